From an optimization exercise on the open Yosys and OpenROAD flow, aimed at small area; shortcuts taken in it are not production practice.
RTL that was checked went through simulation tests only; none was proved equivalent to the original.
Runs are listed by start time; runs that overlapped did not see each other's results, and the first one shown may already differ from the original design.
The series may have gaps, and a smaller design here may also do less where the tests do not look.
For run 3, only the layout was checked, not whether the RTL still works.
In runs 7 to 9 and 11 to 18 the design's own scripts or RTL, not TritonCTS, make the clock network.
The clock input has no modelled driver; a real chip could not lean on it and would need a root buffer or a full tree.

## flow/config.mk

```make
export PLATFORM = sky130hd
export DESIGN_NAME = VM
export DESIGN_NICKNAME = VM
export VERILOG_FILES = /design/flow/design.v
export SDC_FILE = /design/flow/constraint.sdc
export NUM_CORES = 4
export LEC_CHECK = 0
export CAP_MARGIN = 20
export CORE_MARGIN = 2
export CORE_UTILIZATION = 40
export SLEW_MARGIN = 20
```

## flow/run.sh

```bash
#!/bin/bash
# synth_recipe.tcl (not shown) runs the flow's synth.tcl, then flattens the netlist and writes it again
# the make line also repeats each setting of config.mk as NAME=value (left out here)
make -C /OpenROAD-flow-scripts/flow DESIGN_CONFIG=/design/flow/config.mk WORK_HOME=/design/flow/orfs CLKGATE_MAP_FILE= SYNTH_SCRIPT=/design/flow/synth_recipe.tcl finish
```

## flow/constraint.sdc

```tcl
create_clock -name core_clock -period 10.0 [get_ports {clk}]
set_input_delay 2.0000 -clock core_clock [delete_from_list [all_inputs] [get_ports {clk}]]
set_output_delay 2.0000 -clock core_clock [all_outputs]
set_load 0.01 [all_outputs]
```

## flow/design.v

```verilog
`timescale 1ns / 1ps
module divider #(
parameter N = 50000000,
	      WIDTH = 32
)
(
    input clk,
    input rst,
    output reg clk_out,
    output rise
);
reg [WIDTH-1:0]counter;
assign rise = (counter == N-1) && !clk_out;
always @(posedge clk) begin
	if (rst) begin
		counter <= 0;
	end
	else if (counter == N-1) begin
		counter <= 0;
	end
	else begin
		counter <= counter + 1;
	end
end
always @(posedge clk) begin
	if (rst) begin
		clk_out <= 0;
	end
	else if (counter == N-1) begin
		clk_out <= !clk_out;
	end
end
endmodule
`timescale 1ns / 1ps
module coin_collector(one_yuan, ten_yuan, op_start, amount_value, clk, status, counter, g1_bought, g2_bought,
cancel, rst, reset);
input one_yuan;
input ten_yuan;
input clk;
input [3:0] status;
input g1_bought;
input g2_bought;
input cancel;
input rst;
input reset;
output reg [7:0] amount_value;
output reg op_start;
output reg counter;
reg bought_lock;
always @(posedge clk) begin
if (reset) begin
    amount_value<=0;
    op_start<=0;
    counter<=0;
    bought_lock<=0;
end
else begin
if(one_yuan==1) begin
    if(counter==0) begin
    amount_value<=(amount_value+2)>30?amount_value:amount_value+2;
    counter<=1;
    end
end
else if(ten_yuan==1) begin
        if(counter==0) begin
        amount_value<=(amount_value+20)>30?amount_value:amount_value+20;
        counter<=1;
        end
        end
else begin
    counter<=0;
end
if(g1_bought==1) begin
if(bought_lock==0) begin
amount_value<=amount_value-5;
bought_lock<=1;
end
end
else if(g2_bought==1) begin
if(bought_lock==0) begin
amount_value<=amount_value-10;
bought_lock<=1;
end
end
else begin
bought_lock<=0;
end
if(amount_value!=0 && status==1) begin
  op_start<=1;
end
if(status!=1) begin
  op_start<=0;
end
if(cancel==1||rst==0) begin
amount_value<=0;
end
end
end
endmodule  
`timescale 1ns / 1ps
module VMControl(
reset, rst, clk, op_start, coin_value, cancel, buy_g1, buy_g2, on, occupy, get_good, ret_coin, ret_value, good1, good2, status, display_mode,
g1_bought, g2_bought
);
input reset;
input rst;
input clk;
input op_start;
input [7:0] coin_value;
input cancel;
input buy_g1;
input buy_g2;
output reg on;
output reg occupy;
output reg get_good;
output reg ret_coin;
output reg [7:0] ret_value;
output reg good1;
output reg good2;
output reg g1_bought;
output reg g2_bought;
output reg [3:0] status;
output reg [3:0] display_mode;
reg [7:0] amount_twopfive;
reg [7:0] amount_five;
reg buy_lock, cancel_lock, wait_type;
wire clk_n;
reg [31:0] counter;
parameter S_off=0, S0=1, S1=2, S2=3, S3=4, S4=5, S5=6, S6=7, S_wait=8;
parameter WAIT_CYCLES = 500;
always @(posedge clk) begin
if (reset) begin
  amount_twopfive<=5;
  amount_five<=5;
  status<=S_off;
  on<=0;
  occupy<=0;
  get_good<=0;
  ret_coin<=0;
  ret_value<=0;
  good1<=0;
  good2<=0;
  g1_bought<=0;
  g2_bought<=0;
  display_mode<=0;
  buy_lock<=0;
  cancel_lock<=0;
  wait_type<=0;
  counter<=0;
end
else
case (status)
  S_off : begin
    on<=0;
    occupy<=0;
    get_good<=0;
    ret_coin<=0;
    ret_value<=0;
    good1<=0;
    good2<=0;
    ret_value<=coin_value;
	if(rst==1) begin
	status<=S0;
	end
  end
  S0 : begin
    on<=1;
    occupy<=0;
    get_good<=0;
    ret_coin<=0;
    ret_value<=coin_value;
    good1<=0;
    good2<=0;
    display_mode<=0;
    if(op_start==1) begin
      status<=S1;
    end
	else if(rst==0) begin
	status<=S_off;
	end
  end
  S1: begin
    on<=1;
    occupy<=1;
    get_good<=0;
    ret_coin<=0;
    ret_value<=coin_value;
    good1<=0;
    good2<=0;
    if(coin_value<5) begin
      status<=S1;
    end
    else if(coin_value<10) begin
      if(amount_twopfive==0) begin
        status<=S1;
      end
      else begin
        status<=S2;
      end
    end
    else begin
      if(amount_twopfive==0&&amount_five==0) begin
        status<=S1;
      end
      else if(amount_twopfive!=0 && amount_five==0) begin
        status<=S2;
      end
      else if(amount_twopfive==0 && amount_five!=0) begin
        status<=S3;
      end
      else begin
        status<=S4;
      end
    end
	if(rst==0) begin
	status<=S6;
	end
	else if(cancel==1) begin
	cancel_lock<=1;
	status<=S6;
	end
  end
  S2: begin
    on<=1;
    occupy<=1;
    get_good<=0;
    ret_coin<=0;
    ret_value<=coin_value;
    good1<=1;
    good2<=0;
    if(coin_value<10) begin
      status<=S2;
    end
    else if(amount_five==0) begin
      status<=S2;
    end
    else begin
      status<=S4;
    end
	if(rst==0) begin
	status<=S6;
	end
	if(buy_g1==1 && buy_lock==0) begin
	amount_twopfive<=amount_twopfive-1;
	buy_lock<=1;
	g1_bought<=1;
	status<=S5;
	end
	if(cancel==1) begin
	cancel_lock<=1;
	status<=S6;
	end
  end
  S3: begin
    on<=1;
    occupy<=1;
    get_good<=0;
    ret_coin<=0;
    ret_value<=coin_value;
    good1<=0;
    good2<=1;
	if(rst==0) begin
	status<=S6;
	end
	if(buy_g2==1 && buy_lock==0) begin
	amount_five<=amount_five-1;
	buy_lock<=1;
	g2_bought<=1;
	status<=S5;
	end
	if(cancel==1) begin
	cancel_lock<=1;
	status<=S6;
	end
  end
  S4: begin
    on<=1;
    occupy<=1;
    get_good<=0;
    ret_coin<=0;
    ret_value<=coin_value;
    good1<=1;
    good2<=1;
	if(rst==0) begin
	status<=S6;
	end
	if(buy_g1==1 && buy_lock==0) begin
	amount_twopfive<=amount_twopfive-1;
	buy_lock<=1;
	g1_bought<=1;
	status<=S5;
	end
	if(buy_g2==1 && buy_lock==0) begin
	amount_five<=amount_five-1;
	buy_lock<=1;
	g2_bought<=1;
	status<=S5;
	end
	if(cancel==1) begin
	cancel_lock<=1;
	status<=S6;
	end
  end
  S5: begin
  on<=1;
  occupy<=1;
  ret_coin<=0;
  ret_value<=coin_value;
  get_good<=1;
  if(buy_g1==0||buy_g2==0) begin
  buy_lock<=0;
  status<=S_wait;
  wait_type<=0;
  end
  end
  S6: begin
  on<=1;
  occupy<=1;
  get_good<=0;
  ret_coin<=1;
  ret_value<=coin_value;
  good1<=0;
  good2<=0;
  cancel_lock<=0;
  status<=S_wait;
  wait_type<=1;
  end
  S_wait: begin
  if(!wait_type) begin
  if(counter!=WAIT_CYCLES) begin
    on<=1;
    occupy<=1;
    ret_coin<=0;
    ret_value<=coin_value;
      if(coin_value<5) begin
          good1<=0; good2<=0;
        end
        else if(coin_value<10) begin
          if(amount_twopfive==0) begin
            good1<=0; good2<=0;
          end
          else begin
            good1<=1; good2<=0;
          end
        end
        else begin
          if(amount_twopfive==0&&amount_five==0) begin
            good1<=0; good2<=0;
          end
          else if(amount_twopfive!=0 && amount_five==0) begin
            good1<=1; good2<=0;
          end
          else if(amount_twopfive==0 && amount_five!=0) begin
            good1<=0; good2<=1;
          end
          else begin
            good1<=1; good2<=1;
          end
        end
    get_good<=1;
    g1_bought<=0;
      g2_bought<=0;
    counter<=counter+1;
    end
  else if(counter==WAIT_CYCLES) begin
    on<=1;
    occupy<=1;
    ret_coin<=0;
    ret_value<=coin_value;
    get_good<=0;
    g1_bought<=0;
      g2_bought<=0;
    counter<=0;
    status<=S1;
    end
    end
  else begin
  if(counter!=WAIT_CYCLES) begin
      on<=1;
      occupy<=1;
      get_good<=0;
      ret_coin<=1;
      ret_value<=coin_value;
      good1<=0;
      good2<=0;
      counter<=counter+1;
      end
  else if(counter==WAIT_CYCLES) begin
      on<=1;
      occupy<=0;
      get_good<=0;
      ret_coin<=0;
      ret_value<=0;
      good1<=0;
      good2<=0;
      counter<=0;
      status<=S0;
      end
  end
  end
  default: begin
  end
endcase
end
endmodule  
`timescale 1ns / 1ps
module display(
clk,
reset,
rst,
occupy,
coin_value,
AN,
seg_out
    );
input reset;
input rst;
input clk;
input occupy;
input [7:0] coin_value;
output reg [7:0] AN;
output reg [7:0] seg_out;
reg [2:0] scan;
reg [4:0] data;
reg [7:0] temp;
parameter DIV_N = 50;
reg [4:0] data_q;
reg [7:0] seg_q;
wire clk_n;
wire scan_step;
divider #(DIV_N, 32) div(clk,reset,clk_n,scan_step);
always @(posedge clk) begin
	if(reset) begin
		scan<=0;
	end
	else if(scan_step) begin
		scan<=scan+1;
	end
end
always @(posedge clk) begin
	if(reset) begin
		data_q<=5'b11111;
		seg_q<=8'b11111111;
	end
	else begin
		data_q<=data;
		seg_q<=seg_out;
	end
end
always @* begin
if(rst==0) begin
	AN=8'b00000000;
end
else begin
if(occupy==1) begin
	case(scan)
	3'b001: AN=8'b11111110;
	3'b010: AN=8'b11111101;
	3'b011: AN=8'b11111011;
	default: AN=8'b11111111;
	endcase
end
else begin
case(scan)
	3'b001: AN=8'b11110111;
	3'b010: AN=8'b11101111;
	3'b011: AN=8'b11011111;
	3'b100: AN=8'b10111111;
	3'b101: AN=8'b01111111;
	default: AN=8'b11111111;
	endcase
	end
end
end
always @* begin
temp=coin_value>>1;
data=data_q;
if(rst==0) begin
	data=31;
end
else begin
	if(occupy==0) begin
		case(AN)
		8'b11110111: data=0;
		8'b11101111: data=1;
		8'b11011111: data=2;
		8'b10111111: data=3;
		8'b01111111: data=4;
		endcase
	end
	else begin
	if(coin_value<20) begin
				if((coin_value-(temp<<1))==1) begin
		case(AN)
		8'b11111110: data=5'b10101;
		8'b11111101: data=temp[4:0];
		8'b11111011: data=5'b11111;
		endcase
		end
		else begin
		case(AN)
		8'b11111110: data=5'b10000;
		8'b11111101: data=temp[4:0];
		8'b11111011: data=5'b11111;
		endcase
		end
	end
	else begin
				if((coin_value-(temp<<1))==1) begin
		case(AN)
		8'b11111110: data=5'b10101;
		8'b11111101: data=temp[4:0]-10;
		8'b11111011: data=5'b10001;
		endcase
		end
		else begin
		case(AN)
		8'b11111110: data=5'b10000;
		8'b11111101: data=temp[4:0]-10;
		8'b11111011: data=5'b10001;
		endcase
		end
	end
	end
end
end
always @* begin
seg_out=seg_q;
if(occupy==1) begin
	case(data) 
	5'b00000: seg_out=8'b01000000;   
	5'b00001: seg_out=8'b01111001;   
	5'b00010: seg_out=8'b00100100;   
	5'b00011: seg_out=8'b00110000;   
	5'b00100: seg_out=8'b00011001;   
	5'b00101: seg_out=8'b00010010;   
	5'b00110: seg_out=8'b00000010;   
	5'b00111: seg_out=8'b01111000;   
	5'b01000: seg_out=8'b00000000;   
	5'b01001: seg_out=8'b00010000;   
	5'b10000: seg_out=8'b11000000;   
	5'b10001: seg_out=8'b11111001;   
	5'b10010: seg_out=8'b10100100;   
	5'b10011: seg_out=8'b10110000;   
	5'b10100: seg_out=8'b10011001;   
	5'b10101: seg_out=8'b10010010;   
	5'b10110: seg_out=8'b10000010;   
	5'b10111: seg_out=8'b11111000;   
	5'b11000: seg_out=8'b10000000;   
	5'b11001: seg_out=8'b10010000;   
	5'b11111: seg_out=8'b11111111;
	endcase
	end
	else begin
	case(data) 
	5'b00000: seg_out=8'b11000000;   
	5'b00001: seg_out=8'b11000111;   
	5'b00010: seg_out=8'b11000111;   
	5'b00011: seg_out=8'b10000110;   
	5'b00100: seg_out=8'b10001001;   
	default:  seg_out=8'b11111111;
	endcase
	end
end
endmodule
`timescale 1ns / 1ps
module VM(one_yuan, ten_yuan, clk, rst, cancel, buy_g1, buy_g2, on , occupy, get_good, ret_coin, good1, good2, AN, seg_out,status, reset);
input one_yuan;
input ten_yuan;
input clk;
input rst;
input cancel;
input buy_g1;
input buy_g2;
input reset;
output on;
output occupy;
output get_good;
output ret_coin;
output good1;
output good2;
output [7:0] AN;
output [7:0] seg_out;
output wire [3:0] status;
wire op_start;
wire [7:0] amount_value;
wire [7:0] ret_value;
wire [3:0] display_mode;
wire g1_bought, g2_bought;
wire counter;
coin_collector cc(one_yuan, ten_yuan, op_start, amount_value, clk, status, counter, g1_bought, g2_bought, cancel, rst, reset);
VMControl control(reset, rst, clk, op_start, amount_value, cancel, buy_g1, buy_g2, on, occupy, get_good, ret_coin, ret_value, good1, good2, status, display_mode, g1_bought, g2_bought);
display dis(clk, reset, rst, occupy, amount_value, AN, seg_out);
endmodule
```

==> impl_metrics.yaml, run 1 <==
placed_design:
  postPlaceCellArea_um2: 7615
  io_buffers: 33
  hpwl_mm: 11.63
  gpl.final_weighted_congestion: 0.8144
timing:
  final-hold-violation-count: 0
  finalCritPeriodShare: 0.7895
  tightest_slew_ps: 994.7
  max_slew_margin: 0.3329
  fin_skew_ps: 10.33
  setup_violations: 0
  maxClockFrequency_mhz: 126.7
  setup_repair_after_global_routing_missed_its_margin: "false"
  timing_max_transition_violations_final: 0
  minimum_period_implied_by_the_final_worst_setup_slack_ps: 7895
  fin_tns_setup_ps: 0
synth:
  postSynthRegisterBits: 122
  syn_avg_cell_area_um2: 7.876
  synth-edff-count: 0
  dominant_synthesized_flop_cell: "sky130_fd_sc_hd__dfxtp_1"
  yosys_warnings: 4
  synth.net_count: 939
  netlist_instances: 907
  synth_async_sr_flop_share: 0
  synthesized_cell_area_um2: 7143
  ys_seq_area_frac: 0.3419
  ys_types: 79
routing:
  route.detailed.wl_per_inst_um: 14.67
  drt_pre_antenna_iters: 7
  initialDrtViolationCount: 561
  ant_nets: 0
  route.vias.total: 6349
  routed_wl_mm: 17.01
  drc: 0
  vias_per_cell: 5.478
final_layout:
  multiInputGateArea_um2: 4414
  fin_area_um2: 8224
  layout.area.seq_um2: 2442
  nFillCells: 1687
  drive_above_1_share: 0.05675
  antenna_cells: 0
  syn_to_final_growth_pct: 15.13
  design.final.nets: 953
clock_network:
  clock_pin_slew_on_the_worst_setup_and_hold_paths_ps: 50
  htree_levels: 4
  clkLatencyLatePin_ps: 420
  clock_buffers_created_by_tritoncts: 17
  cts-root-buf: "sky130_fd_sc_hd__clkbuf_16"
  tritoncts: "built"
  postCtsResizedCells: 0
  postCtsHoldBufs: 0
  clock_path_buffers: 2
  numClockSinks: 122
  post-cts-setup-buffer-count: 0
global_route:
  gr-usage-all-layers: 0.1892
  number_of_global_route_vias_before_repair: 5720
  grt_start_max_net_pins: 36
  antenna_found_initial: 0
  wire_length_of_the_first_global_routing_pass_mm: 28.61
  gr-total-overflow: 0
worst_hold_path:
  worstHoldPathType: "reg -> reg"
die:
  floorplan.die.width_um: 137.6
  row_count: 48
  die-height_um: 137.6
  fp.coreArea_um2: 17360
  floorplan.initialDensity: 0.4115
  die_area_um2: 18940
  io_pins: 34
critical_path:
  timing.critical_path.mode_cell: "sky130_fd_sc_hd__clkdlybuf4s50_1"
  critPathRequiredTime_ps: 8000
  worstPathCellList: "clkdlybuf4s50_1 > buf_4 > nor2b_1 > o211ai_1 > nor3_2 > a211oi_1 > o31ai_2 > o21ai_1 > a211o_1 > a31o_1 > clkdlybuf4s50_1"
  critical-path-max-stage-delay_ps: 810
  startpoint_to_endpoint_class_of_the_critical_path: "in -> out"
  worst_endpoint_data_arrival_time_ps: 5900
  worstSetupEndpointType: "primary output"
  worst_setup_path_start_kind: "input pin"
  cp_max_fo: 22
  cpMaxStageDelayCell: "sky130_fd_sc_hd__o31ai_2"
status:
  outcome: "complete, no violations"
flow_run:
  cap_violations: 0
[final timing paths]
| kind | from | end | slack, ps | cells after the start |
|---|---|---|---|---|
| setup / recovery | rst | seg_out[1] | 2100 | 11 |
| hold / removal | dis.div.counter[0] | dis.div.counter[0] | 460 | 1 |
| setup reg to reg | dis.scan[2] | dis.seg_q[1] | 5480 | 10 |
| hold reg to reg | dis.div.counter[0] | dis.div.counter[0] | 460 | 1 |
[final cells by class]
cell class	instances	share of cell area
clock buffers	20	0.05431
clock inverters	12	0.01978
inverters	29	0.01324
multi-input cells	713	0.5367
flip-flops and latches	122	0.2970
well taps	225	0.03423
repair buffers	38	0.04473
[synth_stat cells, types with 6 or more instances]
cell type	number	area [um^2]
sky130_fd_sc_hd__buf_2	7	35.03
sky130_fd_sc_hd__a31oi_1	12	75.07
sky130_fd_sc_hd__ha_1	24	300.3
sky130_fd_sc_hd__a211oi_1	17	127.6
sky130_fd_sc_hd__nor4b_1	7	61.31
sky130_fd_sc_hd__nand2b_1	10	62.56
sky130_fd_sc_hd__and4_1	6	52.55
sky130_fd_sc_hd__xor2_1	46	402.9
sky130_fd_sc_hd__and3_1	19	118.9
sky130_fd_sc_hd__a21oi_1	51	255.2
sky130_fd_sc_hd__dfxtp_1	122	2442
sky130_fd_sc_hd__clkbuf_1	32	120.1
sky130_fd_sc_hd__nor2b_1	9	56.30
sky130_fd_sc_hd__nand2_1	80	300.3
sky130_fd_sc_hd__o2111ai_1	6	52.55
sky130_fd_sc_hd__nand4_1	11	68.82
sky130_fd_sc_hd__o211ai_1	8	60.06
sky130_fd_sc_hd__nor3_1	28	140.1
sky130_fd_sc_hd__nand3_1	39	195.2
sky130_fd_sc_hd__nor4_1	14	87.58
sky130_fd_sc_hd__inv_1	27	101.4
sky130_fd_sc_hd__nor2_1	147	551.8
sky130_fd_sc_hd__and2_1	9	56.30
sky130_fd_sc_hd__xnor2_1	35	306.5
sky130_fd_sc_hd__or3_1	6	37.54
sky130_fd_sc_hd__o21ai_0	36	180.2
sky130_fd_sc_hd__a211o_1	6	52.55
[layer usage]
| layer | wire, um | vias up | track usage |
|---|---|---|---|
| met4 | 241 | 0 | 0.06586 |
| met3 | 746 | 22 | 0.04010 |
| met5 | 0 | - | 0 |
| met1 | 8448 | 2931 | 0.2623 |
| met2 | 7570 | 128 | 0.2902 |
| li1 | - | 3268 | - |
[flip-flops by register name, indices dropped and copies added (netlist names), 3 cells and up]
name	count
control.status	4
cc.amount_value	8
dis.scan	3
dis.data_q	5
control.amount_twopfive	8
dis.div.counter	32
dis.seg_q	8
control.counter	32
control.amount_five	8
[layout by cell type (no fill, tap or decap), drive strengths merged, types with 6 or more instances in the layout]
cell type      count
a211oi            18
clkbuf            20
o211ai             8
xnor2             35
nand3             39
xor2              46
o21ai             39
nor4              14
and4               6
and2              11
or3                6
a31oi             12
nor2             147
ha                24
nand2b            10
and3              19
a211o              6
dfxtp            122
o2111ai            6
nand2             80
nor4b             10
inv               31
nor3              29
a21oi             52
nor2b              9
clkdlybuf4s50     33
nand4             11
[logic make-up (layout without fill, tap and decap cells)]
| family | count (synthesis) | in the layout | synth area share |
|---|---|---|---|
| and+or+nand+nor | 405 | 405 | 0.2789 |
| AOI/OAI and AO/OA | 198 | 198 | 0.1897 |
| DFF | 122 | 122 | 0.3419 |
| xor gates and xnor gates | 81 | 81 | 0.09932 |
| buffers and inverters | 72 | 99 | 0.04116 |
| adders and majority gates | 24 | 24 | 0.04204 |
| muxes | 5 | 5 | 0.007007 |
[stage by stage]
stage	hold slack, ps	instances	worst slack, ps	utilization
floorplan	429.2	907	3987	-
finish	463.8	1159	2105	0.4738
global placement	448.6	1127	2260	0.4387
CTS	470.4	1159	2138	0.4738
detailed placement	457.4	1127	2135	0.4387
global route	491.8	1159	1748	0.4738
[critical path: cells and delay by family]
kind	cells	cell delay (ps)
AO/OA/AOI/OAI	6	2110
AND/OR/NAND/NOR	2	600
buffers and inverters	3	1180
Power of run 1 is not shown: the default activity estimate is doubtful for this run.
==> inputs of run 2 (changes only) <==
==> flow/design.v (replaced) <==
module VM(one_yuan, ten_yuan, clk, rst, cancel, buy_g1, buy_g2, on, occupy, get_good, ret_coin, good1, good2, AN, seg_out, status, reset);
input one_yuan;
input ten_yuan;
input clk;
input rst;
input cancel;
input buy_g1;
input buy_g2;
input reset;
output on;
output occupy;
output get_good;
output ret_coin;
output reg good1;
output reg good2;
output reg [7:0] AN;
output reg [7:0] seg_out;
output [3:0] status;
localparam S_off=4'd0, S0=4'd1, S1=4'd2, S2=4'd3, S3=4'd4, S4=4'd5, S5=4'd6, S6=4'd7, S_wait=4'd8;
reg [3:0] st;
reg v;
reg [2:0] s1, s2;         
reg jam;                  
reg pend, ptype;          
reg op_start;
reg [8:0] cnt;            
reg [7:0] amt;            
reg ce;                   
assign status = st;
wire in_off = (st == S_off);
wire in_s0 = (st == S0);
wire in_s1 = (st == S1);
wire in_s2 = (st == S2);
wire in_s3 = (st == S3);
wire in_s4 = (st == S4);
wire in_s5 = (st == S5);
wire in_s6 = (st == S6);
wire in_w = (st == S_wait);
assign on = ~(in_off | in_s0) | v;
assign occupy = ~(in_off | in_s0 | in_s1) | (in_s1 & v);
assign get_good = (in_s5 & v) | (in_w & ~v);
assign ret_coin = in_w & v;
wire s1z = (s1 == 0);
wire s2z = (s2 == 0);
wire ok1 = (amt >= 5) & ~s1z;
wire ok2 = (amt >= 10) & ~s2z;
wire done = (cnt == 9'd500);
wire buy1 = ~jam & buy_g1 & (in_s2 | in_s4);
wire buy2 = ~jam & buy_g2 & (in_s3 | in_s4);
reg [3:0] nst;
reg nv;
always @* begin
  nst = st;
  nv = 1'b1;
  case (st)
    S_off: begin nst = rst ? S0 : S_off; nv = 1'b0; end
    S0: begin
      if (op_start) begin nst = S1; nv = 1'b0; end
      else if (!rst) nst = S_off;
    end
    S1: begin
      if (!rst || cancel) nst = S6;
      else if (ok1 && ok2) nst = S4;
      else if (ok1) nst = S2;
      else if (ok2) nst = S3;
    end
    S2: begin
      if (cancel) nst = S6;
      else if (buy1) begin nst = S5; nv = 1'b0; end
      else if (!rst) nst = S6;
      else if (ok2) nst = S4;
    end
    S3: begin
      if (cancel) nst = S6;
      else if (buy2) begin nst = S5; nv = 1'b0; end
      else if (!rst) nst = S6;
    end
    S4: begin
      if (cancel) nst = S6;
      else if (buy1 || buy2) begin nst = S5; nv = 1'b0; end
      else if (!rst) nst = S6;
    end
    S5: if (!buy_g1 || !buy_g2) begin nst = S_wait; nv = 1'b0; end
    S6: nst = S_wait;
    S_wait: if (done) nst = v ? S0 : S1;
             else nv = v;
    default: ;
  endcase
end
always @(posedge clk) begin
  if (reset) begin
    st <= S_off;
    v <= 1'b0;
    s1 <= 3'd5;
    s2 <= 3'd5;
    jam <= 1'b0;
    pend <= 1'b0;
    ptype <= 1'b0;
    op_start <= 1'b0;
    cnt <= 9'd0;
    good1 <= 1'b0;
    good2 <= 1'b0;
  end else begin
    st <= nst;
    v <= nv;
    s1 <= s1 - buy1;
    s2 <= s2 - buy2;
    if ((buy1 || buy2) && cancel) jam <= 1'b1;
    pend <= buy1 | buy2;
    ptype <= buy1;
    op_start <= in_s0 & (op_start | (amt != 0));
    cnt <= (in_w && !done) ? cnt + 9'd1 : 9'd0;
    if (in_s2 || in_s4) good1 <= 1'b1;
    else if (in_w && !v && !done) good1 <= ok1;
    else if (!in_s5 && !in_w) good1 <= 1'b0;
    else if (in_w && v) good1 <= 1'b0;
    if (in_s3 || in_s4) good2 <= 1'b1;
    else if (in_w && !v && !done) good2 <= ok2;
    else if (!in_s5 && !in_w) good2 <= 1'b0;
    else if (in_w && v) good2 <= 1'b0;
  end
end
always @(posedge clk) begin
  if (reset) begin
    amt <= 8'd0;
    ce <= 1'b0;
  end else begin
    ce <= one_yuan | ten_yuan;
    if (!rst || cancel) amt <= 8'd0;
    else if (pend) amt <= amt - (ptype ? 8'd5 : 8'd10);
    else if (!ce && one_yuan) begin if (amt <= 8'd28) amt <= amt + 8'd2; end
    else if (!ce && ten_yuan) begin if (amt <= 8'd10) amt <= amt + 8'd20; end
  end
end
reg [6:0] div;            
reg [2:0] scan;
reg [4:0] data_q;
reg [7:0] seg_q;
reg [4:0] data;
always @(posedge clk) begin
  if (reset) begin
    div <= 7'd0;
    scan <= 3'd0;
    data_q <= 5'b11111;
    seg_q <= 8'hff;
  end else begin
    div <= (div == 7'd99) ? 7'd0 : div + 7'd1;
    if (div == 7'd49) scan <= scan + 3'd1;
    data_q <= data;
    seg_q <= seg_out;
  end
end
wire hi = (amt >= 8'd20);
always @* begin
  if (!rst) AN = 8'h00;
  else if (occupy)
    case (scan)
      3'd1: AN = 8'b11111110;
      3'd2: AN = 8'b11111101;
      3'd3: AN = 8'b11111011;
      default: AN = 8'hff;
    endcase
  else
    case (scan)
      3'd1: AN = 8'b11110111;
      3'd2: AN = 8'b11101111;
      3'd3: AN = 8'b11011111;
      3'd4: AN = 8'b10111111;
      3'd5: AN = 8'b01111111;
      default: AN = 8'hff;
    endcase
end
always @* begin
  data = data_q;
  if (!rst) data = 5'd31;
  else if (!occupy) begin
    if (scan >= 3'd1 && scan <= 3'd5) data = {2'b00, scan - 3'd1};
  end else
    case (scan)
      3'd1: data = amt[0] ? 5'b10101 : 5'b10000;
      3'd2: data = hi ? amt[5:1] - 5'd10 : amt[5:1];
      3'd3: data = hi ? 5'b10001 : 5'b11111;
      default: ;
    endcase
end
always @* begin
  seg_out = seg_q;
  if (occupy)
    case (data)
      5'b00000: seg_out = 8'b01000000;
      5'b00001: seg_out = 8'b01111001;
      5'b00010: seg_out = 8'b00100100;
      5'b00011: seg_out = 8'b00110000;
      5'b00100: seg_out = 8'b00011001;
      5'b00101: seg_out = 8'b00010010;
      5'b00110: seg_out = 8'b00000010;
      5'b00111: seg_out = 8'b01111000;
      5'b01000: seg_out = 8'b00000000;
      5'b01001: seg_out = 8'b00010000;
      5'b10000: seg_out = 8'b11000000;
      5'b10001: seg_out = 8'b11111001;
      5'b10010: seg_out = 8'b10100100;
      5'b10011: seg_out = 8'b10110000;
      5'b10100: seg_out = 8'b10011001;
      5'b10101: seg_out = 8'b10010010;
      5'b10110: seg_out = 8'b10000010;
      5'b10111: seg_out = 8'b11111000;
      5'b11000: seg_out = 8'b10000000;
      5'b11001: seg_out = 8'b10010000;
      5'b11111: seg_out = 8'b11111111;
      default: ;
    endcase
  else
    case (data)
      5'b00000: seg_out = 8'b11000000;
      5'b00001: seg_out = 8'b11000111;
      5'b00010: seg_out = 8'b11000111;
      5'b00011: seg_out = 8'b10000110;
      5'b00100: seg_out = 8'b10001001;
      default: seg_out = 8'b11111111;
    endcase
end
endmodule
--- a/flow/config.mk
+++ b/flow/config.mk
@@ -6,6 +6,7 @@
 export NUM_CORES = 4
 export LEC_CHECK = 0
+export ABC_AREA = 1
 export CAP_MARGIN = 20
 export CORE_MARGIN = 2
-export CORE_UTILIZATION = 40
+export CORE_UTILIZATION = 60
 export SLEW_MARGIN = 20
==> run 2 against run 1 <==
  * Sequential cell count decreased by 64
  * Global-route usage up 8.3 points
  * Via count is 37% lower
  * Worst hold slack worse by 3.6 ps
  * Setup slack improved by 710 ps
  * Register-to-register slack improved by 1300 ps
  * Core utilization increased by 25 points
  * Die area decreased by 62%
==> impl_metrics.yaml, run 2 <==
status:
  outcome: "complete, no violations"
synth:
  synthesized_cell_area_um2: 3895
  synth.largest_area_cell: "sky130_fd_sc_hd__dfxtp_1"
  yosys_warnings: 1
  synth.net_count: 622
  synth_compound_gate_area_share: 0.1703
  ys_top_cells_by_count: "sky130_fd_sc_hd__nand2_1, sky130_fd_sc_hd__inv_1, sky130_fd_sc_hd__nor2_1"
  synth_most_common_cell: "sky130_fd_sc_hd__nand2_1"
  yosys.area.top_type_share: 0.2981
  synth_async_sr_flop_share: 0
  combinational_family_with_the_most_area_after_synthesis: "simple AND/OR/NAND/NOR gates"
  synth-simple-area-share: 0.3209
  ys_types: 49
  xor_xnor_portion_of_the_synthesized_cell_area: 0.01574
  yosys.area_share.adder: 0.08545
  post_synth_main_area_contributors: "sky130_fd_sc_hd__dfxtp_1, sky130_fd_sc_hd__nand2_1, sky130_fd_sc_hd__inv_1"
  netlist_instances: 588
  postSynthRegisterBits: 58
  post_synth_mux_area_share: 0
  syn_avg_cell_area_um2: 6.624
  dominant_synthesized_flop_cell: "sky130_fd_sc_hd__dfxtp_1"
  synth-edff-count: 0
  ys_seq_area_frac: 0.2981
global_route:
  number_of_global_route_vias_before_repair: 3655
  grt_start_max_net_pins: 27
  wire_length_of_the_first_global_routing_pass_mm: 16.12
  gr-usage-all-layers: 0.2717
  gr-total-overflow: 0
  antenna_found_initial: 0
timing:
  maxClockFrequency_mhz: 139.1
  fin_tns_setup_ps: 0
  fin_skew_ps: 12.49
  timing_max_transition_violations_final: 0
  tightest_slew_ps: 821.2
  finalCritPeriodShare: 0.7189
  final-hold-violation-count: 0
  setup_repair_after_global_routing_missed_its_margin: "false"
  max_slew_margin: 0.4519
  minimum_period_implied_by_the_final_worst_setup_slack_ps: 7189
  setup_violations: 0
critical_path:
  startpoint_to_endpoint_class_of_the_critical_path: "in -> out"
  cp_max_fo: 13
  worstSetupEndpointType: "primary output"
  worst_endpoint_data_arrival_time_ps: 5190
  timing.critical_path.mode_cell: "sky130_fd_sc_hd__nand2_1"
  worst_setup_path_start_kind: "input pin"
  critical-path-max-stage-delay_ps: 590
  cpMaxStageDelayCell: "sky130_fd_sc_hd__clkdlybuf4s50_1"
  worstPathCellList: "clkdlybuf4s50_1 > inv_1 > a21oi_1 > nand2_1 > nand2_1 > inv_1 > nand3_1 > nand2_1 > nor2_1 > nand3_2 > nand2_1 > nand3_1 > nand2_1 > clkdlybuf4s50_1"
  critPathRequiredTime_ps: 8000
routing:
  drt_pre_antenna_iters: 5
  route.vias.total: 4022
  route.detailed.wl_per_inst_um: 13.33
  vias_per_cell: 5.721
  routed_wl_mm: 9.368
  initialDrtViolationCount: 262
  ant_nets: 0
  drc: 0
die:
  die-height_um: 84.57
  die_area_um2: 7152
  io_pins: 34
  floorplan.die.width_um: 84.57
  fp.coreArea_um2: 6314
  floorplan.initialDensity: 0.6169
  row_count: 29
clock_network:
  clkLatencyLatePin_ps: 350
  htree_levels: 3
  post-cts-setup-buffer-count: 0
  tritoncts: "built"
  numClockSinks: 58
  clock_pin_slew_on_the_worst_setup_and_hold_paths_ps: 70
  postCtsHoldBufs: 0
  clock_buffers_created_by_tritoncts: 9
  cts-root-buf: "sky130_fd_sc_hd__clkbuf_8"
  postCtsResizedCells: 0
  clock_path_buffers: 2
final_layout:
  largest_register_ff_count: 9
  layout.cells.most_common: "sky130_fd_sc_hd__nand2_1"
  largest-register: "cnt"
  design.final.nets: 655
  antenna_cells: 0
  largest_registers: "cnt: 9 flops, amt: 8 flops, seg_q: 8 flops"
  final_cell_mix: "sky130_fd_sc_hd__nand2_1, sky130_fd_sc_hd__inv_1, sky130_fd_sc_hd__nor2_1"
  syn_to_final_growth_pct: 16.77
  drive_above_1_share: 0.06709
flow_run:
  cap_violations: 0
placed_design:
  hpwl_mm: 6.841
  gpl.final_weighted_congestion: 0.9269
  io_buffers: 33
worst_hold_path:
  worstHoldPathType: "reg -> reg"
[run 2: metrics by stage]
| step | utilization | hold WS [ps] | area, um^2 | std cells | worst slack, ps |
|---|---|---|---|---|---|
| finish | 0.7204 | 460.2 | 4548 | 703 | 2811 |
| CTS | 0.7204 | 473.1 | 4548 | 703 | 2860 |
| floorplan | - | 417.3 | 3895 | 588 | 4853 |
| global route | 0.7204 | 489.7 | 4548 | 703 | 2436 |
| detailed placement | 0.6752 | 457.4 | 4263 | 687 | 2873 |
| global placement | 0.6752 | 432.5 | 4263 | 687 | 2966 |
[run 2: layer usage]
metal | global-route usage | part of all wire | vias up
met3 | 0.05998 | 0.066 | 25
li1 | - | - | 2002
met4 | 0.1010 | 0.019 | 0
met5 | 0 | 0 | -
met2 | 0.4488 | 0.46 | 152
met1 | 0.3482 | 0.45 | 1843
[run 2: kinds of logic (layout without fill, tap and decap cells)]
kind of cell             Yosys count  in the layout
adder cells (fa/ha/maj)           26             26
buffers and inverters            109            147
AND/OR/NAND/NOR                  282            282
flip-flops                        58             58
AO/OA/AOI/OAI                    106            106
XOR/XNOR                           7              7
[run 2: worst max-delay path, delay by kind of cell]
kind | cells | cell delay, ps
buffers and inverters | 4 | 1410
and+or+nand+nor | 9 | 1590
AOI/OAI and AO/OA | 1 | 180
[run 2: cell type report]
type	instances	area [um^2]
multi-input combinational	421	2307
fill	546	1765
sequential	58	1161
inverter	98	367.9
timing repair buffer	33	330.3
clock buffer	12	165.2
clock inverter	4	120.1
tap	77	96.34
[run 2: final timing paths]
| path | startpoint | endpoint | slack, ps | cells past startpoint |
|---|---|---|---|---|
| hold reg to reg | cnt[0] | cnt[0] | 460 | 1 |
| hold / removal | cnt[0] | cnt[0] | 460 | 1 |
| setup / recovery | rst | seg_out[4] | 2810 | 14 |
| setup reg to reg | scan[1] | seg_q[4] | 6740 | 18 |
Power of run 2 is not shown: the default activity estimate is doubtful for this run.
==> inputs of run 3 (changes only) <==
--- a/flow/design.v
+++ b/flow/design.v
@@ -45,5 +45,6 @@
 wire ok1 = (amt >= 5) & ~s1z;
 wire ok2 = (amt >= 10) & ~s2z;
-wire done = (cnt == 9'd500);
+wire done = cnt[8] & cnt[7] & cnt[5] & cnt[4] & cnt[3] & cnt[1] & cnt[0];
+wire [8:0] cnt_step = {cnt[7:0], ~(cnt[8] ^ cnt[3])};
 wire buy1 = ~jam & buy_g1 & (in_s2 | in_s4);
 wire buy2 = ~jam & buy_g2 & (in_s3 | in_s4);
@@ -98,5 +99,5 @@
     ptype <= 1'b0;
     op_start <= 1'b0;
-    cnt <= 9'd0;
+    cnt <= 9'd238;
     good1 <= 1'b0;
     good2 <= 1'b0;
@@ -110,5 +111,5 @@
     ptype <= buy1;
     op_start <= in_s0 & (op_start | (amt != 0));
-    cnt <= (in_w && !done) ? cnt + 9'd1 : 9'd0;
+    cnt <= (in_w && !done) ? cnt_step : 9'd238;
     if (in_s2 || in_s4) good1 <= 1'b1;
     else if (in_w && !v && !done) good1 <= ok1;
@@ -121,4 +122,6 @@
   end
 end
+wire add_en = pend | (!ce && one_yuan && amt <= 8'd28) | (!ce && !one_yuan && ten_yuan && amt <= 8'd10);
+wire [7:0] add_k = pend ? (ptype ? 8'd251 : 8'd246) : (one_yuan ? 8'd2 : 8'd20);
 always @(posedge clk) begin
   if (reset) begin
@@ -128,10 +131,9 @@
     ce <= one_yuan | ten_yuan;
     if (!rst || cancel) amt <= 8'd0;
-    else if (pend) amt <= amt - (ptype ? 8'd5 : 8'd10);
-    else if (!ce && one_yuan) begin if (amt <= 8'd28) amt <= amt + 8'd2; end
-    else if (!ce && ten_yuan) begin if (amt <= 8'd10) amt <= amt + 8'd20; end
+    else if (add_en) amt <= amt + add_k;
   end
 end
 reg [6:0] div;            
+wire div_jump = (div[5:0] == 6'b011100);
 reg [2:0] scan;
 reg [4:0] data_q;
@@ -140,11 +142,11 @@
 always @(posedge clk) begin
   if (reset) begin
-    div <= 7'd0;
+    div <= 7'd115;
     scan <= 3'd0;
     data_q <= 5'b11111;
     seg_q <= 8'hff;
   end else begin
-    div <= (div == 7'd99) ? 7'd0 : div + 7'd1;
-    if (div == 7'd49) scan <= scan + 3'd1;
+    div <= {div[5:0], ~(div[6] ^ div[0]) ^ div_jump};
+    if (div_jump) scan <= scan + 3'd1;
     data_q <= data;
     seg_q <= seg_out;
==> flow/flow/run.sh (new file) <==
#!/bin/bash
# Standard ORFS layout (standard.sh, synthesis unchanged) with two changes:
# the port buffers use the smallest buffer, and the clock tree is built from
# one cluster without dummy loads.
set -euo pipefail
bash standard.sh \
  "BUFFER_PORTS_ARGS=-buffer_cell sky130_fd_sc_hd__buf_1" \
  "CTS_ARGS=-sink_clustering_enable -repair_clock_nets -sink_clustering_size 100 -sink_clustering_max_diameter 500 -buf_list {sky130_fd_sc_hd__clkbuf_4 sky130_fd_sc_hd__clkbuf_8 sky130_fd_sc_hd__clkbuf_16} -dont_use_dummy_load" \
  finish > flow_make.log 2>&1
==> flow/standard.sh (new file) <==
#!/bin/bash
# synth_recipe.tcl (not shown) runs the flow's synth.tcl, then flattens the netlist and writes it again
# the make line also repeats each setting of config.mk as NAME=value (left out here)
make -C /OpenROAD-flow-scripts/flow DESIGN_CONFIG=/design/flow/config.mk WORK_HOME=/design/flow/orfs CLKGATE_MAP_FILE= SYNTH_SCRIPT=/design/flow/synth_recipe.tcl "${@:-finish}"
removed: flow/run.sh
==> run 3 against run 2 <==
  * Design area is 7.8% lower
  * Fmax is 26% higher
  * Die area is 0.49% higher
  * Clock skew is 7.4 ps higher
  * Highest routed layer unchanged
  * Synthesized cell count decreased by 7.5%
  * Register-to-register slack better by 440 ps
  * Clock-buffer cell count is 3 lower
==> impl_metrics.yaml, run 3 <==
worst_hold_path:
  worstHoldPathType: "reg -> reg"
  min_from: "cnt[6]"
final_layout:
  final_cell_mix: "sky130_fd_sc_hd__nand2_1, sky130_fd_sc_hd__inv_1, sky130_fd_sc_hd__dfxtp_1"
  drive_above_1_share: 0.1603
  instances_no_fill: 651
  antenna_cells: 0
  layout.cells.most_common: "sky130_fd_sc_hd__nand2_1"
  largest-register: "cnt"
  syn_to_final_growth_pct: 7.095
  design.final.nets: 607
  largest_registers: "cnt: 9 flops, amt: 8 flops, seg_q: 8 flops"
  largest_register_ff_count: 9
critical_path:
  cpMaxStageDelayCell: "sky130_fd_sc_hd__inv_1"
  timing.critical_path.from: "rst"
  cp_max_fo: 13
  cp-endpoint: "seg_out[5]"
  worstSetupEndpointType: "primary output"
  critPathRequiredTime_ps: 8000
  worst_setup_path_start_kind: "input pin"
  worst_endpoint_data_arrival_time_ps: 3710
  worst-r2r-setup-slack_ps: 7180
  critical-path-max-stage-delay_ps: 250
  crit_buf_inv: 4
  timing.rr.start: "scan[1]"
  timing.critical_path.depth: 14
  worst_r2r_endpoint: "seg_q[2]"
  worstPathCellList: "buf_1 > inv_1 > nor2_1 > nand2_2 > nand2_1 > inv_2 > nand3_4 > nand2_4 > nor2_8 > nand2_8 > nand2_2 > nand3_2 > nand2_1 > buf_1"
  reg2reg_depth: 20
  startpoint_to_endpoint_class_of_the_critical_path: "in -> out"
  critical_path.top_delay_family: "simple AND/OR/NAND/NOR gates"
clock_network:
  numClockSinks: 58
  htree_levels: 3
  clock_path_buffers: 2
  postCtsResizedCells: 0
  clock_buffers_created_by_tritoncts: 9
  clock_pin_slew_on_the_worst_setup_and_hold_paths_ps: 50
  clkLatencyLatePin_ps: 340
  post-cts-setup-buffer-count: 0
  postCtsHoldBufs: 0
  cts-root-buf: "sky130_fd_sc_hd__clkbuf_8"
  tritoncts: "built"
timing:
  fin_skew_ps: 19.86
  tightest_slew_ps: 898.3
  maxClockFrequency_mhz: 175.0
  final-hold-violation-count: 0
  fin_tns_setup_ps: 0
  finalCritPeriodShare: 0.5715
  timing_max_transition_violations_final: 0
  max_slew_margin: 0.4011
  setup_violations: 0
  setup_repair_after_global_routing_missed_its_margin: "false"
  minimum_period_implied_by_the_final_worst_setup_slack_ps: 5715
placed_design:
  dp.cells: 642
  gpl.final_weighted_congestion: 0.9137
  io_buffers: 33
  hpwl_mm: 6.746
die:
  floorplan.initialDensity: 0.6201
  floorplan.die.width_um: 84.78
  fp.coreArea_um2: 6314
  io_pins: 34
  die_area_um2: 7187
  row_count: 29
  die-height_um: 84.78
synth:
  synth-edff-count: 0
  ys_types: 47
  syn_avg_cell_area_um2: 7.197
  post_synth_main_area_contributors: "sky130_fd_sc_hd__dfxtp_1, sky130_fd_sc_hd__nand2_1, sky130_fd_sc_hd__ha_1"
  postSynthRegisterBits: 58
  synth_most_common_cell: "sky130_fd_sc_hd__nand2_1"
  synth.largest_area_cell: "sky130_fd_sc_hd__dfxtp_1"
  yosys.area.top_type_share: 0.2966
  yosys_warnings: 1
  netlist_instances: 544
  synthesized_cell_area_um2: 3915
  synth.net_count: 575
  synth_async_sr_flop_share: 0
  ys_top_cells_by_count: "sky130_fd_sc_hd__nand2_1, sky130_fd_sc_hd__inv_1, sky130_fd_sc_hd__dfxtp_1"
  ys_seq_area_frac: 0.2966
  dominant_synthesized_flop_cell: "sky130_fd_sc_hd__dfxtp_1"
routing:
  ant_nets: 0
  drc: 0
  initialDrtViolationCount: 178
  vias_per_cell: 5.452
  route.vias.total: 3549
  route.detailed.wl_per_inst_um: 13.83
  drt_pre_antenna_iters: 4
  routed_wl_mm: 9.004
global_route:
  wire_length_of_the_first_global_routing_pass_mm: 15.19
  gr-total-overflow: 0
  number_of_global_route_vias_before_repair: 3356
  grt_start_max_net_pins: 26
  gr-usage-all-layers: 0.2604
  antenna_found_initial: 0
status:
  outcome: "complete, no violations"
flow_run:
  cap_violations: 0
[run 3: metal layers]
layer / track usage / up-vias / share of wire / routed length (um)
met1: 0.3376 / 1620 / 0.46 / 4155
met3: 0.07178 / 10 / 0.043 / 390
met5: 0 / - / 0 / 0
met4: 0.07071 / 0 / 0.012 / 105
li1: - / 1842 / - / -
met2: 0.4273 / 77 / 0.48 / 4353
[run 3: worst min path at each step]
stage | to | cells past startpoint
after global placement | cnt[3] | 1
final | cnt[7] | 1
after global routing | cnt[7] | 1
after CTS | cnt[7] | 1
after detailed placement | cnt[7] | 1
after floorplan | div[5] | 2
[run 3: per-stage QoR]
stage | cell area, um^2 | worst slack, ps | hold slack, ps | util
detailed placement | 4069 | 4293 | 407.0 | 0.6445
finish | 4193 | 4285 | 413.3 | 0.6641
global placement | 4069 | 4350 | 392.8 | 0.6445
CTS | 4193 | 4287 | 415.7 | 0.6641
global route | 4193 | 4071 | 422.1 | 0.6641
floorplan | 3915 | 4958 | 391.6 | -
[run 3: layout make-up]
cell class	count	area (um^2)
clock buffers	9	123.9
fillers	599	2121
inverters	80	304.0
multi-input cells	394	2384
flip-flops and latches	58	1161
well taps	77	96.34
repair buffers	33	123.9
[run 3: kinds of logic (layout without fill, tap and decap cells)]
| group | after synthesis | count (layout) | synth area share |
|---|---|---|---|
| and+or+nand+nor | 272 | 272 | 0.3710 |
| buffers and inverters | 92 | 122 | 0.09460 |
| AOI/OAI and AO/OA | 89 | 89 | 0.1400 |
| DFF | 58 | 58 | 0.2966 |
| adders and majority gates | 23 | 23 | 0.07542 |
| xor gates and xnor gates | 10 | 10 | 0.02237 |
Power of run 3 is not shown: the default activity estimate is doubtful for this run.
==> inputs of run 4 (changes only) <==
--- a/flow/design.v
+++ b/flow/design.v
@@ -43,6 +43,8 @@
 wire s1z = (s1 == 0);
 wire s2z = (s2 == 0);
-wire ok1 = (amt >= 5) & ~s1z;
-wire ok2 = (amt >= 10) & ~s2z;
+wire ge5 = (|amt[7:3]) | (amt[2] & (amt[1] | amt[0]));
+wire ge10 = (|amt[7:4]) | (amt[3] & (amt[2] | amt[1]));
+wire ok1 = ge5 & ~s1z;
+wire ok2 = ge10 & ~s2z;
 wire done = cnt[8] & cnt[7] & cnt[5] & cnt[4] & cnt[3] & cnt[1] & cnt[0];
 wire [8:0] cnt_step = {cnt[7:0], ~(cnt[8] ^ cnt[3])};
@@ -122,5 +124,7 @@
   end
 end
-wire add_en = pend | (!ce && one_yuan && amt <= 8'd28) | (!ce && !one_yuan && ten_yuan && amt <= 8'd10);
+wire le28 = ~(|amt[7:5]) & ~(amt[4] & amt[3] & amt[2] & (amt[1] | amt[0]));
+wire le10 = ~(|amt[7:4]) & ~(amt[3] & (amt[2] | (amt[1] & amt[0])));
+wire add_en = pend | (!ce && one_yuan && le28) | (!ce && !one_yuan && ten_yuan && le10);
 wire [7:0] add_k = pend ? (ptype ? 8'd251 : 8'd246) : (one_yuan ? 8'd2 : 8'd20);
 always @(posedge clk) begin
@@ -136,90 +140,87 @@
 reg [6:0] div;            
 wire div_jump = (div[5:0] == 6'b011100);
-reg [2:0] scan;
+reg [2:0] sp;
 reg [4:0] data_q;
-reg [7:0] seg_q;
-reg [4:0] data;
+reg [4:0] cq;
+reg [4:0] d;
+reg [4:0] code;
 always @(posedge clk) begin
   if (reset) begin
     div <= 7'd115;
-    scan <= 3'd0;
+    sp <= 3'd7;
     data_q <= 5'b11111;
-    seg_q <= 8'hff;
+    cq <= 5'b11111;
   end else begin
     div <= {div[5:0], ~(div[6] ^ div[0]) ^ div_jump};
-    if (div_jump) scan <= scan + 3'd1;
-    data_q <= data;
-    seg_q <= seg_out;
+    if (div_jump) sp <= sp + 3'd1;
+    data_q <= d;
+    cq <= code;
   end
 end
-wire hi = (amt >= 8'd20);
+wire hi = (|amt[7:5]) | (amt[4] & (amt[3] | amt[2]));
+wire [4:0] dig = hi ? amt[5:1] - 5'd10 : amt[5:1];
 always @* begin
   if (!rst) AN = 8'h00;
   else if (occupy)
-    case (scan)
-      3'd1: AN = 8'b11111110;
-      3'd2: AN = 8'b11111101;
-      3'd3: AN = 8'b11111011;
+    case (sp)
+      3'd0: AN = 8'b11111110;
+      3'd1: AN = 8'b11111101;
+      3'd2: AN = 8'b11111011;
       default: AN = 8'hff;
     endcase
   else
-    case (scan)
-      3'd1: AN = 8'b11110111;
-      3'd2: AN = 8'b11101111;
-      3'd3: AN = 8'b11011111;
-      3'd4: AN = 8'b10111111;
-      3'd5: AN = 8'b01111111;
+    case (sp)
+      3'd0: AN = 8'b11110111;
+      3'd1: AN = 8'b11101111;
+      3'd2: AN = 8'b11011111;
+      3'd3: AN = 8'b10111111;
+      3'd4: AN = 8'b01111111;
       default: AN = 8'hff;
     endcase
 end
 always @* begin
-  data = data_q;
-  if (!rst) data = 5'd31;
+  d = data_q;
+  if (!rst) d = 5'd31;
   else if (!occupy) begin
-    if (scan >= 3'd1 && scan <= 3'd5) data = {2'b00, scan - 3'd1};
+    if (sp <= 3'd4) d = {2'b00, sp};
   end else
-    case (scan)
-      3'd1: data = amt[0] ? 5'b10101 : 5'b10000;
-      3'd2: data = hi ? amt[5:1] - 5'd10 : amt[5:1];
-      3'd3: data = hi ? 5'b10001 : 5'b11111;
+    case (sp)
+      3'd0: d = {2'b10, amt[0], 1'b0, amt[0]};
+      3'd1: d = dig;
+      3'd2: d = {hi ? 4'b1000 : 4'b1111, 1'b1};
       default: ;
     endcase
 end
-always @* begin
-  seg_out = seg_q;
-  if (occupy)
-    case (data)
-      5'b00000: seg_out = 8'b01000000;
-      5'b00001: seg_out = 8'b01111001;
-      5'b00010: seg_out = 8'b00100100;
-      5'b00011: seg_out = 8'b00110000;
-      5'b00100: seg_out = 8'b00011001;
-      5'b00101: seg_out = 8'b00010010;
-      5'b00110: seg_out = 8'b00000010;
-      5'b00111: seg_out = 8'b01111000;
-      5'b01000: seg_out = 8'b00000000;
-      5'b01001: seg_out = 8'b00010000;
-      5'b10000: seg_out = 8'b11000000;
-      5'b10001: seg_out = 8'b11111001;
-      5'b10010: seg_out = 8'b10100100;
-      5'b10011: seg_out = 8'b10110000;
-      5'b10100: seg_out = 8'b10011001;
-      5'b10101: seg_out = 8'b10010010;
-      5'b10110: seg_out = 8'b10000010;
-      5'b10111: seg_out = 8'b11111000;
-      5'b11000: seg_out = 8'b10000000;
-      5'b11001: seg_out = 8'b10010000;
-      5'b11111: seg_out = 8'b11111111;
-      default: ;
-    endcase
-  else
-    case (data)
-      5'b00000: seg_out = 8'b11000000;
-      5'b00001: seg_out = 8'b11000111;
-      5'b00010: seg_out = 8'b11000111;
-      5'b00011: seg_out = 8'b10000110;
-      5'b00100: seg_out = 8'b10001001;
-      default: seg_out = 8'b11111111;
-    endcase
+wire valid = ~d[3] | ~(d[2] | d[1]) | (&d);
+always @* begin
+  if (occupy) code = valid ? d : cq;
+  else if (d[4:3] != 2'b00) code = 5'b11111;
+  else case (d[2:0])
+    3'd0: code = 5'b10000;
+    3'd1: code = 5'b11010;
+    3'd2: code = 5'b11010;
+    3'd3: code = 5'b11011;
+    3'd4: code = 5'b11100;
+    default: code = 5'b11111;
+  endcase
+end
+always @* begin
+  seg_out[7] = code[4];
+  case (code[3:0])
+    4'd0: seg_out[6:0] = 7'b1000000;
+    4'd1: seg_out[6:0] = 7'b1111001;
+    4'd2: seg_out[6:0] = 7'b0100100;
+    4'd3: seg_out[6:0] = 7'b0110000;
+    4'd4: seg_out[6:0] = 7'b0011001;
+    4'd5: seg_out[6:0] = 7'b0010010;
+    4'd6: seg_out[6:0] = 7'b0000010;
+    4'd7: seg_out[6:0] = 7'b1111000;
+    4'd8: seg_out[6:0] = 7'b0000000;
+    4'd9: seg_out[6:0] = 7'b0010000;
+    4'd10: seg_out[6:0] = 7'b1000111;
+    4'd11: seg_out[6:0] = 7'b0000110;
+    4'd12: seg_out[6:0] = 7'b0001001;
+    default: seg_out[6:0] = 7'b1111111;
+  endcase
 end
 endmodule
==> flow/flow/run.sh (replaced) <==
#!/bin/bash
# Layout flow: the standard synthesis, then the combinational logic between
# the registers is mapped again by ABC for area (registers, their names and cell
# types are untouched), then the standard ORFS layout with the smallest port
# buffers and a clock tree built without dummy loads.
set -euo pipefail
W=$(pwd)
R=$W/orfs/results/$FLOW_PLATFORM/VM/base
L=$W/orfs/logs/$FLOW_PLATFORM/VM/base
LIB=$FLOW_HOME/platforms/sky130hd/lib/sky130_fd_sc_hd__tt_025C_1v80.lib

# 1. standard synthesis
bash standard.sh synth > $W/log_1_synth.log 2>&1

# 2. remap the combinational logic
cp $R/1_2_yosys.v $W/std_synth.v
python3 $W/flow/mkcells.py $LIB $W/std_synth.v $W/cells.v
DONTUSE=$(grep -o -- '-dont_use [A-Za-z0-9_]*' $L/1_2_yosys.log | sort -u | tr '\n' ' ')
cat > $W/resynth.ys <<EOT
read_verilog $W/cells.v
read_verilog $W/std_synth.v
hierarchy -top $FLOW_TOP
flatten
hierarchy -top $FLOW_TOP
rename -hide w:*.*
techmap
opt -fast
opt_clean -purge
stat -liberty $LIB
abc -liberty $LIB $DONTUSE -script $W/flow/abc.script
splitnets
opt_clean -purge
hilomap -singleton -hicell sky130_fd_sc_hd__conb_1 HI -locell sky130_fd_sc_hd__conb_1 LO
insbuf -buf sky130_fd_sc_hd__buf_4 A X
stat -liberty $LIB
check
write_verilog -noattr -noexpr -nohex -nodec $W/resynth.v
EOT
yosys -l $W/log_2_resynth.log $W/resynth.ys > /dev/null 2>&1
cp $W/resynth.v $R/1_2_yosys.v
rm -f $R/1_synth.odb $R/1_synth.sdc
touch $R/1_2_yosys.v

# 3. layout
bash standard.sh \
  "BUFFER_PORTS_ARGS=-buffer_cell sky130_fd_sc_hd__buf_1" \
  "CTS_ARGS=-sink_clustering_enable -repair_clock_nets -sink_clustering_size 100 -sink_clustering_max_diameter 500 -buf_list {sky130_fd_sc_hd__clkbuf_4 sky130_fd_sc_hd__clkbuf_8 sky130_fd_sc_hd__clkbuf_16} -dont_use_dummy_load" \
  finish > $W/log_3_layout.log 2>&1
==> flow/flow/abc.script (new file) <==
&get -n
&deepsyn -T 120
&put
dch -f
amap
==> flow/flow/mkcells.py (new file) <==
# Emit Verilog models of the sky130hd combinational cells used in a netlist,
# and blackbox stubs for its flip-flops, from the Liberty file.
import re, sys
lib = open(sys.argv[1]).read()
net = open(sys.argv[2]).read()
used = sorted(set(re.findall(r'\b(sky130_fd_sc_hd__\w+)\s+\S+\s*\(', net)))
def cellblock(name):
    i = lib.index('cell ("%s")' % name) if ('cell ("%s")' % name) in lib else lib.index('cell (%s)' % name)
    depth = 0; j = lib.index('{', i)
    k = j
    while True:
        if lib[k] == '{': depth += 1
        elif lib[k] == '}':
            depth -= 1
            if depth == 0: break
        k += 1
    return lib[j:k]
def conv(f):
    f = f.replace('!', '~').replace('+', '|').replace('*', '&')
    # implicit AND by space between operands
    f = re.sub(r'(?<=[\w)])\s+(?=[\w(~])', ' & ', f.strip())
    return f
out = []
for c in used:
    b = cellblock(c)
    pins = re.findall(r'pin\s*\(\s*"?(\w+)"?\s*\)\s*\{(.*?)\n\s{8}\}', b, re.S)
    if 'ff (' in b or 'ff(' in b or 'latch' in b:
        ins = []; outs = []
        for p, body in re.findall(r'pin\s*\(\s*"?(\w+)"?\s*\)\s*\{(.*?)direction\s*:\s*"?(\w+)', b, re.S) and [] or []:
            pass
        dirs = re.findall(r'pin\s*\(\s*"?(\w+)"?\s*\)\s*\{[^{}]*?direction\s*:\s*"?(\w+)"?', b, re.S)
        ports = [p for p, d in dirs]
        decl = ''.join(f"  {'input' if d=='input' else 'output'} {p};\n" for p, d in dirs)
        out.append(f"(* blackbox *)\nmodule {c}({', '.join(ports)});\n{decl}endmodule\n")
        continue
    dirs = re.findall(r'pin\s*\(\s*"?(\w+)"?\s*\)\s*\{[^{}]*?direction\s*:\s*"?(\w+)"?', b, re.S)
    funcs = dict(re.findall(r'pin\s*\(\s*"?(\w+)"?\s*\)\s*\{[^{}]*?function\s*:\s*"([^"]*)"', b, re.S))
    ports = [p for p, d in dirs]
    body = ''
    for p, d in dirs:
        body += f"  {'input' if d=='input' else 'output'} {p};\n"
    for p, d in dirs:
        if d == 'output':
            body += f"  assign {p} = {conv(funcs[p])};\n"
    out.append(f"module {c}({', '.join(ports)});\n{body}endmodule\n")
open(sys.argv[3], 'w').write('\n'.join(out))
==> run 4 against run 3 <==
  * Still clean
  * Non-clock buffer count grew 1
  * Synthesized cell count down 36%
  * Fmax shrank 23%
  * Sequential cell count is 3 lower
  * Worst hold slack improved by 13 ps
  * Critical endpoint is now seg_out[0]
  * Largest cell class unchanged
  * Highest routed layer unchanged
==> impl_metrics.yaml, run 4 <==
status:
  outcome: "complete, no violations"
die:
  fp.coreArea_um2: 4058
  floorplan.die.width_um: 69.45
  floorplan.initialDensity: 0.6334
  die-height_um: 69.45
  row_count: 23
  io_pins: 34
  die_area_um2: 4823
global_route:
  number_of_global_route_vias_before_repair: 2273
  gr-usage-all-layers: 0.2590
  antenna_found_initial: 0
  wire_length_of_the_first_global_routing_pass_mm: 10.21
  grt_start_max_net_pins: 30
  gr-total-overflow: 0
clock_network:
  clock_path_buffers: 2
  postCtsResizedCells: 0
  clkLatencyLatePin_ps: 310
  cts-root-buf: "sky130_fd_sc_hd__clkbuf_8"
  clock_pin_slew_on_the_worst_setup_and_hold_paths_ps: 90
  numClockSinks: 55
  post-cts-setup-buffer-count: 0
  htree_levels: 2
  clock_buffers_created_by_tritoncts: 5
  tritoncts: "built"
  postCtsHoldBufs: 0
worst_hold_path:
  min_from: "cnt[6]"
  worstHoldPathType: "reg -> reg"
timing:
  setup_repair_after_global_routing_missed_its_margin: "false"
  maxClockFrequency_mhz: 134.7
  minimum_period_implied_by_the_final_worst_setup_slack_ps: 7426
  timing_max_transition_violations_final: 0
  fin_skew_ps: 8.476
  tightest_slew_ps: 678.6
  setup_violations: 0
  finalCritPeriodShare: 0.7426
  final-hold-violation-count: 0
  max_slew_margin: 0.5428
  fin_tns_setup_ps: 0
routing:
  vias_per_cell: 5.787
  route.detailed.wl_per_inst_um: 13.77
  route.vias.total: 2529
  initialDrtViolationCount: 162
  drt_pre_antenna_iters: 4
  drc: 0
  routed_wl_mm: 6.016
  ant_nets: 0
synth:
  netlist_instances: 348
  syn_avg_cell_area_um2: 7.385
  synthesized_cell_area_um2: 2570
  yosys_warnings: 1
  synth.net_count: 356
final_layout:
  layout.cells.most_common: "sky130_fd_sc_hd__nor2_1"
  syn_to_final_growth_pct: 10.22
  nFillCells: 358
  largest_registers: "cnt: 9 flops, amt: 8 flops, div: 7 flops"
  antenna_cells: 0
  largest_register_ff_count: 9
  final_cell_mix: "sky130_fd_sc_hd__nor2_1, sky130_fd_sc_hd__dfxtp_1, sky130_fd_sc_hd__clkinv_1"
  layout.area.seq_um2: 1101
  design.final.nets: 397
  largest-register: "cnt"
  multiInputGateArea_um2: 1270
  drive_above_1_share: 0.01550
critical_path:
  critPathRequiredTime_ps: 8000
  timing.critical_path.from: "rst"
  cpMaxStageDelayCell: "sky130_fd_sc_hd__nor2_1"
  critical-path-max-stage-delay_ps: 340
  startpoint_to_endpoint_class_of_the_critical_path: "in -> out"
  crit_buf_inv: 7
  worstPathCellList: "buf_1 > clkinv_1 > a21oi_1 > o41ai_1 > nand2_1 > o32ai_1 > nor2_1 > clkinv_1 > o22ai_1 > clkinv_1 > nor2_1 > clkinv_1 > nor2_1 > clkinv_1 > o31ai_1 > o32a_1 > buf_1"
  worst_setup_path_start_kind: "input pin"
  worst_endpoint_data_arrival_time_ps: 5430
  critical_path.top_delay_family: "compound AO/OA/AOI/OAI gates"
  cp_max_fo: 11
  timing.critical_path.mode_cell: "sky130_fd_sc_hd__clkinv_1"
  timing.rr.start: "v"
  worst-r2r-setup-slack_ps: 5130
  worstSetupEndpointType: "primary output"
placed_design:
  gpl.final_weighted_congestion: 0.8870
  hpwl_mm: 4.579
  io_buffers: 33
flow_run:
  cap_violations: 0
-- run 4: cell type report --
class                      instances  share of cell area
multi-input combinational        240              0.4483
sequential                        55              0.3887
inverter                          53             0.07023
timing repair buffer              34             0.04638
clock buffer                       5             0.02429
tap                               50             0.02208
-- run 4: worst reg2reg max path, stage by stage (launching register included) --
cell and delay [ps]:
sky130_fd_sc_hd__dfxtp_1 380, sky130_fd_sc_hd__clkinv_1 150, sky130_fd_sc_hd__nand2_1 100, sky130_fd_sc_hd__o21ai_0 170, sky130_fd_sc_hd__o31ai_1 570, sky130_fd_sc_hd__clkinv_1 470, sky130_fd_sc_hd__nor2_1 320, sky130_fd_sc_hd__nor2_1 110
sky130_fd_sc_hd__a31oi_1 320, sky130_fd_sc_hd__o32ai_1 190, sky130_fd_sc_hd__nor2_1 340, sky130_fd_sc_hd__clkinv_1 180, sky130_fd_sc_hd__o22ai_1 400, sky130_fd_sc_hd__clkinv_1 210, sky130_fd_sc_hd__a41oi_1 330, sky130_fd_sc_hd__clkinv_1 150
sky130_fd_sc_hd__or3_1 350
-- run 4: path summary, 6_finish.rpt --
path,cells after the start,to
max,17,seg_out[0]
min,1,cnt[7]
max reg2reg,16,cq[0]
min reg2reg,1,cnt[7]
-- run 4: per-layer routing --
| layer | vias up | part of all wire | GRT usage | routed length [um] |
|---|---|---|---|---|
| met1 | 1133 | 0.47 | 0.3517 | 2849 |
| met2 | 86 | 0.45 | 0.4113 | 2700 |
| met5 | - | 0 | 0 | 0 |
| met4 | 0 | 0.017 | 0.09586 | 102 |
| met3 | 13 | 0.060 | 0.04797 | 363 |
| li1 | 1297 | - | - | - |
-- run 4: metrics by stage --
step           hold slack (ps)  area, um^2  worst slack (ps)  std cells  utilization
2_1_floorplan            394.0        2570              3186        348            -
3_3_place_gp             400.5        2764              2899        432       0.6812
3_5_place_dp             408.5        2764              2655        432       0.6812
4_1_cts                  429.6        2833              2631        437       0.6981
5_1_grt                  457.9        2833              1948        437       0.6981
6_report                 426.4        2833              2574        437       0.6981
Power of run 4 is not shown: the default activity estimate is doubtful for this run.
==> inputs of run 5 (changes only) <==
--- a/flow/design.v
+++ b/flow/design.v
@@ -22,7 +22,7 @@
 reg [2:0] s1, s2;         
 reg jam;                  
-reg pend, ptype;          
-reg op_start;
-reg [8:0] cnt;            
+reg [8:0] cnt;
+wire op_start = cnt[0];
+wire ptype = cnt[4];
 reg [7:0] amt;            
 reg ce;                   
@@ -51,4 +51,5 @@
 wire buy1 = ~jam & buy_g1 & (in_s2 | in_s4);
 wire buy2 = ~jam & buy_g2 & (in_s3 | in_s4);
+wire pend = (in_s5 & ~v) | (in_s6 & v);
 reg [3:0] nst;
 reg nv;
@@ -63,5 +64,5 @@
     end
     S1: begin
-      if (!rst || cancel) nst = S6;
+      if (!rst || cancel) begin nst = S6; nv = 1'b0; end
       else if (ok1 && ok2) nst = S4;
       else if (ok1) nst = S2;
@@ -69,18 +70,18 @@
     end
     S2: begin
-      if (cancel) nst = S6;
+      if (cancel) begin nst = S6; nv = buy1; end
       else if (buy1) begin nst = S5; nv = 1'b0; end
-      else if (!rst) nst = S6;
+      else if (!rst) begin nst = S6; nv = 1'b0; end
       else if (ok2) nst = S4;
     end
     S3: begin
-      if (cancel) nst = S6;
+      if (cancel) begin nst = S6; nv = buy2; end
       else if (buy2) begin nst = S5; nv = 1'b0; end
-      else if (!rst) nst = S6;
+      else if (!rst) begin nst = S6; nv = 1'b0; end
     end
     S4: begin
-      if (cancel) nst = S6;
+      if (cancel) begin nst = S6; nv = buy1 | buy2; end
       else if (buy1 || buy2) begin nst = S5; nv = 1'b0; end
-      else if (!rst) nst = S6;
+      else if (!rst) begin nst = S6; nv = 1'b0; end
     end
     S5: if (!buy_g1 || !buy_g2) begin nst = S_wait; nv = 1'b0; end
@@ -98,7 +99,4 @@
     s2 <= 3'd5;
     jam <= 1'b0;
-    pend <= 1'b0;
-    ptype <= 1'b0;
-    op_start <= 1'b0;
     cnt <= 9'd238;
     good1 <= 1'b0;
@@ -110,8 +108,5 @@
     s2 <= s2 - buy2;
     if ((buy1 || buy2) && cancel) jam <= 1'b1;
-    pend <= buy1 | buy2;
-    ptype <= buy1;
-    op_start <= in_s0 & (op_start | (amt != 0));
-    cnt <= (in_w && !done) ? cnt_step : 9'd238;
+    cnt <= (in_w && !done) ? cnt_step : {4'b0111, buy1, 3'b111, in_s0 & (op_start | (amt != 0))};
     if (in_s2 || in_s4) good1 <= 1'b1;
     else if (in_w && !v && !done) good1 <= ok1;
==> run 5 against run 4 <==
  * Design area is 0.53% lower
  * Clock-buffer cell count stayed put
  * Die area stayed put
  * Global-route usage is 0.43 points higher
  * First-iteration DRC count is 48% higher
  * Sequential cell count is 3 lower
  * Fmax is 4.8% lower
  * Critical path depth stayed put
  * Non-clock buffer count stayed put
  * Critical endpoint is now seg_out[1]
  * Highest routed layer unchanged
==> impl_metrics.yaml, run 5 <==
timing:
  timing_max_transition_violations_final: 0
  hold-worst-slack_ps: 429.9
  fin_skew_ps: 21.83
  finalCritPeriodShare: 0.7801
  max_slew_margin: 0.5633
  fin_tns_setup_ps: 0
  tightest_slew_ps: 655.0
  final-hold-violation-count: 0
  maxClockFrequency_mhz: 128.2
  setup_violations: 0
  minimum_period_implied_by_the_final_worst_setup_slack_ps: 7801
  setup_repair_after_global_routing_missed_its_margin: "false"
die:
  die-height_um: 69.45
  io_pins: 34
  fp.coreArea_um2: 4058
  row_count: 23
  floorplan.die.width_um: 69.45
  floorplan.initialDensity: 0.6334
  die_area_um2: 4823
final_layout:
  fin_area_um2: 2818
  instances_no_fill: 444
  nFillCells: 367
  layout.area.seq_um2: 1041
  layout.cells.most_common: "sky130_fd_sc_hd__nor2_1"
  largest_registers: "cnt: 9 flops, amt: 8 flops, div: 7 flops"
  drive_above_1_share: 0.01523
  largest-register: "cnt"
  multiInputGateArea_um2: 1334
  syn_to_final_growth_pct: 9.640
  design.final.nets: 404
  antenna_cells: 0
  final_cell_mix: "sky130_fd_sc_hd__nor2_1, sky130_fd_sc_hd__dfxtp_1, sky130_fd_sc_hd__clkinv_1"
  largest_register_ff_count: 9
placed_design:
  dp.cells: 439
  hpwl_mm: 4.778
  postPlaceCellArea_um2: 2749
  gpl.final_weighted_congestion: 0.8977
  io_buffers: 33
clock_network:
  htree_levels: 2
  post-cts-setup-buffer-count: 0
  clock_path_buffers: 2
  clock_buffers_created_by_tritoncts: 5
  postCtsHoldBufs: 0
  clock_pin_slew_on_the_worst_setup_and_hold_paths_ps: 90
  numClockSinks: 52
  clkLatencyLatePin_ps: 310
  tritoncts: "built"
  postCtsResizedCells: 0
  cts-root-buf: "sky130_fd_sc_hd__clkbuf_8"
critical_path:
  critical-path-max-stage-delay_ps: 610
  startpoint_to_endpoint_class_of_the_critical_path: "in -> out"
  worst_endpoint_data_arrival_time_ps: 5800
  cpMaxStageDelayCell: "sky130_fd_sc_hd__a221oi_1"
  worstSetupEndpointType: "primary output"
  cp_max_fo: 15
  worst_setup_path_start_kind: "input pin"
  worstPathCellList: "buf_1 > clkinv_1 > a31oi_1 > o21ai_0 > a21oi_1 > o21ai_0 > nand2_1 > o32ai_1 > nor2_1 > clkinv_1 > a221oi_1 > clkinv_1 > o21ai_0 > o31ai_1 > nand2b_1 > o22ai_1 > buf_1"
  critPathRequiredTime_ps: 8000
routing:
  vias_per_cell: 5.860
  route.vias.total: 2602
  drt_pre_antenna_iters: 6
  ant_nets: 0
  routed_wl_mm: 6.203
  initialDrtViolationCount: 239
  route.detailed.wl_per_inst_um: 13.97
  drc: 0
worst_hold_path:
  worstHoldPathType: "reg -> reg"
global_route:
  gr-usage-all-layers: 0.2633
  antenna_found_initial: 0
  wire_length_of_the_first_global_routing_pass_mm: 10.41
  number_of_global_route_vias_before_repair: 2269
  gr-total-overflow: 0
  grt_start_max_net_pins: 25
synth:
  netlist_instances: 357
  syn_avg_cell_area_um2: 7.199
  yosys_warnings: 1
  synthesized_cell_area_um2: 2570
  synth.net_count: 365
status:
  outcome: "complete, no violations"
flow_run:
  cap_violations: 0
run 5: critical path: cells and delay by family:
kind / cells / cell delay [ps]
buf+inv: 5 / 1130
compound gates: 9 / 2090
simple gates: 3 / 570
run 5: metal layers:
layer	vias up	part of all wire	track usage
met4	0	0.017	0.08497
met2	104	0.46	0.4252
met5	-	0	0
met3	15	0.064	0.03779
met1	1168	0.46	0.3632
li1	1315	-	-
run 5: final timing paths:
path         slack (ps)  startpoint  cells past startpoint    endpoint
min                 430      cnt[2]                      1      cnt[3]
max reg2reg        6280       st[2]                     14       cq[0]
min reg2reg         430      cnt[2]                      1      cnt[3]
max                2200         rst                     17  seg_out[1]
run 5: through the flow:
step / setup WS, ps / util
4_1_cts: 2269 / 0.6944
2_1_floorplan: 3041 / -
6_report: 2199 / 0.6944
3_3_place_gp: 2614 / 0.6775
3_5_place_dp: 2310 / 0.6775
5_1_grt: 1771 / 0.6944
run 5: cell type report:
cell class	count	area share
multi-input combinational	255	0.4734
sequential	52	0.3695
timing repair buffer	34	0.04663
tap	50	0.02220
clock buffer	5	0.02442
inverter	48	0.06394
Power of run 5 is not shown: the default activity estimate is doubtful for this run.
==> inputs of run 6 (changes only) <==
--- a/flow/design.v
+++ b/flow/design.v
@@ -136,5 +136,6 @@
 wire div_jump = (div[5:0] == 6'b011100);
 reg [2:0] sp;
-reg [4:0] data_q;
+reg [2:0] dq;
+wire [4:0] data_q = {dq[2], dq[2] & dq[1], dq[1], ~(dq[2] ^ dq[1]), dq[0]};
 reg [4:0] cq;
 reg [4:0] d;
@@ -144,10 +145,10 @@
     div <= 7'd115;
     sp <= 3'd7;
-    data_q <= 5'b11111;
+    dq <= 3'b111;
     cq <= 5'b11111;
   end else begin
     div <= {div[5:0], ~(div[6] ^ div[0]) ^ div_jump};
     if (div_jump) sp <= sp + 3'd1;
-    data_q <= d;
+    dq <= {d[4], d[2], d[0]};
     cq <= code;
   end
--- a/flow/flow/run.sh
+++ b/flow/flow/run.sh
@@ -3,5 +3,5 @@
 # the registers is mapped again by ABC for area (registers, their names and cell
 # types are untouched), then the standard ORFS layout with the smallest port
-# buffers and a clock tree built without dummy loads.
+# buffers and a clock tree of one buffer (flow/cts_pre.tcl).
 set -euo pipefail
 W=$(pwd)
@@ -43,6 +43,7 @@
 
 # 3. layout
+export FLOW_CLOCK_BUFFER=sky130_fd_sc_hd__clkbuf_16
 bash standard.sh \
   "BUFFER_PORTS_ARGS=-buffer_cell sky130_fd_sc_hd__buf_1" \
-  "CTS_ARGS=-sink_clustering_enable -repair_clock_nets -sink_clustering_size 100 -sink_clustering_max_diameter 500 -buf_list {sky130_fd_sc_hd__clkbuf_4 sky130_fd_sc_hd__clkbuf_8 sky130_fd_sc_hd__clkbuf_16} -dont_use_dummy_load" \
+  "PRE_CTS_TCL=$W/flow/cts_pre.tcl" \
   finish > $W/log_3_layout.log 2>&1
==> flow/flow/cts_pre.tcl (new file) <==
# Clock tree: the clock port drives a single clock buffer, placed at the centre
# of the registers, which drives every register clock pin. This replaces
# clock_tree_synthesis for this small design (about 50 registers).
proc clock_tree_synthesis { args } {
  set block [ord::get_db_block]
  set sx 0
  set sy 0
  set n 0
  foreach iterm [[$block findNet clk] getITerms] {
    set inst [$iterm getInst]
    set box [$inst getBBox]
    set sx [expr { $sx + ([$box xMin] + [$box xMax]) / 2 }]
    set sy [expr { $sy + ([$box yMin] + [$box yMax]) / 2 }]
    incr n
  }
  set dbu [$block getDbUnitsPerMicron]
  set x [expr { double($sx) / $n / $dbu }]
  set y [expr { double($sy) / $n / $dbu }]
  puts "clock buffer for $n clock pins at ($x, $y)"
  insert_buffer -buffer_cell $::env(FLOW_CLOCK_BUFFER) -net clk \
    -location [list $x $y] -buffer_name clkbuf_root -net_name clknet_root
  [$block findNet clknet_root] setSigType CLOCK
  [$block findNet clk] setSigType CLOCK
  set_propagated_clock [all_clocks]
}
==> run 6 against run 5 <==
  * Synthesized area down 3.3%
  * The flow now stops in clock tree synthesis (4_1_cts)
  * Synthesized cell count down 3.9%
==> impl_metrics.yaml, run 6 <==
synth:
  synthesized_cell_area_um2: 2485
  synth.net_count: 351
  syn_avg_cell_area_um2: 7.245
  netlist_instances: 343
  yosys_warnings: 1
status:
  outcome: "aborted with a tool error"
  haltStage: "clock tree synthesis (4_1_cts)"
  error_message: "Error: cts.tcl, 36 invalid command name \"NULL\""
placed_design:
  hpwl_mm: 4.618
  dp.cells: 426
  gpl.final_weighted_congestion: 0.9340
  io_buffers: 33
  placement.setup.worst_slack_ps: 3019
die:
  floorplan.initialDensity: 0.6212
  io_pins: 34
  floorplan.die.width_um: 68.36
  row_count: 23
  die-height_um: 68.36
## run 6: how the worst max path moves through the flow
stage,from,slack (ps),cells past startpoint,end
detailed placement,rst,3020,16,seg_out[0]
floorplan,rst,3820,12,seg_out[2]
global placement,rst,3200,15,seg_out[6]
## run 6: through the flow
step / instance area (um^2) / hold slack, ps / utilization
after detailed placement: 2671 / 413.0 / 0.6678
after global placement: 2671 / 399.5 / 0.6678
after floorplan: 2485 / 394.0 / -
==> inputs of run 7 (changes only) <==
--- a/flow/flow/run.sh
+++ b/flow/flow/run.sh
@@ -3,5 +3,5 @@
 # the registers is mapped again by ABC for area (registers, their names and cell
 # types are untouched), then the standard ORFS layout with the smallest port
-# buffers and a clock tree of one buffer (flow/cts_pre.tcl).
+# buffers and a clock tree of one level of buffers (flow/cts_pre.tcl).
 set -euo pipefail
 W=$(pwd)
@@ -43,5 +43,6 @@
 
 # 3. layout
-export FLOW_CLOCK_BUFFER=sky130_fd_sc_hd__clkbuf_16
+export FLOW_CLOCK_BUFFER=sky130_fd_sc_hd__clkbuf_8
+export FLOW_CLOCK_GROUPS=3
 bash standard.sh \
   "BUFFER_PORTS_ARGS=-buffer_cell sky130_fd_sc_hd__buf_1" \
==> flow/flow/cts_pre.tcl (replaced) <==
# Clock tree for this small design: the registers are split by position into
# FLOW_CLOCK_GROUPS groups (k-means on their locations) and the clock port
# drives one clock buffer per group, placed at the group's centre, which drives
# that group's register clock pins. This replaces clock_tree_synthesis.
proc clock_tree_synthesis { args } {
  set block [ord::get_db_block]
  set dbu [$block getDbUnitsPerMicron]
  set k $::env(FLOW_CLOCK_GROUPS)
  set pins {}
  foreach iterm [[$block findNet clk] getITerms] {
    set box [[$iterm getInst] getBBox]
    lappend pins [list $iterm [expr { ([$box xMin] + [$box xMax]) / 2.0 / $dbu }] \
      [expr { ([$box yMin] + [$box yMax]) / 2.0 / $dbu }]]
  }
  set pins [lsort -real -index 1 $pins]
  set n [llength $pins]
  # start from k slices along x, then refine with k-means
  set cent {}
  for { set g 0 } { $g < $k } { incr g } {
    set p [lindex $pins [expr { int(($g + 0.5) * $n / $k) }]]
    lappend cent [list [lindex $p 1] [lindex $p 2]]
  }
  for { set it 0 } { $it < 20 } { incr it } {
    set assign {}
    foreach p $pins {
      set best 0
      set bd 1e30
      for { set g 0 } { $g < $k } { incr g } {
        set c [lindex $cent $g]
        set d [expr { abs([lindex $p 1] - [lindex $c 0]) + abs([lindex $p 2] - [lindex $c 1]) }]
        if { $d < $bd } { set bd $d; set best $g }
      }
      lappend assign $best
    }
    set newc {}
    for { set g 0 } { $g < $k } { incr g } {
      set sx 0; set sy 0; set m 0
      foreach p $pins a $assign {
        if { $a == $g } { set sx [expr { $sx + [lindex $p 1] }]; set sy [expr { $sy + [lindex $p 2] }]; incr m }
      }
      if { $m > 0 } { lappend newc [list [expr { $sx / $m }] [expr { $sy / $m }]] } else { lappend newc [lindex $cent $g] }
    }
    set cent $newc
  }
  for { set g 0 } { $g < $k } { incr g } {
    set loads {}
    foreach p $pins a $assign {
      if { $a == $g } {
        set iterm [lindex $p 0]
        lappend loads [get_pins "[[$iterm getInst] getName]/[[$iterm getMTerm] getName]"]
      }
    }
    if { [llength $loads] == 0 } { continue }
    set c [lindex $cent $g]
    puts "clock buffer $g: [llength $loads] clock pins at ($c)"
    insert_buffer -buffer_cell $::env(FLOW_CLOCK_BUFFER) -net clk -load_pins $loads \
      -location $c -buffer_name clkbuf_$g -net_name clknet_$g
  }
  set clk_net [$block findNet clk]
  $clk_net setSigType CLOCK
  foreach iterm [$clk_net getITerms] {
    foreach o [[$iterm getInst] getITerms] {
      if { [$o isOutputSignal] } { [$o getNet] setSigType CLOCK }
    }
  }
  set_propagated_clock [all_clocks]
}
==> run 7 against run 6 <==
  * Synthesized area is the same
  * Now clean on timing, DRC and antenna
  * Synthesized cell count unchanged
==> impl_metrics.yaml, run 7 <==
clock_network:
  postCtsHoldBufs: 0
  clkLatencyLatePin_ps: 170
  post-cts-setup-buffer-count: 0
  postCtsResizedCells: 0
  clock_pin_slew_on_the_worst_setup_and_hold_paths_ps: 120
timing:
  max_slew_margin: 0.4973
  timing_max_transition_violations_final: 0
  fin_skew_ps: 24.34
  minimum_period_implied_by_the_final_worst_setup_slack_ps: 7131
  tightest_slew_ps: 750.6
  setup_repair_after_global_routing_missed_its_margin: "false"
  maxClockFrequency_mhz: 140.2
  final-hold-violation-count: 0
  finalCritPeriodShare: 0.7131
  fin_tns_setup_ps: 0
  setup_violations: 0
worst_hold_path:
  worstHoldPathType: "reg -> reg"
  min_path_cells: 1
final_layout:
  layout.cells.most_common: "sky130_fd_sc_hd__nor2_1"
  layout.area.seq_um2: 1001
  design.final.nets: 389
  drive_above_1_share: 0.01055
  largest-register: "cnt"
  nFillCells: 368
  multiInputGateArea_um2: 1296
  syn_to_final_growth_pct: 9.164
  antenna_cells: 0
  largest_register_ff_count: 9
  final_cell_mix: "sky130_fd_sc_hd__nor2_1, sky130_fd_sc_hd__dfxtp_1, sky130_fd_sc_hd__clkinv_1"
  largest_registers: "cnt: 9 flops, amt: 8 flops, div: 7 flops"
routing:
  routed_wl_mm: 5.927
  initialDrtViolationCount: 167
  drc: 0
  vias_per_cell: 5.774
  route.vias.total: 2477
  drt_pre_antenna_iters: 4
  route.detailed.wl_per_inst_um: 13.82
  ant_nets: 0
global_route:
  grt_start_max_net_pins: 21
  wire_length_of_the_first_global_routing_pass_mm: 9.839
  gr-usage-all-layers: 0.2663
  antenna_found_initial: 0
  gr-total-overflow: 0
  number_of_global_route_vias_before_repair: 2250
critical_path:
  worst-r2r-setup-slack_ps: 6170
  critical_path.top_delay_family: "compound AO/OA/AOI/OAI gates"
  cp_max_fo: 12
  critical-path-max-stage-delay_ps: 380
  worstPathCellList: "buf_1 > clkinv_1 > a31oi_1 > a21oi_1 > nand3_1 > nand2_1 > nor2_1 > nand2_1 > o21ai_0 > clkinv_1 > o21ai_0 > nor2_1 > o31ai_1 > nand2_1 > nand2_1 > buf_1"
  worstSetupEndpointType: "primary output"
  startpoint_to_endpoint_class_of_the_critical_path: "in -> out"
  worst_endpoint_data_arrival_time_ps: 5130
  critPathRequiredTime_ps: 8000
  reg2reg_depth: 11
  timing.critical_path.depth: 16
  cpMaxStageDelayCell: "sky130_fd_sc_hd__a31oi_1"
  worst_setup_path_start_kind: "input pin"
  crit_buf_inv: 4
  timing.critical_path.mode_cell: "sky130_fd_sc_hd__nand2_1"
synth:
  synthesized_cell_area_um2: 2485
  synth.net_count: 351
  netlist_instances: 343
  yosys_warnings: 1
  syn_avg_cell_area_um2: 7.245
die:
  io_pins: 34
  floorplan.die.width_um: 68.36
  floorplan.initialDensity: 0.6212
  fp.coreArea_um2: 4000
  die-height_um: 68.36
  die_area_um2: 4672
  row_count: 23
flow_run:
  cap_violations: 0
placed_design:
  io_buffers: 33
  hpwl_mm: 4.618
  gpl.final_weighted_congestion: 0.9340
status:
  outcome: "complete, no violations"
## run 7: final timing paths
check	startpoint	endpoint
worst max register to register	st[3]	cq[1]
worst min-delay path	cnt[2]	cnt[3]
worst max-delay path	rst	seg_out[0]
worst min register to register	cnt[2]	cnt[3]
## run 7: worst reg2reg max path: stages (launching register included)
cell                       delay [ps]
sky130_fd_sc_hd__dfxtp_1          510
sky130_fd_sc_hd__nor2_1           160
sky130_fd_sc_hd__a31oi_1          650
sky130_fd_sc_hd__clkinv_1         370
sky130_fd_sc_hd__nand2_1          170
sky130_fd_sc_hd__clkinv_1         100
sky130_fd_sc_hd__o41ai_1          680
sky130_fd_sc_hd__nand3_1          140
sky130_fd_sc_hd__nand2_1          120
sky130_fd_sc_hd__nor2_1            90
sky130_fd_sc_hd__o32ai_1          600
sky130_fd_sc_hd__nand2_1          120
## run 7: area by class of cell, clock buffers not listed
class	instances	share of cell area
multi-input cells	244	0.4779
well taps	50	0.02306
flip-flops and latches	50	0.3690
repair buffers	34	0.04843
inverters	48	0.06642
## run 7: stage by stage
stage / cells / utilization / hold slack, ps / setup slack [ps] / area (um^2)
6_report: 429 / 0.6781 / 434.2 / 2869 / 2713
5_1_grt: 429 / 0.6781 / 468.4 / 2545 / 2713
4_1_cts: 429 / 0.6781 / 436.6 / 3005 / 2713
3_5_place_dp: 426 / 0.6678 / 413.0 / 3019 / 2671
3_3_place_gp: 426 / 0.6678 / 399.5 / 3201 / 2671
2_1_floorplan: 343 / - / 394.0 / 3821 / 2485
## run 7: per-layer routing
layer,track usage,vias to the layer above,wire [um]
met1,0.3607,1105,2783
met3,0.03618,14,365
li1,-,1280,-
met5,0,-,0
met2,0.4466,78,2662
met4,0.06500,0,116
Power of run 7 is not shown: the default activity estimate is doubtful for this run.
==> inputs of run 8 (changes only) <==
--- a/flow/flow/run.sh
+++ b/flow/flow/run.sh
@@ -43,6 +43,6 @@
 
 # 3. layout
-export FLOW_CLOCK_BUFFER=sky130_fd_sc_hd__clkbuf_8
-export FLOW_CLOCK_GROUPS=3
+export FLOW_CLOCK_BUFFER=sky130_fd_sc_hd__clkbuf_16
+export FLOW_CLOCK_GROUPS=2
 bash standard.sh \
   "BUFFER_PORTS_ARGS=-buffer_cell sky130_fd_sc_hd__buf_1" \
==> flow/flow/abc.script (replaced) <==
&get -n
&deepsyn -T 60
&put
dch -f
amap
&get -n
&deepsyn -T 60
&put
dch -f
amap
&get -n
&deepsyn -T 60
&put
dch -f
amap
==> run 8 against run 7 <==
  * Synthesized cell count decreased by 0.58%
  * Core utilization rose by 0.14 points
  * Worst hold slack got worse by 2.2 ps
  * Design area down 0.51%
  * Largest cell class unchanged
  * Wire length decreased by 0.22%
  * Critical path depth shrank 1
  * Synthesized area shrank 0.91%
  * Sequential share of layout area rose by 0.19 points
  * Setup slack improved by 190 ps
  * First-iteration DRC count shrank 3.6%
  * Still clean on timing, DRC and antenna
  * Critical endpoint unchanged
  * Sequential cell count unchanged
  * Fmax is 2.7% higher
==> impl_metrics.yaml, run 8 <==
die:
  die-height_um: 68.06
  row_count: 23
  floorplan.die.width_um: 68.06
  die_area_um2: 4632
  io_pins: 34
  floorplan.initialDensity: 0.6200
  fp.coreArea_um2: 3971
critical_path:
  reg2reg_depth: 15
  worst_setup_path_start_kind: "input pin"
  critPathRequiredTime_ps: 8000
  startpoint_to_endpoint_class_of_the_critical_path: "in -> out"
  worstSetupEndpointType: "primary output"
  cp_max_fo: 13
  worst_endpoint_data_arrival_time_ps: 4940
timing:
  setup_violations: 0
  minimum_period_implied_by_the_final_worst_setup_slack_ps: 6943
  setup_repair_after_global_routing_missed_its_margin: "false"
  final-hold-violation-count: 0
  timing_max_transition_violations_final: 0
  fin_tns_setup_ps: 0
  tightest_slew_ps: 694.9
  maxClockFrequency_mhz: 144.0
  finalCritPeriodShare: 0.6943
  fin_skew_ps: 14.75
  max_slew_margin: 0.5367
synth:
  syn_avg_cell_area_um2: 7.221
  synth.net_count: 349
  yosys_warnings: 1
  netlist_instances: 341
  synthesized_cell_area_um2: 2462
clock_network:
  postCtsResizedCells: 0
  clkLatencyLatePin_ps: 160
  postCtsHoldBufs: 0
  post-cts-setup-buffer-count: 0
  clock_pin_slew_on_the_worst_setup_and_hold_paths_ps: 80
final_layout:
  final_cell_mix: "sky130_fd_sc_hd__nor2_1, sky130_fd_sc_hd__dfxtp_1, sky130_fd_sc_hd__clkinv_1"
  nFillCells: 376
  drive_above_1_share: 0.007979
  design.final.nets: 386
  multiInputGateArea_um2: 1270
  largest_registers: "cnt: 9 flops, amt: 8 flops, div: 7 flops"
  syn_to_final_growth_pct: 9.604
  layout.cells.most_common: "sky130_fd_sc_hd__nor2_1"
  largest_register_ff_count: 9
  layout.area.seq_um2: 1001
  largest-register: "cnt"
  antenna_cells: 0
routing:
  ant_nets: 0
  vias_per_cell: 5.765
  route.vias.total: 2456
  drt_pre_antenna_iters: 4
  routed_wl_mm: 5.914
  initialDrtViolationCount: 161
  route.detailed.wl_per_inst_um: 13.88
  drc: 0
worst_hold_path:
  min_path_cells: 2
  worstHoldPathType: "reg -> reg"
global_route:
  antenna_found_initial: 0
  gr-usage-all-layers: 0.2566
  wire_length_of_the_first_global_routing_pass_mm: 9.397
  number_of_global_route_vias_before_repair: 2046
  gr-total-overflow: 0
  grt_start_max_net_pins: 33
flow_run:
  cap_violations: 0
placed_design:
  hpwl_mm: 4.573
  io_buffers: 33
  gpl.final_weighted_congestion: 0.9273
status:
  outcome: "complete, no violations"
run 8: layer usage:
metal | wire, um | global-route usage | share of wire | vias up
li1 | - | - | - | 1268
met1 | 2902 | 0.3730 | 0.49 | 1122
met2 | 2711 | 0.4320 | 0.46 | 60
met3 | 229 | 0.01151 | 0.039 | 6
met4 | 70 | 0.03250 | 0.012 | 0
met5 | 0 | 0 | 0 | -
run 8: area by class of cell, clock buffers not listed:
cell class / instances / share of cell area
multi-input combinational: 241 / 0.4706
inverter: 49 / 0.06815
timing repair buffer: 34 / 0.04868
tap: 50 / 0.02318
sequential: 50 / 0.3709
run 8: per-stage QoR:
| stage | area (um^2) | worst slack, ps | hold WS [ps] | utilization | instances |
|---|---|---|---|---|---|
| final | 2699 | 3057 | 432.1 | 0.6796 | 426 |
| after global routing | 2699 | 2645 | 453.4 | 0.6796 | 426 |
| after CTS | 2699 | 3095 | 437.5 | 0.6796 | 426 |
| after detailed placement | 2649 | 3120 | 409.9 | 0.6670 | 424 |
| after global placement | 2649 | 3255 | 404.6 | 0.6670 | 424 |
| after floorplan | 2462 | 3529 | 394.0 | - | 341 |
run 8: final timing paths:
path                                    to  slack (ps)   start
worst max-delay path            seg_out[0]        3060     rst
worst min-delay path                div[3]         430  div[2]
worst max register to register       cq[3]        6080   st[3]
worst min register to register      div[3]         430  div[2]
run 8: worst max-delay path: stages:
cell                       delay, ps
sky130_fd_sc_hd__buf_1           130
sky130_fd_sc_hd__clkinv_1        310
sky130_fd_sc_hd__a31oi_1         370
sky130_fd_sc_hd__o31ai_1         190
sky130_fd_sc_hd__nand3_1         100
sky130_fd_sc_hd__nand2_1          70
sky130_fd_sc_hd__nor2_1          240
sky130_fd_sc_hd__clkinv_1        170
sky130_fd_sc_hd__o32ai_1         320
sky130_fd_sc_hd__clkinv_1        220
sky130_fd_sc_hd__o22ai_1         240
sky130_fd_sc_hd__o21ai_0         130
sky130_fd_sc_hd__o21ai_0         150
sky130_fd_sc_hd__o22a_1          150
sky130_fd_sc_hd__buf_1           140
Power of run 8 is not shown: the default activity estimate is doubtful for this run.
==> inputs of run 9 (changes only) <==
--- a/flow/design.v
+++ b/flow/design.v
@@ -92,4 +92,6 @@
   endcase
 end
+always @(posedge clk)
+  cnt <= (in_w && !done) ? cnt_step : {4'b0111, buy1, 3'b111, in_s0 & (op_start | (amt != 0))};
 always @(posedge clk) begin
   if (reset) begin
@@ -99,5 +101,4 @@
     s2 <= 3'd5;
     jam <= 1'b0;
-    cnt <= 9'd238;
     good1 <= 1'b0;
     good2 <= 1'b0;
@@ -108,5 +109,4 @@
     s2 <= s2 - buy2;
     if ((buy1 || buy2) && cancel) jam <= 1'b1;
-    cnt <= (in_w && !done) ? cnt_step : {4'b0111, buy1, 3'b111, in_s0 & (op_start | (amt != 0))};
     if (in_s2 || in_s4) good1 <= 1'b1;
     else if (in_w && !v && !done) good1 <= ok1;
@@ -141,4 +141,6 @@
 reg [4:0] d;
 reg [4:0] code;
+always @(posedge clk)
+  cq <= code;
 always @(posedge clk) begin
   if (reset) begin
@@ -146,10 +148,8 @@
     sp <= 3'd7;
     dq <= 3'b111;
-    cq <= 5'b11111;
   end else begin
     div <= {div[5:0], ~(div[6] ^ div[0]) ^ div_jump};
     if (div_jump) sp <= sp + 3'd1;
     dq <= {d[4], d[2], d[0]};
-    cq <= code;
   end
 end
==> run 9 against run 8 <==
  * Still clean
  * Cell count shrank 1.2%
  * Fmax fell by 3.4%
  * Sequential cell count did not move
  * Critical path type unchanged
==> impl_metrics.yaml, run 9 <==
status:
  outcome: "complete, no violations"
timing:
  finalCritPeriodShare: 0.7185
  setup_violations: 0
  timing_max_transition_violations_final: 0
  tightest_slew_ps: 926.8
  final-hold-violation-count: 0
  fin_skew_ps: 10.55
  max_slew_margin: 0.3821
  minimum_period_implied_by_the_final_worst_setup_slack_ps: 7185
  maxClockFrequency_mhz: 139.2
  fin_tns_setup_ps: 0
  setup_repair_after_global_routing_missed_its_margin: "false"
critical_path:
  worst_endpoint_data_arrival_time_ps: 5190
  cp_max_fo: 11
  worstPathCellList: "buf_1 > clkinv_1 > a31oi_1 > o31a_1 > o41ai_1 > nor2_1 > clkinv_1 > a221oi_1 > nor3_1 > a211oi_1 > nor2_1 > o21a_1 > or2_0 > buf_1"
  critical-path-max-stage-delay_ps: 550
  worstSetupEndpointType: "primary output"
  cpMaxStageDelayCell: "sky130_fd_sc_hd__a221oi_1"
  reg2reg_depth: 12
  timing.rr.start: "v"
  worst-r2r-setup-slack_ps: 6550
  critPathRequiredTime_ps: 8000
  worst_setup_path_start_kind: "input pin"
  worst_r2r_endpoint: "cq[2]"
  startpoint_to_endpoint_class_of_the_critical_path: "in -> out"
final_layout:
  drive_above_1_share: 0.008086
  nFillCells: 373
  layout.cells.most_common: "sky130_fd_sc_hd__nor2_1"
  final_cell_mix: "sky130_fd_sc_hd__nor2_1, sky130_fd_sc_hd__clkinv_1, sky130_fd_sc_hd__dfxtp_1"
  largest_registers: "cnt: 9 flops, amt: 8 flops, div: 7 flops"
  largest-register: "cnt"
  syn_to_final_growth_pct: 9.747
  layout.area.seq_um2: 1001
  design.final.nets: 381
  largest_register_ff_count: 9
  antenna_cells: 0
  multiInputGateArea_um2: 1222
routing:
  route.detailed.wl_per_inst_um: 12.93
  drt_pre_antenna_iters: 4
  route.vias.total: 2374
  initialDrtViolationCount: 178
  ant_nets: 0
  vias_per_cell: 5.639
  routed_wl_mm: 5.445
  drc: 0
global_route:
  grt_start_max_net_pins: 27
  gr-total-overflow: 0
  number_of_global_route_vias_before_repair: 1921
  gr-usage-all-layers: 0.2360
  wire_length_of_the_first_global_routing_pass_mm: 8.687
  antenna_found_initial: 0
clock_network:
  clkLatencyLatePin_ps: 160
  postCtsResizedCells: 0
  post-cts-setup-buffer-count: 0
  clock_pin_slew_on_the_worst_setup_and_hold_paths_ps: 90
  postCtsHoldBufs: 0
synth:
  syn_avg_cell_area_um2: 7.220
  synth.net_count: 344
  synthesized_cell_area_um2: 2426
  netlist_instances: 336
  yosys_warnings: 1
die:
  die_area_um2: 4568
  floorplan.die.width_um: 67.59
  fp.coreArea_um2: 3943
  row_count: 23
  io_pins: 34
  floorplan.initialDensity: 0.6154
  die-height_um: 67.59
placed_design:
  hpwl_mm: 4.192
  io_buffers: 33
  gpl.final_weighted_congestion: 0.8821
worst_hold_path:
  min_from: "div[2]"
  min_path_cells: 2
  worstHoldPathType: "reg -> reg"
  worst_hold_path.endpoint: "div[3]"
flow_run:
  cap_violations: 0
run 9: worst max-delay path, delay by kind of cell:
| kind | cells | cell delay [ps] |
|---|---|---|
| AO/OA/AOI/OAI | 6 | 1760 |
| buffers and inverters | 4 | 820 |
| AND/OR/NAND/NOR | 4 | 610 |
run 9: final cells by class, clock buffers not listed:
type,count,share of cell area
Sequential cell,50,0.3759
Inverter,52,0.07331
Timing Repair Buffer,34,0.04934
Multi-Input combinational cell,233,0.4591
Tap cell,50,0.02350
run 9: worst max-delay path by stage:
stage               start    endpoint  slack, ps  cells after the start
CTS                   rst  seg_out[3]       2800                     14
detailed placement    rst  seg_out[0]       2810                     14
finish                rst  seg_out[3]       2810                     14
floorplan             rst  seg_out[0]       3520                     13
global route          rst  seg_out[0]       2340                     14
global placement      rst  seg_out[3]       2940                     14
run 9: stage by stage:
stage	instance area, um^2	worst slack (ps)	util	cells	hold WS [ps]
after CTS	2663	2797	0.6753	421	424.6
final	2663	2815	0.6753	421	419.9
after global routing	2663	2340	0.6753	421	454.5
after global placement	2613	2938	0.6626	419	396.9
after floorplan	2426	3517	-	336	394.0
after detailed placement	2613	2814	0.6626	419	409.4
run 9: metal layers:
layer | global-route usage | vias to the layer above | wire [um]
met5 | 0 | - | 0
met4 | 0.007653 | 0 | 12
met3 | 0.01167 | 2 | 246
met2 | 0.3836 | 70 | 2508
met1 | 0.3613 | 1066 | 2677
li1 | - | 1236 | -
Power of run 9 is not shown: the default activity estimate is doubtful for this run.
==> inputs of run 10 (changes only) <==
--- a/flow/flow/run.sh
+++ b/flow/flow/run.sh
@@ -43,6 +43,6 @@
 
 # 3. layout
-export FLOW_CLOCK_BUFFER=sky130_fd_sc_hd__clkbuf_16
-export FLOW_CLOCK_GROUPS=2
+export FLOW_CLOCK_BUFFER=sky130_fd_sc_hd__clkbuf_4
+export FLOW_CLOCK_GROUPS=4
 bash standard.sh \
   "BUFFER_PORTS_ARGS=-buffer_cell sky130_fd_sc_hd__buf_1" \
--- a/flow/config.mk
+++ b/flow/config.mk
@@ -9,4 +9,4 @@
 export CAP_MARGIN = 20
 export CORE_MARGIN = 2
-export CORE_UTILIZATION = 60
+export CORE_UTILIZATION = 80
 export SLEW_MARGIN = 20
==> run 10 against run 9 <==
  * The run now fails in global placement (3_3_place_gp)
  * Synthesized area stayed put
  * Synthesized cell count unchanged
==> impl_metrics.yaml, run 10 <==
synth:
  synth.net_count: 344
  yosys_warnings: 1
  netlist_instances: 336
  synthesized_cell_area_um2: 2426
  syn_avg_cell_area_um2: 7.220
die:
  io_pins: 34
  floorplan.die.width_um: 59.07
  row_count: 19
  floorplan.initialDensity: 0.8576
  die-height_um: 59.07
placed_design:
  io_buffers: 33
status:
  outcome: "aborted with a tool error"
  error_message: "[ERROR GPL-0301] Utilization 103.816 % exceeds 100%."
  haltStage: "global placement (3_3_place_gp)"
==> inputs of run 11 (changes only) <==
--- a/flow/design.v
+++ b/flow/design.v
@@ -136,20 +136,18 @@
 wire div_jump = (div[5:0] == 6'b011100);
 reg [2:0] sp;
-reg [2:0] dq;
-wire [4:0] data_q = {dq[2], dq[2] & dq[1], dq[1], ~(dq[2] ^ dq[1]), dq[0]};
-reg [4:0] cq;
+reg [3:0] r;
+wire [4:0] data_q = {r[0] & ~(r[1] ^ r[2]), r[2] & r[1], r[2:0]};
+wire [4:0] cq = {r[3], r[2] & r[1], r[2:0]};
 reg [4:0] d;
 reg [4:0] code;
-always @(posedge clk)
-  cq <= code;
 always @(posedge clk) begin
   if (reset) begin
     div <= 7'd115;
     sp <= 3'd7;
-    dq <= 3'b111;
+    r <= 4'b1111;
   end else begin
     div <= {div[5:0], ~(div[6] ^ div[0]) ^ div_jump};
     if (div_jump) sp <= sp + 3'd1;
-    dq <= {d[4], d[2], d[0]};
+    r <= {code[4], (sp <= 3'd1) ? code[2:0] : d[2:0]};
   end
 end
@@ -194,6 +192,6 @@
   else case (d[2:0])
     3'd0: code = 5'b10000;
-    3'd1: code = 5'b11010;
-    3'd2: code = 5'b11010;
+    3'd1: code = 5'b11110;
+    3'd2: code = 5'b11110;
     3'd3: code = 5'b11011;
     3'd4: code = 5'b11100;
@@ -214,7 +212,9 @@
     4'd8: seg_out[6:0] = 7'b0000000;
     4'd9: seg_out[6:0] = 7'b0010000;
-    4'd10: seg_out[6:0] = 7'b1000111;
+    4'd10: seg_out[6:0] = 7'b0000110;    
     4'd11: seg_out[6:0] = 7'b0000110;
     4'd12: seg_out[6:0] = 7'b0001001;
+    4'd13: seg_out[6:0] = 7'b0010011;
+    4'd14: seg_out[6:0] = 7'b1000111;
     default: seg_out[6:0] = 7'b1111111;
   endcase
--- a/flow/flow/run.sh
+++ b/flow/flow/run.sh
@@ -43,6 +43,6 @@
 
 # 3. layout
-export FLOW_CLOCK_BUFFER=sky130_fd_sc_hd__clkbuf_4
-export FLOW_CLOCK_GROUPS=4
+export FLOW_CLOCK_BUFFER=sky130_fd_sc_hd__clkbuf_16
+export FLOW_CLOCK_GROUPS=2
 bash standard.sh \
   "BUFFER_PORTS_ARGS=-buffer_cell sky130_fd_sc_hd__buf_1" \
--- a/flow/config.mk
+++ b/flow/config.mk
@@ -9,4 +9,4 @@
 export CAP_MARGIN = 20
 export CORE_MARGIN = 2
-export CORE_UTILIZATION = 80
+export CORE_UTILIZATION = 60
 export SLEW_MARGIN = 20
==> run 11 against run 10 <==
  * The run now finishes clean
  * Synthesized cell count down 3.0%
  * Synthesized area down 2.8%
==> impl_metrics.yaml, run 11 <==
final_layout:
  final_cell_mix: "sky130_fd_sc_hd__nor2_1, sky130_fd_sc_hd__clkinv_1, sky130_fd_sc_hd__dfxtp_1"
  nFillCells: 334
  multiInputGateArea_um2: 1224
  drive_above_1_share: 0.01108
  instances_no_fill: 409
  layout.cells.most_common: "sky130_fd_sc_hd__nor2_1"
  layout.area.seq_um2: 920.9
  largest_registers: "cnt: 9 flops, amt: 8 flops, div: 7 flops"
  largest-register: "cnt"
  design.final.nets: 371
  syn_to_final_growth_pct: 9.921
  fin_area_um2: 2592
  antenna_cells: 0
  largest_register_ff_count: 9
routing:
  vias_per_cell: 5.949
  initialDrtViolationCount: 208
  drt_pre_antenna_iters: 4
  ant_nets: 0
  route.vias.total: 2433
  route.detailed.wl_per_inst_um: 14.21
  routed_wl_mm: 5.812
  drc: 0
global_route:
  gr-usage-all-layers: 0.2686
  wire_length_of_the_first_global_routing_pass_mm: 9.577
  gr-total-overflow: 0
  antenna_found_initial: 0
  number_of_global_route_vias_before_repair: 2177
  grt_start_max_net_pins: 25
die:
  die-height_um: 66.70
  fp.coreArea_um2: 3716
  row_count: 22
  die_area_um2: 4448
  floorplan.initialDensity: 0.6347
  io_pins: 34
  floorplan.die.width_um: 66.70
clock_network:
  clock_pin_slew_on_the_worst_setup_and_hold_paths_ps: 80
  postCtsResizedCells: 0
  postCtsHoldBufs: 0
  clkLatencyLatePin_ps: 150
  post-cts-setup-buffer-count: 0
timing:
  max_slew_margin: 0.5178
  fin_skew_ps: 7.033
  setup_repair_after_global_routing_missed_its_margin: "false"
  tightest_slew_ps: 714.0
  maxClockFrequency_mhz: 137.5
  timing_max_transition_violations_final: 0
  fin_tns_setup_ps: 0
  finalCritPeriodShare: 0.7273
  minimum_period_implied_by_the_final_worst_setup_slack_ps: 7273
  final-hold-violation-count: 0
  setup_violations: 0
flow_run:
  cap_violations: 0
critical_path:
  worst_endpoint_data_arrival_time_ps: 5270
  critPathRequiredTime_ps: 8000
  worst_setup_path_start_kind: "input pin"
  startpoint_to_endpoint_class_of_the_critical_path: "in -> out"
  worstSetupEndpointType: "primary output"
  timing.rr.start: "st[1]"
  timing.critical_path.from: "rst"
  cp_max_fo: 6
synth:
  syn_avg_cell_area_um2: 7.235
  netlist_instances: 326
  synthesized_cell_area_um2: 2359
  yosys_warnings: 1
  synth.net_count: 334
placed_design:
  postPlaceCellArea_um2: 2542
  gpl.final_weighted_congestion: 0.9803
  io_buffers: 33
  hpwl_mm: 4.487
  dp.cells: 407
worst_hold_path:
  min_from: "cnt[6]"
  worstHoldPathType: "reg -> reg"
status:
  outcome: "complete, no violations"
## run 11: area by class of cell, clock buffers not listed
type	instances	share of cell area
Inverter	53	0.07674
Sequential cell	46	0.3552
Timing Repair Buffer	35	0.05357
Multi-Input combinational cell	225	0.4720
Tap cell	48	0.02317
## run 11: per-stage QoR
stage               hold slack (ps)  worst slack, ps    util
global placement              394.2             3031  0.6842
detailed placement            416.4             2888  0.6842
floorplan                     394.0             3307       -
finish                        428.9             2727  0.6976
CTS                           438.0             2841  0.6976
global route                  463.4             2261  0.6976
## run 11: critical path, stage by stage
cell and delay, ps:
sky130_fd_sc_hd__buf_1 240, sky130_fd_sc_hd__o41ai_1 210, sky130_fd_sc_hd__a31oi_1 350, sky130_fd_sc_hd__clkinv_1 170, sky130_fd_sc_hd__o21ai_0 180, sky130_fd_sc_hd__nor2_1 90
sky130_fd_sc_hd__nor2_1 110, sky130_fd_sc_hd__nor2_1 70, sky130_fd_sc_hd__nor2_1 190, sky130_fd_sc_hd__clkinv_1 170, sky130_fd_sc_hd__o22ai_1 250, sky130_fd_sc_hd__clkinv_1 170
sky130_fd_sc_hd__nor2_1 160, sky130_fd_sc_hd__o21ai_0 130, sky130_fd_sc_hd__o31a_1 160, sky130_fd_sc_hd__o21ai_0 120, sky130_fd_sc_hd__clkinv_1 90, sky130_fd_sc_hd__o21ai_0 190
sky130_fd_sc_hd__o21ai_0 100, sky130_fd_sc_hd__buf_1 130
## run 11: path summary, 6_finish.rpt
kind	to	slack [ps]	depth (start not counted)
setup / recovery	seg_out[1]	2730	20
hold / removal	cnt[7]	430	1
setup reg to reg	r[0]	6110	16
hold reg to reg	cnt[7]	430	1
## run 11: layer usage
layer	wire length (um)	GRT usage	up-vias
met2	2690	0.4750	92
met4	108	0.05612	0
li1	-	-	1221
met1	2688	0.3569	1107
met3	324	0.02196	13
met5	0	0	-
Power of run 11 is not shown: the default activity estimate is doubtful for this run.
==> inputs of run 12 (changes only) <==
--- a/flow/design.v
+++ b/flow/design.v
@@ -121,6 +121,9 @@
 wire le28 = ~(|amt[7:5]) & ~(amt[4] & amt[3] & amt[2] & (amt[1] | amt[0]));
 wire le10 = ~(|amt[7:4]) & ~(amt[3] & (amt[2] | (amt[1] & amt[0])));
-wire add_en = pend | (!ce && one_yuan && le28) | (!ce && !one_yuan && ten_yuan && le10);
-wire [7:0] add_k = pend ? (ptype ? 8'd251 : 8'd246) : (one_yuan ? 8'd2 : 8'd20);
+wire add2 = !ce && one_yuan && le28;
+wire add20 = !ce && !one_yuan && ten_yuan && le10;
+wire [7:0] amt_p2 = {3'b000, amt[4:1] + 4'd1, amt[0]};
+wire [7:0] amt_p20 = {4'b0001, amt[3:2] + 2'd1, amt[1:0]};
+wire [7:0] amt_sub = amt - (ptype ? 8'd5 : 8'd10);
 always @(posedge clk) begin
   if (reset) begin
@@ -130,5 +133,7 @@
     ce <= one_yuan | ten_yuan;
     if (!rst || cancel) amt <= 8'd0;
-    else if (add_en) amt <= amt + add_k;
+    else if (pend) amt <= amt_sub;
+    else if (add2) amt <= amt_p2;
+    else if (add20) amt <= amt_p20;
   end
 end
@@ -139,5 +144,4 @@
 wire [4:0] data_q = {r[0] & ~(r[1] ^ r[2]), r[2] & r[1], r[2:0]};
 wire [4:0] cq = {r[3], r[2] & r[1], r[2:0]};
-reg [4:0] d;
 reg [4:0] code;
 always @(posedge clk) begin
@@ -149,5 +153,5 @@
     div <= {div[5:0], ~(div[6] ^ div[0]) ^ div_jump};
     if (div_jump) sp <= sp + 3'd1;
-    r <= {code[4], (sp <= 3'd1) ? code[2:0] : d[2:0]};
+    r <= {code[4], (sp <= 3'd1) ? code[2:0] : dl};
   end
 end
@@ -173,29 +177,35 @@
     endcase
 end
-always @* begin
-  d = data_q;
-  if (!rst) d = 5'd31;
-  else if (!occupy) begin
-    if (sp <= 3'd4) d = {2'b00, sp};
-  end else
-    case (sp)
-      3'd0: d = {2'b10, amt[0], 1'b0, amt[0]};
-      3'd1: d = dig;
-      3'd2: d = {hi ? 4'b1000 : 4'b1111, 1'b1};
-      default: ;
-    endcase
-end
-wire valid = ~d[3] | ~(d[2] | d[1]) | (&d);
-always @* begin
-  if (occupy) code = valid ? d : cq;
-  else if (d[4:3] != 2'b00) code = 5'b11111;
-  else case (d[2:0])
-    3'd0: code = 5'b10000;
-    3'd1: code = 5'b11110;
-    3'd2: code = 5'b11110;
-    3'd3: code = 5'b11011;
-    3'd4: code = 5'b11100;
-    default: code = 5'b11111;
-  endcase
+wire dig_ok = ~dig[3] | ~(dig[2] | dig[1]) | (&dig);
+reg [2:0] dl;
+always @* begin
+  code = 5'b11111;
+  dl = 3'b111;
+  if (rst) begin
+    if (!occupy) begin
+      case (sp)
+        3'd0: code = 5'b10000;                  
+        3'd1, 3'd2: code = 5'b11110;            
+        3'd3: code = 5'b11011;                  
+        3'd4: code = 5'b11100;                  
+        default:
+          case (r[2:0])
+            3'b010: code = 5'b11110;
+            3'b011: code = 5'b11011;
+            3'b100: code = 5'b11100;
+            default: code = 5'b11111;
+          endcase
+      endcase
+      dl = (sp <= 3'd4) ? sp : r[2:0];
+    end else begin
+      case (sp)
+        3'd0: code = {2'b10, amt[0], 1'b0, amt[0]};
+        3'd1: code = dig_ok ? dig : cq;
+        3'd2: code = hi ? 5'b10001 : 5'b11111;
+        default: code = data_q;
+      endcase
+      dl = (sp == 3'd2) ? code[2:0] : r[2:0];
+    end
+  end
 end
 always @* begin
==> run 12 against run 11 <==
  * Still clean
  * Clock skew up 17 ps
  * Core utilization down 0.27 points
  * Sequential share of layout area up 0.14 points
  * Synthesized cell count up 1.5%
  * Design area down 0.39%
  * Critical path depth down 8
  * Register-to-register slack better by 630 ps
  * Die area down 0.69%
  * Sequential cell count unchanged
  * Critical path type unchanged
==> impl_metrics.yaml, run 12 <==
status:
  outcome: "complete, no violations"
worst_hold_path:
  min_from: "cnt[2]"
  min_path_cells: 1
  worstHoldPathType: "reg -> reg"
timing:
  setup_repair_after_global_routing_missed_its_margin: "false"
  fin_skew_ps: 24.49
  postLayoutSetupSlackWorst_ps: 3732
  timing_max_transition_violations_final: 0
  setup_violations: 0
  finalCritPeriodShare: 0.6268
  maxClockFrequency_mhz: 159.5
  final-hold-violation-count: 0
  max_slew_margin: 0.5169
  fin_tns_setup_ps: 0
  minimum_period_implied_by_the_final_worst_setup_slack_ps: 6268
  tightest_slew_ps: 706.4
critical_path:
  crit_buf_inv: 3
  cp_max_fo: 8
  critical_path.top_delay_family: "simple AND/OR/NAND/NOR gates"
  cp-endpoint: "seg_out[4]"
  worstSetupEndpointType: "primary output"
  worst_setup_path_start_kind: "input pin"
  timing.critical_path.depth: 12
  worst_endpoint_data_arrival_time_ps: 4270
  timing.critical_path.from: "rst"
  cpMaxStageDelayCell: "sky130_fd_sc_hd__nor3_1"
  startpoint_to_endpoint_class_of_the_critical_path: "in -> out"
  critical-path-max-stage-delay_ps: 560
  worst-r2r-setup-slack_ps: 6740
  critPathRequiredTime_ps: 8000
  reg2reg_depth: 13
  timing.rr.start: "amt[5]"
  worstPathCellList: "buf_1 > nand2_1 > nor2_1 > a31oi_1 > nor3_1 > clkinv_1 > o21ai_0 > nand2_1 > nor2_1 > o21ai_0 > o21ai_0 > buf_1"
  worst_r2r_endpoint: "amt[4]"
  timing.critical_path.mode_cell: "sky130_fd_sc_hd__o21ai_0"
global_route:
  globalRouteMet2Util: 0.4763
  grt_start_max_net_pins: 27
  grt_use_met3: 0.01182
  gr-total-overflow: 0
  antenna_found_initial: 0
  gr-usage-all-layers: 0.2617
  number_of_global_route_vias_before_repair: 2176
  use_met1: 0.3439
  grt_most_used_layer: "met2"
  wire_length_of_the_first_global_routing_pass_mm: 9.384
synth:
  syn_avg_cell_area_um2: 7.072
  yosys_warnings: 1
  synthesized_cell_area_um2: 2341
  synth.net_count: 339
  netlist_instances: 331
final_layout:
  largest_register_ff_count: 9
  drive_above_1_share: 0.01090
  largest-register: "cnt"
  antenna_cells: 0
  syn_to_final_growth_pct: 10.32
  largest_registers: "cnt: 9 flops, amt: 8 flops, div: 7 flops"
  final_cell_mix: "sky130_fd_sc_hd__nor2_1, sky130_fd_sc_hd__clkinv_1, sky130_fd_sc_hd__dfxtp_1"
  design.final.nets: 377
  layout.cells.most_common: "sky130_fd_sc_hd__nor2_1"
routing:
  vias_per_cell: 5.839
  route.detailed.wl_per_inst_um: 13.24
  ant_nets: 0
  drc: 0
  initialDrtViolationCount: 303
  drt_pre_antenna_iters: 5
  routed_wl_mm: 5.494
  route.vias.total: 2423
clock_network:
  postCtsResizedCells: 0
  clock_pin_slew_on_the_worst_setup_and_hold_paths_ps: 100
  postCtsHoldBufs: 0
  post-cts-setup-buffer-count: 0
  clkLatencyLatePin_ps: 160
die:
  die-height_um: 66.47
  fp.coreArea_um2: 3716
  io_pins: 34
  floorplan.initialDensity: 0.6300
  die_area_um2: 4418
  row_count: 22
  floorplan.die.width_um: 66.47
placed_design:
  placement.setup.worst_slack_ps: 3782
  gpl.final_weighted_congestion: 0.9321
  hpwl_mm: 4.299
  io_buffers: 33
flow_run:
  cap_violations: 0
## run 12: how the worst min path moves through the flow
stage | end | slack (ps)
3_5_place_dp | cnt[3] | 410
2_1_floorplan | cnt[3] | 390
5_1_grt | cnt[3] | 460
6_report | cnt[3] | 430
4_1_cts | cnt[3] | 430
3_3_place_gp | cnt[3] | 400
## run 12: cell type report, clock buffers not listed
| type | count | area [um^2] |
|---|---|---|
| fill | 329 | 1134 |
| inverter | 47 | 176.4 |
| sequential | 46 | 920.9 |
| multi-input combinational | 237 | 1236 |
| tap | 48 | 60.06 |
| timing repair buffer | 35 | 138.9 |
## run 12: metal layers
metal	wire, um	share of wire
met2	2579	0.47
met5	0	0
met3	361	0.066
met1	2481	0.45
met4	71	0.013
## run 12: metrics by stage
stage | utilization | cell area [um^2] | hold slack (ps) | instances
3_3_place_gp | 0.6815 | 2532 | 395.6 | 413
2_1_floorplan | - | 2341 | 394.0 | 331
4_1_cts | 0.6949 | 2582 | 433.6 | 415
6_report | 0.6949 | 2582 | 429.5 | 415
5_1_grt | 0.6949 | 2582 | 457.7 | 415
3_5_place_dp | 0.6815 | 2532 | 409.3 | 413
## run 12: worst register-to-register path: stages, from the launching register on
cell and delay [ps]:
sky130_fd_sc_hd__dfxtp_1 370, sky130_fd_sc_hd__nor3_1 340, sky130_fd_sc_hd__clkinv_1 220, sky130_fd_sc_hd__nor2_1 280, sky130_fd_sc_hd__clkinv_1 190, sky130_fd_sc_hd__nor2_1 230, sky130_fd_sc_hd__a31oi_1 80, sky130_fd_sc_hd__nor4b_1 500
sky130_fd_sc_hd__o22ai_1 170, sky130_fd_sc_hd__a21oi_1 270, sky130_fd_sc_hd__nor2_1 110, sky130_fd_sc_hd__a21oi_1 160, sky130_fd_sc_hd__o221a_1 180, sky130_fd_sc_hd__nor2_1 50
Power of run 12 is not shown: the default activity estimate is doubtful for this run.
==> inputs of run 13 (changes only) <==
--- a/flow/design.v
+++ b/flow/design.v
@@ -25,16 +25,17 @@
 wire op_start = cnt[0];
 wire ptype = cnt[4];
-reg [7:0] amt;            
+reg [6:0] amt_q;
+wire [7:0] amt = {amt_q[6] | amt_q[5], amt_q};
 reg ce;                   
 assign status = st;
-wire in_off = (st == S_off);
-wire in_s0 = (st == S0);
-wire in_s1 = (st == S1);
-wire in_s2 = (st == S2);
-wire in_s3 = (st == S3);
-wire in_s4 = (st == S4);
-wire in_s5 = (st == S5);
-wire in_s6 = (st == S6);
-wire in_w = (st == S_wait);
+wire in_w = st[3];
+wire in_off = ~st[3] & (st[2:0] == 3'd0);
+wire in_s0 = (st[2:0] == 3'd1);
+wire in_s1 = (st[2:0] == 3'd2);
+wire in_s2 = (st[2:0] == 3'd3);
+wire in_s3 = (st[2:0] == 3'd4);
+wire in_s4 = (st[2:0] == 3'd5);
+wire in_s5 = (st[2:0] == 3'd6);
+wire in_s6 = (st[2:0] == 3'd7);
 assign on = ~(in_off | in_s0) | v;
 assign occupy = ~(in_off | in_s0 | in_s1) | (in_s1 & v);
@@ -51,43 +52,55 @@
 wire buy1 = ~jam & buy_g1 & (in_s2 | in_s4);
 wire buy2 = ~jam & buy_g2 & (in_s3 | in_s4);
+wire buy = buy1 | buy2;
 wire pend = (in_s5 & ~v) | (in_s6 & v);
+wire buy_cancel = buy & cancel;
 reg [3:0] nst;
 reg nv;
 always @* begin
-  nst = st;
-  nv = 1'b1;
-  case (st)
-    S_off: begin nst = rst ? S0 : S_off; nv = 1'b0; end
-    S0: begin
-      if (op_start) begin nst = S1; nv = 1'b0; end
-      else if (!rst) nst = S_off;
-    end
-    S1: begin
-      if (!rst || cancel) begin nst = S6; nv = 1'b0; end
+  if (in_w) begin
+    nst = done ? (v ? S0 : S1) : S_wait;
+    nv = v | done;
+  end else
+  case (st[2:0])
+    3'd0: begin nst = rst ? S0 : S_off; nv = 1'b0; end
+    3'd1: begin
+      nst = op_start ? S1 : (rst ? S0 : S_off);
+      nv = ~op_start;
+    end
+    3'd2: begin
+      if (!rst || cancel) nst = S6;
       else if (ok1 && ok2) nst = S4;
       else if (ok1) nst = S2;
       else if (ok2) nst = S3;
-    end
-    S2: begin
-      if (cancel) begin nst = S6; nv = buy1; end
-      else if (buy1) begin nst = S5; nv = 1'b0; end
-      else if (!rst) begin nst = S6; nv = 1'b0; end
+      else nst = S1;
+      nv = rst & ~cancel;
+    end
+    3'd3: begin
+      if (cancel) nst = S6;
+      else if (buy1) nst = S5;
+      else if (!rst) nst = S6;
       else if (ok2) nst = S4;
-    end
-    S3: begin
-      if (cancel) begin nst = S6; nv = buy2; end
-      else if (buy2) begin nst = S5; nv = 1'b0; end
-      else if (!rst) begin nst = S6; nv = 1'b0; end
-    end
-    S4: begin
-      if (cancel) begin nst = S6; nv = buy1 | buy2; end
-      else if (buy1 || buy2) begin nst = S5; nv = 1'b0; end
-      else if (!rst) begin nst = S6; nv = 1'b0; end
-    end
-    S5: if (!buy_g1 || !buy_g2) begin nst = S_wait; nv = 1'b0; end
-    S6: nst = S_wait;
-    S_wait: if (done) nst = v ? S0 : S1;
-             else nv = v;
-    default: ;
+      else nst = S2;
+      nv = buy_cancel;
+    end
+    3'd4: begin
+      if (cancel) nst = S6;
+      else if (buy2) nst = S5;
+      else if (!rst) nst = S6;
+      else nst = S3;
+      nv = buy_cancel;
+    end
+    3'd5: begin
+      if (cancel) nst = S6;
+      else if (buy) nst = S5;
+      else if (!rst) nst = S6;
+      else nst = S4;
+      nv = buy_cancel;
+    end
+    3'd6: begin
+      nst = (buy_g1 && buy_g2) ? S5 : S_wait;
+      nv = buy_g1 & buy_g2;
+    end
+    default: begin nst = S_wait; nv = 1'b1; end
   endcase
 end
@@ -108,13 +121,7 @@
     s1 <= s1 - buy1;
     s2 <= s2 - buy2;
-    if ((buy1 || buy2) && cancel) jam <= 1'b1;
-    if (in_s2 || in_s4) good1 <= 1'b1;
-    else if (in_w && !v && !done) good1 <= ok1;
-    else if (!in_s5 && !in_w) good1 <= 1'b0;
-    else if (in_w && v) good1 <= 1'b0;
-    if (in_s3 || in_s4) good2 <= 1'b1;
-    else if (in_w && !v && !done) good2 <= ok2;
-    else if (!in_s5 && !in_w) good2 <= 1'b0;
-    else if (in_w && v) good2 <= 1'b0;
+    if (buy_cancel) jam <= 1'b1;
+    good1 <= in_s2 | in_s4 | (in_s5 & good1) | (in_w & ~v & (done ? good1 : ok1));
+    good2 <= in_s3 | in_s4 | (in_s5 & good2) | (in_w & ~v & (done ? good2 : ok2));
   end
 end
@@ -128,12 +135,12 @@
 always @(posedge clk) begin
   if (reset) begin
-    amt <= 8'd0;
+    amt_q <= 7'd0;
     ce <= 1'b0;
   end else begin
     ce <= one_yuan | ten_yuan;
-    if (!rst || cancel) amt <= 8'd0;
-    else if (pend) amt <= amt_sub;
-    else if (add2) amt <= amt_p2;
-    else if (add20) amt <= amt_p20;
+    if (!rst || cancel) amt_q <= 7'd0;
+    else if (pend) amt_q <= amt_sub[6:0];
+    else if (add2) amt_q <= amt_p2[6:0];
+    else if (add20) amt_q <= amt_p20[6:0];
   end
 end
==> run 13 against run 12 <==
  * Still clean
  * Fmax rose by 1.3%
  * Die area fell by 4.4%
  * Design area fell by 4.5%
  * Clock skew fell by 19 ps
  * Via count fell by 4.2%
  * First-iteration DRC count fell by 35%
  * Worst hold slack got worse by 1.3 ps
  * Core utilization fell by 1.1 points
  * Sequential cell count fell by 1
  * Critical path depth rose by 4
  * Critical path type is now reg -> out
  * Highest routed layer unchanged
==> impl_metrics.yaml, run 13 <==
status:
  outcome: "complete, no violations"
die:
  die_area_um2: 4224
  io_pins: 34
  die-height_um: 65.00
  fp.coreArea_um2: 3606
  floorplan.initialDensity: 0.6190
  floorplan.die.width_um: 65.00
  row_count: 22
global_route:
  antenna_found_initial: 0
  gr-total-overflow: 0
  grt_start_max_net_pins: 24
  number_of_global_route_vias_before_repair: 2173
  gr-usage-all-layers: 0.2695
  wire_length_of_the_first_global_routing_pass_mm: 9.384
clock_network:
  postCtsHoldBufs: 0
  post-cts-setup-buffer-count: 0
  clock_pin_slew_on_the_worst_setup_and_hold_paths_ps: 90
  clkLatencyLatePin_ps: 150
  postCtsResizedCells: 0
synth:
  synth.net_count: 320
  synthesized_cell_area_um2: 2232
  yosys_warnings: 1
  netlist_instances: 312
  syn_avg_cell_area_um2: 7.154
timing:
  final-hold-violation-count: 0
  setup_violations: 0
  max_slew_margin: 0.4120
  fin_skew_ps: 5.242
  hold-worst-slack_ps: 428.2
  finalCritPeriodShare: 0.6186
  fin_tns_setup_ps: 0
  setup_repair_after_global_routing_missed_its_margin: "false"
  timing_max_transition_violations_final: 0
  tightest_slew_ps: 874.5
  maxClockFrequency_mhz: 161.6
  minimum_period_implied_by_the_final_worst_setup_slack_ps: 6186
routing:
  drt_pre_antenna_iters: 5
  dr.max_layer_used: "met4"
  routed_wl_mm: 5.568
  ant_nets: 0
  initialDrtViolationCount: 198
  met3_wirelength_um: 357
  route.detailed.wl_per_inst_um: 14.10
  drc: 0
  route.vias.total: 2321
  drt-met1-wl_mm: 2.416
  met2RoutedLength_mm: 2.721
  vias_per_cell: 5.876
final_layout:
  largest_registers: "cnt: 9 flops, amt_q: 7 flops, div: 7 flops"
  syn_to_final_growth_pct: 10.48
  antenna_cells: 0
  design.final.nets: 357
  largest-register: "cnt"
  drive_above_1_share: 0.008646
  layout.cells.most_common: "sky130_fd_sc_hd__nor2_1"
  largest_register_ff_count: 9
  final_cell_mix: "sky130_fd_sc_hd__nor2_1, sky130_fd_sc_hd__dfxtp_1, sky130_fd_sc_hd__clkinv_1"
placed_design:
  hpwl_mm: 4.324
  io_buffers: 33
  gpl.final_weighted_congestion: 0.9540
critical_path:
  worst-r2r-setup-slack_ps: 7110
  cp_max_fo: 7
  crit_buf_inv: 4
  timing.critical_path.mode_cell: "sky130_fd_sc_hd__a21oi_1"
  startpoint_to_endpoint_class_of_the_critical_path: "reg -> out"
  worstPathCellList: "nand2_1 > o31ai_1 > clkinv_1 > o22ai_1 > or2_0 > a21oi_1 > o311ai_0 > clkinv_1 > nor2_1 > nor2_1 > a21oi_1 > clkinv_1 > a21oi_1 > nor2_1 > a21oi_1 > buf_1"
  timing.critical_path.depth: 16
  worst_setup_path_start_kind: "flip-flop"
  critical_path.top_delay_family: "compound AO/OA/AOI/OAI gates"
  cpMaxStageDelayCell: "sky130_fd_sc_hd__o31ai_1"
  critical-path-max-stage-delay_ps: 730
  reg2reg_depth: 9
  worstSetupEndpointType: "primary output"
  worst_endpoint_data_arrival_time_ps: 4190
  critPathRequiredTime_ps: 8000
flow_run:
  cap_violations: 0
worst_hold_path:
  worstHoldPathType: "reg -> reg"
  min_path_cells: 1
-- run 13: final cells by class, clock buffers not listed --
| cell class | count | area (um^2) |
|---|---|---|
| tap | 48 | 60.06 |
| timing repair buffer | 34 | 131.4 |
| multi-input combinational | 224 | 1166 |
| inverter | 42 | 157.7 |
| sequential | 45 | 900.9 |
| fill | 335 | 1140 |
-- run 13: metal layers --
metal  track usage  vias up
li1              -     1164
met1        0.3570     1057
met2        0.4832       93
met3       0.01736        7
met4       0.05319        0
met5             0        -
-- run 13: worst reg2reg max path: cells and delay by family (launching register included) --
| kind | cells | cell delay, ps |
|---|---|---|
| AOI/OAI and AO/OA | 5 | 1320 |
| and+or+nand+nor | 2 | 410 |
| DFF | 1 | 470 |
| buffers and inverters | 2 | 620 |
-- run 13: worst paths after layout --
kind,end,startpoint
setup / recovery,seg_out[5],st[1]
setup reg to reg,r[0],st[1]
hold reg to reg,cnt[7],cnt[6]
hold / removal,cnt[7],cnt[6]
-- run 13: per-stage QoR --
step                      std cells  setup WS (ps)  cell area [um^2]  utilization
after floorplan                 312           4375              2232            -
after global placement          393           4075              2416       0.6700
after detailed placement        393           3978              2416       0.6700
after CTS                       395           3936              2466       0.6839
after global routing            395           3311              2466       0.6839
final                           395           3814              2466       0.6839
Power of run 13 is not shown: the default activity estimate is doubtful for this run.
==> inputs of run 14 (changes only) <==
--- a/flow/design.v
+++ b/flow/design.v
@@ -18,6 +18,7 @@
 output [3:0] status;
 localparam S_off=4'd0, S0=4'd1, S1=4'd2, S2=4'd3, S3=4'd4, S4=4'd5, S5=4'd6, S6=4'd7, S_wait=4'd8;
-reg [3:0] st;
-reg v;
+reg [3:0] q;
+wire [3:0] st = {q[3] & ~q[1] & ~q[0], q[2] & (~q[3] | q[1]), q[1], q[0] & ~(q[3] & q[2] & ~q[1])};
+wire v = q[3] & (q[2:0] != 3'b000);
 reg [2:0] s1, s2;         
 reg jam;                  
@@ -109,6 +110,5 @@
 always @(posedge clk) begin
   if (reset) begin
-    st <= S_off;
-    v <= 1'b0;
+    q <= 4'b0000;
     s1 <= 3'd5;
     s2 <= 3'd5;
@@ -117,6 +117,8 @@
     good2 <= 1'b0;
   end else begin
-    st <= nst;
-    v <= nv;
+    if (nst == S_wait) q <= {1'b1, nv, 2'b00};
+    else if (nst == S_off) q <= {nv, nv, 1'b0, nv};
+    else if (nst == S2 || nst == S3 || nst == S4) q <= nst;
+    else q <= {nv, nst[2:0]};
     s1 <= s1 - buy1;
     s2 <= s2 - buy2;
==> run 14 against run 13 <==
  * Die area up 0.46%
  * Wire length about the same
  * Clock skew up 3.6 ps
  * Synthesized area rose by 0.50%
  * Setup slack worse by 420 ps
==> impl_metrics.yaml, run 14 <==
synth:
  synthesized_cell_area_um2: 2243
  yosys_warnings: 1
  syn_avg_cell_area_um2: 6.967
  synth.net_count: 330
  netlist_instances: 322
timing:
  hold-worst-slack_ps: 442.7
  final-hold-violation-count: 0
  fin_tns_setup_ps: 0
  tightest_slew_ps: 637.4
  max_slew_margin: 0.5641
  setup_repair_after_global_routing_missed_its_margin: "false"
  timing_max_transition_violations_final: 0
  maxClockFrequency_mhz: 151.3
  setup_violations: 0
  finalCritPeriodShare: 0.6609
  minimum_period_implied_by_the_final_worst_setup_slack_ps: 6609
  fin_skew_ps: 8.808
final_layout:
  largest_registers: "cnt: 9 flops, amt_q: 7 flops, div: 7 flops"
  largest-register: "cnt"
  layout.cells.most_common: "sky130_fd_sc_hd__nor2_1"
  fin_area_um2: 2477
  largest_register_ff_count: 9
  drive_above_1_share: 0.008403
  final_cell_mix: "sky130_fd_sc_hd__nor2_1, sky130_fd_sc_hd__dfxtp_1, sky130_fd_sc_hd__clkinv_1"
  design.final.nets: 367
  antenna_cells: 0
  syn_to_final_growth_pct: 10.43
critical_path:
  startpoint_to_endpoint_class_of_the_critical_path: "reg -> out"
  worst_endpoint_data_arrival_time_ps: 4610
  worst_r2r_endpoint: "r[2]"
  critPathRequiredTime_ps: 8000
  cp_max_fo: 10
  reg2reg_depth: 15
  worst_setup_path_start_kind: "flip-flop"
  timing.rr.start: "q[1]"
  worstSetupEndpointType: "primary output"
  worst-r2r-setup-slack_ps: 6300
worst_hold_path:
  min_from: "div[5]"
  min_path_cells: 1
  worst_hold_path.endpoint: "div[6]"
  worstHoldPathType: "reg -> reg"
placed_design:
  gpl.final_weighted_congestion: 0.9730
  io_buffers: 33
  postPlaceCellArea_um2: 2427
  hpwl_mm: 4.284
routing:
  route.detailed.wl_per_inst_um: 13.75
  vias_per_cell: 5.723
  initialDrtViolationCount: 284
  drt_pre_antenna_iters: 5
  routed_wl_mm: 5.569
  route.vias.total: 2318
  drc: 0
  ant_nets: 0
clock_network:
  postCtsHoldBufs: 0
  clock_pin_slew_on_the_worst_setup_and_hold_paths_ps: 90
  postCtsResizedCells: 0
  clkLatencyLatePin_ps: 150
  post-cts-setup-buffer-count: 0
die:
  fp.coreArea_um2: 3633
  die-height_um: 65.15
  row_count: 22
  floorplan.die.width_um: 65.15
  die_area_um2: 4244
  floorplan.initialDensity: 0.6174
  io_pins: 34
global_route:
  grt_start_max_net_pins: 26
  gr-total-overflow: 0
  gr-usage-all-layers: 0.2695
  number_of_global_route_vias_before_repair: 2096
  antenna_found_initial: 0
  wire_length_of_the_first_global_routing_pass_mm: 9.363
flow_run:
  cap_violations: 0
status:
  outcome: "complete, no violations"
run 14: stage by stage:
| stage | utilization | instances | worst slack, ps |
|---|---|---|---|
| 3_5_place_dp | 0.6680 | 403 | 3717 |
| 2_1_floorplan | - | 322 | 4243 |
| 4_1_cts | 0.6818 | 405 | 3486 |
| 6_report | 0.6818 | 405 | 3391 |
| 5_1_grt | 0.6818 | 405 | 2731 |
| 3_3_place_gp | 0.6680 | 403 | 3996 |
run 14: layout make-up, clock buffers not listed:
class | instances | area, um^2
multi-input combinational | 235 | 1197
fill | 348 | 1156
sequential | 44 | 880.8
inverter | 42 | 157.7
timing repair buffer | 34 | 131.4
tap | 48 | 60.06
run 14: how the worst max path moves through the flow:
stage	start	end	cells after the start
6_report	q[1]	seg_out[1]	21
5_1_grt	q[1]	seg_out[1]	21
4_1_cts	q[1]	seg_out[1]	21
3_5_place_dp	q[1]	seg_out[1]	21
3_3_place_gp	q[1]	seg_out[1]	21
2_1_floorplan	q[1]	seg_out[1]	20
run 14: routing by layer:
layer,GRT usage,wire length [um],vias up,part of all wire
met5,0,0,-,0
met2,0.4820,2652,100,0.48
met3,0.01370,343,12,0.062
met1,0.3732,2513,1020,0.45
met4,0.03125,59,0,0.011
li1,-,-,1186,-
run 14: critical path, cell delays in order, from the launching register on:
cell and delay [ps]:
sky130_fd_sc_hd__dfxtp_1 480, sky130_fd_sc_hd__nor2_1 140, sky130_fd_sc_hd__clkinv_1 100, sky130_fd_sc_hd__nor2_1 50, sky130_fd_sc_hd__nor2_1 260, sky130_fd_sc_hd__nor2_1 110, sky130_fd_sc_hd__nor3_1 480, sky130_fd_sc_hd__clkinv_1 320
sky130_fd_sc_hd__nor2_1 250, sky130_fd_sc_hd__clkinv_1 130, sky130_fd_sc_hd__nor3_1 240, sky130_fd_sc_hd__a21oi_1 80, sky130_fd_sc_hd__o21ai_0 550, sky130_fd_sc_hd__clkinv_1 190, sky130_fd_sc_hd__o21ai_0 100, sky130_fd_sc_hd__o21ai_0 80
sky130_fd_sc_hd__a21oi_1 210, sky130_fd_sc_hd__clkinv_1 110, sky130_fd_sc_hd__nand2_1 90, sky130_fd_sc_hd__o31ai_1 100, sky130_fd_sc_hd__o21ai_0 190, sky130_fd_sc_hd__buf_1 170
Power of run 14 is not shown: the default activity estimate is doubtful for this run.
==> inputs of run 15 (changes only) <==
--- a/flow/flow/run.sh
+++ b/flow/flow/run.sh
@@ -17,5 +17,10 @@
 python3 $W/flow/mkcells.py $LIB $W/std_synth.v $W/cells.v
 DONTUSE=$(grep -o -- '-dont_use [A-Za-z0-9_]*' $L/1_2_yosys.log | sort -u | tr '\n' ' ')
-cat > $W/resynth.ys <<EOT
+# ABC is run from NUM_CORES different random seeds in parallel; the netlist
+# with the smallest cell area is kept.
+NRUN=${NUM_CORES:-4}
+for k in $(seq 1 $NRUN); do
+  sed -e "s/@S1@/$k/" -e "s/@S2@/$((k + 10))/" -e "s/@S3@/$((k + 20))/" $W/flow/abc.script.in > $W/abc_$k.script
+  cat > $W/resynth_$k.ys <<EOT
 read_verilog $W/cells.v
 read_verilog $W/std_synth.v
@@ -28,14 +33,30 @@
 opt_clean -purge
 stat -liberty $LIB
-abc -liberty $LIB $DONTUSE -script $W/flow/abc.script
+abc -liberty $LIB $DONTUSE -script $W/abc_$k.script
 splitnets
 opt_clean -purge
 hilomap -singleton -hicell sky130_fd_sc_hd__conb_1 HI -locell sky130_fd_sc_hd__conb_1 LO
 insbuf -buf sky130_fd_sc_hd__buf_4 A X
-stat -liberty $LIB
+tee -o $W/resynth_$k.stat stat -liberty $LIB
 check
-write_verilog -noattr -noexpr -nohex -nodec $W/resynth.v
+write_verilog -noattr -noexpr -nohex -nodec $W/resynth_$k.v
 EOT
-yosys -l $W/log_2_resynth.log $W/resynth.ys > /dev/null 2>&1
+  yosys -l $W/log_2_resynth_$k.log $W/resynth_$k.ys > /dev/null 2>&1 &
+done
+wait
+BEST=""
+BESTA=""
+for k in $(seq 1 $NRUN); do
+  A=$(grep 'Chip area' $W/resynth_$k.stat | awk '{print $NF}' || true)
+  echo "resynth $k: area $A" >> $W/log_2_resynth_pick.log
+  if [[ -n "$A" && -s $W/resynth_$k.v ]]; then
+    if [[ -z "$BESTA" ]] || awk -v a="$A" -v b="$BESTA" 'BEGIN { exit !(a < b) }'; then
+      BEST=$k
+      BESTA=$A
+    fi
+  fi
+done
+echo "picked $BEST ($BESTA)" >> $W/log_2_resynth_pick.log
+cp $W/resynth_$BEST.v $W/resynth.v
 cp $W/resynth.v $R/1_2_yosys.v
 rm -f $R/1_synth.odb $R/1_synth.sdc
==> flow/flow/abc.script.in (new file) <==
&get -n
&deepsyn -T 60 -S @S1@
&put
dch -f
amap
&get -n
&deepsyn -T 60 -S @S2@
&put
dch -f
amap
&get -n
&deepsyn -T 60 -S @S3@
&put
dch -f
amap
removed: flow/flow/abc.script
==> run 15 against run 14 <==
  * Still clean on timing, DRC and antenna
  * Core utilization grew 0.21 points
  * Via count rose by 1.9%
  * Worst hold slack got worse by 17 ps
  * Register-to-register slack better by 610 ps
  * Highest routed layer unchanged
==> impl_metrics.yaml, run 15 <==
timing:
  setup_violations: 0
  fin_tns_setup_ps: 0
  maxClockFrequency_mhz: 152.6
  minimum_period_implied_by_the_final_worst_setup_slack_ps: 6554
  timing_max_transition_violations_final: 0
  tightest_slew_ps: 883.3
  finalCritPeriodShare: 0.6554
  final-hold-violation-count: 0
  fin_skew_ps: 16.86
  max_slew_margin: 0.3959
  setup_repair_after_global_routing_missed_its_margin: "false"
synth:
  synthesized_cell_area_um2: 2225
  synth.net_count: 321
  syn_avg_cell_area_um2: 7.107
  yosys_warnings: 1
  netlist_instances: 313
routing:
  route.vias.total: 2361
  drc: 0
  initialDrtViolationCount: 228
  route.detailed.wl_per_inst_um: 13.67
  ant_nets: 0
  vias_per_cell: 5.947
  drt_pre_antenna_iters: 5
  routed_wl_mm: 5.428
global_route:
  wire_length_of_the_first_global_routing_pass_mm: 9.170
  use_met1: 0.3717
  number_of_global_route_vias_before_repair: 2049
  grt_use_met3: 0.01736
  gr-total-overflow: 0
  antenna_found_initial: 0
  grt_most_used_layer: "met2"
  grt_start_max_net_pins: 27
  globalRouteMet2Util: 0.4536
  gr-usage-all-layers: 0.2666
critical_path:
  worst_endpoint_data_arrival_time_ps: 4550
  worst_setup_path_start_kind: "input pin"
  reg2reg_depth: 13
  timing.critical_path.mode_cell: "sky130_fd_sc_hd__clkinv_1"
  critical_path.top_delay_family: "buffers and inverters"
  timing.rr.start: "q[3]"
  worstSetupEndpointType: "primary output"
  worst-r2r-setup-slack_ps: 6910
  crit_buf_inv: 5
  cp_max_fo: 13
  critical-path-max-stage-delay_ps: 620
  critPathRequiredTime_ps: 8000
  worstPathCellList: "buf_1 > clkinv_1 > nor3_1 > clkinv_1 > o32ai_1 > o21ai_0 > o21ai_0 > clkinv_1 > a22oi_1 > buf_1"
  worst_r2r_endpoint: "r[1]"
  startpoint_to_endpoint_class_of_the_critical_path: "in -> out"
  cpMaxStageDelayCell: "sky130_fd_sc_hd__nor3_1"
final_layout:
  fin_area_um2: 2466
  antenna_cells: 0
  largest_registers: "cnt: 9 flops, amt_q: 7 flops, div: 7 flops"
  syn_to_final_growth_pct: 10.86
  drive_above_1_share: 0.01146
  final_cell_mix: "sky130_fd_sc_hd__nor2_1, sky130_fd_sc_hd__clkinv_1, sky130_fd_sc_hd__dfxtp_1"
  largest_register_ff_count: 9
  layout.cells.most_common: "sky130_fd_sc_hd__nor2_1"
  largest-register: "cnt"
  design.final.nets: 359
die:
  floorplan.initialDensity: 0.6169
  io_pins: 34
  die_area_um2: 4211
  row_count: 22
  fp.coreArea_um2: 3606
  floorplan.die.width_um: 64.89
  die-height_um: 64.89
status:
  outcome: "complete, no violations"
worst_hold_path:
  min_path_cells: 1
  worst_hold_path.endpoint: "cnt[3]"
  min_from: "cnt[2]"
  worstHoldPathType: "reg -> reg"
clock_network:
  postCtsHoldBufs: 0
  postCtsResizedCells: 0
  clock_pin_slew_on_the_worst_setup_and_hold_paths_ps: 80
  clkLatencyLatePin_ps: 160
  post-cts-setup-buffer-count: 0
placed_design:
  postPlaceCellArea_um2: 2416
  io_buffers: 33
  gpl.final_weighted_congestion: 0.9786
  hpwl_mm: 4.122
flow_run:
  cap_violations: 0
## run 15: worst max path at each step
stage	from	to	slack, ps	cells after the start
after floorplan	rst	seg_out[4]	3920	8
after global placement	rst	seg_out[0]	3710	10
after detailed placement	rst	seg_out[4]	3540	10
after CTS	rst	seg_out[4]	3540	10
after global routing	rst	seg_out[4]	3150	10
final	rst	seg_out[4]	3450	10
## run 15: final cells by class, clock buffers not listed
class	count	area, um^2
fill	324	1140
inverter	48	180.2
multi-input combinational	220	1156
sequential	44	880.8
tap	48	60.06
timing repair buffer	35	138.9
## run 15: layer usage
metal  part of all wire  vias up
li1                   -     1175
met1               0.45     1055
met2               0.46      115
met3              0.071       16
met4              0.020        0
met5                  0        -
## run 15: stage by stage
step                        util  hold slack [ps]  std cells  setup WS [ps]
after floorplan                -            394.0        313           3919
after global placement    0.6700            399.4        395           3709
after detailed placement  0.6700            402.5        395           3542
after CTS                 0.6839            431.1        397           3541
after global routing      0.6839            437.5        397           3152
final                     0.6839            426.1        397           3446
## run 15: worst reg2reg max path, stage by stage, from the launching register on
cell	delay [ps]
sky130_fd_sc_hd__dfxtp_1	400
sky130_fd_sc_hd__clkinv_1	120
sky130_fd_sc_hd__nor2_1	190
sky130_fd_sc_hd__clkinv_1	210
sky130_fd_sc_hd__nor2_1	170
sky130_fd_sc_hd__nor2_1	80
sky130_fd_sc_hd__nand2_1	110
sky130_fd_sc_hd__o211ai_1	250
sky130_fd_sc_hd__nor2_1	230
sky130_fd_sc_hd__clkinv_1	100
sky130_fd_sc_hd__o21ai_0	240
sky130_fd_sc_hd__o32ai_1	140
sky130_fd_sc_hd__nor3_1	490
sky130_fd_sc_hd__o21ai_0	200
Power of run 15 is not shown: the default activity estimate is doubtful for this run.
==> inputs of run 16 (changes only) <==
--- a/flow/flow/run.sh
+++ b/flow/flow/run.sh
@@ -17,7 +17,8 @@
 python3 $W/flow/mkcells.py $LIB $W/std_synth.v $W/cells.v
 DONTUSE=$(grep -o -- '-dont_use [A-Za-z0-9_]*' $L/1_2_yosys.log | sort -u | tr '\n' ' ')
-# ABC is run from NUM_CORES different random seeds in parallel; the netlist
-# with the smallest cell area is kept.
-NRUN=${NUM_CORES:-4}
+# ABC is run from 2 * NUM_CORES different random seeds, NUM_CORES at a time;
+# the netlist with the smallest cell area is kept.
+NPAR=${NUM_CORES:-4}
+NRUN=$((2 * NPAR))
 for k in $(seq 1 $NRUN); do
   sed -e "s/@S1@/$k/" -e "s/@S2@/$((k + 10))/" -e "s/@S3@/$((k + 20))/" $W/flow/abc.script.in > $W/abc_$k.script
@@ -43,4 +44,5 @@
 EOT
   yosys -l $W/log_2_resynth_$k.log $W/resynth_$k.ys > /dev/null 2>&1 &
+  if (( k % NPAR == 0 )); then wait; fi
 done
 wait
@@ -64,6 +66,6 @@
 
 # 3. layout
-export FLOW_CLOCK_BUFFER=sky130_fd_sc_hd__clkbuf_16
-export FLOW_CLOCK_GROUPS=2
+export FLOW_CLOCK_BUFFER=sky130_fd_sc_hd__clkbuf_8
+export FLOW_CLOCK_GROUPS=3
 bash standard.sh \
   "BUFFER_PORTS_ARGS=-buffer_cell sky130_fd_sc_hd__buf_1" \
==> run 16 against run 15 <==
  * Cell count decreased by 0.50%
  * Clock skew grew 7.2 ps
  * Synthesized area down 0.62%
  * Critical path type is now reg -> out
  * Critical endpoint is now seg_out[0]
  * Highest routed layer unchanged
==> impl_metrics.yaml, run 16 <==
status:
  outcome: "complete, no violations"
timing:
  finalCritPeriodShare: 0.5618
  final-hold-violation-count: 0
  max_slew_margin: 0.4638
  fin_skew_ps: 24.06
  setup_violations: 0
  fin_tns_setup_ps: 0
  minimum_period_implied_by_the_final_worst_setup_slack_ps: 5618
  timing_max_transition_violations_final: 0
  maxClockFrequency_mhz: 178.0
  tightest_slew_ps: 793.9
  setup_repair_after_global_routing_missed_its_margin: "false"
global_route:
  globalRouteMet2Util: 0.4549
  gr-total-overflow: 0
  wire_length_of_the_first_global_routing_pass_mm: 9.204
  number_of_global_route_vias_before_repair: 2126
  antenna_found_initial: 0
  grt_start_max_net_pins: 23
  grt_use_met3: 0.02257
  use_met1: 0.3621
  gr-usage-all-layers: 0.2634
  grt_most_used_layer: "met2"
final_layout:
  drive_above_1_share: 0.01441
  largest-register: "cnt"
  antenna_cells: 0
  final_cell_mix: "sky130_fd_sc_hd__nor2_1, sky130_fd_sc_hd__dfxtp_1, sky130_fd_sc_hd__clkinv_1"
  postLayoutCoreUtil: 0.6777
  largest_registers: "cnt: 9 flops, amt_q: 7 flops, div: 7 flops"
  largest_register_ff_count: 9
  syn_to_final_growth_pct: 10.53
  design.final.nets: 357
  layout.cells.most_common: "sky130_fd_sc_hd__nor2_1"
clock_network:
  postCtsResizedCells: 0
  postCtsHoldBufs: 0
  clock_pin_slew_on_the_worst_setup_and_hold_paths_ps: 110
  post-cts-setup-buffer-count: 0
  clkLatencyLatePin_ps: 160
synth:
  netlist_instances: 310
  syn_avg_cell_area_um2: 7.132
  yosys_warnings: 1
  synth.net_count: 318
  synthesized_cell_area_um2: 2211
critical_path:
  startpoint_to_endpoint_class_of_the_critical_path: "reg -> out"
  critical_path.top_delay_family: "compound AO/OA/AOI/OAI gates"
  timing.critical_path.depth: 15
  worstSetupEndpointType: "primary output"
  critical-path-max-stage-delay_ps: 440
  reg2reg_depth: 10
  cp_max_fo: 12
  worst_endpoint_data_arrival_time_ps: 3620
  crit_buf_inv: 6
  worst_setup_path_start_kind: "flip-flop"
  cpMaxStageDelayCell: "sky130_fd_sc_hd__dfxtp_1"
  critPathRequiredTime_ps: 8000
  worstPathCellList: "clkinv_1 > nand2_1 > clkinv_1 > nor2_1 > o21ai_0 > buf_4 > o32ai_1 > clkinv_1 > o21ai_0 > clkinv_1 > o21ai_0 > o21bai_1 > o21ai_0 > a22o_1 > buf_1"
flow_run:
  cap_violations: 0
placed_design:
  hpwl_mm: 4.054
  io_buffers: 33
  gpl.final_weighted_congestion: 0.9211
routing:
  route.vias.total: 2338
  drc: 0
  ant_nets: 0
  drt_pre_antenna_iters: 5
  initialDrtViolationCount: 228
  vias_per_cell: 5.919
  routed_wl_mm: 5.266
  route.detailed.wl_per_inst_um: 13.33
die:
  die-height_um: 64.70
  floorplan.die.width_um: 64.70
  floorplan.initialDensity: 0.6131
  row_count: 22
  fp.coreArea_um2: 3606
  die_area_um2: 4186
  io_pins: 34
worst_hold_path:
  min_path_cells: 1
  worstHoldPathType: "reg -> reg"
==> run 16: final timing paths <==
path / startpoint / slack [ps] / to
worst max-delay path: q[0] / 4380 / seg_out[0]
worst min-delay path: cnt[6] / 410 / cnt[7]
worst max register to register: q[2] / 7180 / q[2]
worst min register to register: cnt[6] / 410 / cnt[7]
==> run 16: per-layer routing <==
layer | part of all wire | up-vias
met5 | 0 | -
met2 | 0.45 | 81
met4 | 0.0099 | 0
met1 | 0.48 | 1078
met3 | 0.055 | 7
li1 | - | 1172
==> run 16: layout make-up, clock buffers not listed <==
| cell class | count | area, um^2 |
|---|---|---|
| timing repair buffer | 35 | 138.9 |
| multi-input combinational | 226 | 1176 |
| tap | 48 | 60.06 |
| inverter | 39 | 146.4 |
| sequential | 44 | 880.8 |
| fill | 353 | 1162 |
==> run 16: per-stage QoR <==
step	hold slack [ps]	cells	worst slack, ps	instance area (um^2)
finish	405.4	395	4382	2444
CTS	412.4	395	4439	2444
detailed placement	405.1	392	4541	2402
floorplan	394.0	310	4575	2211
global placement	395.7	392	4636	2402
global route	446.8	395	3943	2444
Power of run 16 is not shown: the default activity estimate is doubtful for this run.
==> inputs of run 17 (changes only) <==
--- a/flow/design.v
+++ b/flow/design.v
@@ -150,5 +150,7 @@
 wire div_jump = (div[5:0] == 6'b011100);
 reg [2:0] sp;
-reg [3:0] r;
+reg [2:0] rl;
+reg rh;
+wire [3:0] r = {rh, rl};
 wire [4:0] data_q = {r[0] & ~(r[1] ^ r[2]), r[2] & r[1], r[2:0]};
 wire [4:0] cq = {r[3], r[2] & r[1], r[2:0]};
@@ -158,11 +160,13 @@
     div <= 7'd115;
     sp <= 3'd7;
-    r <= 4'b1111;
+    rl <= 3'b111;
   end else begin
     div <= {div[5:0], ~(div[6] ^ div[0]) ^ div_jump};
     if (div_jump) sp <= sp + 3'd1;
-    r <= {code[4], (sp <= 3'd1) ? code[2:0] : dl};
-  end
-end
+    rl <= (sp <= 3'd1) ? code[2:0] : dl;
+  end
+end
+always @(posedge clk)
+  rh <= code[4];
 wire hi = (|amt[7:5]) | (amt[4] & (amt[3] | amt[2]));
 wire [4:0] dig = hi ? amt[5:1] - 5'd10 : amt[5:1];
--- a/flow/flow/run.sh
+++ b/flow/flow/run.sh
@@ -1,7 +1,11 @@
 #!/bin/bash
-# Layout flow: the standard synthesis, then the combinational logic between
-# the registers is mapped again by ABC for area (registers, their names and cell
-# types are untouched), then the standard ORFS layout with the smallest port
-# buffers and a clock tree of one level of buffers (flow/cts_pre.tcl).
+# Layout flow: the standard synthesis (standard.sh synth, unchanged), then
+# the combinational logic between the registers is mapped again by ABC for
+# area, from several random seeds, keeping the smallest netlist (registers,
+# their names and cell types are untouched), then the standard ORFS layout
+# (standard.sh) with the smallest port buffers and a clock tree of one level of
+# clock buffers driven by the clock port (flow/cts_pre.tcl).
+# Logs: log_1_synth.log, log_2_resynth_*.log, log_2_resynth_pick.log,
+# log_3_layout.log here, and ORFS's own logs under orfs/logs.
 set -euo pipefail
 W=$(pwd)
@@ -17,10 +21,10 @@
 python3 $W/flow/mkcells.py $LIB $W/std_synth.v $W/cells.v
 DONTUSE=$(grep -o -- '-dont_use [A-Za-z0-9_]*' $L/1_2_yosys.log | sort -u | tr '\n' ' ')
-# ABC is run from 2 * NUM_CORES different random seeds, NUM_CORES at a time;
+# ABC is run from 3 * NUM_CORES different random seeds, NUM_CORES at a time;
 # the netlist with the smallest cell area is kept.
 NPAR=${NUM_CORES:-4}
-NRUN=$((2 * NPAR))
+NRUN=$((3 * NPAR))
 for k in $(seq 1 $NRUN); do
-  sed -e "s/@S1@/$k/" -e "s/@S2@/$((k + 10))/" -e "s/@S3@/$((k + 20))/" $W/flow/abc.script.in > $W/abc_$k.script
+  sed -e "s/@S1@/$k/" -e "s/@S2@/$((k + 20))/" -e "s/@S3@/$((k + 40))/" -e "s/@S4@/$((k + 60))/" $W/flow/abc.script.in > $W/abc_$k.script
   cat > $W/resynth_$k.ys <<EOT
 read_verilog $W/cells.v
@@ -38,5 +42,5 @@
 opt_clean -purge
 hilomap -singleton -hicell sky130_fd_sc_hd__conb_1 HI -locell sky130_fd_sc_hd__conb_1 LO
-insbuf -buf sky130_fd_sc_hd__buf_4 A X
+insbuf -buf sky130_fd_sc_hd__buf_1 A X
 tee -o $W/resynth_$k.stat stat -liberty $LIB
 check
@@ -66,6 +70,6 @@
 
 # 3. layout
-export FLOW_CLOCK_BUFFER=sky130_fd_sc_hd__clkbuf_8
-export FLOW_CLOCK_GROUPS=3
+export FLOW_CLOCK_BUFFER=sky130_fd_sc_hd__clkbuf_16
+export FLOW_CLOCK_GROUPS=2
 bash standard.sh \
   "BUFFER_PORTS_ARGS=-buffer_cell sky130_fd_sc_hd__buf_1" \
--- a/flow/flow/abc.script.in
+++ b/flow/flow/abc.script.in
@@ -14,2 +14,7 @@
 dch -f
 amap
+&get -n
+&deepsyn -T 60 -S @S4@
+&put
+dch -f
+amap
==> run 17 against run 16 <==
  * Still clean on timing, DRC and antenna
  * Design area up 0.36%
  * Core utilization up 0.24 points
  * Sequential share of layout area down 0.13 points
  * Setup slack worse by 410 ps
  * Critical path type unchanged
  * Largest cell class unchanged
==> impl_metrics.yaml, run 17 <==
status:
  outcome: "complete, no violations"
global_route:
  grt_start_max_net_pins: 26
  wire_length_of_the_first_global_routing_pass_mm: 8.825
  gr-total-overflow: 0
  antenna_found_initial: 0
  number_of_global_route_vias_before_repair: 2024
  gr-usage-all-layers: 0.2543
clock_network:
  clkLatencyLatePin_ps: 160
  post-cts-setup-buffer-count: 0
  clock_pin_slew_on_the_worst_setup_and_hold_paths_ps: 90
  postCtsHoldBufs: 0
  postCtsResizedCells: 0
timing:
  setup_violations: 0
  tightest_slew_ps: 903.8
  max_slew_margin: 0.3960
  minimum_period_implied_by_the_final_worst_setup_slack_ps: 6031
  maxClockFrequency_mhz: 165.8
  timing_max_transition_violations_final: 0
  finalCritPeriodShare: 0.6031
  fin_tns_setup_ps: 0
  setup_repair_after_global_routing_missed_its_margin: "false"
  final-hold-violation-count: 0
  fin_skew_ps: 16.79
critical_path:
  worstPathCellList: "nor2_1 > clkinv_1 > nor2_1 > o21ai_0 > nand4_1 > nor3_1 > nor3_1 > o32ai_1 > o21ai_0 > nor2_1 > o21ai_0 > o21ai_0 > clkinv_1 > o22a_1 > buf_1"
  worstSetupEndpointType: "primary output"
  cp_max_fo: 13
  cp-endpoint: "seg_out[0]"
  crit_buf_inv: 3
  worst_endpoint_data_arrival_time_ps: 4030
  worst_setup_path_start_kind: "flip-flop"
  reg2reg_depth: 10
  timing.critical_path.mode_cell: "sky130_fd_sc_hd__o21ai_0"
  critPathRequiredTime_ps: 8000
  timing.critical_path.from: "q[1]"
  timing.rr.start: "q[2]"
  critical_path.top_delay_family: "compound AO/OA/AOI/OAI gates"
  worst_r2r_endpoint: "rl[0]"
  worst-r2r-setup-slack_ps: 6560
  critical-path-max-stage-delay_ps: 520
  cpMaxStageDelayCell: "sky130_fd_sc_hd__nand4_1"
  startpoint_to_endpoint_class_of_the_critical_path: "reg -> out"
  timing.critical_path.depth: 15
synth:
  yosys_warnings: 1
  syn_avg_cell_area_um2: 7.027
  synthesized_cell_area_um2: 2213
  synth.net_count: 323
  netlist_instances: 315
routing:
  route.vias.total: 2332
  drc: 0
  route.detailed.wl_per_inst_um: 13.48
  vias_per_cell: 5.859
  initialDrtViolationCount: 245
  ant_nets: 0
  routed_wl_mm: 5.367
  drt_pre_antenna_iters: 5
placed_design:
  io_buffers: 33
  gpl.final_weighted_congestion: 0.9714
  postPlaceCellArea_um2: 2401
  hpwl_mm: 4.126
flow_run:
  cap_violations: 0
final_layout:
  largest_register_ff_count: 9
  design.final.nets: 360
  drive_above_1_share: 0.008571
  largest-register: "cnt"
  fin_area_um2: 2452
  multiInputGateArea_um2: 1176
  final_cell_mix: "sky130_fd_sc_hd__nor2_1, sky130_fd_sc_hd__dfxtp_1, sky130_fd_sc_hd__clkinv_1"
  layout.area.seq_um2: 880.8
  nFillCells: 315
  layout.cells.most_common: "sky130_fd_sc_hd__nor2_1"
  antenna_cells: 0
  largest_registers: "cnt: 9 flops, amt_q: 7 flops, div: 7 flops"
  syn_to_final_growth_pct: 10.80
worst_hold_path:
  worstHoldPathType: "reg -> reg"
  min_path_cells: 1
die:
  row_count: 22
  die_area_um2: 4191
  floorplan.initialDensity: 0.6138
  fp.coreArea_um2: 3606
  die-height_um: 64.74
  floorplan.die.width_um: 64.74
  io_pins: 34
## run 17: stage by stage
stage	worst slack, ps	utilization	cells	hold slack [ps]
after CTS	3844	0.6797	398	425.8
after floorplan	4717	-	315	394.0
after detailed placement	4017	0.6659	396	403.4
final	3969	0.6801	398	428.9
after global routing	3478	0.6801	398	453.6
after global placement	4269	0.6659	396	398.5
## run 17: cell type report, clock buffers not listed
class                   count  share of cell area
inverters                  41             0.06276
multi-input cells         229              0.4796
flip-flops and latches     44              0.3592
well taps                  48             0.02449
repair buffers             34             0.05357
## run 17: how the worst min path moves through the flow
stage / startpoint / end / slack (ps)
floorplan: cnt[2] / cnt[3] / 390
CTS: cnt[2] / cnt[3] / 430
detailed placement: cnt[2] / cnt[3] / 400
finish: cnt[2] / cnt[3] / 430
global route: div[2] / div[3] / 450
global placement: cnt[2] / cnt[3] / 400
## run 17: per-layer routing
metal,share of wire,GRT usage
met5,0,0
met4,0.016,0.06117
met3,0.057,0.01042
met2,0.47,0.4330
met1,0.46,0.3564
Power of run 17 is not shown: the default activity estimate is doubtful for this run.
==> inputs of run 18 (changes only) <==
--- a/flow/flow/run.sh
+++ b/flow/flow/run.sh
@@ -21,8 +21,8 @@
 python3 $W/flow/mkcells.py $LIB $W/std_synth.v $W/cells.v
 DONTUSE=$(grep -o -- '-dont_use [A-Za-z0-9_]*' $L/1_2_yosys.log | sort -u | tr '\n' ' ')
-# ABC is run from 3 * NUM_CORES different random seeds, NUM_CORES at a time;
+# ABC is run from 2 * NUM_CORES different random seeds, NUM_CORES at a time;
 # the netlist with the smallest cell area is kept.
 NPAR=${NUM_CORES:-4}
-NRUN=$((3 * NPAR))
+NRUN=$((2 * NPAR))
 for k in $(seq 1 $NRUN); do
   sed -e "s/@S1@/$k/" -e "s/@S2@/$((k + 20))/" -e "s/@S3@/$((k + 40))/" -e "s/@S4@/$((k + 60))/" $W/flow/abc.script.in > $W/abc_$k.script
@@ -70,6 +70,6 @@
 
 # 3. layout
-export FLOW_CLOCK_BUFFER=sky130_fd_sc_hd__clkbuf_16
-export FLOW_CLOCK_GROUPS=2
+export FLOW_CLOCK_CHOICES='{sky130_fd_sc_hd__clkbuf_8 3} {sky130_fd_sc_hd__clkbuf_16 2}'
+export FLOW_CLOCK_MAX_SLEW=0.110
 bash standard.sh \
   "BUFFER_PORTS_ARGS=-buffer_cell sky130_fd_sc_hd__buf_1" \
--- a/flow/flow/cts_pre.tcl
+++ b/flow/flow/cts_pre.tcl
@@ -1,10 +1,54 @@
 # Clock tree for this small design: the registers are split by position into
-# FLOW_CLOCK_GROUPS groups (k-means on their locations) and the clock port
-# drives one clock buffer per group, placed at the group's centre, which drives
-# that group's register clock pins. This replaces clock_tree_synthesis.
+# k groups (k-means on their locations) and the clock port drives one clock
+# buffer per group, placed at the group's centre, which drives that group's
+# register clock pins. This replaces clock_tree_synthesis.
+# The smallest choice in FLOW_CLOCK_CHOICES ("buffer groups" pairs) whose
+# largest clock-pin slew, estimated from placement in a trial run of its own,
+# is at most FLOW_CLOCK_MAX_SLEW (ns) is used; else the last choice.
+set ::my_cts_script [file normalize [info script]]
+
+proc my_clock_trial { buf k } {
+  set t $::env(RESULTS_DIR)/cts_trial_${k}_$buf.tcl
+  set f [open $t w]
+  foreach lib $::env(LIB_FILES) { puts $f "read_liberty $lib" }
+  puts $f "read_db $::env(RESULTS_DIR)/3_place.odb"
+  puts $f "read_sdc $::env(RESULTS_DIR)/3_place.sdc"
+  puts $f "source $::env(PLATFORM_DIR)/setRC.tcl"
+  puts $f "source $::my_cts_script"
+  puts $f "my_clock_tree $buf $k"
+  puts $f "detailed_placement"
+  puts $f "estimate_parasitics -placement"
+  puts $f {set sl 0}
+  puts $f {foreach p [get_pins -hierarchical */CLK] { set x [get_property $p slew_max]; if { $x > $sl } { set sl $x } }}
+  puts $f {puts "FLOW_MAXSLEW $sl"}
+  close $f
+  set exe openroad
+  if { [info exists ::env(OPENROAD_EXE)] } { set exe $::env(OPENROAD_EXE) }
+  set out [exec $exe -no_init -exit $t 2>@1]
+  set fl [open $::env(RESULTS_DIR)/cts_trial_${k}_$buf.log w]
+  puts $fl $out
+  close $fl
+  if { [regexp {FLOW_MAXSLEW ([0-9.eE+-]+)} $out -> sl] } { return $sl }
+  return 1e9
+}
+
 proc clock_tree_synthesis { args } {
+  set choices $::env(FLOW_CLOCK_CHOICES)
+  set pick [lindex $choices end]
+  foreach c [lrange $choices 0 end-1] {
+    set sl [my_clock_trial [lindex $c 0] [lindex $c 1]]
+    puts "clock tree trial $c: largest clock-pin slew $sl ns"
+    if { $sl <= $::env(FLOW_CLOCK_MAX_SLEW) } {
+      set pick $c
+      break
+    }
+  }
+  puts "clock tree: $pick"
+  my_clock_tree [lindex $pick 0] [lindex $pick 1]
+}
+
+proc my_clock_tree { buffer k } {
   set block [ord::get_db_block]
   set dbu [$block getDbUnitsPerMicron]
-  set k $::env(FLOW_CLOCK_GROUPS)
   set pins {}
   foreach iterm [[$block findNet clk] getITerms] {
@@ -54,5 +98,5 @@
     set c [lindex $cent $g]
     puts "clock buffer $g: [llength $loads] clock pins at ($c)"
-    insert_buffer -buffer_cell $::env(FLOW_CLOCK_BUFFER) -net clk -load_pins $loads \
+    insert_buffer -buffer_cell $buffer -net clk -load_pins $loads \
       -location $c -buffer_name clkbuf_$g -net_name clknet_$g
   }
==> run 18 against run 17 <==
  * Still clean on timing, DRC and antenna
  * Fmax down 0.31%
  * Design area down 0.36%
  * Critical path depth unchanged
  * Synthesized cell count stayed put
  * Cell count up 0.25%
  * Sequential cell count is the same
  * Global-route usage about the same
  * Largest cell class unchanged
  * Highest routed layer unchanged
==> impl_metrics.yaml, run 18 <==
status:
  outcome: "complete, no violations"
worst_hold_path:
  worst_hold_path.endpoint: "cnt[3]"
  min_from: "cnt[2]"
  min_path_cells: 1
  worstHoldPathType: "reg -> reg"
clock_network:
  postCtsHoldBufs: 0
  clock_pin_slew_on_the_worst_setup_and_hold_paths_ps: 100
  postCtsResizedCells: 0
  clkLatencyLatePin_ps: 150
  post-cts-setup-buffer-count: 0
final_layout:
  antenna_cells: 0
  drive_above_1_share: 0.01140
  largest_registers: "cnt: 9 flops, amt_q: 7 flops, div: 7 flops"
  design.final.nets: 361
  syn_to_final_growth_pct: 10.40
  final_cell_mix: "sky130_fd_sc_hd__nor2_1, sky130_fd_sc_hd__dfxtp_1, sky130_fd_sc_hd__clkinv_1"
  largest_register_ff_count: 9
  instances_no_fill: 399
  layout.cells.most_common: "sky130_fd_sc_hd__nor2_1"
  largest-register: "cnt"
global_route:
  gr-total-overflow: 0
  antenna_found_initial: 0
  wire_length_of_the_first_global_routing_pass_mm: 8.852
  number_of_global_route_vias_before_repair: 2038
  gr-usage-all-layers: 0.2547
  grt_start_max_net_pins: 23
  use_met1: 0.3553
  grt_use_met3: 0.01563
  grt_most_used_layer: "met2"
  globalRouteMet2Util: 0.4304
routing:
  drt_pre_antenna_iters: 5
  route.detailed.wl_per_inst_um: 13.34
  drc: 0
  initialDrtViolationCount: 204
  vias_per_cell: 5.885
  routed_wl_mm: 5.322
  ant_nets: 0
  route.vias.total: 2348
critical_path:
  startpoint_to_endpoint_class_of_the_critical_path: "reg -> out"
  worst_endpoint_data_arrival_time_ps: 4050
  timing.critical_path.from: "q[1]"
  worst_r2r_endpoint: "rl[0]"
  worstSetupEndpointType: "primary output"
  reg2reg_depth: 10
  worst_setup_path_start_kind: "flip-flop"
  critPathRequiredTime_ps: 8000
  cp_max_fo: 13
  worst-r2r-setup-slack_ps: 6540
  timing.rr.start: "q[2]"
timing:
  maxClockFrequency_mhz: 165.3
  fin_tns_setup_ps: 0
  final-hold-violation-count: 0
  setup_repair_after_global_routing_missed_its_margin: "false"
  finalCritPeriodShare: 0.6050
  tightest_slew_ps: 934.3
  timing_max_transition_violations_final: 0
  max_slew_margin: 0.3756
  fin_skew_ps: 7.988
  setup_violations: 0
  minimum_period_implied_by_the_final_worst_setup_slack_ps: 6050
synth:
  syn_avg_cell_area_um2: 7.027
  netlist_instances: 315
  synth.net_count: 323
  yosys_warnings: 1
  synthesized_cell_area_um2: 2213
die:
  io_pins: 34
  floorplan.initialDensity: 0.6138
  floorplan.die.width_um: 64.74
  die-height_um: 64.74
  row_count: 22
  fp.coreArea_um2: 3606
  die_area_um2: 4191
flow_run:
  cap_violations: 0
placed_design:
  io_buffers: 33
  hpwl_mm: 4.126
  gpl.final_weighted_congestion: 0.9714
  dp.cells: 396
## run 18: critical path, cell delays in order, from the launching register on
cell	delay (ps)
sky130_fd_sc_hd__dfxtp_1	460
sky130_fd_sc_hd__nor2_1	130
sky130_fd_sc_hd__clkinv_1	90
sky130_fd_sc_hd__nor2_1	90
sky130_fd_sc_hd__o21ai_0	340
sky130_fd_sc_hd__nand4_1	520
sky130_fd_sc_hd__nor3_1	470
sky130_fd_sc_hd__nor3_1	80
sky130_fd_sc_hd__o32ai_1	480
sky130_fd_sc_hd__o21ai_0	280
sky130_fd_sc_hd__nor2_1	180
sky130_fd_sc_hd__o21ai_0	110
sky130_fd_sc_hd__o21ai_0	150
sky130_fd_sc_hd__clkinv_1	160
sky130_fd_sc_hd__o22a_1	240
sky130_fd_sc_hd__buf_1	130
## run 18: how the worst max path moves through the flow
stage | end | slack [ps] | depth (start not counted)
5_1_grt | seg_out[0] | 3450 | 15
3_5_place_dp | seg_out[4] | 4020 | 14
4_1_cts | seg_out[4] | 3830 | 14
3_3_place_gp | seg_out[0] | 4270 | 7
2_1_floorplan | seg_out[0] | 4720 | 5
6_report | seg_out[0] | 3950 | 15
## run 18: metal layers
metal	vias up	share of wire	wire (um)
li1	1176	-	-
met1	1052	0.46	2427
met2	107	0.46	2451
met3	13	0.066	351
met4	0	0.017	92
met5	-	0	0
## run 18: through the flow
| step | area [um^2] | hold WS, ps | worst slack [ps] | utilization |
|---|---|---|---|---|
| after floorplan | 2213 | 394.0 | 4717 | - |
| after global placement | 2401 | 398.5 | 4269 | 0.6659 |
| after detailed placement | 2401 | 403.4 | 4017 | 0.6659 |
| after CTS | 2442 | 427.5 | 3826 | 0.6773 |
| after global routing | 2444 | 455.6 | 3454 | 0.6777 |
| final | 2444 | 429.5 | 3950 | 0.6777 |
## run 18: final cells by class, clock buffers not listed
class	count	area (um^2)
Tap cell	48	60.06
Timing Repair Buffer	34	131.4
Sequential cell	44	880.8
Inverter	41	153.9
Multi-Input combinational cell	229	1176
Fill cell	321	1162
Power of run 18 is not shown: the default activity estimate is doubtful for this run.

[separate check: timing with driven ports]
No port has a modelled driver above. Below, the same layouts with a new extraction and two added sets of constraints. Step 1 assumes that a clkbuf_16 drives the clock port and a buf_2 every other input. Step 2, shift: input delay + t, output delay - t, t = (earliest + latest rising clock arrival at the registers) / 2. This alone moves slack from input paths to output paths. Slacks: ideal ports / drivers / drivers and shift; pairs: ideal ports / drivers.
run	t (ns)	slack for setup (ns)	pins driven straight from the clock port
run 1	0.463	2.105 / 2.079 / 2.079	1
run 2	0.370	2.811 / 2.785 / 2.785	1
run 3	0.354	4.285 / 4.244 / 4.244	1
run 4	0.331	2.574 / 2.551 / 2.551	1
run 5	0.325	2.199 / 2.178 / 2.178	1
run 7	0.208	2.869 / 2.847 / 2.847	3
run 8	0.204	3.057 / 3.033 / 3.033	2
run 9	0.202	2.815 / 2.793 / 2.793	2
run 11	0.198	2.727 / 2.701 / 2.701	2
run 12	0.193	3.732 / 3.705 / 3.705	2
run 13	0.197	3.814 / 3.767 / 3.900	2
run 14	0.198	3.391 / 3.343 / 3.540	2
run 15	0.193	3.446 / 3.405 / 3.405	2
run 16	0.197	4.382 / 4.335 / 4.460	3
run 17	0.196	3.969 / 3.922 / 4.107	2
run 18	0.197	3.950 / 3.903 / 4.100	3
After both steps setup and hold are still met in every run listed.
